This design comes from an exercise in tuning for small area on the open sky130 flow, not from production work.
Only simulation tests tie the RTL to the original design; equivalence was not proved.
Runs are listed by start time; runs that overlapped did not see each other's results, and the first one shown may already differ from the original design.
The series may have gaps, and a smaller design here may also do less where the tests do not look.
Power figures rest on the tool's default switching activity, not on a simulated workload.

<file path="design.v">
`default_nettype none
typedef struct packed {
  logic [31:0] pc;
  logic [31:0] instr;
} fetcher_output;
typedef struct packed {
  logic [4:0]  rd;
  logic [31:0] rs1;
  logic [31:0] rs2;
  logic [31:0] mem_addr;
  logic        is_valid_instr;
  logic        is_add;
  logic        is_sub;
  logic        is_xor;
  logic        is_or;
  logic        is_and;
  logic        is_mul;
  logic        is_mulh;
  logic        is_mulhu;
  logic        is_mulhsu;
  logic        is_div;
  logic        is_divu;
  logic        is_rem;
  logic        is_remu;
  logic        is_sll;
  logic        is_slt;
  logic        is_sltu;
  logic        is_srl;
  logic        is_sra;
  logic        is_lui;
  logic        is_lb;
  logic        is_lbu;
  logic        is_lhu;
  logic        is_lh;
  logic        is_lw;
  logic        is_sb;
  logic        is_sh;
  logic        is_sw;
  logic        is_ecall;
  logic        is_ebreak;
  logic        is_csrrw;
  logic        is_csrrs;
  logic        is_csrrc;
} decoder_output;
typedef struct packed {
  logic [4:0]  rd;
  logic [31:0] rd_data;
  logic [31:0] mem_addr;
  logic [31:0] mem_data;
  logic        is_lb;
  logic        is_lbu;
  logic        is_lh;
  logic        is_lhu;
  logic        is_lw;
  logic        is_sb;
  logic        is_sh;
  logic        is_sw;
} executor_output;
typedef struct packed {
  logic [4:0] rd;
  logic [31:0] rd_data;
} accessor_output;
typedef struct packed {
  logic        wen;
  logic [31:0] waddr;
  logic [31:0] wdata;
} writeback_output;
`timescale 1 ns / 1 ps
`default_nettype none
 `default_nettype none
module fetcher(
  input  logic clk,
  input  logic reset,
  input  logic [31:0] pc,
  output logic [31:0] imem_addr,
  input  logic [31:0] imem_data,
  output fetcher_output out
);
  assign imem_addr = pc;
  always_comb begin
    if (reset) begin
      out.pc = 32'b0;
      out.instr = 32'b0;
    end else begin
      out.instr = imem_data;
      out.pc = pc;
    end
  end
endmodule
`timescale 1 ns / 1 ps
`default_nettype none
module regfile(
  input  logic        clk,
  input  logic [4:0]  rs1,
  input  logic [4:0]  rs2,
  output logic [31:0] reg_rs1,
  output logic [31:0] reg_rs2,
  input  logic        wen,
  input  logic [4:0]  waddr,
  input  logic [31:0] wdata
);
  logic [31:0] regs[31:0];
  always_ff @(posedge clk) begin
    reg_rs1 <= rs1 > 0 ? regs[rs1] : 0;
    reg_rs2 <= rs2 > 0 ? regs[rs2] : 0;
    if (wen) begin
      if(waddr > 0) regs[waddr] <= wdata;
    end
  end
endmodule
`timescale 1 ns / 1 ps
`default_nettype none
 `default_nettype none
module decoder (
  input  logic clk,
  input  logic reset,
  input  fetcher_output in,
  input  logic [31:0] reg_rs1,
  input  logic [31:0] reg_rs2,
  output logic [31:0] pc,
  output logic [4:0] rs1,
  output logic [4:0] rs2,
  output decoder_output out
);
  logic [31:0] instr;
  assign instr = in.instr;
  logic [31:0] fetcher_pc;
  assign fetcher_pc = in.pc;
  logic [4:0] opcode;
  assign opcode = instr[6:2];
  logic [1:0] quadrant, cfunct2, cmath_funct2;
  assign quadrant = instr[1:0];
  logic uncompressed;
  assign uncompressed = quadrant == 2'b11;
  logic [2:0] funct3, cfunct3;
  logic [3:0] cfunct4;
  assign funct3 = instr[14:12];
  assign cfunct3 = instr[15:13];
  assign cfunct2 = instr[11:10];
  assign cmath_funct2 = instr[6:5];
  assign cfunct4 = instr[15:12];
  logic [5:0] cfunct6;
  assign cfunct6 = instr[15:10];
  logic [6:0] funct7;
  assign funct7 = instr[31:25];
  logic instr_auipc, instr_jal, instr_jalr, instr_beq, instr_bne, instr_blt, instr_bltu, instr_bge,
        instr_bgeu, instr_add, instr_sub, instr_mul, instr_mulh, instr_mulhu, instr_mulhsu,
        instr_div, instr_divu, instr_rem, instr_remu, instr_xor, instr_or, instr_and, instr_sll,
        instr_slt, instr_sltu, instr_srl, instr_sra, instr_lui, instr_lb, instr_lbu, instr_lhu,
        instr_lh, instr_lw, instr_sb, instr_sh, instr_sw, instr_ecall, instr_ebreak, instr_csrrw,
        instr_csrrs, instr_csrrc;
  logic [31:0] immediate, i_immediate, s_immediate, b_immediate, u_immediate, j_immediate;
  assign i_immediate = {{20{instr[31]}}, instr[31:20]};
  assign s_immediate = {{20{instr[31]}}, instr[31:25], instr[11:7]};
  assign b_immediate = {{20{instr[31]}}, instr[7], instr[30:25], instr[11:8], 1'b0};
  assign u_immediate = {instr[31], instr[30:20], instr[19:12], 12'b0};
  assign j_immediate = {{12{instr[31]}}, instr[19:12], instr[20], instr[30:21], 1'b0};
  logic [31:0] cl_immediate, clwsp_immediate, cli_immediate, css_immediate, cj_immediate,
    cb_immediate, clui_immediate, caddi_immediate, caddi16sp_immediate, caddi4spn_immediate;
  assign cl_immediate = {25'b0, instr[5], instr[12:10], instr[6], 2'b00};
  assign clwsp_immediate = {24'b0, instr[3:2], instr[12], instr[6:4], 2'b00};
  assign cli_immediate = {{26{instr[12]}}, instr[12], instr[6:2]};
  assign css_immediate = {24'b0, instr[8:7], instr[12:9], 2'b00};
  assign cj_immediate = {{20{instr[12]}}, instr[12], instr[8], instr[10], instr[9], instr[6],
                          instr[7], instr[2], instr[11], instr[5], instr[4], instr[3], 1'b0};
  assign cb_immediate = {{23{instr[12]}}, instr[12], instr[6:5], instr[2], instr[11:10], instr[4:3], 1'b0};
  assign clui_immediate = {{14{instr[12]}}, instr[12], instr[6:2], 12'b0};
  assign caddi_immediate = {{26{instr[12]}}, instr[12], instr[6:2]};
  assign caddi16sp_immediate = {{22{instr[12]}}, instr[12], instr[4:3], instr[5], instr[2], instr[6], 4'b0};
  assign caddi4spn_immediate = {22'b0, instr[10:7], instr[12:11], instr[5], instr[6], 2'b00};
  always_comb begin
    case (1'b1)
      instr_load_op || instr_jalr: immediate = i_immediate;
      instr_store_op: immediate = s_immediate;
      instr_lui_op || instr_auipc: immediate = u_immediate;
      instr_jal_op: immediate = j_immediate;
      instr_branch_op: immediate = b_immediate;
      instr_math_immediate_op: immediate = i_immediate;
      instr_clwsp: immediate = clwsp_immediate;
      instr_cswsp: immediate = css_immediate;
      instr_csw: immediate = cl_immediate;
      instr_clw: immediate = cl_immediate;
      instr_cj || instr_cjal: immediate = cj_immediate;
      instr_cbeqz || instr_cbnez: immediate = cb_immediate;
      instr_cli: immediate = cli_immediate;
      instr_clui: immediate = clui_immediate;
      instr_caddi: immediate = caddi_immediate;
      instr_caddi16sp: immediate = caddi16sp_immediate;
      instr_caddi4spn: immediate = caddi4spn_immediate;
      instr_candi: immediate = caddi_immediate;
      default: immediate = 32'b0;
    endcase
  end
  logic instr_lui_op, instr_jal_op, instr_jalr_op, instr_cj, instr_cjal, instr_cjr, instr_cjalr,
    instr_clui;
  assign instr_lui_op = opcode == 5'b01101 && uncompressed;
  assign instr_lui = instr_lui_op || instr_clui;
  assign instr_clui = quadrant == 2'b01 && cfunct3 == 3'b011 && clui_immediate != 0 &&
    instr[11:7] != 2;
  assign instr_auipc = opcode == 5'b00101 && uncompressed;
  assign instr_jal_op = opcode == 5'b11011 && uncompressed;
  assign instr_jal = instr_jal_op || instr_cj || instr_cjal;
  assign instr_jalr_op = opcode == 5'b11001 && uncompressed && funct3 == 3'b000;
  assign instr_jalr = instr_jalr_op || instr_cjr || instr_cjalr;
  assign instr_cj = quadrant == 2'b01 && cfunct3 == 3'b101;
  assign instr_cjal = quadrant == 2'b01 && cfunct3 == 3'b001;
  assign instr_cjr = quadrant == 2'b10 && cfunct3 == 3'b100 && instr[12] == 0 && instr[6:2] == 0 &&
    instr[11:7] != 0;
  assign instr_cjalr = quadrant == 2'b10 && cfunct3 == 3'b100 && instr[12] == 1 && instr[6:2] == 0 &&
    instr[11:7] != 0;
  logic instr_branch_op, instr_cbeqz, instr_cbnez;
  assign instr_branch_op = opcode == 5'b11000 && uncompressed;
  assign instr_beq = (instr_branch_op && funct3 == 3'b000) || instr_cbeqz;
  assign instr_bne = (instr_branch_op && funct3 == 3'b001) || instr_cbnez;
  assign instr_blt = instr_branch_op && funct3 == 3'b100;
  assign instr_bge = instr_branch_op && funct3 == 3'b101;
  assign instr_bltu = instr_branch_op && funct3 == 3'b110;
  assign instr_bgeu = instr_branch_op && funct3 == 3'b111;
  assign instr_cbeqz = quadrant == 2'b01 && cfunct3 == 3'b110;
  assign instr_cbnez = quadrant == 2'b01 && cfunct3 == 3'b111;
  logic instr_load_op, instr_clwsp, instr_clw;
  assign instr_load_op = opcode == 5'b00000 && uncompressed;
  assign instr_lb = instr_load_op && funct3 == 3'b000;
  assign instr_lh = instr_load_op && funct3 == 3'b001;
  assign instr_lw = (instr_load_op && funct3 == 3'b010) || instr_clwsp || instr_clw;
  assign instr_lbu = instr_load_op && funct3 == 3'b100;
  assign instr_lhu = instr_load_op && funct3 == 3'b101;
  assign instr_clwsp = quadrant == 2'b10 && cfunct3 == 3'b010 && instr[11:7] != 5'b0;
  assign instr_clw = quadrant == 2'b00 && cfunct3 == 3'b010;
  logic instr_store_op, instr_cswsp, instr_csw;
  assign instr_store_op = opcode == 5'b01000 && uncompressed;
  assign instr_sb = instr_store_op && funct3 == 3'b000;
  assign instr_sh = instr_store_op && funct3 == 3'b001;
  assign instr_sw = (instr_store_op && funct3 == 3'b010) || instr_cswsp || instr_csw;
  assign instr_cswsp = quadrant == 2'b10 && cfunct3 == 3'b110;
  assign instr_csw = quadrant == 2'b00 && cfunct3 == 3'b110;
  logic math_low;
  assign math_low = funct7 == 7'b0000000;
  logic math_high;
  assign math_high = funct7 == 7'b0100000;
  logic instr_math_immediate, instr_math_immediate_op, instr_cli, instr_caddi, instr_caddi16sp,
    instr_caddi4spn, instr_cslli, instr_csrli, instr_csrai, instr_candi, instr_addi, instr_slti,
    instr_sltiu, instr_xori, instr_ori, instr_andi, instr_slli, instr_srli, instr_srai;
  assign instr_math_immediate_op = opcode == 5'b00100 && uncompressed;
  assign instr_addi = (instr_math_immediate_op && funct3 == 3'b000) || instr_cli || instr_caddi ||
    instr_caddi16sp || instr_caddi4spn;
  assign instr_caddi = quadrant == 2'b01 && cfunct3 == 3'b000;
  assign instr_caddi16sp = quadrant == 2'b01 && cfunct3 == 3'b011 && instr[11:7] == 2 &&
    caddi16sp_immediate != 0;
  assign instr_caddi4spn = quadrant == 2'b00 && cfunct3 == 3'b000 && caddi4spn_immediate != 0;
  assign instr_cli = quadrant == 2'b01 && cfunct3 == 3'b010;
  assign instr_slti = instr_math_immediate_op && funct3 == 3'b010;
  assign instr_sltiu = instr_math_immediate_op && funct3 == 3'b011;
  assign instr_xori = instr_math_immediate_op && funct3 == 3'b100;
  assign instr_ori = instr_math_immediate_op && funct3 == 3'b110;
  assign instr_andi = (instr_math_immediate_op && funct3 == 3'b111) || instr_candi;
  assign instr_candi = quadrant == 2'b01 && cfunct3 == 3'b100 && cfunct2 == 2'b10;
  assign instr_slli = (instr_math_immediate_op && math_low && funct3 == 3'b001) || instr_cslli;
  assign instr_srli = (instr_math_immediate_op && math_low && funct3 == 3'b101) || instr_csrli;
  assign instr_srai = (instr_math_immediate_op && math_high && funct3 == 3'b101) || instr_csrai;
  assign instr_cslli = quadrant == 2'b10 && cfunct4 == 4'b0000;
  assign instr_csrli = quadrant == 2'b01 && cfunct4 == 4'b1000 && cfunct2 == 2'b00;
  assign instr_csrai = quadrant == 2'b01 && cfunct4 == 4'b1000 && cfunct2 == 2'b01;
  assign instr_math_immediate = instr_addi || instr_slti || instr_sltiu || instr_xori || instr_ori || instr_andi ||
    instr_slli || instr_srli || instr_srai;
  logic instr_math_op, instr_cmv, instr_cadd, instr_cand, instr_cor, instr_cxor, instr_csub;
  assign instr_math_op = opcode == 5'b01100 && uncompressed;
  assign instr_add = (instr_math_op && math_low && funct3 == 3'b000) || instr_cmv || instr_cadd || instr_addi;
  assign instr_cmv = quadrant == 2'b10 && cfunct4 == 4'b1000 && instr[6:2] != 0;
  assign instr_cadd = quadrant == 2'b10 && cfunct4 == 4'b1001 && instr[6:2] != 0;
  assign instr_sub = (instr_math_op && math_high && funct3 == 3'b000) || instr_csub;
  assign instr_csub = quadrant == 2'b01 && cfunct6 == 6'b100011 && cmath_funct2 == 2'b00;
  assign instr_sll = instr_math_op && math_low && funct3 == 3'b001 || instr_slli;
  assign instr_slt = instr_math_op && math_low && funct3 == 3'b010 || instr_slti;
  assign instr_sltu = instr_math_op && math_low && funct3 == 3'b011 || instr_sltiu;
  assign instr_xor = (instr_math_op && math_low && funct3 == 3'b100) || instr_cxor || instr_xori;
  assign instr_cxor = quadrant == 2'b01 && cfunct6 == 6'b100011 && cmath_funct2 == 2'b01;
  assign instr_srl = instr_math_op && math_low && funct3 == 3'b101 || instr_srli;
  assign instr_sra = instr_math_op && math_high && funct3 == 3'b101 || instr_srai;
  assign instr_or = (instr_math_op && math_low && funct3 == 3'b110) || instr_cor || instr_ori;
  assign instr_cor = quadrant == 2'b01 && cfunct6 == 6'b100011 && cmath_funct2 == 2'b10;
  assign instr_and = (instr_math_op && math_low && funct3 == 3'b111) || instr_cand || instr_andi;
  assign instr_cand = quadrant == 2'b01 && cfunct6 == 6'b100011 && cmath_funct2 == 2'b11;
  logic instr_m;
  assign instr_m = instr_math_op && funct7 == 7'b0000001;
  assign instr_mul = instr_m && funct3 == 3'b000;
  assign instr_mulh = instr_m && funct3 == 3'b001;
  assign instr_mulhu = instr_m && funct3 == 3'b011;
  assign instr_mulhsu = instr_m && funct3 == 3'b010;
  assign instr_div = instr_m && funct3 == 3'b100;
  assign instr_divu = instr_m && funct3 == 3'b101;
  assign instr_rem = instr_m && funct3 == 3'b110;
  assign instr_remu = instr_m && funct3 == 3'b111;
  logic instr_csr, instr_csrrwi, instr_csrrsi, instr_csrrci;
  assign instr_csr = opcode == 5'b11100 && uncompressed;
  assign instr_csrrw = instr_csr && funct3 == 3'b001 || instr_csrrwi;
  assign instr_csrrs = instr_csr && funct3 == 3'b010 || instr_csrrsi;
  assign instr_csrrc = instr_csr && funct3 == 3'b011 || instr_csrrci;
  assign instr_csrrwi = instr_csr && funct3 == 3'b101;
  assign instr_csrrsi = instr_csr && funct3 == 3'b110;
  assign instr_csrrci = instr_csr && funct3 == 3'b111;
  logic instr_error;
  assign instr_error = opcode == 5'b11100 && uncompressed && funct3 == 0 && rs1 == 0 && rd == 0;
  assign instr_ecall = instr_error && !{|instr[31:20]};
  assign instr_ebreak = instr_error && |instr[31:20];
  logic instr_valid;
  assign instr_valid = instr_auipc || instr_jal || instr_jalr || instr_beq || instr_bne || instr_blt
    || instr_bltu || instr_bge || instr_bgeu || instr_add || instr_sub || instr_xor || instr_or ||
    instr_and || instr_mul || instr_mulh || instr_mulhu || instr_mulhsu || instr_div || instr_divu
    || instr_rem || instr_remu || instr_sll || instr_slt || instr_sltu || instr_srl || instr_sra ||
    instr_lui || instr_lb || instr_lbu || instr_lh || instr_lhu || instr_lw || instr_sb || instr_sh
    || instr_sw || instr_ecall || instr_ebreak;
  logic [4:0] rd;
  always_comb begin
    case (1'b1)
      instr_beq || instr_bne || instr_blt || instr_bge || instr_bltu || instr_bgeu ||
        instr_sb || instr_sh || instr_sw || instr_cj || instr_cjr: rd = 0;
      instr_cjal || instr_cjalr: rd = 1;
      instr_clw || instr_caddi4spn: rd = {2'b01, instr[4:2]};
      instr_csrai || instr_csrli || instr_candi || instr_cand ||
        instr_cor || instr_cxor || instr_csub: rd = {2'b01, instr[9:7]};
      default: rd = instr[11:7];
    endcase
  end
  always_comb begin
    case (1'b1)
      instr_clwsp || instr_cswsp || instr_caddi4spn: rs1 = 2;
      instr_clw || instr_csw || instr_cbeqz || instr_cbnez ||
        instr_csrai || instr_csrli || instr_candi || instr_cand ||
        instr_cor || instr_cxor || instr_csub: rs1 = {2'b01, instr[9:7]};
      instr_cjr || instr_cjalr || instr_cslli: rs1 = instr[11:7];
      instr_cli || instr_cmv: rs1 = 0;
      instr_caddi || instr_caddi16sp || instr_cadd: rs1 = instr[11:7];
      default: rs1 = instr[19:15];
    endcase  
  end
  always_comb begin
    case(1'b1)
      instr_cswsp || instr_cslli || instr_csrai || instr_csrli || instr_cmv || instr_cadd: rs2 = instr[6:2];
      instr_csw || instr_cand || instr_cor || instr_cxor || instr_csub: rs2 = {2'b01, instr[4:2]};
      instr_cbeqz || instr_cbnez: rs2 = 0;
      default: rs2 = instr[24:20];
    endcase
  end
  logic instr_math, instr_shift;
  assign instr_math = instr_add || instr_sub || instr_sll || instr_slt || instr_sltu || instr_xor || instr_srl ||
    instr_sra || instr_or || instr_and || instr_mul || instr_mulh || instr_mulhu || instr_mulhsu || instr_div ||
    instr_divu || instr_rem || instr_remu;
  assign instr_shift = instr_sll || instr_slt || instr_sltu || instr_xor || instr_srl || instr_sra;
  logic [31:0] math_arg;
  always_comb
    if (instr_math_immediate) math_arg = instr_shift ? {27'b0, rs2} : immediate;
    else math_arg = reg_rs2;
  logic [31:0] pc_inc;
  assign pc_inc = uncompressed ? 4 : 2;
  always_ff @(posedge clk) begin
    if (reset) begin
      pc <= 0;
      out <= 0;
    end else begin
      pc <= fetcher_pc + pc_inc;
      out.mem_addr <= $signed(immediate) + $signed(reg_rs1);
      out.rs1 <= instr_lui ? immediate : reg_rs1;
      out.rs2 <= instr_math ? math_arg : reg_rs2;
      out.rd <= rd;
      out.is_add <= instr_add;
      out.is_sub <= instr_sub;
      out.is_xor <= instr_xor;
      out.is_or <= instr_or;
      out.is_and <= instr_and;
      out.is_mul <= instr_mul;
      out.is_mulh <= instr_mulh;
      out.is_mulhu <= instr_mulhu;
      out.is_mulhsu <= instr_mulhsu;
      out.is_div <= instr_div;
      out.is_divu <= instr_divu;
      out.is_rem <= instr_rem;
      out.is_remu <= instr_remu;
      out.is_sll <= instr_sll;
      out.is_slt <= instr_slt;
      out.is_sltu <= instr_sltu;
      out.is_srl <= instr_srl;
      out.is_sra <= instr_sra;
      out.is_lui <= instr_lui;
      out.is_lb <= instr_lb;
      out.is_lbu <= instr_lbu;
      out.is_lhu <= instr_lhu;
      out.is_lh <= instr_lh;
      out.is_lw <= instr_lw;
      out.is_sb <= instr_sb;
      out.is_sh <= instr_sh;
      out.is_sw <= instr_sw;
      out.is_ecall <= instr_ecall;
      out.is_ebreak <= instr_ebreak;
      out.is_csrrw <= instr_csrrw;
      out.is_csrrs <= instr_csrrs;
      out.is_csrrc <= instr_csrrc;
      out.is_valid_instr <= instr_valid;
      case(1'b1)
        instr_auipc: begin
          out.rd <= rd;
          out.rs1 <= reg_rs1;
          out.rs2 <= reg_rs2;
          out.is_add <= 1;
        end
        instr_jal || instr_jalr: begin
          pc <= instr_jalr ?
            ($signed(immediate) + $signed(reg_rs1)) & 32'hfffffffe :
            $signed(fetcher_pc) + $signed(immediate);
          out.rs1 <= fetcher_pc;
          out.rs2 <= pc_inc;
          out.rd <= rd;
          out.is_add <= 1;
        end
        instr_beq || instr_bne || instr_blt || instr_bltu || instr_bge || instr_bgeu: begin
          case(1'b1)
            instr_beq: pc <= reg_rs1 == reg_rs2 ? fetcher_pc + immediate : fetcher_pc + pc_inc;
            instr_bne: pc <= reg_rs1 != reg_rs2 ? fetcher_pc + immediate : fetcher_pc + pc_inc;
            instr_blt: pc <= $signed(reg_rs1) < $signed(reg_rs2) ? fetcher_pc + immediate : fetcher_pc + pc_inc;
            instr_bltu: pc <= reg_rs1 < reg_rs2 ? fetcher_pc + immediate : fetcher_pc + pc_inc;
            instr_bge: pc <= $signed(reg_rs1) >= $signed(reg_rs2) ? fetcher_pc + immediate : fetcher_pc + pc_inc;
            instr_bgeu: pc <= reg_rs1 >= reg_rs2 ? fetcher_pc + immediate : fetcher_pc + pc_inc;
          endcase  
          out.rs1 <= 0;
          out.rs2 <= 0;
          out.rd <= 0;
        end
      endcase
    end
  end
endmodule
`timescale 1 ns / 1 ps
`default_nettype none
 `default_nettype none
module executor(
  input  logic clk,
  input  logic reset,
  input  decoder_output in,
  output executor_output out
);
  logic [31:0] rs1, rs2;
  assign rs1 = in.rs1;
  assign rs2 = in.rs2;
  logic [1:0]  state;
  localparam init = 2'b00;
  localparam divide = 2'b10;
  logic [6:0]  mul_div_counter;
  logic [63:0] mul_div_x, mul_div_y;
  logic [63:0] mul_div_store;
  logic stalled;
  always_comb
    stalled = state != init;
  logic mul_sign_x, mul_sign_y;
  logic signed [63:0] multiply;
  assign mul_sign_x = in.rs1[0] & in.is_mulh;
  assign mul_sign_y = in.rs2[0] & (in.is_mulh | in.is_mulhsu);
  assign multiply = {mul_sign_x, in.rs1} * {mul_sign_y, in.rs2};
  always_ff @(posedge clk) begin
    if (reset) begin
      state <= init;
      out <= 0;
      mul_div_counter <= 0;
      mul_div_store <= 0;
      mul_div_x <= 0;
      mul_div_y <= 0;
    end else begin
      case (state)
        init: begin
          out.rd <= in.rd;
          out.rd_data <= 0;
          out.mem_addr <= in.mem_addr;
          out.mem_data <= in.rs2;
          out.is_lb <= in.is_lb;
          out.is_lbu <= in.is_lbu;
          out.is_lh <= in.is_lh;
          out.is_lhu <= in.is_lhu;
          out.is_lw <= in.is_lw;
          out.is_sb <= in.is_sb;
          out.is_sh <= in.is_sh;
          out.is_sw <= in.is_sw;
          case (1'b1)
            in.is_add: out.rd_data <= rs1 + rs2;
            in.is_lui: out.rd_data <= rs1;
            in.is_sub: out.rd_data <= rs1 - rs2;
            in.is_sll: out.rd_data <= rs1 << rs2;
            in.is_slt: out.rd_data <= {31'b0, $signed(rs1) < $signed(rs2)};
            in.is_sltu: out.rd_data <= {31'b0, rs1 < rs2};
            in.is_xor: out.rd_data <= rs1 ^ rs2;
            in.is_srl: out.rd_data <= rs1 >> rs2;
            in.is_sra: out.rd_data <= $signed(rs1) >>> rs2;
            in.is_or: out.rd_data <= rs1 | rs2;
            in.is_and: out.rd_data <= rs1 & rs2;
            in.is_mul || in.is_mulh || in.is_mulhu || in.is_mulhsu: begin
              if (in.is_mul) begin
                out.rd_data <= multiply[31:0];
              end else begin
                out.rd_data <= multiply[63:32];
              end
            end
            in.is_div || in.is_divu || in.is_rem || in.is_remu: begin
              mul_div_counter <= 65;
              state <= divide;
              mul_div_store <= 0;
              mul_div_x <= {32'b0, rs1};
              mul_div_y <= {1'b0, rs2, 31'b0};
            end
            in.is_ecall || in.is_ebreak || in.is_csrrw || in.is_csrrs || in.is_csrrc: ;
            in.is_valid_instr: ;
          endcase  
        end  
        divide: begin
          if (mul_div_counter > 0) begin
            if (mul_div_x <= mul_div_y) begin
              mul_div_store <= (mul_div_store << 1) | 1;
              mul_div_x <= mul_div_x - mul_div_y;
            end else begin
              mul_div_store <= mul_div_store << 1;
            end
            mul_div_y <= mul_div_y >> 1;
            mul_div_counter <= mul_div_counter - 1;
          end else begin
            case (1'b1)
              in.is_div: out.rd_data <= in.rs1[31] != in.rs2[31] ? -mul_div_store[31:0] : mul_div_store[31:0];
              in.is_divu: out.rd_data <= mul_div_store[31:0];
              in.is_rem: out.rd_data <= in.rs1[31] ? -mul_div_x[31:0] : mul_div_x[31:0];
              in.is_remu: out.rd_data <= mul_div_x[31:0];
            endcase
            state <= init;
          end
        end  
        default: ;
      endcase
    end
  end
endmodule
`timescale 1 ns / 1 ps
`default_nettype none
 `default_nettype none
module accessor(
    input  logic clk,
    input  logic reset,
    input  executor_output in,
    output logic [31:0] mem_addr,
    output logic [3:0]  mem_wstrb,
    output logic [31:0] mem_wdata,
    input  logic [31:0] mem_rdata,
    output accessor_output out
);
  logic addr16;
  assign addr16 = in.mem_addr[1];
  logic [1:0] addr24;
  assign addr24 = in.mem_addr[1:0];
  logic [31:0] write_request;
  always_comb begin
    if(reset) begin
      mem_addr = 0;
      mem_wstrb = 0;
      write_request = 0;
    end else begin
      mem_addr = {in.mem_addr[31:2], 2'b00};
      mem_wstrb = 4'b0000;
      write_request = in.mem_data;
      case (1'b1)
        in.is_lw || in.is_lh || in.is_lhu || in.is_lb || in.is_lbu: begin
          mem_wstrb = 4'b0000;
          mem_addr = {in.mem_addr[31:2], 2'b00};
        end
        in.is_sw || in.is_sh || in.is_sb: begin
          case (1'b1)
            in.is_sw: begin
              mem_addr = in.mem_addr;
              mem_wstrb = 4'b1111;
              write_request = in.mem_data;
            end
            in.is_sh: begin
              mem_wstrb = in.mem_addr[1] ? 4'b1100 : 4'b0011;
              write_request = {2{in.mem_data[15:0]}};
            end
            in.is_sb: begin
              mem_wstrb = 4'b0001 << in.mem_addr[1:0];
              write_request = {4{in.mem_data[7:0]}};
            end
          endcase  
          mem_addr = {in.mem_addr[31:2], 2'b00};
        end  
      endcase  
    end  
  end  
  always_ff @(posedge clk) begin
    if (reset) begin
      out <= 0;
      mem_wdata <= 0;
    end else begin
      mem_wdata <= write_request;
      out.rd_data <= in.rd_data;
      out.rd <= in.rd;
      case (1'b1)
        in.is_lb: begin
          case (addr24)
            2'b00: out.rd_data <= {{24{mem_rdata[7]}}, mem_rdata[7:0]};
            2'b01: out.rd_data <= {{24{mem_rdata[15]}}, mem_rdata[15:8]};
            2'b10: out.rd_data <= {{24{mem_rdata[23]}}, mem_rdata[23:16]};
            2'b11: out.rd_data <= {{24{mem_rdata[31]}}, mem_rdata[31:24]};
          endcase
        end
        in.is_lbu: begin
          case (addr24)
            2'b00: out.rd_data <= {24'b0, mem_rdata[7:0]};
            2'b01: out.rd_data <= {24'b0, mem_rdata[15:8]};
            2'b10: out.rd_data <= {24'b0, mem_rdata[23:16]};
            2'b11: out.rd_data <= {24'b0, mem_rdata[31:24]};
          endcase
        end
        in.is_lh: begin
          case (addr16)
            1'b0: out.rd_data <= {{16{mem_rdata[15]}}, mem_rdata[15:0]};
            1'b1: out.rd_data <= {{16{mem_rdata[31]}}, mem_rdata[31:16]};
          endcase
        end
        in.is_lhu: begin
          case (addr16)
            1'b0: out.rd_data <= {16'b0, mem_rdata[15:0]};
            1'b1: out.rd_data <= {16'b0, mem_rdata[31:16]};
          endcase
        end
        in.is_lw: out.rd_data <= mem_rdata;
      endcase
    end  
  end
endmodule
`timescale 1 ns / 1 ps
`default_nettype none
 `default_nettype none
module writeback(
  input  logic clk,
  input  logic reset,
  input accessor_output in,
  output logic wen,
  output logic [4:0] waddr,
  output logic [31:0] wdata
);
  always_comb begin
    if(reset) begin
      wen = 0;
      waddr = 0;
      wdata = 32'b0;
    end else begin
      wen = 1;
      waddr = in.rd;
      wdata = in.rd_data;
    end
  end  
endmodule
`timescale 1 ns / 1 ps
`default_nettype none
 `default_nettype none
module littlecpu(
  input  logic clk,
  input  logic reset,
  output logic [31:0] imem_addr,
  input  logic [31:0] imem_data,
  output logic [31:0] mem_addr,
  output logic [31:0] mem_wdata,
  output logic [3:0]  mem_wstrb,
  input  logic [31:0] mem_rdata,
  output logic trap
  );
  assign trap = 0;
  logic  [31:0] pc;
  fetcher_output fetcher_out;
  fetcher fetcher(
    .clk(clk),
    .reset(reset),
    .pc(pc),
    .imem_data(imem_data),
    .out(fetcher_out),
    .imem_addr(imem_addr)
  );
  logic [31:0] reg_rs1, reg_rs2, wdata;
  logic [4:0]  rs1, rs2;
  logic [4:0]  waddr;
  logic        wen;
  regfile regfile(
    .clk(clk),
    .rs1(rs1),
    .rs2(rs2),
    .reg_rs1(reg_rs1),
    .reg_rs2(reg_rs2),
    .wen(wen),
    .waddr(waddr),
    .wdata(wdata)
  );
  decoder_output decoder_out;
  decoder decoder(
    .clk(clk),
    .reset(reset),
    .in(fetcher_out),
    .reg_rs1(reg_rs1),
    .reg_rs2(reg_rs2),
    .pc(pc),
    .rs1(rs1),
    .rs2(rs2),
    .out(decoder_out)
  );
  executor_output executor_out;
  executor executor(
    .clk(clk),
    .reset(reset),
    .in(decoder_out),
    .out(executor_out)
  );
  accessor_output accessor_out;
  accessor accessor(
    .clk(clk),
    .reset(reset),
    .in(executor_out),
    .mem_addr(mem_addr),
    .mem_wstrb(mem_wstrb),
    .mem_wdata(mem_wdata),
    .mem_rdata(mem_rdata),
    .out(accessor_out)
  );
  logic writeback_ready;
  writeback writeback(
    .clk(clk),
    .reset(reset),
    .in(accessor_out),
    .wen(wen),
    .waddr(waddr),
    .wdata(wdata)
  );
endmodule
</file>
<file path="run.sh">
#!/bin/bash
# synth_recipe.tcl (not shown) runs the flow's synth.tcl, then flattens the netlist and writes it again
# the make line also repeats each setting of config.mk as NAME=value (left out here)
make -C /OpenROAD-flow-scripts/flow DESIGN_CONFIG=/design/flow/config.mk WORK_HOME=/design/flow/orfs CLKGATE_MAP_FILE= SYNTH_SCRIPT=/design/flow/synth_recipe.tcl finish
</file>
<file path="config.mk">
export PLATFORM = sky130hd
export DESIGN_NAME = littlecpu
export DESIGN_NICKNAME = littlecpu
export VERILOG_FILES = /design/flow/design.v
export SDC_FILE = /design/flow/constraint.sdc
export NUM_CORES = 4
export LEC_CHECK = 0
export CAP_MARGIN = 20
export CORE_MARGIN = 2
export CORE_UTILIZATION = 40
export SLEW_MARGIN = 20
</file>
<file path="constraint.sdc">
create_clock -name core_clock -period 12.0 [get_ports {clk}]
set_input_delay 2.4000 -clock core_clock [delete_from_list [all_inputs] [get_ports {clk}]]
set_output_delay 2.4000 -clock core_clock [all_outputs]
set_load 0.01 [all_outputs]
</file>
==> flow_metrics.py, run 1 <==
metrics = {
    "worst_setup_path": {
        "required_ps": 12750,
        "arrival_ps": 11170,
        "reg2reg_depth": 30,
        "critPathBufInv": 8,
        "cp_max_fo": 26,
        "crit_family": "adder cells",
        "cp_common_cell": "fa_1",
        "critPathSlowestCell": "clkinv_1",
        "critical_path.endpoint_type": "flop",
        "cp.depth": 30,
        "slowest_delay_ps": 860,
        "startpoint_type": "flop",
        "worstSetupPathType": "flop to flop",
    },
    "yosys": {
        "async_flop_share_pct": 0,
        "syn_inst": 14115,
        "avgSynthCellArea_um2": 8.90,
        "synthTopCellsByArea": "edfxtp_1 (24%), fa_1 (15%), dfxtp_1 (9.1%)",
        "synth_top_area_share_pct": 24.5,
        "syn-cell-area_um2": 126000,
        "seq_area_frac_synth_pct": 33.6,
        "synth_edf_count": 1024,
        "synth_flop_cell": "edfxtp_1",
        "yosys_warnings": 6,
        "synth_top_area_cell": "edfxtp_1",
        "synth.distinct_cells": 124,
        "ys_ff_latch": 1593,
    },
    "clock_network": {
        "postCtsSetupBuffers": 0,
        "cts.sinks": 1593,
        "numCtsBuffers": 187,
        "clock_latency_ps": 940,
        "cts_hold_buf": 0,
        "htree_levels": 4,
        "clk_pin_slew_ps": 90,
        "cts-resized-gates": 0,
        "clk_path_buf_depth": 4,
        "root_buffer": "clkbuf_16",
        "cts_tree": "built",
    },
    "final_layout": {
        "finalNetCount": 15352,
        "multi_input_area_um2": 74800,
        "utilization_pct": 44.1,
        "stdcell_count": 18124,
        "nFillCells": 30572,
        "seq_area_um2": 42200,
        "drive_above_1_share_pct": 6.56,
        "stdcell_area_um2": 138000,
        "synthToLayoutAreaGrowth_pct": 9.70,
    },
    "drt": {
        "antenna_left": 0,
        "num_vias": 114032,
        "dr.pass1.iters": 9,
        "wire_per_inst_um": 32.9,
        "vias_per_cell": 6.29,
        "wl_um": 595000,
        "drtIter0Drc": 15216,
        "drc": 0,
    },
    "min_path": {
        "hold_path_class": "flop to flop",
        "holdPathStages": 2,
    },
    "sta": {
        "hold_slack_ps": 388,
        "rsz0062_at_grt": "false",
        "tightest_slew_ps": 1270,
        "final.min_clock_period_ps": 10420,
        "final-hold-violation-count": 0,
        "final.period_utilization_pct": 86.9,
        "fmax_mhz": 96.0,
        "finalClockSkew_ps": 153,
        "setup_slack_ps": 1580,
        "maxSlewHeadroom_pct": 14.5,
        "setup_viol": 0,
        "slew_violations": 0,
        "final.setup.tns_ps": 0,
    },
    "power": {
        "p_leak_nw": 54.0,
        "p_total_mw": 18.7,
        "p_per_area_nw_per_um2": 136,
        "ir_drop_v": 0.000132,
    },
    "global_route": {
        "grt_max_degree": 173,
        "grt_pass1_vias": 110138,
        "antenna_found_initial": 48,
        "grt_pass1_wl_um": 833000,
        "grt-ovfl-total": 0,
        "track_usage_pct": 36.5,
    },
    "die": {
        "die_height_um": 564,
        "design.die.area_um2": 318000,
        "io_pins": 167,
        "std_cell_rows": 205,
        "fp.dieW_um": 564,
        "core-area_um2": 312000,
        "start_util_pct": 40.2,
    },
    "place": {
        "placed_area_um2": 131000,
        "routabilityCongestion": 1.07,
        "dp_hpwl_um": 420000,
        "pre_cts_slack_ps": 1950,
        "dp.cells": 17762,
        "port_buffers": 163,
    },
    "run": {
        "max-cap-violations": 0,
    },
    "outcome": {
        "run_status": "timing/DRC/antenna clean",
    },
}
-- synthesized netlist by cell type (all sizes together) (34+ instances only) --
cell       n
o21ai    452
and2      41
xor2     108
a211oi   110
o21bai    46
nand4     57
a31oi    104
o31ai     49
nand2   2514
or3       34
a21oi   1049
nor3     140
a21o     156
inv     1297
fa       963
nand2b    41
and3     113
a221oi   107
a311oi   130
nor2    1168
a22oi    162
buf      394
o211ai    46
o22ai    131
nand3    448
edfxtp  1024
o21a      43
nor2b    132
nor4     141
mux2i    313
clkbuf   631
o221ai   287
dfxtp    569
xnor2    179
ha       508
-- tightest hold or removal path: cells and delay by family (launching register included) --
family / cells / cell delay [ps]
flops: 1 / 300
mux: 1 / 60
simple gates: 1 / 80
-- worst paths after layout --
check / start / to / slack (ps)
worst max-delay path: decoder.out[110] / executor.out[92] / 1580
worst min-delay path: decoder.out[55] / executor.out[62] / 390
worst max register to register: decoder.out[110] / executor.out[92] / 1580
worst min register to register: decoder.out[55] / executor.out[62] / 390
-- report_power, final --
group | total [mW] | leakage [nW] | internal (mW) | switching [mW]
Clock | 5.93 | 2.98 | 3.38 | 2.55
Sequential | 6.41 | 14.2 | 5.99 | 0.415
Combinational | 6.38 | 36.8 | 1.81 | 4.56
-- cell type report --
cell class	instances	area share, %
clock buffer	247	3.73
inverter	1316	3.59
multi-input combinational	10215	54.3
sequential	1593	30.7
antenna	21	0.0381
clock inverter	90	0.746
timing repair buffer	502	3.20
tap	4140	3.76
-- sequential cells by signal (all words and copies together), names as in the netlist --
| name | count |
|---|---|
| accessor.mem_wdata | 32 |
| decoder.out | 128 |
| accessor.out | 37 |
| regfile.reg_rs2 | 32 |
| executor.state | 1 |
| regfile.regs | 1024 |
| executor.mul_div_counter | 7 |
| executor.mul_div_y | 63 |
| regfile.reg_rs1 | 32 |
| executor.mul_div_x | 64 |
| decoder.pc | 32 |
| executor.mul_div_store | 32 |
| executor.out | 109 |
-- kinds of logic (layout without fill, tap and decap cells) --
logic type | after synthesis | in the layout | share of synthesized area [%]
AOI/OAI and AO/OA | 3135 | 3135 | 16.5
xor gates and xnor gates | 287 | 287 | 2.01
adders and majority gates | 1471 | 1471 | 20.4
buffers and inverters | 2341 | 2155 | 7.38
DFF | 1593 | 1593 | 33.6
muxes | 360 | 360 | 3.21
other | 1 | 56 | 0.00299
and+or+nand+nor | 4927 | 4927 | 16.9
-- layer usage --
| metal | wire length (um) | vias to the layer above | track usage (%) |
|---|---|---|---|
| li1 | - | 48240 | - |
| met1 | 217000 | 56497 | 44.2 |
| met2 | 262000 | 7285 | 56.4 |
| met3 | 62800 | 1984 | 8.94 |
| met4 | 53400 | 26 | 27.2 |
| met5 | 178 | - | 0 |
-- cell usage in the layout, fill, tap and decap left out, types with 162 or more instances in the layout --
cell                n
buf_4             317
nand2_1          2503
xnor2_1           179
a22oi_1           162
ha_1              508
fa_1              963
edfxtp_1         1024
o21ai_0           425
inv_1            1283
o221ai_1          286
nor2_1           1113
nand3_1           445
mux2i_1           312
dfxtp_1           508
clkbuf_16         188
a21oi_1          1045
clkdlybuf4s50_1   162
==> run 2: too many edits to list; what changed since run 1 <==
design.v: 732 -> 9371 lines; modules unchanged: 4
  regfile: edited, 19 -> 31 lines
  decoder: edited, 318 -> 329 lines
  executor: edited, 101 -> 103 lines
  mul33: new, 8614 lines, shown in part
==> module regfile as of run 2 <==
module regfile(
  input  logic        clk,
  input  logic [4:0]  rs1,
  input  logic [4:0]  rs2,
  output logic [31:0] reg_rs1,
  output logic [31:0] reg_rs2,
  input  logic        wen,
  input  logic [4:0]  waddr,
  input  logic [31:0] wdata
);
  logic [31:0] regs[1:31];
  logic [31:0] sel1, sel2, rd1, rd2;
  assign sel1 = 32'b1 << rs1;
  assign sel2 = 32'b1 << rs2;
  always_comb begin
    rd1 = 0;
    rd2 = 0;
    for (int i = 1; i < 32; i++) begin
      rd1 = rd1 | ({32{sel1[i]}} & regs[i]);
      rd2 = rd2 | ({32{sel2[i]}} & regs[i]);
    end
  end
  always_ff @(posedge clk) begin
    reg_rs1 <= rd1;
    reg_rs2 <= rd2;
  end
  for (genvar g = 1; g < 32; g++) begin : r
    always_ff @(posedge clk)
      if (wen && waddr == g) regs[g] <= wdata;
  end
endmodule
==> module decoder, changes in run 2 <==
@@ -240,13 +240,34 @@
     else math_arg = reg_rs2;
   logic [31:0] pc_inc;
   assign pc_inc = uncompressed ? 4 : 2;
+  logic [31:0] pc_plus, pc_target, rs1_imm;
+  assign pc_plus = fetcher_pc + pc_inc;
+  assign pc_target = fetcher_pc + immediate;
+  assign rs1_imm = immediate + reg_rs1;
+  logic [32:0] cmp;
+  logic br_eq, br_ltu, br_lt, taken;
+  assign cmp = {1'b0, reg_rs1} - {1'b0, reg_rs2};
+  assign br_eq = reg_rs1 == reg_rs2;
+  assign br_ltu = cmp[32];
+  assign br_lt = (reg_rs1[31] ^ reg_rs2[31]) ? reg_rs1[31] : br_ltu;
+  always_comb begin
+    case (1'b1)
+      instr_beq: taken = br_eq;
+      instr_bne: taken = !br_eq;
+      instr_blt: taken = br_lt;
+      instr_bltu: taken = br_ltu;
+      instr_bge: taken = !br_lt;
+      instr_bgeu: taken = !br_ltu;
+      default: taken = 0;
+    endcase
+  end
   always_ff @(posedge clk) begin
     if (reset) begin
       pc <= 0;
       out <= 0;
     end else begin
-      pc <= fetcher_pc + pc_inc;
-      out.mem_addr <= $signed(immediate) + $signed(reg_rs1);
+      pc <= pc_plus;
+      out.mem_addr <= rs1_imm;
       out.rs1 <= instr_lui ? immediate : reg_rs1;
       out.rs2 <= instr_math ? math_arg : reg_rs2;
       out.rd <= rd;
@@ -285,33 +306,23 @@
       out.is_valid_instr <= instr_valid;
       case(1'b1)
         instr_auipc: begin
-          out.rd <= rd;
           out.rs1 <= reg_rs1;
           out.rs2 <= reg_rs2;
           out.is_add <= 1;
         end
         instr_jal || instr_jalr: begin
-          pc <= instr_jalr ?
-            ($signed(immediate) + $signed(reg_rs1)) & 32'hfffffffe :
-            $signed(fetcher_pc) + $signed(immediate);
+          pc <= instr_jalr ? {rs1_imm[31:1], 1'b0} : pc_target;
           out.rs1 <= fetcher_pc;
           out.rs2 <= pc_inc;
-          out.rd <= rd;
           out.is_add <= 1;
         end
         instr_beq || instr_bne || instr_blt || instr_bltu || instr_bge || instr_bgeu: begin
-          case(1'b1)
-            instr_beq: pc <= reg_rs1 == reg_rs2 ? fetcher_pc + immediate : fetcher_pc + pc_inc;
-            instr_bne: pc <= reg_rs1 != reg_rs2 ? fetcher_pc + immediate : fetcher_pc + pc_inc;
-            instr_blt: pc <= $signed(reg_rs1) < $signed(reg_rs2) ? fetcher_pc + immediate : fetcher_pc + pc_inc;
-            instr_bltu: pc <= reg_rs1 < reg_rs2 ? fetcher_pc + immediate : fetcher_pc + pc_inc;
-            instr_bge: pc <= $signed(reg_rs1) >= $signed(reg_rs2) ? fetcher_pc + immediate : fetcher_pc + pc_inc;
-            instr_bgeu: pc <= reg_rs1 >= reg_rs2 ? fetcher_pc + immediate : fetcher_pc + pc_inc;
-          endcase  
+          pc <= taken ? pc_target : pc_plus;
           out.rs1 <= 0;
           out.rs2 <= 0;
           out.rd <= 0;
         end
+        default: ;
       endcase
     end
   end
==> module executor as of run 2 <==
module executor(
  input  logic clk,
  input  logic reset,
  input  decoder_output in,
  output executor_output out
);
  logic [31:0] rs1, rs2;
  assign rs1 = in.rs1;
  assign rs2 = in.rs2;
  logic        busy;
  logic [6:0]  counter;
  logic mul_sign_x, mul_sign_y;
  logic [63:0] multiply;
  assign mul_sign_x = rs1[0] & in.is_mulh;
  assign mul_sign_y = rs2[0] & (in.is_mulh | in.is_mulhsu);
  mul33 mul(.a(rs1), .b(rs2), .sa(mul_sign_x), .sb(mul_sign_y), .p(multiply));
  logic        do_sub;
  logic [32:0] sum;
  assign do_sub = !in.is_add;
  assign sum = {1'b0, rs1} + {1'b0, rs2 ^ {32{do_sub}}} + {32'b0, do_sub};
  logic ltu, lts;
  assign ltu = !sum[32];
  assign lts = (rs1[31] ^ rs2[31]) ? rs1[31] : ltu;
  logic [31:0] sh_in, sh_out, sh_rev;
  logic        sh_big, sh_fill;
  always_comb
    for (int i = 0; i < 32; i++) sh_in[i] = in.is_sll ? rs1[31 - i] : rs1[i];
  assign sh_big = |rs2[31:5];
  assign sh_fill = in.is_sra & !in.is_sll & !in.is_srl & rs1[31];
  assign sh_out = sh_big ? {32{sh_fill}} : 32'($signed({sh_fill, sh_in}) >>> rs2[4:0]);
  always_comb
    for (int i = 0; i < 32; i++) sh_rev[i] = sh_out[31 - i];
  logic is_muls, is_divs, starts_div;
  assign is_muls = in.is_mul | in.is_mulh | in.is_mulhu | in.is_mulhsu;
  assign is_divs = in.is_div | in.is_divu | in.is_rem | in.is_remu;
  logic [31:0] result;
  always_comb begin
    starts_div = 0;
    case (1'b1)
      in.is_add: result = sum[31:0];
      in.is_lui: result = rs1;
      in.is_sub: result = sum[31:0];
      in.is_sll: result = sh_rev;
      in.is_slt: result = {31'b0, lts};
      in.is_sltu: result = {31'b0, ltu};
      in.is_xor: result = rs1 ^ rs2;
      in.is_srl: result = sh_out;
      in.is_sra: result = sh_out;
      in.is_or: result = rs1 | rs2;
      in.is_and: result = rs1 & rs2;
      is_muls: result = in.is_mul ? multiply[31:0] : multiply[63:32];
      default: begin
        result = 0;
        starts_div = is_divs;
      end
    endcase
  end
  logic [31:0] dx, dy, rem_x, quo;
  logic        y_zero, y_one, quo_ones, flip31, set30;
  assign dx = out.mem_addr;
  assign dy = out.mem_data;
  assign y_zero = dy == 0;
  assign y_one = dy == 1;
  assign quo_ones = y_zero & (dx == 0);
  assign flip31 = dy[0] & ((|dy[31:1]) | !dx[31]);
  assign set30 = y_one & (dx == 32'h80000000);
  assign rem_x = dx ^ {flip31, set30, 30'b0};
  always_ff @(posedge clk) begin
    if (reset) begin
      busy <= 0;
      counter <= 0;
      out <= 0;
    end else if (!busy) begin
      out.rd <= in.rd;
      out.rd_data <= result;
      out.mem_addr <= in.mem_addr;
      out.mem_data <= in.rs2;
      out.is_lb <= in.is_lb;
      out.is_lbu <= in.is_lbu;
      out.is_lh <= in.is_lh;
      out.is_lhu <= in.is_lhu;
      out.is_lw <= in.is_lw;
      out.is_sb <= in.is_sb;
      out.is_sh <= in.is_sh;
      out.is_sw <= in.is_sw;
      if (starts_div) begin
        busy <= 1;
        counter <= 65;
      end
    end else if (counter != 0) begin
      counter <= counter - 1;
    end else begin
      case (1'b1)
        in.is_div: out.rd_data <= {{31{quo_ones & !(in.rs1[31] ^ in.rs2[31])}}, quo_ones};
        in.is_divu: out.rd_data <= {32{quo_ones}};
        in.is_rem: out.rd_data <= in.rs1[31] ? -rem_x : rem_x;
        in.is_remu: out.rd_data <= rem_x;
        default: ;
      endcase
      busy <= 0;
    end
  end
endmodule
==> module mul33 as of run 2, first 82 of 8614 lines <==
module mul33(input [31:0] a, input [31:0] b, input sa, input sb, output [63:0] p);
  wire pp1;
  assign pp1 = a[0] & b[0];
  wire pp2;
  assign pp2 = a[0] & b[1];
  wire pp3;
  assign pp3 = a[0] & b[2];
  wire pp4;
  assign pp4 = a[0] & b[3];
  wire pp5;
  assign pp5 = a[0] & b[4];
  wire pp6;
  assign pp6 = a[0] & b[5];
  wire pp7;
  assign pp7 = a[0] & b[6];
  wire pp8;
  assign pp8 = a[0] & b[7];
  wire pp9;
  assign pp9 = a[0] & b[8];
  wire pp10;
  assign pp10 = a[0] & b[9];
  wire pp11;
  assign pp11 = a[0] & b[10];
  wire pp12;
  assign pp12 = a[0] & b[11];
  wire pp13;
  assign pp13 = a[0] & b[12];
  wire pp14;
  assign pp14 = a[0] & b[13];
  wire pp15;
  assign pp15 = a[0] & b[14];
  wire pp16;
  assign pp16 = a[0] & b[15];
  wire pp17;
  assign pp17 = a[0] & b[16];
  wire pp18;
  assign pp18 = a[0] & b[17];
  wire pp19;
  assign pp19 = a[0] & b[18];
  wire pp20;
  assign pp20 = a[0] & b[19];
  wire pp21;
  assign pp21 = a[0] & b[20];
  wire pp22;
  assign pp22 = a[0] & b[21];
  wire pp23;
  assign pp23 = a[0] & b[22];
  wire pp24;
  assign pp24 = a[0] & b[23];
  wire pp25;
  assign pp25 = a[0] & b[24];
  wire pp26;
  assign pp26 = a[0] & b[25];
  wire pp27;
  assign pp27 = a[0] & b[26];
  wire pp28;
  assign pp28 = a[0] & b[27];
  wire pp29;
  assign pp29 = a[0] & b[28];
  wire pp30;
  assign pp30 = a[0] & b[29];
  wire pp31;
  assign pp31 = a[0] & b[30];
  wire pp32;
  assign pp32 = a[0] & b[31];
  wire pp33;
  assign pp33 = a[0] & sb;
  wire pp34;
  assign pp34 = a[1] & b[0];
  wire pp35;
  assign pp35 = a[1] & b[1];
  wire pp36;
  assign pp36 = a[1] & b[2];
  wire pp37;
  assign pp37 = a[1] & b[3];
  wire pp38;
  assign pp38 = a[1] & b[4];
  wire pp39;
  assign pp39 = a[1] & b[5];
  wire pp40;
  assign pp40 = a[1] & b[6];
  wire pp41;
==> run 2 against run 1 <==
Compared with the run above: hold slack improved by 72 ps; critical path type unchanged; critical endpoint unchanged; power shrank 10%; die area fell by 19%; first-iteration DRC count is 12% higher; via count is 18% lower; global-route usage grew 4.6 points; worst setup slack got worse by 640 ps; fmax down 5.8%.
==> flow_metrics.py, run 2 <==
metrics = {
    "outcome": {
        "run_status": "timing/DRC/antenna clean",
    },
    "yosys": {
        "synth_top_area_share_pct": 29.2,
        "synth_flop_cell": "edfxtp_1",
        "yosys_warnings": 7,
        "synth_edf_count": 992,
        "synth.distinct_cells": 103,
        "syn_inst": 10095,
        "netlist_top_cells_count": "inv_1 (1,150), nor2_1 (1,059), fa_1 (994)",
        "synthTopCellsByArea": "edfxtp_1 (29%), fa_1 (19%), dfxtp_1 (8.0%)",
        "synth_top_area_cell": "edfxtp_1",
        "async_flop_share_pct": 0,
        "seq_area_frac_synth_pct": 37.2,
        "ys_ff_latch": 1402,
        "yosys.cell_count.top_type": "inv_1",
        "avgSynthCellArea_um2": 10.1,
        "syn-cell-area_um2": 102000,
    },
    "clock_network": {
        "root_buffer": "clkbuf_16",
        "cts-resized-gates": 0,
        "cts.sinks": 1402,
        "cts_tree": "built",
        "htree_levels": 4,
        "postCtsSetupBuffers": 0,
        "cts_hold_buf": 0,
        "clock_latency_ps": 850,
        "clk_pin_slew_ps": 70,
        "numCtsBuffers": 149,
        "clk_path_buf_depth": 3,
    },
    "worst_setup_path": {
        "crit_family": "adder cells",
        "endpoint": "executor.out[92]",
        "arrival_ps": 11780,
        "reg2reg_depth": 38,
        "rrSetupSlack_ps": 940,
        "critPathBufInv": 9,
        "critPathSlowestCell": "inv_1",
        "cp_max_fo": 11,
        "timing.rr.start": "decoder.out[114]",
        "cp.depth": 38,
        "required_ps": 12720,
        "crit_start": "decoder.out[114]",
        "cp_common_cell": "fa_1",
        "slowest_delay_ps": 700,
        "critical_path.endpoint_type": "flop",
        "startpoint_type": "flop",
        "reg2reg_to": "executor.out[92]",
        "worstSetupPathType": "flop to flop",
    },
    "die": {
        "io_pins": 167,
        "std_cell_rows": 185,
        "fp.dieW_um": 509,
        "die_height_um": 509,
        "core-area_um2": 254000,
        "start_util_pct": 40.2,
        "design.die.area_um2": 259000,
    },
    "sta": {
        "finalClockSkew_ps": 44.4,
        "fmax_mhz": 90.4,
        "final.period_utilization_pct": 92.2,
        "rsz0062_at_grt": "false",
        "slew_violations": 0,
        "hold_slack_ps": 460,
        "maxSlewHeadroom_pct": 8.45,
        "final-hold-violation-count": 0,
        "final.setup.tns_ps": 0,
        "final.min_clock_period_ps": 11060,
        "setup_viol": 0,
        "tightest_slew_ps": 1370,
    },
    "final_layout": {
        "final_cell_mix": "inv_1 (1,144), fa_1 (994), edfxtp_1 (992)",
        "drive_above_1_share_pct": 8.63,
        "finalNetCount": 11477,
        "largest_reg_flops": 992,
        "layout_commonest_cell": "inv_1",
        "regMostFlops": "regfile.regs",
        "reg_top3": "regfile.regs: 992 flops, decoder.out: 128 flops, executor.out: 109 flops",
        "nFillCells": 23630,
        "synthToLayoutAreaGrowth_pct": 12.0,
    },
    "power": {
        "p_per_area_nw_per_um2": 147,
        "ir_drop_v": 0.000232,
        "p_leak_nw": 44.3,
    },
    "drt": {
        "wl_um": 543000,
        "wire_per_inst_um": 39.8,
        "vias_per_cell": 6.81,
        "num_vias": 93027,
        "drtIter0Drc": 17113,
        "dr.pass1.iters": 14,
        "drc": 0,
        "antenna_left": 0,
    },
    "run": {
        "max-cap-violations": 0,
    },
    "global_route": {
        "grt_pass1_vias": 90984,
        "antenna_found_initial": 51,
        "grt_max_degree": 117,
        "grt_pass1_wl_um": 738000,
        "grt-ovfl-total": 0,
        "track_usage_pct": 41.1,
    },
    "place": {
        "dp_hpwl_um": 364000,
        "port_buffers": 163,
        "routabilityCongestion": 1.01,
    },
    "min_path": {
        "hold_path_class": "flop to flop",
    },
}
-- run 2: cell types whose count changed after synthesis, sizes merged, moves of 219 or more --
cell,change
nand3,-275
a22oi,+308
a21oi,-671
o221ai,-270
ha,-219
nand2,-1524
-- run 2: worst min path at each step --
| stage | start | end | cells after the start |
|---|---|---|---|
| after floorplan | executor.out[82] | executor.out[82] | 2 |
| after global placement | executor.counter[6] | executor.counter[6] | 2 |
| after detailed placement | executor.out[79] | executor.out[79] | 1 |
| after CTS | decoder.out[11] | executor.out[6] | 2 |
| after global routing | executor.counter[6] | executor.counter[6] | 2 |
| final | executor.out[79] | executor.out[79] | 1 |
-- run 2: area by class of cell --
cell class                      instances  area [um2]  area share [%]
Tap cell                             3366        4210            3.68
Multi-Input combinational cell       6868       57900            50.6
Antenna cell                           38        95.1          0.0831
Clock buffer                          181        4000            3.50
Inverter                             1168        4380            3.83
Clock inverter                         95        1240            1.08
Sequential cell                      1402       38000            33.2
Timing Repair Buffer                  539        4530            3.96
-- run 2: per-stage QoR --
| stage | power, mW | cells | area, um2 | setup WS (ps) | util (%) |
|---|---|---|---|---|---|
| floorplan | 8.69 | 10097 | 102000 | 1520 | - |
| global placement | 11.6 | 13338 | 109000 | 1330 | 42.9 |
| detailed placement | 11.6 | 13339 | 109000 | 1280 | 42.9 |
| CTS | 16.6 | 13615 | 114000 | 1260 | 45.0 |
| global route | 17.3 | 13635 | 114000 | 884 | 45.0 |
| finish | 16.8 | 13657 | 114000 | 939 | 45.0 |
-- run 2: kinds of logic (layout without fill, tap and decap cells) --
| family | count (synthesis) | after routing | synth area share, % |
|---|---|---|---|
| AND/OR/NAND/NOR | 2972 | 2972 | 13.0 |
| AO/OA/AOI/OAI | 2144 | 2144 | 15.1 |
| buffers and inverters | 1827 | 1983 | 6.87 |
| flip-flops | 1402 | 1402 | 37.2 |
| adder cells (fa/ha/maj) | 1283 | 1283 | 23.0 |
| multiplexers | 256 | 256 | 2.94 |
| XOR/XNOR | 210 | 210 | 1.80 |
| other | 1 | 41 | 0.00367 |
-- run 2: where the power goes --
group | internal, mW | total [mW] | switching, mW | leakage [nW]
logic | 1.86 | 6.30 | 4.44 | 29.6
registers | 5.27 | 5.50 | 0.230 | 12.2
clock network | 2.87 | 5.03 | 2.16 | 2.51
-- run 2: metal layers --
metal	global-route usage, %	vias up	part of all wire (%)
li1	-	35482	-
met1	46.9	45549	33
met2	61.5	8949	43
met3	14.6	3009	14
met4	34.8	38	11
met5	0	-	0.047
==> run 3: changes to the inputs <==
==> flow/run.sh (new file) <==
#!/bin/bash
# Own flow: the standard synthesis, then an area-oriented remap of the combinational logic
# (full-adder polarity choice + ABC area mapping; flip-flops, full and half adders kept as they
# are, checked equivalent with ABC's cec), then the standard layout from the floorplan on.
# Each tool writes its full output to a log of its own in this folder.
set -euo pipefail
W=$(pwd)
F=$W/flow
R=$W/orfs/results/$FLOW_PLATFORM/littlecpu/base
LIB=$FLOW_HOME/platforms/$FLOW_PLATFORM/lib/sky130_fd_sc_hd__tt_025C_1v80.lib
YBIN=$FLOW_HOME/../tools/install/yosys/bin
YOSYS=$(command -v yosys || echo $YBIN/yosys)
ABC=$(command -v yosys-abc || echo $YBIN/yosys-abc)

bash standard.sh synth > $W/std_synth.log 2>&1
cp $R/1_2_yosys.v $W/std_synth.v

remap() {
  python3 $F/fapol.py $W/std_synth.v $W/fapol.v > $W/fapol.log 2>&1
  $YOSYS -p "read_liberty -ignore_miss_func $LIB; write_verilog -noattr $W/models_all.v" > $W/models.log 2>&1
  python3 $F/mkmodels.py $W/models_all.v $W/models_remap.v $W/models_eq.v >> $W/models.log 2>&1
  local du
  du=$(grep -A40 "DONT_USE_CELLS +=" $FLOW_HOME/platforms/$FLOW_PLATFORM/config.mk | grep -o "sky130_fd_sc_hd__[a-z0-9_]*" | sed 's/^/-dont_use /' | tr '\n' ' ')
  $YOSYS -p "read_liberty -lib $LIB; read_verilog $W/fapol.v; hierarchy -top $FLOW_TOP; \
    techmap -map $W/models_remap.v; techmap; opt -purge; \
    abc -liberty $LIB $du -script $F/area.abc; opt_clean -purge; \
    splitnets; opt_clean -purge; \
    hilomap -singleton -hicell sky130_fd_sc_hd__conb_1 HI -locell sky130_fd_sc_hd__conb_1 LO; \
    insbuf -buf sky130_fd_sc_hd__buf_4 A X; \
    write_verilog -noattr -nohex -nodec $W/remap.v; stat -liberty $LIB" > $W/remap.log 2>&1
  grep -oE "sky130_fd_sc_hd__[a-z0-9]*df[a-z0-9_]* +\S+" $W/std_synth.v | sort > $W/ff_std.txt
  grep -oE "sky130_fd_sc_hd__[a-z0-9]*df[a-z0-9_]* +\S+" $W/remap.v | sort > $W/ff_remap.txt
  cmp $W/ff_std.txt $W/ff_remap.txt > $W/ff_cmp.log 2>&1
  # and the logic between them the same
  python3 $F/cutff.py $W/std_synth.v $W/cut_std.v > $W/cut.log 2>&1
  python3 $F/cutff.py $W/remap.v $W/cut_remap.v >> $W/cut.log 2>&1
  for x in std remap; do
    $YOSYS -p "read_liberty -lib $LIB; read_verilog $W/cut_$x.v; hierarchy -top $FLOW_TOP; \
      techmap -map $W/models_eq.v; techmap; opt_clean; flatten; write_blif $W/cut_$x.blif" > $W/blif_$x.log 2>&1
  done
  $ABC -c "cec $W/cut_std.blif $W/cut_remap.blif" > $W/cec.log 2>&1
  grep -q "Networks are equivalent" $W/cec.log
}
if remap; then
  cp $W/remap.v $R/1_2_yosys.v
  echo "remap used" > $W/remap_status.txt
else
  echo "remap failed; standard netlist kept" > $W/remap_status.txt
fi
touch $R/1_2_yosys.v
bash standard.sh finish > $W/layout.log 2>&1
==> flow/area.abc (new file) <==
strash
&get -n
&st
&syn2
&dch -f
&nf -a
&put
topo
==> flow/cutff.py (new file) <==
#!/usr/bin/env python3
"""Cut a mapped netlist at its flip-flops for a combinational equivalence check: each flip-flop
instance is removed, its output becomes an input port and its inputs output ports, named after
the instance. usage: cutff.py IN.v OUT.v"""
import re, sys
src = open(sys.argv[1]).read()
inst_re = re.compile(r'^\s*(sky130_fd_sc_hd__\w+)\s+(\S+)\s*\((.*?)\);\n', re.S | re.M)
ports_in, ports_out, assigns = [], [], []
def keep(m):
    t, name, body = m.group(1), m.group(2), m.group(3)
    if not re.search(r'__(e|s|se)?df', t):
        return m.group(0)
    key = re.sub(r'[^A-Za-z0-9_]', '_', name.lstrip('\\'))
    for p, n in re.findall(r'\.(\w+)\((.*?)\)\s*(?:,|$)', body, re.S):
        n = n.strip()
        if p == 'CLK' or n == '': continue
        pn = f"ff_{key}_{p}"
        if p in ('Q', 'Q_N'):
            ports_in.append(pn); assigns.append(f"  assign {n} = {pn} ;\n")
        else:
            ports_out.append(pn); assigns.append(f"  assign {pn} = {n} ;\n")
    return ''
body = inst_re.sub(keep, src)
m = re.search(r'module\s+(\S+)\s*\((.*?)\);', body, re.S)
allp = m.group(2).strip() + ''.join(', ' + p for p in ports_in + ports_out)
body = body[:m.start()] + f"module {m.group(1)}({allp});\n" + ''.join(f"  input {p};\n" for p in ports_in) + ''.join(f"  output {p};\n" for p in ports_out) + body[m.end():]
i = body.rindex('endmodule')
body = body[:i] + ''.join(assigns) + body[i:]
open(sys.argv[2], 'w').write(body)
print(len(ports_in), 'flip-flop outputs cut')
==> flow/fapol.py (new file) <==
#!/usr/bin/env python3
"""Flip the polarity of full adders in a mapped netlist to remove inverters between them.
A full adder is self-dual: FA(~a,~b,~c) = (~sum, ~cout). Flipping one means putting inverters
on its three inputs and two outputs, which leaves the logic unchanged; a later ABC pass folds
the inverter pairs this creates. usage: fapol.py IN.v OUT.v"""
import re, sys
src = open(sys.argv[1]).read()
inst_re = re.compile(r'^(\s*)(sky130_fd_sc_hd__\w+)\s+(\S+)\s*\((.*?)\);\n', re.S | re.M)
pin_re = re.compile(r'\.(\w+)\(\s*(.*?)\s*\)(?=\s*[,)]|\s*$)', re.S)
insts = []
for m in inst_re.finditer(src):
    pins = {}
    for pm in re.finditer(r'\.(\w+)\((.*?)\)\s*(?:,|$)', m.group(4), re.S):
        pins[pm.group(1)] = pm.group(2).strip()
    insts.append(dict(type=m.group(2), name=m.group(3), pins=pins, span=m.span()))
OUTP = {'X', 'Y', 'Q', 'Q_N', 'SUM', 'COUT', 'HI', 'LO'}
drv = {}
loads = {}
for k, it in enumerate(insts):
    for p, n in it['pins'].items():
        if p in OUTP: drv[n] = (k, p)
        else: loads.setdefault(n, []).append((k, p))
def kind(t):
    t = t.replace('sky130_fd_sc_hd__', '')
    if re.match(r'(clk)?inv', t): return 'inv'
    if re.match(r'(clk)?buf_|clkbuf', t): return 'buf'
    if re.match(r'fa_', t): return 'fa'
    if re.match(r'ha_', t): return 'ha'
    if re.match(r'(e|s)?df|sdf|dl', t): return 'ff'
    if t.startswith('conb'): return 'const'
    return 'logic'
kinds = [kind(it['type']) for it in insts]
def trace(n):
    par = 0
    while n in drv and kinds[drv[n][0]] in ('inv', 'buf'):
        k = drv[n][0]
        if kinds[k] == 'inv': par ^= 1
        n = insts[k]['pins']['A']
    if n in drv:
        k, p = drv[n]
        return n, par, kinds[k], k
    return n, par, 'pi', None
fas = [k for k in range(len(insts)) if kinds[k] == 'fa']
fa_index = {k: i for i, k in enumerate(fas)}
# input terms: for FA j pin: (src_fa or None, parity, fixed_cost_kind)
terms = []
for k in range(len(insts)):
    kd = kinds[k]
    if kd not in ('fa', 'ha'): continue
    for p in ('A', 'B', 'CIN'):
        if p not in insts[k]['pins']: continue
        root, par, rk, rkidx = trace(insts[k]['pins'][p])
        me = fa_index.get(k) if kd == 'fa' else None
        if rk in ('fa', 'ha'):
            terms.append((fa_index.get(rkidx) if rk == 'fa' else None, me, par, 1.0))
        elif rk in ('ff', 'pi', 'const'):
            terms.append((None, me, par, 1.0))
        else:
            terms.append((None, me, par, 0.0))
# FA outputs going (through inv/buf chains) to flops / outputs
for k in fas:
    for p in ('SUM', 'COUT'):
        n0 = insts[k]['pins'].get(p)
        stack = [(n0, 0)]
        while stack:
            n, par = stack.pop()
            for (l, lp) in loads.get(n, []):
                if kinds[l] in ('inv', 'buf'):
                    stack.append((insts[l]['pins'][kinds[l] == 'inv' and 'Y' or 'X'], par ^ (kinds[l] == 'inv')))
                elif kinds[l] == 'ff':
                    terms.append((fa_index[k], None, par, 1.0))
N = len(fas)
f = [0] * N
adj = [[] for _ in range(N)]
for t, (a, b, w, wt) in enumerate(terms):
    if wt == 0: continue
    if a is not None: adj[a].append(t)
    if b is not None and b != a: adj[b].append(t)
def tcost(t):
    a, b, w, wt = terms[t]
    v = w ^ (f[a] if a is not None else 0) ^ (f[b] if b is not None else 0)
    return wt * v
def total(): return sum(tcost(t) for t in range(len(terms)))
before = total()
changed = True
it = 0
while changed and it < 50:
    changed = False; it += 1
    for i in range(N):
        c0 = sum(tcost(t) for t in adj[i])
        f[i] ^= 1
        c1 = sum(tcost(t) for t in adj[i])
        if c1 < c0: changed = True
        else: f[i] ^= 1
after = total()
sys.stderr.write(f"fapol: {N} full adders, inverter cost {before:.0f} -> {after:.0f}, flipped {sum(f)}\n")
# emit
out = []
pos = 0
cnt = [0]
def newnet():
    cnt[0] += 1
    return f"fapol_n{cnt[0]}"
newwires = []
extra = []
for k, it_ in enumerate(insts):
    s, e = it_['span']
    out.append(src[pos:s]); pos = e
    if kinds[k] == 'fa' and f[fa_index[k]]:
        pins = dict(it_['pins'])
        for p in ('A', 'B', 'CIN'):
            nn = newnet(); newwires.append(nn)
            extra.append(f"  sky130_fd_sc_hd__inv_1 fapol_i{cnt[0]} (.A({pins[p]} ), .Y({nn}));\n")
            pins[p] = nn
        for p in ('SUM', 'COUT'):
            nn = newnet(); newwires.append(nn)
            extra.append(f"  sky130_fd_sc_hd__inv_1 fapol_i{cnt[0]} (.A({nn}), .Y({pins[p]} ));\n")
            pins[p] = nn
        body = ",\n".join(f"    .{p}({n} )" for p, n in pins.items())
        out.append(f"  {it_['type']} {it_['name']} (\n{body}\n  );\n")
    else:
        out.append(src[s:e])
out.append(src[pos:])
res = "".join(out)
i = res.rindex("endmodule")
res = res[:i] + "".join(f"  wire {w};\n" for w in newwires) + "".join(extra) + res[i:]
open(sys.argv[2], 'w').write(res)
==> flow/mkmodels.py (new file) <==
#!/usr/bin/env python3
"""From a Yosys write_verilog of the liberty file, keep the combinational cell models as a techmap
file: without full/half adders for the remap (OUT_REMAP), with them for the equivalence check
(OUT_EQ). usage: mkmodels.py ALL.v OUT_REMAP.v OUT_EQ.v"""
import re, sys
s = open(sys.argv[1]).read()
remap, eq = [], []
for body, name in re.findall(r'(module (\S+)\(.*?endmodule\n)', s, re.S):
    if 'always' in body or 'reg ' in body: continue
    if re.search(r'tap|fill|decap|diode|probe|lpflow|ebuf|einv|dlclkp|sdlclkp', name): continue
    if 'assign' not in body: continue
    eq.append(body)
    if not re.search(r'__(fa|ha)_\d', name): remap.append(body)
open(sys.argv[2], 'w').write('\n'.join(remap))
open(sys.argv[3], 'w').write('\n'.join(eq))
print(len(remap), len(eq), 'models')
==> standard.sh (new file) <==
#!/bin/bash
# synth_recipe.tcl (not shown) runs the flow's synth.tcl, then flattens the netlist and writes it again
# the make line also repeats each setting of config.mk as NAME=value (left out here)
make -C /OpenROAD-flow-scripts/flow DESIGN_CONFIG=/design/flow/config.mk WORK_HOME=/design/flow/orfs CLKGATE_MAP_FILE= SYNTH_SCRIPT=/design/flow/synth_recipe.tcl "${@:-finish}"
removed: run.sh
==> run 3 against run 2 <==
Compared with the run above: final cell count decreased by 9.6%; non-clock buffer count increased by 35; final area fell by 5.1%; critical path depth fell by 1; synthesized area down 8.3%; hold slack got worse by 47 ps; global-route usage is 2.9 points higher; combinational power fell by 26%; die area decreased by 8.2%; critical path type unchanged; largest cell class unchanged; highest routed layer unchanged.
==> flow_metrics.py, run 3 <==
metrics = {
    "worst_setup_path": {
        "critPathSlowestCell": "a211oi_1",
        "crit_family": "adder cells",
        "required_ps": 12710,
        "slowest_delay_ps": 790,
        "critical_path.endpoint_type": "flop",
        "cp_common_cell": "fa_1",
        "cp_max_fo": 9,
        "startpoint_type": "flop",
        "critPathBufInv": 3,
        "worstSetupPathType": "flop to flop",
        "crit_start": "decoder.out[87]",
        "arrival_ps": 12300,
        "timing.rr.start": "decoder.out[87]",
        "rrSetupSlack_ps": 410,
    },
    "clock_network": {
        "clk_path_buf_depth": 3,
        "htree_levels": 4,
        "clock_latency_ps": 860,
        "cts_hold_buf": 0,
        "postCtsSetupBuffers": 0,
        "numCtsBuffers": 155,
        "cts.sinks": 1402,
        "cts_tree": "built",
        "clk_pin_slew_ps": 60,
        "root_buffer": "clkbuf_16",
    },
    "place": {
        "port_buffers": 163,
        "dp_hpwl_um": 368000,
        "placed_area_um2": 103000,
        "dp.cells": 12020,
        "routabilityCongestion": 1.08,
    },
    "min_path": {
        "hp-start": "decoder.out[62]",
        "hold_path_class": "flop to flop",
    },
    "final_layout": {
        "drive_above_1_share_pct": 8.76,
        "multi_input_area_um2": 55100,
        "synthToLayoutAreaGrowth_pct": 15.9,
        "reg_top3": "regfile.regs: 992 flops, decoder.out: 128 flops, executor.out: 109 flops",
        "seq_area_um2": 38000,
        "stdcell_count": 12345,
        "final_cell_mix": "nor2_1 (1,259), fa_1 (994), edfxtp_1 (992)",
        "stdcell_area_um2": 109000,
        "layout_commonest_cell": "nor2_1",
        "nFillCells": 21393,
        "regMostFlops": "regfile.regs",
        "finalNetCount": 10398,
        "largest_reg_flops": 992,
    },
    "power": {
        "ir_drop_v": 0.000168,
        "p_leak_nw": 41.2,
        "p_per_area_nw_per_um2": 140,
        "p_total_mw": 15.2,
    },
    "run": {
        "max-cap-violations": 0,
    },
    "global_route": {
        "grt_pass1_vias": 85965,
        "grt_max_degree": 75,
        "grt_pass1_wl_um": 717000,
        "grt-ovfl-total": 0,
        "track_usage_pct": 43.9,
        "antenna_found_initial": 42,
    },
    "sta": {
        "maxSlewHeadroom_pct": 14.7,
        "finalClockSkew_ps": 51.9,
        "final.setup.tns_ps": 0,
        "rsz0062_at_grt": "false",
        "fmax_mhz": 86.3,
        "hold_slack_ps": 413,
        "final.period_utilization_pct": 96.6,
        "setup_viol": 0,
        "slew_violations": 0,
        "final-hold-violation-count": 0,
        "tightest_slew_ps": 1280,
        "final.min_clock_period_ps": 11590,
    },
    "drt": {
        "antenna_left": 0,
        "num_vias": 88175,
        "dr.pass1.iters": 17,
        "wl_um": 533000,
        "drtIter0Drc": 19468,
        "wire_per_inst_um": 43.2,
        "vias_per_cell": 7.14,
        "drc": 0,
    },
    "yosys": {
        "syn-cell-area_um2": 93700,
        "avgSynthCellArea_um2": 11.2,
        "yosys_warnings": 7,
        "syn_inst": 8353,
    },
    "die": {
        "core-area_um2": 233000,
        "io_pins": 167,
        "fp.dieW_um": 488,
        "std_cell_rows": 177,
        "design.die.area_um2": 238000,
        "die_height_um": 488,
        "start_util_pct": 40.2,
    },
    "outcome": {
        "run_status": "timing/DRC/antenna clean",
    },
}
==> run 3: path summary, 6_finish.rpt <==
path,endpoint,cells past startpoint
setup reg to reg,executor.out[103],37
setup / recovery,executor.out[103],37
hold / removal,executor.out[69],1
hold reg to reg,executor.out[69],1
==> run 3: layer usage <==
| layer | share of wire, % | global-route usage, % |
|---|---|---|
| met1 | 32 | 50.1 |
| met4 | 11 | 38.1 |
| met5 | 0.12 | 0.572 |
| met2 | 42 | 64.1 |
| met3 | 15 | 17.4 |
==> run 3: final cells by class <==
class | count | area share [%]
tap | 3132 | 3.61
sequential | 1402 | 35.0
inverter | 332 | 1.15
multi-input combinational | 6584 | 50.7
timing repair buffer | 574 | 4.55
clock inverter | 90 | 0.997
clock buffer | 198 | 3.88
antenna | 33 | 0.0761
==> run 3: per-stage QoR <==
step / util [%] / worst slack (ps)
after CTS: 46.5 / 486
after global placement: 44.2 / 342
final: 46.6 / 410
after detailed placement: 44.2 / 535
after global routing: 46.6 / 12.4
after floorplan: - / 431
==> run 3: what timing repair did <==
item                                    4_1_cts  5_1_grt
hold endpoints to repair                      0        0
endpoints found under the setup margin        0        2
gates resized for setup                       0        1
==> run 3: where the power goes <==
part	switching (mW)	internal, mW
logic	3.21	1.46
clock network	2.20	2.85
registers	0.260	5.27
==> run 4: changes to the inputs <==
--- a/design.v
+++ b/design.v
@@ -77,15 +77,8 @@
   output fetcher_output out
 );
   assign imem_addr = pc;
-  always_comb begin
-    if (reset) begin
-      out.pc = 32'b0;
-      out.instr = 32'b0;
-    end else begin
-      out.instr = imem_data;
-      out.pc = pc;
-    end
-  end
+  assign out.instr = imem_data;
+  assign out.pc = pc;
 endmodule
 `timescale 1 ns / 1 ps
 `default_nettype none
@@ -100,24 +93,31 @@
   input  logic [31:0] wdata
 );
   logic [31:0] regs[1:31];
-  logic [31:0] sel1, sel2, rd1, rd2;
-  assign sel1 = 32'b1 << rs1;
-  assign sel2 = 32'b1 << rs2;
+  logic [4:0]  ra1, ra2;
+  logic        wen_q;
+  logic [4:0]  waddr_q;
+  logic [31:0] wdata_q;
+  always_ff @(posedge clk) begin
+    ra1 <= rs1;
+    ra2 <= rs2;
+    wen_q <= wen;
+    waddr_q <= waddr;
+    wdata_q <= wdata;
+  end
+  logic [31:0] sel1, sel2;
+  assign sel1 = 32'b1 << ra1;
+  assign sel2 = 32'b1 << ra2;
   always_comb begin
-    rd1 = 0;
-    rd2 = 0;
+    reg_rs1 = 0;
+    reg_rs2 = 0;
     for (int i = 1; i < 32; i++) begin
-      rd1 = rd1 | ({32{sel1[i]}} & regs[i]);
-      rd2 = rd2 | ({32{sel2[i]}} & regs[i]);
+      reg_rs1 = reg_rs1 | ({32{sel1[i]}} & regs[i]);
+      reg_rs2 = reg_rs2 | ({32{sel2[i]}} & regs[i]);
     end
   end
-  always_ff @(posedge clk) begin
-    reg_rs1 <= rd1;
-    reg_rs2 <= rd2;
-  end
   for (genvar g = 1; g < 32; g++) begin : r
     always_ff @(posedge clk)
-      if (wen && waddr == g) regs[g] <= wdata;
+      if (wen_q && waddr_q == g) regs[g] <= wdata_q;
   end
 endmodule
 `timescale 1 ns / 1 ps
@@ -130,12 +130,15 @@
   input  logic [31:0] reg_rs1,
   input  logic [31:0] reg_rs2,
   output logic [31:0] pc,
-  output logic [4:0] rs1,
-  output logic [4:0] rs2,
+  output logic [4:0] rs1_out,
+  output logic [4:0] rs2_out,
   output decoder_output out
 );
   logic [31:0] instr;
   assign instr = in.instr;
+  logic [4:0] rs1, rs2;
+  assign rs1_out = reset ? 5'b0 : rs1;
+  assign rs2_out = reset ? 5'b0 : rs2;
   logic [31:0] fetcher_pc;
   assign fetcher_pc = in.pc;
   logic [4:0] opcode;
@@ -365,15 +368,25 @@
     else math_arg = reg_rs2;
   logic [31:0] pc_inc;
   assign pc_inc = uncompressed ? 4 : 2;
-  logic [31:0] pc_plus, pc_target, rs1_imm;
-  assign pc_plus = fetcher_pc + pc_inc;
-  assign pc_target = fetcher_pc + immediate;
-  assign rs1_imm = immediate + reg_rs1;
-  logic [32:0] cmp;
+  logic [31:0] pc_plus, pc_target, rs1_imm, cmp;
+  logic        pc_c, rs1_imm_c, cmp_c;
+  logic [31:0] inc_c;
+  assign pc_plus[0] = fetcher_pc[0];
+  assign inc_c[0] = 1'b0;
+  assign pc_plus[1] = fetcher_pc[1] ^ !uncompressed;
+  assign inc_c[1] = fetcher_pc[1] & !uncompressed;
+  assign pc_plus[2] = fetcher_pc[2] ^ (uncompressed | inc_c[1]);
+  assign inc_c[2] = fetcher_pc[2] & (uncompressed | inc_c[1]);
+  for (genvar i = 3; i < 32; i++) begin : inc
+    assign pc_plus[i] = fetcher_pc[i] ^ inc_c[i-1];
+    assign inc_c[i] = fetcher_pc[i] & inc_c[i-1];
+  end
+  bkadd #(32) add_target(.a(fetcher_pc), .b(immediate), .ci(1'b0), .s(pc_target), .co(pc_c));
+  bkadd #(32) add_rs1_imm(.a(immediate), .b(reg_rs1), .ci(1'b0), .s(rs1_imm), .co(rs1_imm_c));
+  bkadd #(32) add_cmp(.a(reg_rs1), .b(~reg_rs2), .ci(1'b1), .s(cmp), .co(cmp_c));
   logic br_eq, br_ltu, br_lt, taken;
-  assign cmp = {1'b0, reg_rs1} - {1'b0, reg_rs2};
   assign br_eq = reg_rs1 == reg_rs2;
-  assign br_ltu = cmp[32];
+  assign br_ltu = !cmp_c;
   assign br_lt = (reg_rs1[31] ^ reg_rs2[31]) ? reg_rs1[31] : br_ltu;
   always_comb begin
     case (1'b1)
@@ -452,6 +465,41 @@
     end
   end
 endmodule
+module bkadd #(parameter W = 32) (input [W-1:0] a, input [W-1:0] b, input ci, output [W-1:0] s, output co);
+  localparam L = W <= 2 ? 1 : W <= 4 ? 2 : W <= 8 ? 3 : W <= 16 ? 4 : W <= 32 ? 5 : W <= 64 ? 6 : 7;
+  wire [W-1:0] g0 = a & b;
+  wire [W-1:0] p0 = a ^ b;
+  wire [W-1:0] gg [0:2*L-1];
+  wire [W-1:0] pp [0:2*L-1];
+  assign gg[0] = {g0[W-1:1], g0[0] | (p0[0] & ci)};
+  assign pp[0] = p0;
+  genvar l, i;
+  for (l = 0; l < L; l = l + 1) begin : up
+    for (i = 0; i < W; i = i + 1) begin : b
+      if ((i % (2 << l)) == (2 << l) - 1) begin : op
+        assign gg[l+1][i] = gg[l][i] | (pp[l][i] & gg[l][i - (1 << l)]);
+        assign pp[l+1][i] = pp[l][i] & pp[l][i - (1 << l)];
+      end else begin : pass
+        assign gg[l+1][i] = gg[l][i];
+        assign pp[l+1][i] = pp[l][i];
+      end
+    end
+  end
+  for (l = L - 1; l > 0; l = l - 1) begin : dn
+    for (i = 0; i < W; i = i + 1) begin : b
+      if ((i % (1 << l)) == (1 << (l - 1)) - 1 && i >= (1 << l)) begin : op
+        assign gg[2*L-l][i] = gg[2*L-l-1][i] | (pp[2*L-l-1][i] & gg[2*L-l-1][i - (1 << (l - 1))]);
+        assign pp[2*L-l][i] = pp[2*L-l-1][i] & pp[2*L-l-1][i - (1 << (l - 1))];
+      end else begin : pass
+        assign gg[2*L-l][i] = gg[2*L-l-1][i];
+        assign pp[2*L-l][i] = pp[2*L-l-1][i];
+      end
+    end
+  end
+  wire [W-1:0] c = gg[2*L-1];    
+  assign s = p0 ^ {c[W-2:0], ci};
+  assign co = c[W-1];
+endmodule
 `timescale 1 ns / 1 ps
 `default_nettype none
  `default_nettype none
@@ -474,7 +522,7 @@
   logic        do_sub;
   logic [32:0] sum;
   assign do_sub = !in.is_add;
-  assign sum = {1'b0, rs1} + {1'b0, rs2 ^ {32{do_sub}}} + {32'b0, do_sub};
+  bkadd #(32) alu_add(.a(rs1), .b(rs2 ^ {32{do_sub}}), .ci(do_sub), .s(sum[31:0]), .co(sum[32]));
   logic ltu, lts;
   assign ltu = !sum[32];
   assign lts = (rs1[31] ^ rs2[31]) ? rs1[31] : ltu;
@@ -9278,17 +9326,9 @@
   output logic [4:0] waddr,
   output logic [31:0] wdata
 );
-  always_comb begin
-    if(reset) begin
-      wen = 0;
-      waddr = 0;
-      wdata = 32'b0;
-    end else begin
-      wen = 1;
-      waddr = in.rd;
-      wdata = in.rd_data;
-    end
-  end  
+  assign wen = !reset;
+  assign waddr = in.rd;
+  assign wdata = in.rd_data;
 endmodule
 `timescale 1 ns / 1 ps
 `default_nettype none
@@ -9337,8 +9377,8 @@
     .reg_rs1(reg_rs1),
     .reg_rs2(reg_rs2),
     .pc(pc),
-    .rs1(rs1),
-    .rs2(rs2),
+    .rs1_out(rs1),
+    .rs2_out(rs2),
     .out(decoder_out)
   );
   executor_output executor_out;
==> flow/run.sh (replaced) <==
#!/bin/bash
set -euo pipefail
W=$(pwd)
F=$W/flow
R=$W/orfs/results/$FLOW_PLATFORM/littlecpu/base
LIB=$FLOW_HOME/platforms/$FLOW_PLATFORM/lib/sky130_fd_sc_hd__tt_025C_1v80.lib
YBIN=$FLOW_HOME/../tools/install/yosys/bin
YOSYS=$(command -v yosys || echo $YBIN/yosys)
ABC=$(command -v yosys-abc || echo $YBIN/yosys-abc)
OPENROAD=$(command -v openroad || echo $FLOW_HOME/../tools/install/OpenROAD/bin/openroad)

bash standard.sh synth > $W/std_synth.log 2>&1
cp $R/1_2_yosys.v $W/std_synth.v

prep() {
  python3 $F/fapol.py $W/std_synth.v $W/fapol.v > $W/fapol.log 2>&1
  $YOSYS -p "read_liberty -ignore_miss_func $LIB; write_verilog -noattr $W/models_all.v" > $W/models.log 2>&1
  python3 $F/mkmodels.py $W/models_all.v $W/models_remap.v $W/models_eq.v >> $W/models.log 2>&1
  grep -oE "sky130_fd_sc_hd__[a-z0-9]*df[a-z0-9_]* +\S+" $W/std_synth.v | sort > $W/ff_std.txt
  python3 $F/cutff.py $W/std_synth.v $W/cut_std.v > $W/cut_std.log 2>&1
  $YOSYS -p "read_liberty -lib $LIB; read_verilog $W/cut_std.v; hierarchy -top $FLOW_TOP; \
    techmap -map $W/models_eq.v; techmap; opt_clean; flatten; write_blif $W/cut_std.blif" > $W/blif_std.log 2>&1
}

remap() {
  local t=$1 du
  du=$(grep -A40 "DONT_USE_CELLS +=" $FLOW_HOME/platforms/$FLOW_PLATFORM/config.mk | grep -o "sky130_fd_sc_hd__[a-z0-9_]*" | sed 's/^/-dont_use /' | tr '\n' ' ')
  $YOSYS -p "read_liberty -lib $LIB; read_verilog $W/fapol.v; hierarchy -top $FLOW_TOP; \
    techmap -map $W/models_remap.v; techmap; opt -purge; \
    abc -liberty $LIB $du -script $F/$t.abc; opt_clean -purge; \
    splitnets; opt_clean -purge; \
    hilomap -singleton -hicell sky130_fd_sc_hd__conb_1 HI -locell sky130_fd_sc_hd__conb_1 LO; \
    insbuf -buf sky130_fd_sc_hd__buf_4 A X; \
    write_verilog -noattr -nohex -nodec $W/remap_$t.v; stat -liberty $LIB" > $W/remap_$t.log 2>&1
  grep -oE "sky130_fd_sc_hd__[a-z0-9]*df[a-z0-9_]* +\S+" $W/remap_$t.v | sort > $W/ff_$t.txt
  cmp $W/ff_std.txt $W/ff_$t.txt > $W/ff_cmp_$t.log 2>&1
  python3 $F/cutff.py $W/remap_$t.v $W/cut_$t.v > $W/cut_$t.log 2>&1
  $YOSYS -p "read_liberty -lib $LIB; read_verilog $W/cut_$t.v; hierarchy -top $FLOW_TOP; \
    techmap -map $W/models_eq.v; techmap; opt_clean; flatten; write_blif $W/cut_$t.blif" > $W/blif_$t.log 2>&1
  $ABC -c "cec $W/cut_std.blif $W/cut_$t.blif" > $W/cec_$t.log 2>&1
  grep -q "Networks are equivalent" $W/cec_$t.log
  NET=$W/remap_$t.v $OPENROAD -no_init -exit $F/sta.tcl > $W/sta_$t.log 2>&1
  local area slack
  area=$(grep "Chip area for module" $W/remap_$t.log | tail -1 | awk '{print $NF}')
  slack=$(grep "^SLACK" $W/sta_$t.log | awk '{print $2}')
  echo "$t $area $slack" >> $W/remap_results.txt
}

best=""
if prep; then
  : > $W/remap_results.txt
  for t in m1 m2 m3 m4; do remap $t || echo "$t failed" >> $W/remap_results.txt; done
  best=$(awk 'NF == 3 && $3 >= 2e-10 { print $2, $1 }' $W/remap_results.txt | sort -g | head -1 | awk '{print $2}')
fi
if [[ -n "$best" ]]; then
  cp $W/remap_$best.v $R/1_2_yosys.v
  echo "remap $best used" > $W/remap_status.txt
else
  echo "no remap used; standard netlist kept" > $W/remap_status.txt
fi
touch $R/1_2_yosys.v
bash standard.sh "BUFFER_PORTS_ARGS=-buffer_cell sky130_fd_sc_hd__buf_1" \
  "CTS_ARGS=-sink_clustering_enable -repair_clock_nets -buf_list sky130_fd_sc_hd__clkbuf_8 -sink_clustering_size 12 -sink_clustering_max_diameter 60 -dont_use_dummy_load" \
  finish > $W/layout.log 2>&1
==> flow/m1.abc (new file) <==
strash
&get -n
&st
&dc2
&dc2
&syn2
&dch -f
&nf -a -R 1000
&put
topo
==> flow/m2.abc (new file) <==
strash
&get -n
&st
&dc2
&syn3
&dch -f
&nf -a -R 1000
&put
topo
==> flow/m3.abc (new file) <==
strash
&get -n
&st
&dc2
&syn2
&dch -f
&nf -a -R 1000
&put
strash
&get -n
&st
&dc2
&syn2
&dch -f
&nf -a -R 1000
&put
topo
==> flow/m4.abc (new file) <==
strash
&get -n
&st
&dc2
&syn2
&dch -f
&nf -a -R 1000
&put
topo
==> flow/sta.tcl (new file) <==
# pre-layout setup slack of a mapped netlist (no wires)
set P $::env(FLOW_HOME)/platforms/$::env(FLOW_PLATFORM)
read_lef $P/lef/sky130_fd_sc_hd.tlef
read_lef $P/lef/sky130_fd_sc_hd_merged.lef
read_liberty $P/lib/sky130_fd_sc_hd__tt_025C_1v80.lib
read_verilog $::env(NET)
link_design $::env(FLOW_TOP)
read_sdc $::env(FLOW_SDC)
puts "SLACK [sta::worst_slack_cmd max]"
removed: flow/area.abc
==> run 4 against run 3 <==
Compared with the run above: still clean; first-iteration DRC count decreased by 6.9%; clock skew increased by 87 ps; combinational power increased by 6.2%; sequential share of layout area increased by 1.8 points; routed wire length decreased by 5.6%; critical path depth increased by 4; fmax decreased by 0.26%; final area decreased by 5.7%; worst setup slack got worse by 31 ps; critical path type unchanged; highest routed layer unchanged.
==> flow_metrics.py, run 4 <==
metrics = {
    "outcome": {
        "run_status": "timing/DRC/antenna clean",
    },
    "sta": {
        "finalClockSkew_ps": 139,
        "fmax_mhz": 86.1,
        "final.period_utilization_pct": 96.8,
        "setup_slack_ps": 379,
        "final-hold-violation-count": 0,
        "hold_slack_ps": 330,
        "setup_viol": 0,
        "final.min_clock_period_ps": 11620,
        "tightest_slew_ps": 1220,
        "maxSlewHeadroom_pct": 18.7,
        "slew_violations": 0,
    },
    "global_route": {
        "grt-ovfl-total": 0,
        "grt_pass1_vias": 80776,
        "grt_max_degree": 120,
        "antenna_found_initial": 53,
        "track_usage_pct": 42.8,
        "grt_pass1_wl_um": 677000,
    },
    "drt": {
        "wire_per_inst_um": 43.5,
        "wl_um": 503000,
        "drc": 0,
        "dr.pass1.iters": 15,
        "drtIter0Drc": 18133,
        "antenna_left": 0,
        "vias_per_cell": 7.13,
        "num_vias": 82382,
    },
    "final_layout": {
        "final_cell_mix": "nor2_1 (1,287), fa_1 (1,036), edfxtp_1 (992)",
        "multi_input_area_um2": 52800,
        "regMostFlops": "regfile.regs",
        "drive_above_1_share_pct": 10.3,
        "largest_reg_flops": 992,
        "seq_area_um2": 37700,
        "layout_commonest_cell": "nor2_1",
        "reg_top3": "regfile.regs: 992 flops, decoder.out: 128 flops, executor.out: 109 flops",
        "stdcell_count": 11555,
        "finalNetCount": 9944,
        "nFillCells": 20967,
        "utilization_pct": 45.5,
        "synthToLayoutAreaGrowth_pct": 12.8,
    },
    "die": {
        "fp.dieW_um": 480,
        "start_util_pct": 40.3,
        "die_height_um": 480,
        "core-area_um2": 225000,
        "io_pins": 167,
        "design.die.area_um2": 231000,
        "std_cell_rows": 174,
    },
    "worst_setup_path": {
        "cp_max_fo": 5,
        "arrival_ps": 12390,
        "critPathSlowestCell": "dfxtp_1",
        "startpoint_type": "flop",
        "cp_common_cell": "a21o_1",
        "slowest_delay_ps": 830,
        "required_ps": 12770,
        "critical_path.endpoint_type": "flop",
        "worstSetupPathType": "flop to flop",
    },
    "place": {
        "dp_hpwl_um": 345000,
        "pre_cts_slack_ps": 147,
        "port_buffers": 163,
        "dp.cells": 11349,
        "routabilityCongestion": 1.05,
    },
    "min_path": {
        "hold_path_class": "flop to flop",
    },
    "clock_network": {
        "clk_path_buf_depth": 3,
        "clk_pin_slew_ps": 80,
        "cts.sinks": 1386,
        "clock_latency_ps": 980,
        "cts_tree": "built",
        "htree_levels": 4,
        "root_buffer": "clkbuf_8",
        "cts_hold_buf": 0,
        "numCtsBuffers": 147,
    },
    "yosys": {
        "syn_inst": 7710,
        "yosys_warnings": 6,
        "syn-cell-area_um2": 90700,
        "avgSynthCellArea_um2": 11.8,
    },
    "power": {
        "p_per_area_nw_per_um2": 128,
        "p_leak_nw": 40.7,
        "p_total_mw": 13.1,
        "ir_drop_v": 0.000121,
    },
    "run": {
        "max-cap-violations": 0,
    },
}
==> run 4: through the flow <==
step / area (um2) / setup TNS, ps
floorplan: 90700 / 0
global route: 102000 / -4.98
CTS: 102000 / 0
detailed placement: 99800 / 0
finish: 102000 / 0
global placement: 99700 / 0
==> run 4: report_power, final <==
group	total (mW)	internal (mW)	leakage (nW)	switching, mW
combinational	4.96	1.53	27.1	3.43
sequential	5.41	5.21	12.5	0.195
clock	2.75	1.08	1.06	1.66
total	13.1	7.83	40.7	5.29
==> run 4: critical path: cells and delay by family (launching register included) <==
kind | cells | cell delay [ps]
adder cells (fa/ha/maj) | 9 | 4400
AND/OR/NAND/NOR | 4 | 770
flip-flops | 1 | 830
AO/OA/AOI/OAI | 25 | 5000
buffers and inverters | 3 | 500
==> run 4: worst paths after layout <==
kind	slack, ps	to	start	cells past startpoint
setup / recovery	380	executor.out[102]	decoder.out[128]	41
hold / removal	330	regfile.wdata_q[28]	accessor.out[28]	0
setup reg to reg	380	executor.out[102]	decoder.out[128]	41
hold reg to reg	330	regfile.wdata_q[28]	accessor.out[28]	0
==> run 4: metal layers <==
layer | wire, um | GRT usage, % | part of all wire (%) | vias up
met5 | 421 | 0.394 | 0.084 | -
met4 | 45300 | 29.2 | 9.0 | 47
met3 | 76700 | 17.0 | 15 | 2289
met2 | 207000 | 61.3 | 41 | 8249
met1 | 174000 | 52.9 | 34 | 41053
li1 | - | - | - | 30744
==> run 4: cell type report <==
class	count	area share (%)
multi-input cells	6069	51.6
flip-flops and latches	1386	36.8
repair buffers	721	5.06
well taps	2992	3.66
clock buffers	147	1.98
inverters	204	0.803
diodes	36	0.0880
==> run 4: repair_timing <==
item | CTS | global route
endpoints found under the hold margin | 0 | 0
gates resized for setup | 0 | 58
endpoints found under the setup margin | 0 | 5
buffers inserted | 0 | 23
==> run 5: changes to the inputs <==
--- a/config.mk
+++ b/config.mk
@@ -5,7 +5,7 @@
 export SDC_FILE = /design/flow/constraint.sdc
 export NUM_CORES = 4
 export LEC_CHECK = 0
-export CAP_MARGIN = 20
+export CAP_MARGIN = 10
 export CORE_MARGIN = 2
 export CORE_UTILIZATION = 40
-export SLEW_MARGIN = 20
+export SLEW_MARGIN = 10
==> run 5 against run 4 <==
Compared with the run above: the layout now fails its checks (capacitance limit); sequential power barely moved; sequential cell count unchanged; core utilization shrank 0.14 points; hold slack worse by 39 ps; final area down 0.31%; synthesized area did not move; combinational power is 0.8% lower; power down 0.41%; synthesized cell count is the same; highest routed layer unchanged.
==> flow_metrics.py, run 5 <==
metrics = {
    "drt": {
        "wl_um": 503000,
        "wire_per_inst_um": 43.6,
        "route.met3.wl_um": 78100,
        "drc": 0,
        "num_vias": 82325,
        "dr.pass1.iters": 15,
        "wl_met2_um": 208000,
        "wl_met1_um": 173000,
        "vias_per_cell": 7.13,
        "drtIter0Drc": 17608,
        "top_layer_used": "met5",
        "antenna_left": 0,
    },
    "power": {
        "p_per_area_nw_per_um2": 128,
        "p_sw_share_pct": 40.3,
        "ir_drop_v": 0.000123,
        "p_leak_nw": 40.5,
        "switchingPower_mw": 5.27,
        "p_int_mw": 7.80,
        "power_frac_comb_pct": 37.7,
        "p_clk_share_pct": 21.0,
        "seqPwrFrac_pct": 41.4,
    },
    "min_path": {
        "holdPathStages": 0,
        "hold_path_class": "flop to flop",
        "hp-start": "accessor.out[10]",
        "hold_path_end": "regfile.wdata_q[10]",
    },
    "global_route": {
        "grt_pass1_vias": 80737,
        "track_usage_pct": 42.8,
        "grt_max_degree": 120,
        "grt-ovfl-total": 0,
        "antenna_found_initial": 43,
        "grt_pass1_wl_um": 677000,
    },
    "worst_setup_path": {
        "critPathSlowestCell": "fa_1",
        "reg2reg_to": "executor.out[103]",
        "slowest_delay_ps": 580,
        "cp_common_cell": "a21o_1",
        "reg2reg_depth": 41,
        "critical_path.endpoint_type": "flop",
        "worstSetupPathType": "flop to flop",
        "rrSetupSlack_ps": 370,
        "timing.rr.start": "decoder.out[100]",
        "startpoint_type": "flop",
        "arrival_ps": 12450,
        "required_ps": 12820,
        "cp_max_fo": 4,
    },
    "place": {
        "routabilityCongestion": 1.05,
        "dp_hpwl_um": 345000,
        "placed_area_um2": 99700,
        "port_buffers": 163,
        "dp.cells": 11349,
    },
    "outcome": {
        "violations": "capacitance limit",
        "run_status": "failed layout checks",
    },
    "die": {
        "start_util_pct": 40.3,
        "io_pins": 167,
        "die_height_um": 480,
        "std_cell_rows": 174,
        "core-area_um2": 225000,
        "fp.dieW_um": 480,
        "design.die.area_um2": 231000,
    },
    "yosys": {
        "syn_inst": 7710,
        "syn-cell-area_um2": 90700,
        "yosys_warnings": 6,
        "avgSynthCellArea_um2": 11.8,
    },
    "final_layout": {
        "finalNetCount": 9929,
        "synthToLayoutAreaGrowth_pct": 12.5,
        "stdcell_area_um2": 102000,
        "largest_reg_flops": 992,
        "stdcell_count": 11539,
        "drive_above_1_share_pct": 9.86,
        "regMostFlops": "regfile.regs",
        "nFillCells": 20920,
        "reg_top3": "regfile.regs: 992 flops, decoder.out: 128 flops, executor.out: 109 flops",
        "layout_commonest_cell": "nor2_1",
        "final_cell_mix": "nor2_1 (1,292), fa_1 (1,038), edfxtp_1 (992)",
    },
    "clock_network": {
        "cts.sinks": 1386,
        "htree_levels": 4,
        "clock_latency_ps": 1010,
        "clk_path_buf_depth": 3,
        "clk_pin_slew_ps": 90,
        "numCtsBuffers": 146,
        "cts_tree": "built",
        "root_buffer": "clkbuf_8",
    },
    "sta": {
        "setup_viol": 0,
        "final.period_utilization_pct": 96.9,
        "finalClockSkew_ps": 151,
        "maxSlewHeadroom_pct": 1.76,
        "tightest_slew_ps": 1460,
        "fmax_mhz": 86.0,
        "slew_violations": 0,
        "final-hold-violation-count": 0,
        "final.min_clock_period_ps": 11630,
    },
    "run": {
        "max-cap-violations": 1,
    },
}
run 5: how the worst max path moves through the flow:
| stage | slack, ps | startpoint | cells after the start | endpoint |
|---|---|---|---|---|
| 6_report | 370 | decoder.out[100] | 41 | executor.out[103] |
| 5_1_grt | -20 | decoder.out[107] | 47 | executor.out[101] |
| 4_1_cts | 120 | decoder.out[82] | 41 | executor.out[102] |
| 3_5_place_dp | 150 | decoder.out[82] | 41 | executor.out[102] |
| 3_3_place_gp | 150 | decoder.out[82] | 42 | executor.out[101] |
| 2_1_floorplan | 380 | decoder.out[65] | 40 | executor.out[101] |
run 5: critical path, delay by kind of cell (launching register included):
kind | cells | cell delay [ps]
xor gates and xnor gates | 2 | 300
AOI/OAI and AO/OA | 22 | 4740
and+or+nand+nor | 5 | 1060
DFF | 1 | 470
adders and majority gates | 10 | 4600
buffers and inverters | 2 | 380
run 5: layout make-up:
class / count / area, um2 / area share, %
well taps: 2992 / 3740 / 3.67
inverters: 204 / 803 / 0.787
diodes: 35 / 87.6 / 0.0859
clock buffers: 146 / 2010 / 1.97
flip-flops and latches: 1386 / 37700 / 36.9
repair buffers: 707 / 5030 / 4.93
multi-input cells: 6069 / 52700 / 51.6
run 5: power by group through the flow:
stage / Sequential, mW / Clock [mW] / Combinational, mW
after detailed placement: 5.50 / 0 / 4.70
after global routing: 5.41 / 2.90 / 5.11
after floorplan: 5.45 / 0 / 2.32
after CTS: 5.39 / 2.73 / 4.73
after global placement: 5.50 / 0 / 4.67
final: 5.41 / 2.74 / 4.92
run 5: stage by stage:
stage / power, mW / util [%] / TNS, ps / worst slack, ps / hold slack, ps
4_1_cts: 12.8 / 45.2 / 0 / 119 / 307
6_report: 13.1 / 45.3 / 0 / 373 / 291
3_3_place_gp: 10.2 / 44.3 / 0 / 153 / 318
3_5_place_dp: 10.2 / 44.3 / 0 / 145 / 312
2_1_floorplan: 7.77 / - / 0 / 384 / 310
5_1_grt: 13.4 / 45.3 / -28.3 / -18.9 / 309
run 5: per-layer routing:
| layer | up-vias | global-route usage, % |
|---|---|---|
| li1 | 30710 | - |
| met1 | 41137 | 52.8 |
| met2 | 8179 | 61.1 |
| met3 | 2271 | 17.5 |
| met4 | 28 | 28.9 |
| met5 | - | 0 |
run 5: what timing repair did:
item                                    CTS  global route
setup buffers                             0             9
hold buffers                              0             0
endpoints found under the setup margin    0             4
resized for setup                         0            30
==> run 6: changes to the inputs <==
--- a/design.v
+++ b/design.v
@@ -399,14 +399,58 @@
       default: taken = 0;
     endcase
   end
+  logic [31:0] rs1_next;
+  always_comb begin
+    case (1'b1)
+      instr_auipc: rs1_next = reg_rs1;
+      instr_jal || instr_jalr: rs1_next = fetcher_pc;
+      instr_beq || instr_bne || instr_blt || instr_bltu || instr_bge || instr_bgeu: rs1_next = 0;
+      default: rs1_next = instr_lui ? immediate : reg_rs1;
+    endcase
+  end
   always_ff @(posedge clk) begin
+    out.rs1 <= rs1_next;
     if (reset) begin
       pc <= 0;
-      out <= 0;
+      out.rd <= 0;
+      out.rs2 <= 0;
+      out.mem_addr <= 0;
+      out.is_valid_instr <= 0;
+      out.is_add <= 0;
+      out.is_sub <= 0;
+      out.is_xor <= 0;
+      out.is_or <= 0;
+      out.is_and <= 0;
+      out.is_mul <= 0;
+      out.is_mulh <= 0;
+      out.is_mulhu <= 0;
+      out.is_mulhsu <= 0;
+      out.is_div <= 0;
+      out.is_divu <= 0;
+      out.is_rem <= 0;
+      out.is_remu <= 0;
+      out.is_sll <= 0;
+      out.is_slt <= 0;
+      out.is_sltu <= 0;
+      out.is_srl <= 0;
+      out.is_sra <= 0;
+      out.is_lui <= 0;
+      out.is_lb <= 0;
+      out.is_lbu <= 0;
+      out.is_lhu <= 0;
+      out.is_lh <= 0;
+      out.is_lw <= 0;
+      out.is_sb <= 0;
+      out.is_sh <= 0;
+      out.is_sw <= 0;
+      out.is_ecall <= 0;
+      out.is_ebreak <= 0;
+      out.is_csrrw <= 0;
+      out.is_csrrs <= 0;
+      out.is_csrrc <= 0;
     end else begin
       pc <= pc_plus;
       out.mem_addr <= rs1_imm;
-      out.rs1 <= instr_lui ? immediate : reg_rs1;
       out.rs2 <= instr_math ? math_arg : reg_rs2;
       out.rd <= rd;
       out.is_add <= instr_add;
@@ -444,19 +488,16 @@
       out.is_valid_instr <= instr_valid;
       case(1'b1)
         instr_auipc: begin
-          out.rs1 <= reg_rs1;
           out.rs2 <= reg_rs2;
           out.is_add <= 1;
         end
         instr_jal || instr_jalr: begin
           pc <= instr_jalr ? {rs1_imm[31:1], 1'b0} : pc_target;
-          out.rs1 <= fetcher_pc;
           out.rs2 <= pc_inc;
           out.is_add <= 1;
         end
         instr_beq || instr_bne || instr_blt || instr_bltu || instr_bge || instr_bgeu: begin
           pc <= taken ? pc_target : pc_plus;
-          out.rs1 <= 0;
           out.rs2 <= 0;
           out.rd <= 0;
         end
@@ -570,14 +611,37 @@
   assign flip31 = dy[0] & ((|dy[31:1]) | !dx[31]);
   assign set30 = y_one & (dx == 32'h80000000);
   assign rem_x = dx ^ {flip31, set30, 30'b0};
+  logic [31:0] rd_data_next;
+  always_comb begin
+    rd_data_next = out.rd_data;
+    if (!busy) rd_data_next = result;
+    else if (counter == 0)
+      case (1'b1)
+        in.is_div: rd_data_next = {{31{quo_ones & !(in.rs1[31] ^ in.rs2[31])}}, quo_ones};
+        in.is_divu: rd_data_next = {32{quo_ones}};
+        in.is_rem: rd_data_next = in.rs1[31] ? -rem_x : rem_x;
+        in.is_remu: rd_data_next = rem_x;
+        default: ;
+      endcase
+  end
   always_ff @(posedge clk) begin
+    out.rd_data <= rd_data_next;
     if (reset) begin
       busy <= 0;
       counter <= 0;
-      out <= 0;
+      out.rd <= 0;
+      out.mem_addr <= 0;
+      out.mem_data <= 0;
+      out.is_lb <= 0;
+      out.is_lbu <= 0;
+      out.is_lh <= 0;
+      out.is_lhu <= 0;
+      out.is_lw <= 0;
+      out.is_sb <= 0;
+      out.is_sh <= 0;
+      out.is_sw <= 0;
     end else if (!busy) begin
       out.rd <= in.rd;
-      out.rd_data <= result;
       out.mem_addr <= in.mem_addr;
       out.mem_data <= in.rs2;
       out.is_lb <= in.is_lb;
@@ -595,13 +659,6 @@
     end else if (counter != 0) begin
       counter <= counter - 1;
     end else begin
-      case (1'b1)
-        in.is_div: out.rd_data <= {{31{quo_ones & !(in.rs1[31] ^ in.rs2[31])}}, quo_ones};
-        in.is_divu: out.rd_data <= {32{quo_ones}};
-        in.is_rem: out.rd_data <= in.rs1[31] ? -rem_x : rem_x;
-        in.is_remu: out.rd_data <= rem_x;
-        default: ;
-      endcase
       busy <= 0;
     end
   end
@@ -9273,46 +9330,51 @@
       endcase  
     end  
   end  
+  logic [31:0] rd_data_next;
+  always_comb begin
+    rd_data_next = in.rd_data;
+    case (1'b1)
+      in.is_lb: begin
+        case (addr24)
+          2'b00: rd_data_next = {{24{mem_rdata[7]}}, mem_rdata[7:0]};
+          2'b01: rd_data_next = {{24{mem_rdata[15]}}, mem_rdata[15:8]};
+          2'b10: rd_data_next = {{24{mem_rdata[23]}}, mem_rdata[23:16]};
+          2'b11: rd_data_next = {{24{mem_rdata[31]}}, mem_rdata[31:24]};
+        endcase
+      end
+      in.is_lbu: begin
+        case (addr24)
+          2'b00: rd_data_next = {24'b0, mem_rdata[7:0]};
+          2'b01: rd_data_next = {24'b0, mem_rdata[15:8]};
+          2'b10: rd_data_next = {24'b0, mem_rdata[23:16]};
+          2'b11: rd_data_next = {24'b0, mem_rdata[31:24]};
+        endcase
+      end
+      in.is_lh: begin
+        case (addr16)
+          1'b0: rd_data_next = {{16{mem_rdata[15]}}, mem_rdata[15:0]};
+          1'b1: rd_data_next = {{16{mem_rdata[31]}}, mem_rdata[31:16]};
+        endcase
+      end
+      in.is_lhu: begin
+        case (addr16)
+          1'b0: rd_data_next = {16'b0, mem_rdata[15:0]};
+          1'b1: rd_data_next = {16'b0, mem_rdata[31:16]};
+        endcase
+      end
+      in.is_lw: rd_data_next = mem_rdata;
+      default: ;
+    endcase
+  end
   always_ff @(posedge clk) begin
+    out.rd_data <= rd_data_next;
     if (reset) begin
-      out <= 0;
+      out.rd <= 0;
       mem_wdata <= 0;
     end else begin
       mem_wdata <= write_request;
-      out.rd_data <= in.rd_data;
       out.rd <= in.rd;
-      case (1'b1)
-        in.is_lb: begin
-          case (addr24)
-            2'b00: out.rd_data <= {{24{mem_rdata[7]}}, mem_rdata[7:0]};
-            2'b01: out.rd_data <= {{24{mem_rdata[15]}}, mem_rdata[15:8]};
-            2'b10: out.rd_data <= {{24{mem_rdata[23]}}, mem_rdata[23:16]};
-            2'b11: out.rd_data <= {{24{mem_rdata[31]}}, mem_rdata[31:24]};
-          endcase
-        end
-        in.is_lbu: begin
-          case (addr24)
-            2'b00: out.rd_data <= {24'b0, mem_rdata[7:0]};
-            2'b01: out.rd_data <= {24'b0, mem_rdata[15:8]};
-            2'b10: out.rd_data <= {24'b0, mem_rdata[23:16]};
-            2'b11: out.rd_data <= {24'b0, mem_rdata[31:24]};
-          endcase
-        end
-        in.is_lh: begin
-          case (addr16)
-            1'b0: out.rd_data <= {{16{mem_rdata[15]}}, mem_rdata[15:0]};
-            1'b1: out.rd_data <= {{16{mem_rdata[31]}}, mem_rdata[31:16]};
-          endcase
-        end
-        in.is_lhu: begin
-          case (addr16)
-            1'b0: out.rd_data <= {16'b0, mem_rdata[15:0]};
-            1'b1: out.rd_data <= {16'b0, mem_rdata[31:16]};
-          endcase
-        end
-        in.is_lw: out.rd_data <= mem_rdata;
-      endcase
-    end  
+    end
   end
 endmodule
 `timescale 1 ns / 1 ps
--- a/flow/run.sh
+++ b/flow/run.sh
@@ -30,8 +30,11 @@
     abc -liberty $LIB $du -script $F/$t.abc; opt_clean -purge; \
     splitnets; opt_clean -purge; \
     hilomap -singleton -hicell sky130_fd_sc_hd__conb_1 HI -locell sky130_fd_sc_hd__conb_1 LO; \
-    insbuf -buf sky130_fd_sc_hd__buf_4 A X; \
-    write_verilog -noattr -nohex -nodec $W/remap_$t.v; stat -liberty $LIB" > $W/remap_$t.log 2>&1
+    insbuf -buf sky130_fd_sc_hd__buf_1 A X; \
+    write_verilog -noattr -nohex -nodec $W/abc_$t.v" > $W/remap_$t.log 2>&1
+  # full-adder polarities again, now against the mapped cells around them
+  python3 $F/fapol2.py $LIB $W/abc_$t.v $W/remap_$t.v > $W/fapol2_$t.log 2>&1
+  $YOSYS -p "read_liberty -lib $LIB; read_verilog $W/remap_$t.v; hierarchy -top $FLOW_TOP; stat -liberty $LIB" > $W/stat_$t.log 2>&1
   grep -oE "sky130_fd_sc_hd__[a-z0-9]*df[a-z0-9_]* +\S+" $W/remap_$t.v | sort > $W/ff_$t.txt
   cmp $W/ff_std.txt $W/ff_$t.txt > $W/ff_cmp_$t.log 2>&1
   python3 $F/cutff.py $W/remap_$t.v $W/cut_$t.v > $W/cut_$t.log 2>&1
@@ -41,7 +44,7 @@
   grep -q "Networks are equivalent" $W/cec_$t.log
   NET=$W/remap_$t.v $OPENROAD -no_init -exit $F/sta.tcl > $W/sta_$t.log 2>&1
   local area slack
-  area=$(grep "Chip area for module" $W/remap_$t.log | tail -1 | awk '{print $NF}')
+  area=$(grep "Chip area for module" $W/stat_$t.log | tail -1 | awk '{print $NF}')
   slack=$(grep "^SLACK" $W/sta_$t.log | awk '{print $2}')
   echo "$t $area $slack" >> $W/remap_results.txt
 }
@@ -49,7 +52,7 @@
 best=""
 if prep; then
   : > $W/remap_results.txt
-  for t in m1 m2 m3 m4; do remap $t || echo "$t failed" >> $W/remap_results.txt; done
+  for t in m1 m2 m3 m4 m5 m6; do remap $t || echo "$t failed" >> $W/remap_results.txt; done
   best=$(awk 'NF == 3 && $3 >= 2e-10 { print $2, $1 }' $W/remap_results.txt | sort -g | head -1 | awk '{print $2}')
 fi
 if [[ -n "$best" ]]; then
==> flow/fapol2.py (new file) <==
#!/usr/bin/env python3
"""Choose full-adder polarities in a mapped netlist, cell by cell.

A full adder is self-dual: FA(~a,~b,~c) = (~sum, ~cout). Flipping one puts inverters on its
inputs and outputs, which leaves the logic unchanged; the inverters then fold into the cells
around it: an inverter pair cancels, an inverter after a single-load gate turns the gate into
its complement (and2 -> nand2, ...). Flips are chosen by a local search on the area this saves.
usage: fapol2.py LIBERTY IN.v OUT.v"""
import itertools, re, sys

lib_path, src_path, out_path = sys.argv[1:4]
P = 'sky130_fd_sc_hd__'

# ---- cell areas and complement pairs (same inputs, inverted output) from the liberty file
lib = open(lib_path).read()
area, pinfo = {}, {}
for c in re.split(r'\n\s*cell\s*\(', lib)[1:]:
    n = re.match(r'\s*"?(\w+)"?', c).group(1)
    if not n.startswith(P): continue
    n = n[len(P):]
    a = re.search(r'\barea\s*:\s*([\d.]+)', c)
    if not a: continue
    area[n] = float(a.group(1))
    pins = {}
    for pm in re.finditer(r'\n\s*pin\s*\(\s*"?(\w+)"?\s*\)\s*\{(.*?)\n\s*\}', c, re.S):
        d = re.search(r'direction\s*:\s*"?(\w+)', pm.group(2))
        f = re.search(r'\bfunction\s*:\s*"([^"]*)"', pm.group(2))
        pins[pm.group(1)] = (d.group(1) if d else None, f.group(1) if f else None)
    pinfo[n] = pins

def truth(n):
    pins = pinfo[n]
    ins = sorted(p for p, (d, f) in pins.items() if d == 'input')
    outs = [(p, f) for p, (d, f) in pins.items() if d == 'output' and f]
    if len(outs) != 1 or len(ins) > 6: return None
    op, f = outs[0]
    e = f.replace('!', ' not ').replace('&', ' and ').replace('|', ' or ').replace('^', ' != ')
    t = []
    for v in itertools.product([False, True], repeat=len(ins)):
        env = dict(zip(ins, v))
        t.append(bool(eval(re.sub(r'\b([A-Z]\w*)\b', lambda m: str(env[m.group(1)]) if m.group(1) in env else m.group(1), e))))
    return tuple(ins), op, tuple(t)

SKIP = re.compile(r'lpflow|probe|clk|dly|conb|tap|fill|decap|diode|ebuf|einv|df|dl|sdf|fa_|ha_|buf|inv|mux4|maj')
tabs = {}
for n in area:
    if SKIP.search(n): continue
    try:
        r = truth(n)
    except Exception:
        r = None
    if r: tabs[n] = r
comp = {}
for x, (ins, op, t) in tabs.items():
    best = None
    for y, (ins2, op2, t2) in tabs.items():
        if ins2 == ins and all(a != b for a, b in zip(t, t2)):
            if best is None or area[y] < area[best]: best = y
    if best: comp[x] = (best, op, tabs[best][1])
INV = 'inv_1'
A_INV = area[INV]

# ---- netlist
src = open(src_path).read()
head_end = None
cells = []   # [type, name, {pin: net}] ; type None = deleted
for m in re.finditer(r'^\s*' + P + r'(\w+)\s+(\S+)\s*\((.*?)\);\n', src, re.S | re.M):
    pins = {p: v.strip() for p, v in re.findall(r'\.(\w+)\((.*?)\)\s*(?:,|$)', m.group(3), re.S)}
    cells.append([m.group(1), m.group(2), pins])
first = re.search(r'^\s*' + P, src, re.M).start()
last_m = None
for last_m in re.finditer(r'^\s*' + P + r'\w+\s+\S+\s*\(.*?\);\n', src, re.S | re.M): pass
prefix, suffix = src[:first], src[last_m.end():]
OUTP = {'X', 'Y', 'Q', 'Q_N', 'SUM', 'COUT', 'HI', 'LO'}
port_out = set()
for m in re.finditer(r'^\s*output\s+(?:\[(\d+):(\d+)\]\s*)?(\S+)\s*;', prefix, re.M):
    if m.group(1):
        for i in range(int(m.group(2)), int(m.group(1)) + 1): port_out.add(f"{m.group(3)}[{i}]")
    else: port_out.add(m.group(3))

def build():
    drv, loads = {}, {}
    for k, (t, nm, pins) in enumerate(cells):
        if t is None: continue
        for p, n in pins.items():
            if p in OUTP: drv[n] = (k, p)
            else: loads.setdefault(n, []).append((k, p))
    return drv, loads
drv, loads = build()
def is_inv(t): return t is not None and re.match(r'(clk)?inv_\d|clkinvlp', t) is not None
def fanout(n): return len(loads.get(n, [])) + (1 if n in port_out else 0)

fas = [k for k, c in enumerate(cells) if c[0] and c[0].startswith('fa_')]
idx = {k: i for i, k in enumerate(fas)}
N = len(fas)
unary = [0.0] * N
pairs = []
for k in fas:
    i = idx[k]
    for p in ('A', 'B', 'CIN'):
        n = cells[k][2][p]
        d = drv.get(n)
        if d is None:
            unary[i] += A_INV; continue
        dk, dp = d
        dt = cells[dk][0]
        if dk in idx:
            pairs.append((idx[dk], i, A_INV)); continue
        if is_inv(dt) and fanout(n) == 1:
            m = cells[dk][2]['A']
            s = drv.get(m)
            if s is not None and s[0] in idx:
                pairs.append((idx[s[0]], i, -A_INV))   # the inverter goes if the polarities differ
            else:
                unary[i] -= area[dt]
            continue
        if dt in comp and fanout(n) == 1:
            unary[i] += area[comp[dt][0]] - area[dt]; continue
        unary[i] += A_INV
    for p in ('SUM', 'COUT'):
        s = cells[k][2][p]
        need_inv = s in port_out
        for (l, lp) in loads.get(s, []):
            lt = cells[l][0]
            if l in idx: continue                      # counted as that adder's input
            if is_inv(lt):
                y = cells[l][2]['Y']
                if fanout(y) == 1 and loads.get(y) and loads[y][0][0] in idx: continue   # pair term
                unary[i] -= area[lt]; continue
            need_inv = True
        if need_inv: unary[i] += A_INV
f = [0] * N
adj = [[] for _ in range(N)]
for t, (a, b, w) in enumerate(pairs):
    adj[a].append(t); adj[b].append(t)
def local(i):
    c = unary[i] * f[i]
    for t in adj[i]:
        a, b, w = pairs[t]
        c += w * (f[a] ^ f[b])
    return c
import random
rng = random.Random(1)
def total():
    return sum(unary[i] * f[i] for i in range(N)) + sum(w * (f[a] ^ f[b]) for a, b, w in pairs)
def descend():
    changed, rounds = True, 0
    while changed and rounds < 100:
        changed = False; rounds += 1
        for i in range(N):
            c0 = local(i); f[i] ^= 1; c1 = local(i)
            if c1 < c0 - 1e-9: changed = True
            else: f[i] ^= 1
best_f, best_c = None, None
for start in (0, 1):
    f[:] = [start] * N
    descend()
    # annealing from there
    cur = total()
    T = 4.0
    steps = 40 * N
    for s_ in range(steps):
        i = rng.randrange(N)
        c0 = local(i); f[i] ^= 1; d = local(i) - c0
        if d <= 0 or rng.random() < pow(2.718281828, -d / T):
            cur += d
        else:
            f[i] ^= 1
        T = max(0.02, 4.0 * (1 - s_ / steps))
    descend()
    c = total()
    if best_c is None or c < best_c: best_c, best_f = c, list(f)
f[:] = best_f
est = sum(unary[i] * f[i] for i in range(N)) + sum(w * (f[a] ^ f[b]) for a, b, w in pairs)

# ---- rewrite: flipped adders get inverters on all pins, then inverters are folded
cnt = [0]
def newnet():
    cnt[0] += 1
    return f"fapol2_n{cnt[0]}"
newnets = []
for k in fas:
    if not f[idx[k]]: continue
    pins = cells[k][2]
    for p in ('A', 'B', 'CIN'):
        nn = newnet(); newnets.append(nn)
        cells.append([INV, f"fapol2_i{cnt[0]}", {'A': pins[p], 'Y': nn}])
        pins[p] = nn
    for p in ('SUM', 'COUT'):
        nn = newnet(); newnets.append(nn)
        cells.append([INV, f"fapol2_i{cnt[0]}", {'A': nn, 'Y': pins[p]}])
        pins[p] = nn

def rewire(old, new):
    for (l, lp) in loads.get(old, []):
        cells[l][2][lp] = new
        loads.setdefault(new, []).append((l, lp))
    loads[old] = []

def drop(k):
    c = cells[k]
    for p, n in c[2].items():
        if p in OUTP:
            if drv.get(n, (None,))[0] == k: del drv[n]
        else:
            loads[n] = [(l, lp) for (l, lp) in loads.get(n, []) if l != k]
    c[0] = None

def fold():
    global drv, loads
    drv, loads = build()
    work = [k for k, c in enumerate(cells) if is_inv(c[0])]
    while work:
        nxt = []
        for k in work:
            c = cells[k]
            if not is_inv(c[0]): continue
            a, y = c[2]['A'], c[2]['Y']
            if fanout(y) == 0:
                drop(k); continue
            if y in port_out: continue
            d = drv.get(a)
            if d is None: continue
            g = cells[d[0]]
            if is_inv(g[0]):
                # inverter fed by an inverter: its loads take the first inverter's input
                src_net = g[2]['A']
                moved = [l for (l, lp) in loads.get(y, [])]
                rewire(y, src_net); drop(k)
                nxt.extend(l for l in moved if is_inv(cells[l][0]))
                if fanout(a) == 0: drop(d[0])
                continue
            if g[0] in comp and fanout(a) == 1 and a not in port_out:
                # the only load of a gate with a complement: use the complement
                ct, op_old, op_new = comp[g[0]]
                drop(k)
                del drv[a]
                del g[2][op_old]
                g[2][op_new] = y
                g[0] = ct
                drv[y] = (d[0], op_new)
                nxt.extend(l for (l, lp) in loads.get(y, []) if is_inv(cells[l][0]))
                continue
        # two inverters on the same net: keep one
        seen = {}
        for k, c in enumerate(cells):
            if not is_inv(c[0]): continue
            a, y = c[2]['A'], c[2]['Y']
            if y in port_out: continue
            if a in seen:
                moved = [l for (l, lp) in loads.get(y, [])]
                rewire(y, seen[a]); drop(k)
                nxt.extend(l for l in moved if is_inv(cells[l][0]))
            else:
                seen[a] = y
        work = nxt
fold()

tot0 = 0.0
body = []
for t, nm, pins in cells:
    if t is None: continue
    pl = ",\n".join(f"    .{p}({n} )" for p, n in pins.items())
    body.append(f"  {P}{t} {nm} (\n{pl}\n  );\n")
used = set()
for t, nm, pins in cells:
    if t is None: continue
    used.update(pins.values())
decl = "".join(f"  wire {n};\n" for n in newnets if n in used)
open(out_path, 'w').write(prefix + decl + "".join(body) + suffix)
sys.stderr.write(f"fapol2: {N} full adders, {sum(f)} flipped, estimated change {est:.1f} um2\n")
==> flow/m5.abc (new file) <==
strash
&get -n
&st
&dc2
&syn3
&dc2
&dch -f
&nf -a -R 1000
&put
topo
==> flow/m6.abc (new file) <==
strash
dc2
&get -n
&st
&syn2
&dch -f
&nf -a -R 1000
&put
topo
--- a/config.mk
+++ b/config.mk
@@ -5,7 +5,7 @@
 export SDC_FILE = /design/flow/constraint.sdc
 export NUM_CORES = 4
 export LEC_CHECK = 0
-export CAP_MARGIN = 10
+export CAP_MARGIN = 20
 export CORE_MARGIN = 2
 export CORE_UTILIZATION = 40
-export SLEW_MARGIN = 10
+export SLEW_MARGIN = 20
==> run 6 against run 5 <==
Compared with the run above: now clean on timing, DRC and antenna; final cell count fell by 0.36%; sequential share of layout area rose by 0.40 points; final area decreased by 0.23%; count of clock-buffer cells in the layout grew 5; synthesized area is 0.40% higher; clock power up 3%; first-iteration DRC count down 3.6%; critical endpoint is now executor.out[102]; core utilization fell by 0.45 points; sequential cell count is the same; largest cell class unchanged; routed wire length decreased by 2.9%; sequential power grew 4.1%.
==> flow_metrics.py, run 6 <==
metrics = {
    "worst_setup_path": {
        "worstSetupPathType": "flop to flop",
        "critical_path.endpoint_type": "flop",
        "cp_max_fo": 9,
        "slowest_delay_ps": 920,
        "arrival_ps": 12340,
        "critPathSlowestCell": "nor2_1",
        "critPathBufInv": 1,
        "startpoint_type": "flop",
        "cp_common_cell": "fa_1",
        "crit_family": "adder cells",
        "cp.depth": 42,
        "required_ps": 12740,
        "reg2reg_depth": 42,
    },
    "place": {
        "port_buffers": 163,
        "dp.cells": 11309,
        "routabilityCongestion": 1.04,
        "dp_hpwl_um": 329000,
        "placed_area_um2": 99500,
    },
    "drt": {
        "wl_met2_um": 204000,
        "wl_met1_um": 163000,
        "route.met3.wl_um": 71900,
        "drtIter0Drc": 16968,
        "drc": 0,
        "vias_per_cell": 7.13,
        "antenna_left": 0,
        "top_layer_used": "met5",
        "wire_per_inst_um": 42.5,
        "dr.pass1.iters": 14,
        "num_vias": 82003,
        "wl_um": 488000,
    },
    "power": {
        "p_per_area_nw_per_um2": 171,
        "p_leak_nw": 40.2,
        "ir_drop_v": 0.000381,
    },
    "die": {
        "core-area_um2": 227000,
        "io_pins": 167,
        "fp.dieW_um": 481,
        "design.die.area_um2": 231000,
        "die_height_um": 481,
        "std_cell_rows": 175,
        "start_util_pct": 40.1,
    },
    "final_layout": {
        "final_cell_mix": "nor2_1 (1,341), fa_1 (1,038), edfxtp_1 (1,024)",
        "largest_reg_flops": 992,
        "layout_commonest_cell": "nor2_1",
        "synthToLayoutAreaGrowth_pct": 11.8,
        "stdcell_area_um2": 102000,
        "finalNetCount": 9875,
        "regMostFlops": "regfile.regs",
        "nFillCells": 21033,
        "stdcell_count": 11497,
        "reg_top3": "regfile.regs: 992 flops, decoder.out: 128 flops, executor.out: 109 flops",
        "drive_above_1_share_pct": 8.50,
    },
    "sta": {
        "fmax_mhz": 86.2,
        "rsz0062_at_grt": "false",
        "final.period_utilization_pct": 96.7,
        "tightest_slew_ps": 1390,
        "setup_viol": 0,
        "final.min_clock_period_ps": 11600,
        "slew_violations": 0,
        "finalClockSkew_ps": 181,
        "final.setup.tns_ps": 0,
        "final-hold-violation-count": 0,
        "maxSlewHeadroom_pct": 6.44,
    },
    "outcome": {
        "run_status": "timing/DRC/antenna clean",
    },
    "global_route": {
        "grt-ovfl-total": 0,
        "grt_pass1_wl_um": 660000,
        "grt_max_degree": 69,
        "grt_pass1_vias": 80194,
        "antenna_found_initial": 39,
        "track_usage_pct": 41.3,
    },
    "min_path": {
        "holdPathStages": 0,
        "hold_path_class": "flop to flop",
    },
    "clock_network": {
        "cts_tree": "built",
        "clk_pin_slew_ps": 90,
        "cts_hold_buf": 0,
        "cts.sinks": 1386,
        "clock_latency_ps": 1010,
        "root_buffer": "clkbuf_8",
        "clk_path_buf_depth": 3,
        "htree_levels": 4,
        "numCtsBuffers": 151,
    },
    "yosys": {
        "syn_inst": 7777,
        "avgSynthCellArea_um2": 11.7,
        "yosys_warnings": 6,
        "syn-cell-area_um2": 91000,
    },
    "run": {
        "max-cap-violations": 0,
    },
}
-- run 6: cell type report --
cell class | count | area (um2) | share of cell area [%]
Sequential cell | 1386 | 38000 | 37.3
Timing Repair Buffer | 580 | 4110 | 4.04
Clock buffer | 151 | 2080 | 2.04
Antenna cell | 30 | 75.1 | 0.0738
Multi-Input combinational cell | 6131 | 52900 | 52.0
Tap cell | 3009 | 3760 | 3.70
Inverter | 210 | 822 | 0.808
-- run 6: final timing paths --
| kind | slack (ps) | from | end |
|---|---|---|---|
| worst min-delay path | 250 | accessor.out[3] | regfile.wdata_q[3] |
| worst max register to register | 400 | decoder.out[102] | executor.out[102] |
| worst max-delay path | 400 | decoder.out[102] | executor.out[102] |
| worst min register to register | 250 | accessor.out[3] | regfile.wdata_q[3] |
-- run 6: power breakdown --
group	internal, mW	switching, mW	total (mW)
Combinational	2.78	6.13	8.92
Sequential	5.36	0.274	5.63
Clock	1.11	1.70	2.82
Total	9.25	8.11	17.4
-- run 6: metal layers --
| metal | global-route usage, % | up-vias |
|---|---|---|
| li1 | - | 30630 |
| met1 | 50.1 | 40724 |
| met2 | 59.6 | 8155 |
| met3 | 14.7 | 2462 |
| met4 | 32.5 | 32 |
| met5 | 0.166 | - |
-- run 6: timing repair --
item                       CTS  global route
buffers inserted             0             7
setup endpoints to repair    0             4
gates resized for setup      0            20
-- run 6: through the flow --
step / setup WS [ps] / total power, mW / utilization, % / hold slack (ps)
2_1_floorplan: 662 / 9.96 / - / 310
3_3_place_gp: -16.4 / 14.1 / 43.9 / 314
3_5_place_dp: -10.9 / 14.2 / 43.9 / 312
4_1_cts: 67.2 / 16.9 / 44.8 / 280
5_1_grt: 10.5 / 17.9 / 44.8 / 273
6_report: 402 / 17.4 / 44.9 / 253
==> run 7: changes to the inputs <==
--- a/flow/run.sh
+++ b/flow/run.sh
@@ -63,5 +63,5 @@
 fi
 touch $R/1_2_yosys.v
 bash standard.sh "BUFFER_PORTS_ARGS=-buffer_cell sky130_fd_sc_hd__buf_1" \
-  "CTS_ARGS=-sink_clustering_enable -repair_clock_nets -buf_list sky130_fd_sc_hd__clkbuf_8 -sink_clustering_size 12 -sink_clustering_max_diameter 60 -dont_use_dummy_load" \
+  "CTS_ARGS=-sink_clustering_enable -repair_clock_nets -buf_list sky130_fd_sc_hd__clkbuf_8 -sink_clustering_size 14 -sink_clustering_max_diameter 70 -dont_use_dummy_load" \
   finish > $W/layout.log 2>&1
==> run 7 against run 6 <==
Compared with the run above: clock power down 6%; power down 1.3%; final cell count down 0.16%; first-iteration DRC count up 1.7%; synthesized area unchanged; via count up 0.35%; routed wire length about the same; largest cell class unchanged.
==> flow_metrics.py, run 7 <==
metrics = {
    "sta": {
        "maxSlewHeadroom_pct": 10.3,
        "fmax_mhz": 87.0,
        "final.period_utilization_pct": 95.8,
        "setup_viol": 0,
        "setup_slack_ps": 509,
        "finalClockSkew_ps": 158,
        "tightest_slew_ps": 1340,
        "final.setup.tns_ps": 0,
        "final.min_clock_period_ps": 11490,
        "final-hold-violation-count": 0,
        "slew_violations": 0,
        "rsz0062_at_grt": "false",
    },
    "global_route": {
        "grt_pass1_wl_um": 659000,
        "grt-ovfl-total": 0,
        "track_usage_pct": 41.3,
        "grt_max_degree": 69,
        "grt_pass1_vias": 79956,
        "antenna_found_initial": 41,
    },
    "yosys": {
        "syn_inst": 7777,
        "syn-cell-area_um2": 91000,
        "avgSynthCellArea_um2": 11.7,
        "yosys_warnings": 6,
    },
    "run": {
        "max-cap-violations": 0,
    },
    "worst_setup_path": {
        "arrival_ps": 12240,
        "critical_path.endpoint_type": "flop",
        "slowest_delay_ps": 600,
        "worstSetupPathType": "flop to flop",
        "critPathSlowestCell": "fa_1",
        "cp_max_fo": 10,
        "cp_common_cell": "fa_1",
        "required_ps": 12750,
        "reg2reg_depth": 44,
        "startpoint_type": "flop",
    },
    "clock_network": {
        "clock_latency_ps": 1000,
        "numCtsBuffers": 132,
        "clk_pin_slew_ps": 100,
        "cts_tree": "built",
        "clk_path_buf_depth": 3,
        "cts.sinks": 1386,
        "htree_levels": 4,
        "root_buffer": "clkbuf_8",
    },
    "die": {
        "io_pins": 167,
        "fp.dieW_um": 481,
        "core-area_um2": 227000,
        "start_util_pct": 40.1,
        "design.die.area_um2": 231000,
        "std_cell_rows": 175,
        "die_height_um": 481,
    },
    "place": {
        "port_buffers": 163,
        "pre_cts_slack_ps": -10.9,
        "routabilityCongestion": 1.04,
        "dp_hpwl_um": 329000,
    },
    "drt": {
        "vias_per_cell": 7.17,
        "wire_per_inst_um": 42.5,
        "dr.pass1.iters": 15,
        "drtIter0Drc": 17262,
        "wl_um": 488000,
        "antenna_left": 0,
        "num_vias": 82291,
        "drc": 0,
    },
    "final_layout": {
        "layout_commonest_cell": "nor2_1",
        "drive_above_1_share_pct": 8.41,
        "regMostFlops": "regfile.regs",
        "utilization_pct": 44.8,
        "synthToLayoutAreaGrowth_pct": 11.6,
        "reg_top3": "regfile.regs: 992 flops, decoder.out: 128 flops, executor.out: 109 flops",
        "final_cell_mix": "nor2_1 (1,341), fa_1 (1,038), edfxtp_1 (1,024)",
        "finalNetCount": 9864,
        "nFillCells": 21065,
        "largest_reg_flops": 992,
    },
    "power": {
        "p_leak_nw": 40.1,
        "p_per_area_nw_per_um2": 169,
        "p_total_mw": 17.1,
        "ir_drop_v": 0.000358,
    },
    "min_path": {
        "hold_path_class": "flop to flop",
        "holdPathStages": 0,
    },
    "outcome": {
        "run_status": "timing/DRC/antenna clean",
    },
}
## run 7: worst paths after layout
kind,startpoint,to,slack (ps)
worst max-delay path,decoder.out[100],executor.out[102],510
worst min-delay path,accessor.out[11],regfile.wdata_q[11],250
worst max register to register,decoder.out[100],executor.out[102],510
worst min register to register,accessor.out[11],regfile.wdata_q[11],250
## run 7: cell type report
cell class	count	area [um2]	share of cell area, %
multi-input combinational	6131	52900	52.1
sequential	1386	38000	37.4
timing repair buffer	588	4170	4.10
tap	3009	3760	3.71
clock buffer	132	1820	1.79
inverter	210	828	0.816
antenna	23	57.6	0.0567
## run 7: repair_timing
action                     4_1_cts  5_1_grt
setup endpoints to repair        0        5
hold buffers                     0        0
gates resized for setup          0       23
setup buffers                    0       14
## run 7: worst max-delay path: cells and delay by family (launching register included)
| kind | cells | cell delay, ps |
|---|---|---|
| buf+inv | 1 | 280 |
| flops | 1 | 340 |
| simple gates | 10 | 1820 |
| fa+ha+maj | 10 | 4880 |
| mux | 1 | 180 |
| compound gates | 22 | 3810 |
## run 7: per-layer routing
layer	GRT usage, %	wire length [um]	vias to the layer above
met5	0.352	254	-
met4	32.0	49000	34
met3	14.4	71200	2440
met2	59.7	203000	8308
met1	50.2	164000	40915
li1	-	-	30594
## run 7: stage by stage
step	hold slack, ps	area, um2	cells
global route	264	102000	11463
CTS	260	101000	11441
detailed placement	312	99500	11309
floorplan	310	91000	7779
finish	245	102000	11479
global placement	314	99500	11307
## run 7: power by group
part / switching (mW) / internal, mW
Sequential: 0.276 / 5.36
Clock: 1.66 / 0.980
Combinational: 6.07 / 2.79
Total: 8.01 / 9.12
==> run 8: changes to the inputs <==
--- a/flow/run.sh
+++ b/flow/run.sh
@@ -63,5 +63,5 @@
 fi
 touch $R/1_2_yosys.v
 bash standard.sh "BUFFER_PORTS_ARGS=-buffer_cell sky130_fd_sc_hd__buf_1" \
-  "CTS_ARGS=-sink_clustering_enable -repair_clock_nets -buf_list sky130_fd_sc_hd__clkbuf_8 -sink_clustering_size 14 -sink_clustering_max_diameter 70 -dont_use_dummy_load" \
+  "CTS_ARGS=-sink_clustering_enable -repair_clock_nets -buf_list sky130_fd_sc_hd__clkbuf_8 -sink_clustering_size 16 -sink_clustering_max_diameter 60 -dont_use_dummy_load" \
   finish > $W/layout.log 2>&1
==> run 8 against run 7 <==
Compared with the run above: non-clock buffer count fell by 5; sequential cell count did not move; critical path type unchanged; core utilization down 0.072 points; synthesized area unchanged; sequential share of layout area rose by 0.059 points; synthesized cell count did not move; power fell by 0.34%; critical endpoint unchanged; clock skew is 57 ps higher; worst setup slack gained 35 ps; final cell count is 0.11% lower; still clean; combinational power up 0.6%.
==> flow_metrics.py, run 8 <==
metrics = {
    "outcome": {
        "run_status": "timing/DRC/antenna clean",
    },
    "clock_network": {
        "cts_tree": "built",
        "clock_latency_ps": 1040,
        "clk_path_buf_depth": 3,
        "clk_pin_slew_ps": 100,
        "numCtsBuffers": 121,
        "cts.sinks": 1386,
        "cts_hold_buf": 0,
        "root_buffer": "clkbuf_8",
        "htree_levels": 3,
    },
    "final_layout": {
        "largest_reg_flops": 992,
        "reg_top3": "regfile.regs: 992 flops, decoder.out: 128 flops, executor.out: 109 flops",
        "regMostFlops": "regfile.regs",
        "final_cell_mix": "nor2_1 (1,340), fa_1 (1,038), edfxtp_1 (1,024)",
        "layout_commonest_cell": "nor2_1",
        "stdcell_count": 11466,
        "seq_area_um2": 38000,
        "nFillCells": 21087,
        "synthToLayoutAreaGrowth_pct": 11.4,
        "drive_above_1_share_pct": 8.24,
        "finalNetCount": 9848,
        "multi_input_area_um2": 52900,
    },
    "global_route": {
        "track_usage_pct": 41.2,
        "grt_pass1_vias": 79864,
        "antenna_found_initial": 38,
        "grt_pass1_wl_um": 658000,
        "grt-ovfl-total": 0,
        "grt_max_degree": 69,
    },
    "drt": {
        "antenna_left": 0,
        "dr.pass1.iters": 19,
        "num_vias": 82170,
        "wl_um": 487000,
        "drc": 0,
        "drtIter0Drc": 17099,
        "wire_per_inst_um": 42.5,
        "vias_per_cell": 7.17,
    },
    "place": {
        "dp.cells": 11309,
        "port_buffers": 163,
        "routabilityCongestion": 1.04,
        "dp_hpwl_um": 329000,
    },
    "worst_setup_path": {
        "required_ps": 12720,
        "cp_max_fo": 28,
        "crit_family": "adder cells",
        "startpoint_type": "flop",
        "critPathSlowestCell": "dfxtp_2",
        "rrSetupSlack_ps": 540,
        "critical_path.endpoint_type": "flop",
        "reg2reg_depth": 45,
        "slowest_delay_ps": 620,
        "timing.rr.start": "decoder.out[93]",
        "arrival_ps": 12180,
        "reg2reg_to": "executor.out[102]",
        "worstSetupPathType": "flop to flop",
        "critPathBufInv": 2,
    },
    "power": {
        "ir_drop_v": 0.000367,
        "p_leak_nw": 40.0,
        "p_per_area_nw_per_um2": 168,
    },
    "die": {
        "io_pins": 167,
        "design.die.area_um2": 231000,
        "core-area_um2": 227000,
        "std_cell_rows": 175,
        "fp.dieW_um": 481,
        "die_height_um": 481,
        "start_util_pct": 40.1,
    },
    "sta": {
        "final.period_utilization_pct": 95.5,
        "final.min_clock_period_ps": 11460,
        "final-hold-violation-count": 0,
        "finalClockSkew_ps": 215,
        "setup_viol": 0,
        "final.setup.tns_ps": 0,
        "maxSlewHeadroom_pct": 9.54,
        "slew_violations": 0,
        "tightest_slew_ps": 1340,
        "fmax_mhz": 87.3,
    },
    "run": {
        "max-cap-violations": 0,
    },
    "yosys": {
        "avgSynthCellArea_um2": 11.7,
        "syn-cell-area_um2": 91000,
        "syn_inst": 7777,
        "yosys_warnings": 6,
    },
    "min_path": {
        "hold_path_class": "flop to flop",
        "holdPathStages": 0,
        "hp-start": "accessor.out[11]",
        "hold_path_end": "regfile.wdata_q[11]",
    },
}
==> run 8: layout make-up <==
cell class	instances	area share [%]
tap	3009	3.71
antenna	26	0.0642
inverter	210	0.814
sequential	1386	37.5
clock buffer	121	1.64
multi-input combinational	6131	52.2
timing repair buffer	583	4.09
==> run 8: worst max path at each step <==
stage | from | end | slack, ps | depth (start not counted)
2_1_floorplan | decoder.out[66] | executor.out[102] | 660 | 50
3_3_place_gp | decoder.out[93] | executor.out[102] | -20 | 45
3_5_place_dp | imem_data[7] | decoder.pc[31] | -10 | 41
4_1_cts | decoder.out[109] | executor.out[102] | 20 | 51
5_1_grt | decoder.out[102] | executor.out[102] | -9 | 52
6_report | decoder.out[93] | executor.out[102] | 540 | 45
==> run 8: worst reg2reg max path, delay by kind of cell (launching register included) <==
| kind | cells | cell delay (ps) |
|---|---|---|
| adder cells (fa/ha/maj) | 9 | 4320 |
| AO/OA/AOI/OAI | 24 | 4170 |
| AND/OR/NAND/NOR | 9 | 1360 |
| flip-flops | 1 | 620 |
| buffers and inverters | 2 | 580 |
| multiplexers | 1 | 180 |
==> run 8: power by group <==
group / switching, mW / internal, mW / total [mW]
combinational: 6.12 / 2.78 / 8.91
clock: 1.65 / 0.889 / 2.54
sequential: 0.275 / 5.36 / 5.63
==> run 8: metal layers <==
layer	share of wire, %	vias to the layer above	track usage (%)
met4	10	22	32.4
met1	33	40785	49.8
met5	0.031	-	0.311
met2	42	8292	59.6
met3	15	2503	14.4
li1	-	30568	-
==> run 8: timing repair <==
action                                  in CTS  in global routing
buffers inserted                             0                  9
resized for setup                            0                 22
endpoints found under the setup margin       0                  7
hold endpoints to repair                     0                  0
==> run 8: per-stage QoR <==
stage | power (mW) | setup WS (ps) | hold slack [ps] | utilization, % | area, um2
2_1_floorplan | 9.96 | 662 | 310 | - | 91000
3_3_place_gp | 14.1 | -16.4 | 314 | 43.9 | 99500
3_5_place_dp | 14.2 | -10.9 | 312 | 43.9 | 99500
4_1_cts | 16.6 | 21.5 | 266 | 44.6 | 101000
5_1_grt | 17.5 | -8.84 | 273 | 44.7 | 101000
6_report | 17.1 | 544 | 236 | 44.7 | 101000
==> run 9: changes to the inputs <==
--- a/flow/run.sh
+++ b/flow/run.sh
@@ -63,5 +63,5 @@
 fi
 touch $R/1_2_yosys.v
 bash standard.sh "BUFFER_PORTS_ARGS=-buffer_cell sky130_fd_sc_hd__buf_1" \
-  "CTS_ARGS=-sink_clustering_enable -repair_clock_nets -buf_list sky130_fd_sc_hd__clkbuf_8 -sink_clustering_size 16 -sink_clustering_max_diameter 60 -dont_use_dummy_load" \
+  "CTS_ARGS=-sink_clustering_enable -repair_clock_nets -buf_list sky130_fd_sc_hd__clkbuf_8 -sink_clustering_size 14 -sink_clustering_max_diameter 70 -dont_use_dummy_load" \
   finish > $W/layout.log 2>&1
--- a/config.mk
+++ b/config.mk
@@ -8,4 +8,5 @@
 export CAP_MARGIN = 20
 export CORE_MARGIN = 2
 export CORE_UTILIZATION = 40
+export GPL_ROUTABILITY_DRIVEN = 0
 export SLEW_MARGIN = 20
==> run 9 against run 8 <==
Compared with the run above: sequential share of layout area increased by 0.098 points; core utilization shrank 0.11 points; critical path depth did not move; via count about the same; synthesized cell count unchanged; power up 0.96%; clock power increased by 4%; combinational power rose by 0.7%; first-iteration DRC count is 15% higher; fmax down 0.44%; final cell count shrank 0.13%; critical path type unchanged; largest power group unchanged.
==> flow_metrics.py, run 9 <==
metrics = {
    "min_path": {
        "hp-start": "accessor.out[25]",
        "hold_path_class": "flop to flop",
        "hold_path_end": "regfile.wdata_q[25]",
        "holdPathStages": 0,
    },
    "clock_network": {
        "htree_levels": 4,
        "clock_latency_ps": 970,
        "root_buffer": "clkbuf_8",
        "numCtsBuffers": 132,
        "cts_tree": "built",
        "clk_path_buf_depth": 3,
        "cts.sinks": 1386,
        "cts_hold_buf": 0,
        "clk_pin_slew_ps": 90,
    },
    "sta": {
        "finalClockSkew_ps": 139,
        "final.setup.tns_ps": 0,
        "tightest_slew_ps": 1300,
        "fmax_mhz": 86.9,
        "maxSlewHeadroom_pct": 12.5,
        "slew_violations": 0,
        "final.min_clock_period_ps": 11510,
        "rsz0062_at_grt": "false",
        "setup_slack_ps": 494,
        "final.period_utilization_pct": 95.9,
        "setup_viol": 0,
        "final-hold-violation-count": 0,
        "hold_slack_ps": 263,
    },
    "final_layout": {
        "reg_top3": "regfile.regs: 992 flops, decoder.out: 128 flops, executor.out: 109 flops",
        "stdcell_count": 11451,
        "layout_commonest_cell": "nor2_1",
        "finalNetCount": 9828,
        "nFillCells": 20996,
        "drive_above_1_share_pct": 8.04,
        "stdcell_area_um2": 101000,
        "utilization_pct": 44.6,
        "largest_reg_flops": 992,
        "synthToLayoutAreaGrowth_pct": 11.1,
        "regMostFlops": "regfile.regs",
        "final_cell_mix": "nor2_1 (1,341), fa_1 (1,038), edfxtp_1 (1,024)",
    },
    "yosys": {
        "yosys_warnings": 6,
        "avgSynthCellArea_um2": 11.7,
        "syn-cell-area_um2": 91000,
        "syn_inst": 7777,
    },
    "place": {
        "pre_cts_slack_ps": 231,
        "placed_area_um2": 98900,
        "dp_hpwl_um": 293000,
        "dp.cells": 11261,
        "port_buffers": 163,
    },
    "worst_setup_path": {
        "critical_path.endpoint_type": "flop",
        "worstSetupPathType": "flop to flop",
        "rrSetupSlack_ps": 490,
        "critPathBufInv": 1,
        "startpoint_type": "flop",
        "timing.rr.start": "decoder.out[88]",
        "critPathSlowestCell": "clkinv_1",
        "crit_family": "compound AO/OA/AOI/OAI gates",
        "cp_max_fo": 8,
        "reg2reg_depth": 45,
        "reg2reg_to": "executor.out[102]",
        "required_ps": 12750,
        "cp_common_cell": "fa_1",
        "arrival_ps": 12260,
        "slowest_delay_ps": 620,
    },
    "die": {
        "fp.dieW_um": 481,
        "design.die.area_um2": 231000,
        "start_util_pct": 40.1,
        "die_height_um": 481,
        "std_cell_rows": 175,
        "io_pins": 167,
        "core-area_um2": 227000,
    },
    "drt": {
        "wire_per_inst_um": 39.3,
        "vias_per_cell": 7.18,
        "drc": 0,
        "drtIter0Drc": 19640,
        "wl_um": 450000,
        "num_vias": 82231,
        "antenna_left": 0,
        "dr.pass1.iters": 21,
    },
    "power": {
        "p_total_mw": 17.2,
        "ir_drop_v": 0.000361,
        "p_leak_nw": 39.8,
        "p_per_area_nw_per_um2": 170,
    },
    "global_route": {
        "antenna_found_initial": 38,
        "grt_max_degree": 68,
        "track_usage_pct": 38.0,
        "grt_pass1_vias": 79764,
        "grt_pass1_wl_um": 616000,
        "grt-ovfl-total": 0,
    },
    "outcome": {
        "run_status": "timing/DRC/antenna clean",
    },
    "run": {
        "max-cap-violations": 0,
    },
}
[run 9: per-layer routing]
layer | vias up | GRT usage, % | share of wire (%)
li1 | 30517 | - | -
met1 | 39833 | 43.7 | 31
met2 | 8914 | 53.5 | 40
met3 | 2931 | 18.5 | 18
met4 | 36 | 29.9 | 11
met5 | - | 1.64 | 0.12
[run 9: layout make-up]
class                   count  area, um2  area share (%)
diodes                     31       77.6          0.0767
clock buffers             132       1820            1.80
inverters                 210        852           0.842
multi-input cells        6131      52900            52.3
flip-flops and latches   1386      38000            37.6
well taps                3009       3760            3.72
repair buffers            552       3720            3.68
[run 9: how the worst max path moves through the flow]
stage | startpoint | to | slack (ps) | cells past startpoint
final | decoder.out[88] | executor.out[102] | 490 | 45
after global routing | decoder.out[88] | executor.out[102] | 10 | 44
after detailed placement | decoder.out[76] | executor.out[102] | 230 | 51
after global placement | decoder.out[76] | executor.out[102] | 170 | 51
after floorplan | decoder.out[66] | executor.out[102] | 660 | 50
after CTS | decoder.out[108] | executor.out[102] | 210 | 50
[run 9: report_power, final]
| part | switching, mW | internal, mW | leakage (nW) |
|---|---|---|---|
| logic | 6.19 | 2.78 | 26.3 |
| clock network | 1.66 | 0.980 | 0.949 |
| registers | 0.267 | 5.36 | 12.5 |
[run 9: what timing repair did]
item,in CTS,in global routing
setup buffers,0,25
endpoints found under the setup margin,0,4
gates resized for setup,0,26
==> run 10: changes to the inputs <==
--- a/design.v
+++ b/design.v
@@ -613,7 +613,7 @@
   assign rem_x = dx ^ {flip31, set30, 30'b0};
   logic [31:0] rd_data_next;
   always_comb begin
-    rd_data_next = out.rd_data;
+    rd_data_next = 0;
     if (!busy) rd_data_next = result;
     else if (counter == 0)
       case (1'b1)
@@ -626,32 +626,24 @@
   end
   always_ff @(posedge clk) begin
     out.rd_data <= rd_data_next;
+    out.is_lb <= !reset && !busy && in.is_lb;
+    out.is_lbu <= !reset && !busy && in.is_lbu;
+    out.is_lh <= !reset && !busy && in.is_lh;
+    out.is_lhu <= !reset && !busy && in.is_lhu;
+    out.is_lw <= !reset && !busy && in.is_lw;
+    out.is_sb <= !reset && !busy && in.is_sb;
+    out.is_sh <= !reset && !busy && in.is_sh;
+    out.is_sw <= !reset && !busy && in.is_sw;
     if (reset) begin
       busy <= 0;
       counter <= 0;
       out.rd <= 0;
       out.mem_addr <= 0;
       out.mem_data <= 0;
-      out.is_lb <= 0;
-      out.is_lbu <= 0;
-      out.is_lh <= 0;
-      out.is_lhu <= 0;
-      out.is_lw <= 0;
-      out.is_sb <= 0;
-      out.is_sh <= 0;
-      out.is_sw <= 0;
     end else if (!busy) begin
       out.rd <= in.rd;
       out.mem_addr <= in.mem_addr;
       out.mem_data <= in.rs2;
-      out.is_lb <= in.is_lb;
-      out.is_lbu <= in.is_lbu;
-      out.is_lh <= in.is_lh;
-      out.is_lhu <= in.is_lhu;
-      out.is_lw <= in.is_lw;
-      out.is_sb <= in.is_sb;
-      out.is_sh <= in.is_sh;
-      out.is_sw <= in.is_sw;
       if (starts_div) begin
         busy <= 1;
         counter <= 65;
--- a/config.mk
+++ b/config.mk
@@ -8,5 +8,4 @@
 export CAP_MARGIN = 20
 export CORE_MARGIN = 2
 export CORE_UTILIZATION = 40
-export GPL_ROUTABILITY_DRIVEN = 0
 export SLEW_MARGIN = 20
==> run 10 against run 9 <==
Compared with the run above: still clean on timing, DRC and antenna; hold slack improved by 52 ps; final area rose by 5.1%; core utilization fell by 1.4 points; sequential power increased by 2%; clock skew up 21 ps; sequential share of layout area fell by 2.1 points; non-clock buffer count is 37 lower; clock power shrank 4%; combinational power down 3.7%; via count rose by 6.3%; final cell count rose by 11%; largest power group unchanged.
==> flow_metrics.py, run 10 <==
metrics = {
    "die": {
        "die_height_um": 501,
        "io_pins": 167,
        "design.die.area_um2": 251000,
        "fp.dieW_um": 501,
        "start_util_pct": 40.2,
        "std_cell_rows": 182,
        "core-area_um2": 246000,
    },
    "yosys": {
        "async_flop_share_pct": 0,
        "syn-cell-area_um2": 99000,
        "synthTopCellsByArea": "edfxtp_1 (30%), fa_1 (21%), dfxtp_1 (8.0%)",
        "ys_ff_latch": 1386,
        "synth.distinct_cells": 95,
        "yosys.cell_count.top_type": "fa_1",
        "syn_inst": 9444,
        "synth_edf_count": 992,
        "synth_top_area_cell": "edfxtp_1",
        "synth_top_area_share_pct": 30.1,
        "synth_flop_cell": "edfxtp_1",
        "avgSynthCellArea_um2": 10.5,
        "yosys_warnings": 6,
        "netlist_top_cells_count": "fa_1 (1,038), inv_1 (999), edfxtp_1 (992)",
        "seq_area_frac_synth_pct": 38.1,
    },
    "worst_setup_path": {
        "critPathBufInv": 3,
        "cp.depth": 34,
        "required_ps": 12810,
        "timing.rr.start": "decoder.out[117]",
        "reg2reg_depth": 34,
        "crit_family": "adder cells",
        "slowest_delay_ps": 1020,
        "arrival_ps": 12400,
        "cp_common_cell": "fa_1",
        "crit_start": "decoder.out[117]",
        "startpoint_type": "flop",
        "endpoint": "executor.out[103]",
        "worstSetupPathType": "flop to flop",
        "rrSetupSlack_ps": 410,
        "reg2reg_to": "executor.out[103]",
        "critPathSlowestCell": "dfxtp_2",
        "cp_max_fo": 24,
        "critical_path.endpoint_type": "flop",
    },
    "clock_network": {
        "cts.sinks": 1386,
        "clk_pin_slew_ps": 100,
        "htree_levels": 3,
        "cts_tree": "built",
        "cts_hold_buf": 0,
        "clk_path_buf_depth": 3,
        "clock_latency_ps": 1010,
        "root_buffer": "clkbuf_8",
        "numCtsBuffers": 121,
    },
    "global_route": {
        "grt_pass1_vias": 86045,
        "grt-ovfl-total": 0,
        "grt_pass1_wl_um": 691000,
        "track_usage_pct": 39.6,
        "grt_max_degree": 67,
        "antenna_found_initial": 69,
    },
    "final_layout": {
        "layout_commonest_cell": "fa_1",
        "drive_above_1_share_pct": 7.58,
        "nFillCells": 23397,
        "regMostFlops": "regfile.regs",
        "multi_input_area_um2": 55600,
        "reg_top3": "regfile.regs: 992 flops, decoder.out: 128 flops, executor.out: 109 flops",
        "seq_area_um2": 37700,
        "final_cell_mix": "fa_1 (1,038), inv_1 (998), edfxtp_1 (992)",
        "largest_reg_flops": 992,
        "finalNetCount": 10825,
        "synthToLayoutAreaGrowth_pct": 7.37,
    },
    "min_path": {
        "hold_path_class": "flop to flop",
    },
    "power": {
        "p_total_mw": 16.9,
        "p_leak_nw": 42.2,
        "ir_drop_v": 0.000197,
        "p_per_area_nw_per_um2": 159,
    },
    "sta": {
        "tightest_slew_ps": 1390,
        "maxSlewHeadroom_pct": 6.49,
        "slew_violations": 0,
        "final.setup.tns_ps": 0,
        "finalClockSkew_ps": 160,
        "final.min_clock_period_ps": 11590,
        "final-hold-violation-count": 0,
        "fmax_mhz": 86.3,
        "setup_viol": 0,
        "rsz0062_at_grt": "false",
        "final.period_utilization_pct": 96.6,
    },
    "drt": {
        "wl_um": 507000,
        "vias_per_cell": 6.90,
        "dr.pass1.iters": 17,
        "wire_per_inst_um": 40.0,
        "drtIter0Drc": 16854,
        "num_vias": 87450,
        "antenna_left": 0,
        "drc": 0,
    },
    "place": {
        "dp_hpwl_um": 340000,
        "port_buffers": 163,
        "routabilityCongestion": 1.12,
    },
    "run": {
        "max-cap-violations": 0,
    },
    "outcome": {
        "run_status": "timing/DRC/antenna clean",
    },
}
[run 10: worst min-delay path by stage]
stage	startpoint	endpoint	slack, ps	cells after the start
floorplan	accessor.out[32]	regfile.waddr_q[0]	310	0
global placement	accessor.out[22]	regfile.wdata_q[22]	310	0
detailed placement	accessor.out[32]	regfile.waddr_q[0]	310	0
CTS	accessor.out[18]	regfile.wdata_q[18]	280	0
global route	accessor.out[18]	regfile.wdata_q[18]	300	0
finish	accessor.out[18]	regfile.wdata_q[18]	320	0
[run 10: final cells by class]
class	instances	share of cell area, %
inverters	1019	3.60
diodes	56	0.132
multi-input cells	6366	52.3
clock buffers	121	1.57
well taps	3220	3.79
repair buffers	515	3.10
flip-flops and latches	1386	35.5
[run 10: cells by family (layout without fill, tap and decap cells)]
family | after synthesis | in the layout | share of synthesized area, %
XOR/XNOR | 114 | 114 | 1.01
AO/OA/AOI/OAI | 2007 | 2007 | 14.7
adder cells (fa/ha/maj) | 1350 | 1350 | 24.9
other | 1 | 59 | 0.00379
AND/OR/NAND/NOR | 2675 | 2675 | 12.1
multiplexers | 217 | 217 | 2.68
buffers and inverters | 1694 | 1655 | 6.52
flip-flops | 1386 | 1386 | 38.1
[run 10: where the power goes]
group / internal [mW] / switching (mW)
sequential: 5.37 / 0.353
clock: 0.890 / 1.64
combinational: 2.72 / 5.92
total: 8.98 / 7.91
[run 10: timing repair]
item | CTS | global route
resized for setup | 0 | 1
setup endpoints to repair | 0 | 1
endpoints found under the hold margin | 0 | 0
buffers inserted | 0 | 0
[run 10: through the flow]
stage,setup slack (ps),instance area [um2],instances,util [%],hold WS (ps)
finish,407,106000,12683,43.2,315
global route,137,106000,12655,43.2,304
CTS,517,106000,12624,43.1,279
detailed placement,577,104000,12503,42.5,312
global placement,209,104000,12500,42.4,314
floorplan,1690,99000,9446,-,310
[run 10: routing by layer]
| layer | global-route usage, % | vias to the layer above | part of all wire, % | wire length (um) |
|---|---|---|---|---|
| met2 | 56.5 | 8597 | 41 | 207000 |
| met4 | 32.5 | 36 | 11 | 53700 |
| li1 | - | 33043 | - | - |
| met5 | 0 | - | 0.061 | 310 |
| met3 | 15.6 | 2737 | 15 | 76200 |
| met1 | 46.8 | 43037 | 33 | 170000 |

-- port drivers added, routing unchanged --
The results above use ideal ports. As a check the final layouts listed here were re-extracted and re-timed, cells and wires unchanged. Step 1: set_driving_cell puts a clkbuf_16 on clk and a buf_2 on each other input, an assumption about the parent block. Step 2 also shifts input and output timing later by t, the mid clock arrival at the registers, as if the neighbouring blocks saw the same clock. Three values: no drivers, after step 1, after step 2; two values: the first two.
run	shift t [ns]	setup WS [ns]	clock arrival spread, ns	worst register clock-pin slew, ns
run 1	0.979	1.578 / 1.578 / 1.578	0.153 / 0.152	0.09 / 0.09
run 2	0.913	0.939 / 0.939 / 0.939	0.046 / 0.045	0.07 / 0.07
run 3	0.918	0.410 / 0.410 / 0.410	0.053 / 0.052	0.07 / 0.07
run 4	0.994	0.379 / 0.379 / -0.108	0.141 / 0.142	0.09 / 0.09
run 5	1.016	0.373 / 0.373 / 0.007	0.170 / 0.171	0.09 / 0.09
run 6	1.010	0.402 / 0.402 / -0.223	0.182 / 0.181	0.09 / 0.09
run 7	1.018	0.509 / 0.509 / -0.245	0.161 / 0.161	0.11 / 0.11
run 8	1.028	0.544 / 0.544 / -0.340	0.214 / 0.215	0.11 / 0.11
run 9	0.990	0.494 / 0.494 / 0.176	0.144 / 0.143	0.10 / 0.10
run 10	1.028	0.407 / 0.407 / 0.407	0.172 / 0.172	0.11 / 0.11
With both steps, setup timing fails in run 4, run 6, run 7 and run 8, where it was met with ideal ports. The setup slack of run 8, which loses most, moves by 0.000 ns with the drivers and by -0.884 ns with both steps.
